Source: an optimization exercise on an open RTL-to-GDS flow (aim: small area and a short achievable clock period). Production flows keep margins and buffers that such runs may drop. Only simulation tests tie the RTL to the original design; equivalence was not proved. The runs stand in the order in which they began. Some may have run side by side, so a run need not build on the results above it, and the first need not be the original design. The series may have gaps, and a smaller design here may also do less where the tests do not look. The clock port is modelled as an ideal driver; clocking choices that lean on that would not hold on a real chip. Power and IR drop assume default switching activity.

==> config.mk <==
export PLATFORM = sky130hd
export DESIGN_NAME = singlecycle
export DESIGN_NICKNAME = singlecycle
export VERILOG_FILES = /design/flow/design.v
export SDC_FILE = /design/flow/constraint.sdc
export NUM_CORES = 8
export LEC_CHECK = 0
export CAP_MARGIN = 20
export CORE_MARGIN = 2
export CORE_UTILIZATION = 40
export SLEW_MARGIN = 20
==> constraint.sdc <==
create_clock -name core_clock -period 15.0 [get_ports {i_clk}]
set_input_delay 3.0000 -clock core_clock [delete_from_list [all_inputs] [get_ports {i_clk}]]
set_output_delay 3.0000 -clock core_clock [all_outputs]
set_load 0.01 [all_outputs]
==> design.v <==
module Address_Generator (
  input logic          i_rst   ,
  input logic          i_clk   ,
  input logic          br_sel  ,
  input logic  [31:0]   pc_four,
  input logic  [31:0]   pc_bru ,
  output logic [31:0]   pc
);
  logic [31:0] nxt_pc;
  always_comb begin   
    nxt_pc = br_sel ? pc_bru : pc_four;
  end
  always_ff @(posedge i_clk or posedge i_rst) begin  
    if (i_rst) begin
      pc <= 32'd0;
    end else begin
	   pc <= nxt_pc;
	 end
  end 
endmodule
module PCPlus4(
	input  logic [31:0]   pc,
	output logic [31:0]   pc_four
);
  always_comb begin
	 pc_four = pc + 4;
  end
endmodule
module decoder (
  input  logic [31:0]   instr   ,
  output logic [4:0]    rs1_addr,
  output logic [4:0]    rs2_addr,
  output logic [4:0]    rd_addr ,
  output logic [6:0]    OP      ,
  output logic [2:0]    funct3  ,
  output logic          funct7  ,
  output logic          OPb5    ,
  output logic [24:0]   imm     ,
  output logic [6:0]    funct77
);
  always_comb begin
    rs1_addr = instr[19:15];
	 rs2_addr = instr[24:20];
	 rd_addr  = instr[11:7];
	 OP       = instr[6:0];
	 OPb5	 	 = instr[5];
	 funct3   = instr[14:12];
	 funct7   = instr[30];
	 imm      = instr[31:7];
	 funct77  = instr[31:25];
  end
endmodule
module regfile (
  input  logic [4:0]   i_rs1_addr,
  input  logic [4:0]   i_rs2_addr,
  input  logic [4:0]   i_rd_addr ,
  input  logic [31:0]  i_rd_data ,
  input  logic         i_clk     ,
  input  logic         i_rd_wren ,
  input  logic         i_rst     ,
  output logic [31:0]  o_rs1_data,
  output logic [31:0]  o_rs2_data,
  output logic [31:0]  checkx1   ,   
  output logic [31:0]  checkx2   ,
  output logic [31:0]  checkx3   ,
  output logic [31:0]  checkx4   ,
  output logic [31:0]  checkx5   ,
  output logic [31:0]  checkx6   ,
  output logic [31:0]  checkx7
);
  logic [31:0] Registers[31:0];
  integer j;
  always_comb begin
    o_rs1_data = Registers[i_rs1_addr];
    o_rs2_data = Registers[i_rs2_addr];
    checkx1 = Registers[1];
    checkx2 = Registers[2];
    checkx3 = Registers[3];
    checkx4 = Registers[4];
    checkx5 = Registers[5];
    checkx6 = Registers[6];
	 checkx7 = Registers[7];
  end
  always_ff @(posedge i_clk or posedge i_rst) begin
    if (i_rst) begin
      for(j = 0; j < 32;j = j + 1) begin
        Registers[j] <= 32'd0;
      end
    end else if (i_rd_wren && (|i_rd_addr)) begin     
      Registers[i_rd_addr] <= i_rd_data;
    end
  end
endmodule
module ImmGen (
	input  logic [24:0]   imm    ,
	input  logic [2:0]    ImmSel ,
	output logic [31:0]   ImmExtD
);
  always_comb begin
    casex(ImmSel)
      3'b000:  ImmExtD = {{20{imm[24]}}, imm[24:13]};                             
		3'b001:  ImmExtD = {{20{imm[24]}}, imm[24:18], imm[4:0]};                   
		3'b010:  ImmExtD = {{20{imm[24]}}, imm[0],  imm[23:18], imm[4:1], 1'b0};    
		3'b011:  ImmExtD = {{12{imm[24]}}, imm[12:5],  imm[13], imm[23:14], 1'b0};  
		3'b100:  ImmExtD = {imm[24:5], 12'b000000000000 };                          
		default: ImmExtD = 32'd0;                                                   
    endcase
  end
endmodule
module brc(
  input  logic [31:0]   i_rs1_data,       
  input  logic [31:0]   i_rs2_data,       
  input  logic          i_br_un   ,       
  input  logic [31:0]   ImmExtD   ,
  input  logic				i_slti_sel,
  output logic          o_br_less ,       
  output logic          o_br_equal        
);
  logic [31:0] eq_bits;              
  logic [32:0] sub_result;           
  logic [31:0] i_rs2_data_tmp;
  assign i_rs2_data_tmp = (i_slti_sel)? ImmExtD : i_rs2_data;
  assign eq_bits = ~(i_rs1_data ^ i_rs2_data_tmp);
  assign o_br_equal = &eq_bits;
  always_comb begin
    sub_result = {1'b0, i_rs1_data} + {1'b0, (~i_rs2_data_tmp + 1)};
    if (i_br_un) begin
      o_br_less = !sub_result[32];  
    end else begin
      o_br_less = (i_rs1_data[31] ^ i_rs2_data_tmp[31]) ? i_rs1_data[31] : sub_result[31];
    end
  end
endmodule
module Controller (
  input  logic [31:0]  instr      ,
  input  logic [6:0]   OP         ,
  input  logic [6:0]   funct77    ,
  input  logic [2:0]   funct3     ,
  input  logic         funct7     ,
  input	logic			  OPb5       ,
  input  logic			  br_less    ,
  input  logic			  br_equal   ,
  output logic         mem_wren   ,
  output logic         rd_wren    ,
  output logic 		  op_a_sel   ,
  output logic 		  op_b_sel   ,
  output logic 		  br_sel     ,
  output logic	 		  br_unsigned,
  output logic 		  slti_sel   ,
  output logic 		  insn_vld   ,
  output logic [3:0]   alu_op     ,
  output logic [1:0]   wb_sel     ,
  output logic [2:0]   ImmSel
);
  logic [1:0] alu_control;
  logic 		  br_sel_tmp;
  always_comb begin
    if (instr == 32'b0) begin
      insn_vld = 0;   
    end else begin
      case (OP)
        7'b0000011: insn_vld = 1;  
		  7'b0100011: insn_vld = 1;  
		  7'b0110011: insn_vld = 1;  
	     7'b1100011: insn_vld = 1;  
		  7'b0010011: insn_vld = 1;  
		  7'b1101111: insn_vld = 1;  
		  7'b1100111: insn_vld = 1;  
		  7'b0110111: insn_vld = 1;  
        7'b0010111: insn_vld = 1;  
        default: insn_vld = 0;   
      endcase
    end
  end
  always_comb begin
    br_unsigned = 0;
    slti_sel = 0;
    if (OP == 7'b1100011) begin
      case(funct3)
	     3'b000:   br_unsigned =  0;  
		  3'b001:   br_unsigned =  0;  
		  3'b100:   br_unsigned =  0;   
		  3'b101:   br_unsigned =  0;   
		  3'b110:   br_unsigned =  1;   
		  3'b111:   br_unsigned =  1;  
		  default : br_unsigned =  0;
	   endcase
    end else if (OP == 7'b0110011) begin
		case(funct3)
		  3'b010:   br_unsigned =  0;  
		  3'b011:   br_unsigned =  1;  
		  default: br_unsigned = 0;
		endcase
    end else if (OP == 7'b0010011) begin
		case(funct3)
		  3'b010: begin
		    slti_sel = 1;
			 br_unsigned = 0;	 
		  end
		  3'b011: begin
		    slti_sel = 1;
		    br_unsigned = 1;	 
		  end
		  default: begin
		    slti_sel = 0;
		    br_unsigned = 0;
		  end
      endcase
    end else begin
      br_unsigned = 0;
    end
  end	
  always_comb begin
    case(funct3)
	   3'b000:   br_sel_tmp = (br_equal)? 1'b1 : 1'b0;  
		3'b001:   br_sel_tmp = (~br_equal)? 1'b1 : 1'b0;  
		3'b100:   br_sel_tmp = (br_less)? 1'b1 : 1'b0;   
		3'b101:   br_sel_tmp = (!br_less | br_equal)? 1'b1 : 1'b0;   
		3'b110:   br_sel_tmp = (br_less)? 1'b1 : 1'b0;   
		3'b111:   br_sel_tmp = (!br_less | br_equal)? 1'b1 : 1'b0;  
		default : br_sel_tmp =  1'b0;
    endcase
  end
  always_comb begin
    casex (OP)
	   7'b0000011: begin         
		  mem_wren = 1'b0;
		  rd_wren = 1'b1;
		  op_a_sel = 1'b0;
		  op_b_sel = 1'b1;
		  br_sel = 1'b0;
		  wb_sel = 2'b01;
		  alu_control= 2'b00;
		  ImmSel    = 3'b000;
      end 
      7'b0100011: begin   
		  mem_wren = 1'b1;
		  rd_wren = 1'b0;
		  op_a_sel = 1'b0;
		  op_b_sel = 1'b1;
		  br_sel = 1'b0;
		  wb_sel = 2'b00;
		  alu_control= 2'b00;
		  ImmSel    = 3'b001;
      end
		7'b0110011: begin   
		  mem_wren = 1'b0;
		  rd_wren = 1'b1;
		  op_a_sel = 1'b0;
		  op_b_sel = 1'b0;
		  br_sel = 1'b0;
		  wb_sel = 2'b00;
		  alu_control= 2'b10;
		  ImmSel    = 3'b000;
      end
      7'b1100011: begin   
		  mem_wren = 1'b0;
		  rd_wren = 1'b0;
		  op_a_sel = 1'b1;
		  op_b_sel = 1'b1;
		  br_sel = br_sel_tmp;
		  wb_sel = 2'b00;
		  alu_control= 2'b00;  
		  ImmSel    = 3'b010;
      end
      7'b0010011: begin   
		  mem_wren = 1'b0;
		  rd_wren = 1'b1;
		  op_a_sel = 1'b0;
		  op_b_sel = 1'b1;
		  br_sel = 1'b0;
		  wb_sel = 2'b00;
		  alu_control= 2'b10;
		  ImmSel    = 3'b000;
      end
      7'b1101111: begin  
		  mem_wren = 1'b0;
		  rd_wren = 1'b1;
		  op_a_sel = 1'b1;
		  op_b_sel = 1'b1;
		  br_sel = 1'b1;
		  wb_sel = 2'b11;
		  alu_control= 2'b11;
		  ImmSel    = 3'b011;
	   end
      7'b1100111: begin  
		  mem_wren = 1'b0;	
		  rd_wren = 1'b1;
		  op_a_sel = 1'b0;
		  op_b_sel = 1'b1;
		  br_sel = 1'b1;
		  wb_sel = 2'b11;
		  alu_control= 2'b11;
		  ImmSel    = 3'b000;
      end
      7'b0110111: begin  
		  mem_wren = 1'b0;
		  rd_wren = 1'b1;
		  op_a_sel = 1'b0;
		  op_b_sel = 1'b1;
		  br_sel = 1'b0;
		  wb_sel = 2'b00;
		  alu_control= 2'b01;
		  ImmSel = 3'b100;
      end
      7'b0010111: begin  
		  mem_wren = 1'b0;
		  rd_wren = 1'b1;
		  op_a_sel = 1'b1;
		  op_b_sel = 1'b1;
		  br_sel = 1'b0;
		  wb_sel = 2'b00;
		  alu_control= 2'b00;
		  ImmSel = 3'b100;
      end 
      default: begin
		  mem_wren = 1'b0;
		  rd_wren = 1'b0;
		  op_a_sel = 1'b0;
		  op_b_sel = 1'b0;
		  br_sel = 1'b0;
		  wb_sel = 2'b00;
		  alu_control= 2'b00;
		  ImmSel    = 3'b000;
		end 
    endcase
  end
  logic RtypeSub;
  assign RtypeSub = funct7 & OPb5;  
  always @ (*) begin
    case(alu_control)
      2'b00: alu_op = 4'b0000;  
		2'b01: alu_op = 4'b1100;  
		2'b11: alu_op = 4'b0000;  
	   default: begin
		  case(funct3)  
		    3'b000: 
			   if (RtypeSub)
				  alu_op = 4'b0001;  
				else
				  alu_op = 4'b0000;  
	       3'b001: alu_op = 4'b0100;  
			 3'b010: alu_op = 4'b0101;  
			 3'b011: alu_op = 4'b1000;  
			 3'b100: alu_op = 4'b1010;  
			 3'b101: 
			   if (~funct7)
				  alu_op = 4'b1011;	 
				else
				  alu_op = 4'b0111;   
			 3'b110: alu_op = 4'b0011;  
			 3'b111: alu_op = 4'b0010;  
			 default: alu_op = 4'b0000;  
			endcase
      end		
    endcase
	end
endmodule
module alu(
  input  logic [31:0]   i_operand_a, i_operand_b,   
  input  logic				op_a_sel, op_b_sel      ,	
  input  logic [31:0] 	pc                      ,
  input	logic	[31:0] 	ImmExtD                 ,
  input  logic [3:0]  	i_alu_op                ,   
  input	logic				br_less                 ,
  output logic [31:0] 	o_alu_data  			       
);
  logic [31:0]   o_alu_data_temp;
  logic [31:0]   operand_a, operand_b;
  logic [31:0]   shift_temp;	
  assign operand_a = (op_a_sel)? pc : i_operand_a;
  assign operand_b = (op_b_sel)? ImmExtD : i_operand_b;
  always_comb begin
    shift_temp = operand_a;  
      case(i_alu_op)
        4'b0000: o_alu_data_temp =   operand_a + operand_b;   
        4'b0001: o_alu_data_temp =   operand_a + ~operand_b + 1;   
        4'b0010: o_alu_data_temp =   operand_a & operand_b;	   
        4'b0011: o_alu_data_temp =   operand_a | operand_b;    
		  4'b0100: begin    
		    if (operand_b[0]) shift_temp = {shift_temp[30:0], 1'b0};
          if (operand_b[1]) shift_temp = {shift_temp[29:0], 2'b00};
          if (operand_b[2]) shift_temp = {shift_temp[27:0], 4'b0000};
          if (operand_b[3]) shift_temp = {shift_temp[23:0], 8'b00000000};
          if (operand_b[4]) shift_temp = {shift_temp[15:0], 16'b0000000000000000};
          o_alu_data_temp = shift_temp;
        end 
        4'b0101: o_alu_data_temp =	(br_less) ? 32'd1 : 32'd0 ;  
		  4'b0111: begin
		    if (operand_b[0]) shift_temp = {shift_temp[31], shift_temp[31:1]};
          if (operand_b[1]) shift_temp = {{2{shift_temp[31]}}, shift_temp[31:2]};
          if (operand_b[2]) shift_temp = {{4{shift_temp[31]}}, shift_temp[31:4]};
          if (operand_b[3]) shift_temp = {{8{shift_temp[31]}}, shift_temp[31:8]};
          if (operand_b[4]) shift_temp = {{16{shift_temp[31]}}, shift_temp[31:16]};
          o_alu_data_temp = shift_temp;
		  end
        4'b1000: o_alu_data_temp =   (br_less) ? 32'd1 : 32'd0;  
        4'b1010: o_alu_data_temp =   operand_a ^ operand_b;  
        4'b1011: begin
		    if (operand_b[0]) shift_temp = {1'b0, shift_temp[31:1]};
          if (operand_b[1]) shift_temp = {2'b00, shift_temp[31:2]};
          if (operand_b[2]) shift_temp = {4'b0000, shift_temp[31:4]};
          if (operand_b[3]) shift_temp = {8'b00000000, shift_temp[31:8]};
          if (operand_b[4]) shift_temp = {16'b0000000000000000, shift_temp[31:16]};
          o_alu_data_temp = shift_temp;
		  end
		  4'b1100: o_alu_data_temp = operand_b;  
        default:  o_alu_data_temp = 32'b0;
		endcase
	end
	always_comb begin
	  o_alu_data = o_alu_data_temp;
	end
endmodule 
module lsu (
  input  logic           i_clk      ,                   
  input  logic           i_rst      ,                   
  input  logic [31:0]    i_st_data  ,      
  input  logic [31:0]    i_lsu_addr ,     
  input  logic           i_lsu_wren ,          
  input  logic [2:0]     funct3     ,
  input	logic	[31:0] 	 i_io_sw    ,      
  input	logic	[31:0] 	 i_io_btn   ,     
  output logic [31:0]    o_ld_data  ,      
  output logic [1:0]     byte_offset,
  output logic [6:0] 	 o_io_hex0  ,    
  output logic [6:0] 	 o_io_hex1  ,
  output logic [6:0] 	 o_io_hex2  ,
  output logic [6:0] 	 o_io_hex3  ,
  output logic [6:0] 	 o_io_hex4  ,
  output logic [6:0] 	 o_io_hex5  ,
  output logic [6:0] 	 o_io_hex6  ,
  output logic [6:0] 	 o_io_hex7  ,
  output logic [31:0] 	 o_io_ledg  ,    
  output logic [31:0] 	 o_io_ledr ,    
  output logic [31:0] 	 o_io_lcd	    
);
  logic [7:0] 	reg_7_segment [7:0];
  logic [31:0] sram_ld_data;
  logic [31:0] sram_st_data;
  localparam [31:0] RED_LED_START    = 32'h7000, RED_LED_END   = 32'h700F;
  localparam [31:0] GREEN_LED_START  = 32'h7010, GREEN_LED_END = 32'h701F;
  localparam [31:0] SEVEN_SEG_START  = 32'h7020   , SEVEN_SEG_END = 32'h7027;
  localparam [31:0] LCD_CTRL_START   = 32'h7030, LCD_CTRL_END  = 32'h703F;
  localparam [31:0] SWITCH_START     = 32'h7800, SWITCH_END    = 32'h780F;
  localparam [31:0] BUTTON_START     = 32'h7810, BUTTON_END    = 32'h781F;
  localparam [31:0] SDRAM_START      = 32'h2000, SDRAM_END     = 32'h3FFF;
  localparam F3_B   = 3'b000;   
  localparam F3_H   = 3'b001;   
  localparam F3_W   = 3'b010;   
  localparam F3_BU  = 3'b100;   
  localparam F3_HU  = 3'b101;   
  assign byte_offset = i_lsu_addr[1:0];
  logic [31:0] mem [63:0];
  logic [5:0]  i_addr;
  assign i_addr  = i_lsu_addr[7:2];
  assign sram_ld_data = mem[i_addr];
  always_ff @(posedge i_clk) begin
    if (i_lsu_wren)
      mem[i_addr] <= sram_st_data;
  end
  logic [31:0] ld_data;
  always_comb begin 
    case(i_lsu_addr[1:0]) 
      2'b00: ld_data = sram_ld_data;
      2'b01: ld_data = {8'b0, sram_ld_data[31:8]};
      2'b10: ld_data = {16'b0, sram_ld_data[31:16]};
      2'b11: ld_data = {24'b0, sram_ld_data[31:24]};
    endcase
  end
  always_comb begin
    o_ld_data = 32'b0;
      if (!i_lsu_wren) begin
		  if (i_lsu_addr >= SDRAM_START && i_lsu_addr <= SDRAM_END) begin
		    o_ld_data = ld_data;
			 case (funct3)
			   F3_W: begin  
				o_ld_data = ld_data;
			 end
			 F3_H: begin  
				if (byte_offset != 2'b11)
				  o_ld_data = {{16{ld_data[15]}},ld_data[15:0]};
				else
				  o_ld_data = 32'b0;  
			 end
			 F3_B: begin  
			   o_ld_data = {{24{ld_data[7]}},ld_data[7:0]};
			 end
			 F3_BU: begin  
			   o_ld_data = {24'b0,ld_data[7:0]};
			 end
			 F3_HU: begin  
			   if (byte_offset != 2'b11)
				  o_ld_data = {16'b0,ld_data[15:0]};
				else
				  o_ld_data = 32'b0;  
			 end
			 default : o_ld_data = 32'b0;  
		  endcase	
		  end else if (i_lsu_addr >= RED_LED_START && i_lsu_addr <= RED_LED_END) begin
				o_ld_data = {15'b0, o_io_ledr[16:0]};
			end else if (i_lsu_addr >= GREEN_LED_START && i_lsu_addr <= GREEN_LED_END) begin
				o_ld_data = {24'b0, o_io_ledg[7:0]};
			end else if (i_lsu_addr >= 32'h7020 && i_lsu_addr <= 32'h7023) begin
				case (funct3)
					F3_W: begin  
						case (byte_offset)
							2'b00:
								o_ld_data = {reg_7_segment[3], reg_7_segment[2], reg_7_segment[1], reg_7_segment[0]};
							2'b01: 
								o_ld_data = {8'b0,reg_7_segment[3], reg_7_segment[2], reg_7_segment[1]};
							2'b10:
								o_ld_data = {16'b0,reg_7_segment[3], reg_7_segment[2]};
							2'b11:
								o_ld_data = {24'b0,reg_7_segment[3]};
						endcase		
					end
					F3_H: begin  
						case (byte_offset)
							2'b00:
								o_ld_data = {{16{reg_7_segment[1][7]}}, reg_7_segment[1], reg_7_segment[0]};
							2'b01: 
								o_ld_data = {{16{reg_7_segment[2][7]}}, reg_7_segment[2], reg_7_segment[1]};
							2'b10:
								o_ld_data = {{16{reg_7_segment[3][7]}},reg_7_segment[3], reg_7_segment[2]};
							2'b11:
								o_ld_data = 32'b0;  
						endcase	
					end
					F3_B: begin  
						case (byte_offset)
							2'b00:
								o_ld_data = {{24{reg_7_segment[0][7]}}, reg_7_segment[0]};
							2'b01: 
								o_ld_data = {{24{reg_7_segment[1][7]}}, reg_7_segment[1]};
							2'b10:
								o_ld_data = {{24{reg_7_segment[2][7]}}, reg_7_segment[2]};
							2'b11:
								o_ld_data = {{24{reg_7_segment[3][7]}},reg_7_segment[3]};
						endcase
					end
					F3_BU: begin  
							case (byte_offset)
							2'b00:
								o_ld_data = {24'b0, reg_7_segment[0]};
							2'b01: 
								o_ld_data = {24'b0, reg_7_segment[1]};
							2'b10:
								o_ld_data = {24'b0, reg_7_segment[2]};
							2'b11:
								o_ld_data = {24'b0,reg_7_segment[3]};
						endcase
					end
					F3_HU: begin  
						case (byte_offset)
							2'b00:
								o_ld_data = {16'b0, reg_7_segment[1], reg_7_segment[0]};
							2'b01: 
								o_ld_data = {16'b0, reg_7_segment[2], reg_7_segment[1]};
							2'b10:
								o_ld_data = {16'b0,reg_7_segment[3], reg_7_segment[2]};
							2'b11:
								o_ld_data = 32'b0;  
						endcase	
					end
					default : o_ld_data = 32'b0;  
				endcase
			end else if (i_lsu_addr >= 32'h7024 && i_lsu_addr <= 32'h7027) begin
				case (funct3)
					F3_W: begin  
						case (byte_offset)
							2'b00:
								o_ld_data = {reg_7_segment[7], reg_7_segment[6], reg_7_segment[5], reg_7_segment[4]};
							2'b01: 
								o_ld_data = {8'b0,reg_7_segment[7], reg_7_segment[6], reg_7_segment[5]};
							2'b10:
								o_ld_data = {16'b0,reg_7_segment[7], reg_7_segment[6]};
							2'b11:
								o_ld_data = {24'b0,reg_7_segment[7]};
						endcase		
					end
					F3_H: begin  
						case (byte_offset)
							2'b00:
								o_ld_data = {{16{reg_7_segment[5][7]}}, reg_7_segment[5], reg_7_segment[4]};
							2'b01: 
								o_ld_data = {{16{reg_7_segment[6][7]}}, reg_7_segment[6], reg_7_segment[5]};
							2'b10:
								o_ld_data = {{16{reg_7_segment[7][7]}},reg_7_segment[7], reg_7_segment[6]};
							2'b11:
								o_ld_data = 32'b0;  
						endcase	
					end
					F3_B: begin  
						case (byte_offset)
							2'b00:
								o_ld_data = {{24{reg_7_segment[4][7]}}, reg_7_segment[4]};
							2'b01: 
								o_ld_data = {{24{reg_7_segment[5][7]}}, reg_7_segment[5]};
							2'b10:
								o_ld_data = {{24{reg_7_segment[6][7]}}, reg_7_segment[6]};
							2'b11:
								o_ld_data = {{24{reg_7_segment[7][7]}},reg_7_segment[7]};
						endcase
					end
					F3_BU: begin  
							case (byte_offset)
							2'b00:
								o_ld_data = {24'b0, reg_7_segment[4]};
							2'b01: 
								o_ld_data = {24'b0, reg_7_segment[5]};
							2'b10:
								o_ld_data = {24'b0, reg_7_segment[6]};
							2'b11:
								o_ld_data = {24'b0,reg_7_segment[7]};
						endcase
					end
					F3_HU: begin  
						case (byte_offset)
							2'b00:
								o_ld_data = {16'b0, reg_7_segment[5], reg_7_segment[4]};
							2'b01: 
								o_ld_data = {16'b0, reg_7_segment[6], reg_7_segment[5]};
							2'b10:
								o_ld_data = {16'b0,reg_7_segment[7], reg_7_segment[6]};
							2'b11:
								o_ld_data = 32'b0;  
						endcase	
					end
					default : o_ld_data = 32'b0;  
				endcase
			end else if (i_lsu_addr >= LCD_CTRL_START && i_lsu_addr <= LCD_CTRL_END) begin
				o_ld_data = o_io_lcd;
			end else if (i_lsu_addr >= SWITCH_START && i_lsu_addr <= SWITCH_END) begin
				o_ld_data = {14'b0, i_io_sw[17:0]};
			end else if (i_lsu_addr >= BUTTON_START && i_lsu_addr <= BUTTON_END) begin
				o_ld_data = {22'b0, i_io_btn[9:0]};
			end else begin
				o_ld_data = 32'b0;
			end
		end
	 end
	 always_comb begin
		sram_st_data = sram_ld_data;
		if (i_lsu_addr >= SDRAM_START && i_lsu_addr <= SDRAM_END) begin
			case (byte_offset)
				2'b00: begin
					case (funct3)
						F3_W: begin  
							sram_st_data = i_st_data;
						end
						F3_H: begin  
							sram_st_data [15:0] = i_st_data [15:0];
						end
						F3_B: begin  
							sram_st_data [7:0] = i_st_data [7:0];
						end
						default: ; 
					endcase
				end
				2'b01: begin
					case (funct3)
						F3_W: begin  
							sram_st_data [31:8] = i_st_data [23:0];
						end
						F3_H: begin  
							sram_st_data [23:8] = i_st_data [15:0];
						end
						F3_B: begin  
							sram_st_data [15:8] = i_st_data [7:0];
						end
						default: ; 
					endcase
				end
				2'b10: begin
					case (funct3)
						F3_W: begin  
							sram_st_data [31:16] = i_st_data [15:0];
						end
						F3_H: begin  
							sram_st_data [31:16] = i_st_data [15:0];
						end
						F3_B: begin  
							sram_st_data [23:16] = i_st_data [7:0];
						end
						default: ; 
					endcase
				end
				2'b11: begin
					case (funct3)
						F3_W: begin  
							sram_st_data [31:24] = i_st_data [7:0];
						end
						F3_H: begin  
							sram_st_data [31:24] = i_st_data [7:0];
						end
						F3_B: begin  
							sram_st_data [31:24] = i_st_data [7:0];
						end
						default: ; 
					endcase
				end
			endcase
		end
	 end
	 always_ff @(posedge i_clk or posedge i_rst) begin
        if (i_rst) begin
            reg_7_segment[0] <= 8'h0;
				reg_7_segment[1] <= 8'h0;
				reg_7_segment[2] <= 8'h0;
				reg_7_segment[3] <= 8'h0;
				reg_7_segment[4] <= 8'h0;
				reg_7_segment[5] <= 8'h0;
				reg_7_segment[6] <= 8'h0;
				reg_7_segment[7] <= 8'h0;
            o_io_ledg <= 32'b0;
            o_io_ledr <= 32'b0;
            o_io_lcd  <= 32'b0;
		 end else if(i_lsu_wren) begin
			if (i_lsu_addr >= RED_LED_START && i_lsu_addr <= RED_LED_END) begin
				o_io_ledr <= i_st_data[16:0];
			end else if (i_lsu_addr >= GREEN_LED_START && i_lsu_addr <= GREEN_LED_END) begin
				o_io_ledg <= i_st_data[7:0];
			end else if (i_lsu_addr >= 32'h7020 && i_lsu_addr <= 32'h7023) begin
				case (byte_offset)
				2'b00: begin
					case (funct3)
						F3_W: begin  
							reg_7_segment[0] <= i_st_data [7:0];
							reg_7_segment[1] <= i_st_data [15:8];
							reg_7_segment[2] <= i_st_data [23:16];
							reg_7_segment[3] <= i_st_data [31:24];
						end
						F3_H: begin  
							reg_7_segment[0] <= i_st_data [7:0];
							reg_7_segment[1] <= i_st_data [15:8];
						end
						F3_B: begin  
							reg_7_segment[0] <= i_st_data [7:0];
						end
						default: ; 
					endcase
				end
				2'b01: begin
					case (funct3)
						F3_W: begin  
							reg_7_segment[1] <= i_st_data [7:0];
							reg_7_segment[2] <= i_st_data [15:8];
							reg_7_segment[3] <= i_st_data [23:16];
						end
						F3_H: begin  
							reg_7_segment[1] <= i_st_data [7:0];
							reg_7_segment[2] <= i_st_data [15:8];
						end
						F3_B: begin  
							reg_7_segment[1] <= i_st_data [7:0];
						end
						default: ; 
					endcase
				end
				2'b10: begin
					case (funct3)
						F3_W: begin  
							reg_7_segment[2] <= i_st_data [7:0];
							reg_7_segment[3] <= i_st_data [15:8];
						end
						F3_H: begin  
							reg_7_segment[2] <= i_st_data [7:0];
							reg_7_segment[3] <= i_st_data [15:8];
						end
						F3_B: begin  
							reg_7_segment[2] <= i_st_data [7:0];
						end
						default: ; 
					endcase
				end
				2'b11: begin
					case (funct3)
						F3_W: begin  
							reg_7_segment[3] <= i_st_data [7:0];
						end
						F3_H: begin  
						end
						F3_B: begin  
							reg_7_segment[3] <= i_st_data [7:0];
						end
						default: ; 
					endcase
				end
			endcase	
			end else if (i_lsu_addr >= 32'h7023 && i_lsu_addr <= 32'h7027) begin
				case (byte_offset)
				2'b00: begin
					case (funct3)
						F3_W: begin  
							reg_7_segment[4] <= i_st_data [7:0];
							reg_7_segment[5] <= i_st_data [15:8];
							reg_7_segment[6] <= i_st_data [23:16];
							reg_7_segment[7] <= i_st_data [31:24];
						end
						F3_H: begin  
							reg_7_segment[4] <= i_st_data [7:0];
							reg_7_segment[5] <= i_st_data [15:8];
						end
						F3_B: begin  
							reg_7_segment[4] <= i_st_data [7:0];
						end
						default: ; 
					endcase
				end
				2'b01: begin
					case (funct3)
						F3_W: begin  
							reg_7_segment[5] <= i_st_data [7:0];
							reg_7_segment[6] <= i_st_data [15:8];
							reg_7_segment[7] <= i_st_data [23:16];
						end
						F3_H: begin  
							reg_7_segment[5] <= i_st_data [7:0];
							reg_7_segment[6] <= i_st_data [15:8];
						end
						F3_B: begin  
							reg_7_segment[5] <= i_st_data [7:0];
						end
						default: ; 
					endcase
				end
				2'b10: begin
					case (funct3)
						F3_W: begin  
							reg_7_segment[6] <= i_st_data [7:0];
							reg_7_segment[7] <= i_st_data [15:8];
						end
						F3_H: begin  
							reg_7_segment[6] <= i_st_data [7:0];
							reg_7_segment[7] <= i_st_data [15:8];
						end
						F3_B: begin  
							reg_7_segment[6] <= i_st_data [7:0];
						end
						default: ; 
					endcase
				end
				2'b11: begin
					case (funct3)
						F3_W: begin  
							reg_7_segment[7] <= i_st_data [7:0];
						end
						F3_H: begin  
						end
						F3_B: begin  
							reg_7_segment[7] <= i_st_data [7:0];
						end
						default: ; 
					endcase
				end
			endcase
			end else if (i_lsu_addr >= LCD_CTRL_START && i_lsu_addr <= LCD_CTRL_END) begin
				o_io_lcd <= i_st_data;
			end
		 end
	end
    always_comb begin
        o_io_hex0 = reg_7_segment[0][6:0];
        o_io_hex1 = reg_7_segment[1][6:0];
        o_io_hex2 = reg_7_segment[2][6:0];
        o_io_hex3 = reg_7_segment[3][6:0];
        o_io_hex4 = reg_7_segment[4][6:0];
        o_io_hex5 = reg_7_segment[5][6:0];
        o_io_hex6 = reg_7_segment[6][6:0];
        o_io_hex7 = reg_7_segment[7][6:0];
    end
endmodule
module mux_1(
  input  logic [31:0] 	pc_four  ,
  input 	logic	[31:0] 	alu_data ,
  input 	logic	[31:0] 	ld_data_2,
  input 	logic	[1:0] 	wb_sel   ,
  output logic [31:0] 	wb_data
);
  always_comb begin
    case (wb_sel)
      2'b00: 	wb_data 	= alu_data;
	   2'b01: 	wb_data 	= ld_data_2;
		default: wb_data 	= pc_four;
	 endcase
  end
endmodule	
module pc_inst_debug(
	input  logic          i_clk     ,
	input  logic          i_rst     ,
	input  logic          insn_vld  ,
	input  logic [31:0]   pc        ,
	output logic          o_insn_vld,
	output logic [31:0]   o_pc_debug
);
  always_ff @(posedge i_clk or posedge i_rst) begin
    if (i_rst) begin
	   o_insn_vld <= 1'b0;
		o_pc_debug <= 32'b0;
	 end else begin
		o_insn_vld <= insn_vld;
		o_pc_debug <= pc;
	 end
  end
endmodule
module singlecycle(
	input i_clk,
	input i_rst,
	input [31:0] i_io_sw,
	input [31:0] i_io_btn,
	output wire [31:0]	o_imem_addr,
	input  wire [31:0]	i_imem_data,
	output wire [31:0]	o_pc_debug,
	output wire 			o_insn_vld,
	output wire [31:0] 	o_io_ledg,
	output wire [31:0]	o_io_ledr,
	output wire [31:0]	o_io_lcd,
	output wire [6:0]	o_io_hex0,
	output wire [6:0]	o_io_hex1,
	output wire [6:0]	o_io_hex2,
	output wire [6:0]	o_io_hex3,
	output wire [6:0]	o_io_hex4,
	output wire [6:0]	o_io_hex5,
	output wire [6:0]	o_io_hex6,
	output wire [6:0]	o_io_hex7
);
	wire [31:0] checkx4;
	wire [31:0] checkx5;
	wire 			br_sel;
	wire [31:0] pc, pc_four, pc_bru;
	wire [31:0]	instr;
	wire [4:0] 	rs1_addr, rs2_addr, rd_addr;
	wire [31:0] i_operand_a, i_operand_b;
	wire [31:0] o_alu_data;
	wire [6:0] 	OP;
	wire [2:0] 	funct3;
	wire 			funct7, OPb5;
	wire [24:0] imm;
	wire [6:0] 	funct77;
	wire 			rd_wren;
	wire [31:0] rs1_data, rs2_data, st_data;
	wire [2:0] 	ImmSel;
	wire [31:0] ImmExtD;
	wire 			br_unsigned, br_less, br_equal;
	wire 			mem_wren;
	wire 			op_a_sel, op_b_sel;
	wire [3:0] 	alu_op;
	wire [1:0]	wb_sel;
	wire [31:0] alu_data, addr, wb_data;
	wire [31:0] io_sw;
	wire [31:0] io_hex0, io_hex1, io_hex2, io_hex3, io_hex4, io_hex5, io_hex6, io_hex7;
	wire [31:0] ld_data, io_lcd, io_ledg, io_ledr;
	wire 			slti_sel;
	wire 			insn_vld;
	wire [31:0] ld_data_2;
	wire [6:0] io_hex0_o, io_hex1_o,io_hex2_o,io_hex3_o,io_hex4_o,io_hex5_o,io_hex6_o, io_hex7_o;
	Address_Generator u0(
		.i_rst	(i_rst		),
		.i_clk	(i_clk		),
		.br_sel	(br_sel		),
		.pc_four	(pc_four		),
		.pc_bru	(alu_data	),	
		.pc		(pc			)
	);
	PCPlus4 u1(
		.pc 		(pc		),
		.pc_four (pc_four	)
	);
	assign o_imem_addr = pc;
	assign instr = i_imem_data;
	decoder u3(
		.instr 	(instr	),
		.rs1_addr(rs1_addr),
		.rs2_addr(rs2_addr),
		.rd_addr	(rd_addr	),
		.OP		(OP		),
		.funct3 	(funct3	),
		.funct7 	(funct7	),
		.OPb5 	(OPb5		),
		.imm 		(imm		),
		.funct77 (funct77	)
	);
	regfile u4(
		.i_rs1_addr(rs1_addr),
		.i_rs2_addr(rs2_addr),
		.i_rd_addr	(rd_addr	),
		.i_rd_data	(wb_data	),
		.i_clk 	(i_clk	),
		.i_rd_wren (rd_wren	),
		.i_rst 	(i_rst	),
		.o_rs1_data(rs1_data),
		.o_rs2_data(rs2_data),
		.checkx1 (	),
		.checkx2 (	),
		.checkx3 (	),
		.checkx4 (	),
		.checkx5 (	),
		.checkx6 (	),
		.checkx7 (	)
	);
	ImmGen u5(
		.imm		(imm		),
		.ImmSel 	(ImmSel	),
		.ImmExtD (ImmExtD	)
	);
	brc u6(
		.i_rs1_data 	(rs1_data	),
		.i_rs2_data 	(rs2_data	),
		.ImmExtD		(ImmExtD		),
		.i_slti_sel 	(slti_sel	),
		.i_br_un(br_unsigned),
		.o_br_less 	(br_less		),
		.o_br_equal 	(br_equal	)
	);
	Controller u7(
		.OP				(OP			),
		.instr 			(instr		),
		.funct3 			(funct3		),
		.funct77		(funct77	),
		.funct7 			(funct7		),
		.OPb5 			(OPb5			),
		.br_less 		(br_less		),
		.br_equal 		(br_equal	),
		.mem_wren 		(mem_wren	),
		.rd_wren 		(rd_wren		),
		.op_a_sel 		(op_a_sel	),
		.op_b_sel 		(op_b_sel	),
		.br_sel 			(br_sel		),
		.br_unsigned	(br_unsigned),
		.slti_sel		(slti_sel	),
		.insn_vld 		(insn_vld	),
		.alu_op 			(alu_op		),
		.wb_sel 			(wb_sel		),
		.ImmSel 			(ImmSel		)
	);
	alu u8(
		.i_operand_a 	(rs1_data),
		.i_operand_b 	(rs2_data),
		.op_a_sel 	(op_a_sel),
		.op_b_sel 	(op_b_sel),
		.pc 			(pc		),
		.ImmExtD		(ImmExtD	),
		.i_alu_op 		(alu_op	),
		.br_less 	(br_less	),
		.o_alu_data 	(alu_data)
	);
	lsu u9(
		.i_st_data (rs2_data	),
		.i_lsu_addr 	(alu_data	),
		.i_clk 	(i_clk		),
		.i_lsu_wren 	(mem_wren	),
		.i_rst 	(i_rst		),
		.funct3	(funct3		),
		.i_io_sw 	(i_io_sw		),
		.i_io_btn (i_io_btn),
		.o_io_hex0 (o_io_hex0	),
		.o_io_hex1 (o_io_hex1	),
		.o_io_hex2 (o_io_hex2	),
		.o_io_hex3 (o_io_hex3	),
		.o_io_hex4 (o_io_hex4	),
		.o_io_hex5 (o_io_hex5	),
		.o_io_hex6 (o_io_hex6	),
		.o_io_hex7 (o_io_hex7	),
		.o_io_ledg (o_io_ledg	),
		.o_io_ledr (o_io_ledr	),
		.o_io_lcd 	(o_io_lcd	),
		.byte_offset (	),
		.o_ld_data (ld_data)
	);
	mux_1 u10(
		.pc_four (pc_four	),
		.alu_data(alu_data),
		.ld_data_2 (ld_data),
		.wb_sel 	(wb_sel	),
		.wb_data (wb_data	)
	);
	pc_inst_debug u11(
		.i_clk (i_clk),
		.i_rst (i_rst),
		.insn_vld (insn_vld),
		.pc (pc),
		.o_insn_vld (o_insn_vld),
		.o_pc_debug (o_pc_debug)
	);
endmodule
==> run.sh <==
#!/bin/bash
# synth_recipe.tcl (not shown) runs the flow's synth.tcl, then flattens the netlist and writes it again
# the make line also repeats each setting of config.mk as NAME=value (left out here)
make -C /OpenROAD-flow-scripts/flow DESIGN_CONFIG=/design/flow/config.mk WORK_HOME=/design/flow/orfs CLKGATE_MAP_FILE= SYNTH_SCRIPT=/design/flow/synth_recipe.tcl finish
==> summary.txt, run 1 <==
I/O pin cnt 315; Power Density 142 nW/µm²; Die Y 642 µm; Max Cap Violations 0; vias in the first global route around 130k; CTS buffer count 348; Static Leakage slightly above 70 nW; Slew HR 0.118; post-synth cell types roughly 140; die width roughly 640 µm; Synth top area share 0.378; Root Driver clkbuf_16; Inst Count DP 20,700; crit-path max FO 43; Slowest-stage cell, CP nor2_2; cell repeated most along the worst path buf_4; Final min period about 15 ns; Met3 Wirelength roughly 110 mm; Residual DRC 0; 1st-iter DRT viols about 26,000; cell area after synthesis between 150,000 and 200,000 µm²; fmax about 69 MHz; vias per cell 6.87; CP Capture Type flip-flop; HPWL after DPL about 550 mm; Area Overhead vs Synth 14.9%; H-tree depth 5; DR vias around 150k; die area around 410,000 µm²; Reg2Reg Depth 42; Post-synth EDFFs between 2,000 and 2,500; Cell Area, Placed 176,000 µm²; synthesized instance count between 15,000 and 20,000; largest net degree at the start of global routing 156; Global Route Usage Sum 0.392; post-synth top area cell edfxtp_1; Initial DRT Pass Iterations 10; ys flop type edfxtp_1; top-count cell post-synth nand2_1; worst skew pair latency approximately 1.0 ns; global placement routability congestion about 1.1; Initial Utilization 0.401; status no timing/DRC/antenna violations; CTS tree done; worst reg2reg setup slack 3.49 ns; r2r startpoint u4.Registers[24][0]; Worst EP arrival between 15 and 20 ns; RSZ-0062 raised after global routing false; share of cells above drive strength 1 0.137; Routed Antenna Nets 0; Fin. Hold Viols 0; clock skew 0.0597 ns; post-synthesis sequential area ratio 0.564; Tcrit/Tclk final 0.968; final instance area 187,000 µm²; M1 wire length between 200 and 300 mm; first-pass GRT wire length 1130 mm; clock-pin slew on the worst setup and hold paths approximately 0.060 ns; clock sink count ~3,300; IO Port Bufs ~240; final worst slack 0.483 ns; hold_buf cts 0; CP required about 16 ns; worst setup path end u4.Registers[21][15]; worst-margin pin slew ~1.3 ns; Routed WL per cell a little under 40 µm; Setup CP Type in2reg; startpoint types input pin; register bit count reported by yosys 3,258; Finished Layout Cells approximately 21,000; ys async rst share 0.371; Place WS 0.528 ns; Warnings, synthesis 13; postcts setup bufs 0; grt total ovfl 0; initial antenna violation count 96; Crit. Startpoint i_imem_data[16]; Worst VDD drop roughly 0.13 mV; most area-consuming cells after synthesis edfxtp_1 38%, dfrtp_1 19%, nand2_1 5.4%; # resized after CTS 0; Final Max Slew Viols 0; Setup Viol. Count Final 0; CP peak stage delay 1.04 ns; Final nets ~16,000; Post-Route WL 839 mm; total power approximately 27 mW; worst r2r dst u4.Registers[1][17]; synthesized area per cell between 10 and 15 µm²; synth cell count leaders 2,322 x nand2_1, 2,048 x edfxtp_1, 1,288 x nor2_1, 1,210 x dfrtp_1, 897 x nand3_1; Core Rows about 230; metal2 WL about 340 mm; core box area 406,000 µm²; Final Core Density 0.461; Clock Path Buffers 4; Top Metal Used met5; worst min-delay path category reg2reg
-- power by group --
group / internal, mW / leakage, nW / switching [mW] / total, mW
Combinational: 1.95 / 30.9 / 5.07 / 7.03
Clock: 4.71 / 5.31 / 3.74 / 8.45
Sequential: 10.8 / 35.0 / 0.290 / 11.1
-- through the flow --
stage / hold WS (ns) / TNS [ns]
after floorplan: 0.435 / -5705.89
after CTS: 0.404 / 0
after global placement: 0.390 / 0
final: 0.404 / 0
after global routing: 0.410 / 0
after detailed placement: 0.390 / 0
-- cell usage in the layout (no fill, tap or decap), types with 351 or more instances in the layout --
cell type and n:
and3_1 495, clkbuf_16 351, a31oi_1 627, nor2_1 1142, nand2_1 2313, a21oi_1 685
dfrtp_1 1210, buf_4 859, edfxtp_1 2048, nand3_1 890, a22oi_1 487
-- cell families (layout without fill, tap and decap cells) --
logic type                 after synthesis  in the layout  synth area share
adders and majority gates              138            138            0.0107
other                                    1            149         0.0000230
xor gates and xnor gates               103            103           0.00554
AOI/OAI and AO/OA                     3940           3940             0.171
buffers and inverters                 1618           2044            0.0532
and+or+nand+nor                       5956           5956             0.168
DFF                                   3258           3258             0.564
muxes                                  419            419            0.0274
-- layer usage --
metal | track usage | vias up
met1 | 0.484 | 72600
met2 | 0.547 | 12700
met5 | 0.00347 | -
met3 | 0.145 | 3592
met4 | 0.315 | 40
li1 | - | 58500
-- layout make-up --
type | instances | area, µm²
Timing Repair Buffer | 1272 | 12300
Multi-Input combinational cell | 10600 | 64600
Sequential cell | 3258 | 91800
Fill cell | 37800 | 219000
Inverter | 144 | 547
Antenna cell | 110 | 275
Tap cell | 5428 | 6790
Clock buffer | 478 | 9720
Clock inverter | 150 | 1100
-- worst min path at each step --
stage                                   start                  end  slack, ns  depth (start not counted)
after floorplan                      u0.pc[1]    u11.o_pc_debug[1]       0.43                          0
after global placement    u4.Registers[0][15]  u4.Registers[0][15]       0.39                          0
after detailed placement   u4.Registers[0][6]   u4.Registers[0][6]       0.39                          0
after CTS                  u4.Registers[0][6]   u4.Registers[0][6]       0.40                          0
after global routing       u4.Registers[0][6]   u4.Registers[0][6]       0.41                          0
final                      u4.Registers[0][6]   u4.Registers[0][6]       0.40                          0
-- sequential cells by signal (all words and copies together) (netlist names) --
| signal | count |
|---|---|
| u11.o_insn_vld | 1 |
| u4.Registers | 1024 |
| u9.o_io_ledr | 17 |
| u9.mem | 2048 |
| u9.o_io_lcd | 32 |
| u11.o_pc_debug | 32 |
| u0.pc | 32 |
| u9.o_io_ledg | 8 |
| u9.reg_7_segment | 64 |
-- critical path, delay by kind of cell --
| family | cells | cell delay (ns) |
|---|---|---|
| simple gates | 7 | 3.10 |
| fa+ha+maj | 1 | 0.32 |
| compound gates | 16 | 6.17 |
| buf+inv | 6 | 2.25 |
| mux | 1 | 0.31 |
==> run 2: changes to the inputs <==
==> design.v (replaced) <==
module regfile (
  input  logic        i_clk,
  input  logic        i_rst,
  input  logic [4:0]  i_rs1,
  input  logic [4:0]  i_rs2,
  input  logic [4:0]  i_rd,
  input  logic        i_we,
  input  logic [31:0] i_wd,
  output logic [31:0] o_rs1,
  output logic [31:0] o_rs2
);
  logic [31:0] valid;
  logic [31:0] regs [32];
  assign valid[0] = 1'b0;
  assign regs[0]  = '0;
  genvar i;
  generate
    for (i = 1; i < 32; i++) begin : g_reg
      logic [31:0] r;
      logic        v;
      wire wen = i_we && (i_rd == i);
      always_ff @(posedge i_clk)
        if (wen) r <= i_wd;
      always_ff @(posedge i_clk or posedge i_rst)
        if (i_rst) v <= 1'b0;
        else if (wen) v <= 1'b1;
      assign regs[i]  = r;
      assign valid[i] = v;
    end
  endgenerate
  always_comb begin
    o_rs1 = '0;
    o_rs2 = '0;
    for (int k = 1; k < 32; k++) begin
      o_rs1 = o_rs1 | ({32{valid[k] && (i_rs1 == k)}} & regs[k]);
      o_rs2 = o_rs2 | ({32{valid[k] && (i_rs2 == k)}} & regs[k]);
    end
  end
endmodule
module brc (
  input  logic [31:0] i_a,
  input  logic [31:0] i_b,
  input  logic        i_un,
  output logic        o_less,
  output logic        o_eq
);
  logic [32:0] d;
  assign d = {1'b0, i_a} - {1'b0, i_b};
  assign o_eq = (i_a == i_b);
  assign o_less = i_un ? (d[32] | (i_b == 32'b0))
                       : ((i_a[31] ^ i_b[31]) ? i_a[31] : d[31]);
endmodule
module alu (
  input  logic [31:0] i_a,
  input  logic [31:0] i_b,
  input  logic        i_sub,
  input  logic [2:0]  i_f3,
  input  logic        i_arith,      
  input  logic        i_less,       
  input  logic        i_op,         
  output logic [31:0] o_sum,
  output logic [31:0] o_res
);
  assign o_sum = i_a + (i_sub ? ~i_b : i_b) + {31'b0, i_sub};
  logic [31:0] shr, shl;
  logic [63:0] shr_w;
  assign shr_w = {{32{i_arith & i_a[31]}}, i_a} >> i_b[4:0];
  assign shr   = shr_w[31:0];
  assign shl = i_a << i_b[4:0];
  always_comb begin
    if (!i_op) o_res = o_sum;
    else case (i_f3)
      3'b000: o_res = o_sum;
      3'b001: o_res = shl;
      3'b010: o_res = {31'b0, i_less};
      3'b011: o_res = {31'b0, i_less};
      3'b100: o_res = i_a ^ i_b;
      3'b101: o_res = shr;
      3'b110: o_res = i_a | i_b;
      default: o_res = i_a & i_b;
    endcase
  end
endmodule
module lsu (
  input  logic        i_clk,
  input  logic        i_rst,
  input  logic [31:0] i_addr,
  input  logic [31:0] i_st_data,
  input  logic        i_st,         
  input  logic [2:0]  i_f3,
  input  logic [31:0] i_io_sw,
  input  logic [31:0] i_io_btn,
  output logic [31:0] o_ld_data,
  output logic [16:0] o_ledr,
  output logic [7:0]  o_ledg,
  output logic [31:0] o_lcd,
  output logic [63:0] o_seg
);
  wire [1:0] off = i_addr[1:0];
  wire in_mem  = (i_addr[31:13] == 19'd1);
  wire in_ledr = (i_addr[31:4] == 28'h700);
  wire in_ledg = (i_addr[31:4] == 28'h701);
  wire in_seg0 = (i_addr[31:2] == 30'h1C08);
  wire in_seg1 = (i_addr[31:2] == 30'h1C09);
  wire in_lcd  = (i_addr[31:4] == 28'h703);
  wire in_sw   = (i_addr[31:4] == 28'h780);
  wire in_btn  = (i_addr[31:4] == 28'h781);
  logic [63:0] wsel;
  always_comb
    for (int w = 0; w < 64; w++) wsel[w] = (i_addr[7:2] == w);
  logic [31:0] words [64];
  logic [31:0] mem_rd;
  always_comb begin
    mem_rd = '0;
    for (int w = 0; w < 64; w++) mem_rd = mem_rd | ({32{wsel[w]}} & words[w]);
  end
  logic [3:0]  m0, mask;
  logic [31:0] sdata;
  always_comb begin
    case (i_f3)
      3'b010:  m0 = 4'b1111;
      3'b001:  m0 = 4'b0011;
      3'b000:  m0 = 4'b0001;
      default: m0 = 4'b0000;
    endcase
    mask  = m0 << off;
    sdata = i_st_data << {off, 3'b000};
  end
  logic [31:0] mem_wd;
  always_comb
    for (int b = 0; b < 4; b++)
      mem_wd[8*b +: 8] = mask[b] ? sdata[8*b +: 8] : mem_rd[8*b +: 8];
  wire mem_we = i_st && in_mem;
  genvar g;
  generate
    for (g = 0; g < 64; g++) begin : g_mem
      logic [31:0] q;
      always_ff @(posedge i_clk)
        if (mem_we && wsel[g]) q <= mem_wd;
      assign words[g] = q;
    end
  endgenerate
  logic [63:0] seg;
  wire seg_h3 = (i_f3 == 3'b001) && (off == 2'b11);    
  always_ff @(posedge i_clk or posedge i_rst) begin
    if (i_rst) begin
      o_ledr <= '0;
      o_ledg <= '0;
      o_lcd  <= '0;
      seg    <= '0;
    end else if (i_st) begin
      if (in_ledr) o_ledr <= i_st_data[16:0];
      if (in_ledg) o_ledg <= i_st_data[7:0];
      if (in_lcd)  o_lcd  <= i_st_data;
      for (int b = 0; b < 4; b++) begin
        if (in_seg0 && mask[b] && !seg_h3) seg[8*b +: 8]      <= sdata[8*b +: 8];
        if (in_seg1 && mask[b] && !seg_h3) seg[32 + 8*b +: 8] <= sdata[8*b +: 8];
      end
    end
  end
  assign o_seg = seg;
  logic [31:0] wsrc, al;
  always_comb begin
    wsrc = ({32{in_mem}} & mem_rd) | ({32{in_seg0}} & seg[31:0]) | ({32{in_seg1}} & seg[63:32]);
    al   = wsrc >> {off, 3'b000};
    case (i_f3)
      3'b010:  o_ld_data = al;
      3'b001:  o_ld_data = (off == 2'b11) ? 32'b0 : {{16{al[15]}}, al[15:0]};
      3'b000:  o_ld_data = {{24{al[7]}}, al[7:0]};
      3'b100:  o_ld_data = {24'b0, al[7:0]};
      3'b101:  o_ld_data = (off == 2'b11) ? 32'b0 : {16'b0, al[15:0]};
      default: o_ld_data = 32'b0;
    endcase
    o_ld_data = o_ld_data
              | ({32{in_ledr}} & {15'b0, o_ledr})
              | ({32{in_ledg}} & {24'b0, o_ledg})
              | ({32{in_lcd}}  & o_lcd)
              | ({32{in_sw}}   & {14'b0, i_io_sw[17:0]})
              | ({32{in_btn}}  & {22'b0, i_io_btn[9:0]});
  end
endmodule
module singlecycle(
  input  wire        i_clk,
  input  wire        i_rst,
  input  wire [31:0] i_io_sw,
  input  wire [31:0] i_io_btn,
  output wire [31:0] o_imem_addr,
  input  wire [31:0] i_imem_data,
  output wire [31:0] o_pc_debug,
  output wire        o_insn_vld,
  output wire [31:0] o_io_ledg,
  output wire [31:0] o_io_ledr,
  output wire [31:0] o_io_lcd,
  output wire [6:0]  o_io_hex0,
  output wire [6:0]  o_io_hex1,
  output wire [6:0]  o_io_hex2,
  output wire [6:0]  o_io_hex3,
  output wire [6:0]  o_io_hex4,
  output wire [6:0]  o_io_hex5,
  output wire [6:0]  o_io_hex6,
  output wire [6:0]  o_io_hex7
);
  logic [31:0] pc, pc_dbg;
  logic        vld;
  wire  [31:0] ins = i_imem_data;
  assign o_imem_addr = pc;
  wire [6:0] op = ins[6:0];
  wire [2:0] f3 = ins[14:12];
  wire is_load  = (op == 7'b0000011);
  wire is_store = (op == 7'b0100011);
  wire is_r     = (op == 7'b0110011);
  wire is_br    = (op == 7'b1100011);
  wire is_i     = (op == 7'b0010011);
  wire is_jal   = (op == 7'b1101111);
  wire is_jalr  = (op == 7'b1100111);
  wire is_lui   = (op == 7'b0110111);
  wire is_auipc = (op == 7'b0010111);
  wire insn_vld = is_load | is_store | is_r | is_br | is_i | is_jal | is_jalr | is_lui | is_auipc;
  wire rd_we    = is_load | is_r | is_i | is_jal | is_jalr | is_lui | is_auipc;
  logic [31:0] imm;
  always_comb begin
    if (is_store)             imm = {{20{ins[31]}}, ins[31:25], ins[11:7]};
    else if (is_br)           imm = {{20{ins[31]}}, ins[7], ins[30:25], ins[11:8], 1'b0};
    else if (is_jal)          imm = {{12{ins[31]}}, ins[19:12], ins[20], ins[30:21], 1'b0};
    else if (is_lui | is_auipc) imm = {ins[31:12], 12'b0};
    else                      imm = {{20{ins[31]}}, ins[31:20]};
  end
  logic [31:0] rs1, rs2, wb;
  regfile u_rf (
    .i_clk(i_clk), .i_rst(i_rst),
    .i_rs1(ins[19:15]), .i_rs2(ins[24:20]), .i_rd(ins[11:7]),
    .i_we(rd_we), .i_wd(wb),
    .o_rs1(rs1), .o_rs2(rs2)
  );
  wire slti = is_i && (f3[2:1] == 2'b01);
  wire un   = (is_br && f3[2:1] == 2'b11) || ((is_r || is_i) && f3 == 3'b011);
  logic less, eq;
  brc u_brc (.i_a(rs1), .i_b(slti ? imm : rs2), .i_un(un), .o_less(less), .o_eq(eq));
  logic taken;
  always_comb
    case (f3)
      3'b000:  taken = eq;
      3'b001:  taken = !eq;
      3'b100:  taken = less;
      3'b101:  taken = !less | eq;
      3'b110:  taken = less;
      3'b111:  taken = !less | eq;
      default: taken = 1'b0;
    endcase
  wire a_pc = is_br | is_jal | is_auipc;
  logic [31:0] sum, res;
  alu u_alu (
    .i_a(a_pc ? pc : rs1), .i_b(is_r ? rs2 : imm),
    .i_sub(is_r && ins[30] && f3 == 3'b000),
    .i_f3(f3), .i_arith(ins[30]), .i_less(less), .i_op(is_r | is_i),
    .o_sum(sum), .o_res(res)
  );
  logic [31:0] ld;
  logic [16:0] ledr;
  logic [7:0]  ledg;
  logic [63:0] seg;
  lsu u_lsu (
    .i_clk(i_clk), .i_rst(i_rst), .i_addr(sum), .i_st_data(rs2), .i_st(is_store),
    .i_f3(f3), .i_io_sw(i_io_sw), .i_io_btn(i_io_btn), .o_ld_data(ld),
    .o_ledr(ledr), .o_ledg(ledg), .o_lcd(o_io_lcd), .o_seg(seg)
  );
  assign o_io_ledr = {15'b0, ledr};
  assign o_io_ledg = {24'b0, ledg};
  assign o_io_hex0 = seg[6:0];
  assign o_io_hex1 = seg[14:8];
  assign o_io_hex2 = seg[22:16];
  assign o_io_hex3 = seg[30:24];
  assign o_io_hex4 = seg[38:32];
  assign o_io_hex5 = seg[46:40];
  assign o_io_hex6 = seg[54:48];
  assign o_io_hex7 = seg[62:56];
  wire [31:0] pc4 = pc + 32'd4;
  always_comb begin
    if (is_load)              wb = ld;
    else if (is_jal | is_jalr) wb = pc4;
    else if (is_lui)          wb = imm;
    else                      wb = res;
  end
  wire jump = is_jal | is_jalr | (is_br & taken);
  always_ff @(posedge i_clk or posedge i_rst) begin
    if (i_rst) begin
      pc     <= '0;
      pc_dbg <= '0;
      vld    <= 1'b0;
    end else begin
      pc     <= jump ? sum : pc4;
      pc_dbg <= pc;
      vld    <= insn_vld;
    end
  end
  assign o_pc_debug = pc_dbg;
  assign o_insn_vld = vld;
endmodule
==> run 2 against run 1 <==
Hold slack better by 0.080 ns. Core utilization up 4.2 points. Worst setup slack better by 0.43 ns. Die area down 12%. Cell area down 4.3%. Synthesized cell count down 31%. Largest cell class unchanged.
==> summary.txt, run 2 <==
status no timing/DRC/antenna violations; global placement routability congestion between 1 and 1.5; worst skew pair latency between 1 and 1.5 ns; Final min period ~14 ns; cell area after synthesis about 140,000 µm²; final instance area 179,000 µm²; Initial Utilization 0.403; Final nets between 10,000 and 15,000; most common cell after layout, fill and taps aside edfxtp_1; biggest regs u_lsu.g_mem.q: 2048 flops, u_rf.g.r: 992 flops, u_lsu.seg: 64 flops; Tcrit/Tclk final 0.939; register bit count reported by yosys approximately 3,300; Power Density approximately 140 nW/µm²; ys async rst share 0.0666; Warnings, synthesis 6; Residual DRC 0; Setup CP Type in2reg; worst-margin pin slew ~1.3 ns; met2 Use GR 0.620; Routed WL per cell between 40 and 50 µm; clock-pin slew on the worst setup and hold paths 0.05 ns; CP peak stage delay 1.31 ns; Core Rows roughly 220; Max Cap Violations 0; largest net degree at the start of global routing slightly above 100; crit-path max FO 31; vias per cell around 7.4; core box area between 300,000 and 400,000 µm²; ys flop type edfxtp_1; Synth top area share 0.637; H-tree depth 5; Worst EP arrival about 15 ns; die area around 360,000 µm²; post-synth top area cell edfxtp_1; Final Max Slew Viols 0; top-count cell post-synth edfxtp_1; Slew HR 0.116; startpoint types input pin; Routed Antenna Nets 0; grt total ovfl 0; initial antenna violation count just under 90; worst min-delay path category reg2reg; setup TNS 0 ns; die width 603 µm; clock sink count about 3,300; Root Driver clkbuf_16; first-pass GRT wire length about 1100 mm; fmax 71.0 MHz; Cell Area, Placed around 170,000 µm²; clock skew about 0.10 ns; grt peak-use layer met2; post-synth cell types 114; IO Port Bufs around 240; Post-Route WL roughly 840 mm; post-synthesis sequential area ratio 0.675; CTS tree done; met1 GRT Util 0.536; synthesized area per cell about 13 µm²; hold_buf cts 0; DR vias around 130k; share of cells above drive strength 1 0.225; Setup Viol. Count Final 0; most frequent cells in the layout 3,040 x edfxtp_1, 1,298 x buf_4, 989 x a22oi_1; Slowest-stage cell, CP clkdlybuf4s50_1; Initial DRT Pass Iterations 14; Clock Path Buffers 4; Largest Register u_lsu.g_mem.q; RSZ-0062 raised after global routing false; I/O pin cnt roughly 320; synthesized instance count ~11,000; Area Overhead vs Synth 24.9%; CTS buffer count roughly 350; Worst VDD drop approximately 0.11 mV; most area-consuming cells after synthesis edfxtp_1 64%, a22oi_1 5.2%, dfrtp_1 3.8%; Global Route Usage Sum 0.448; number of flip-flops under the largest register name 2,048; cell repeated most along the worst path buf_4; Fin. Hold Viols 0; 1st-iter DRT viols 28,900; CP required roughly 16 ns; vias in the first global route 117,000; final worst slack 0.918 ns; Die Y 603 µm; # resized after CTS 0; Post-synth EDFFs between 3,000 and 4,000; synth cell count leaders 3,040 x edfxtp_1, 993 x a22oi_1, 791 x nand2_1, 555 x nand3_1, 539 x clkbuf_1; GR Util met3 0.191; HPWL after DPL 566 mm; postcts setup bufs 0; Static Leakage between 60 and 70 nW; CP Capture Type flip-flop; Place WS ~0.61 ns
==> run 2: area by class of cell <==
type / count / area (µm²)
antenna: 61 / 153
clock buffer: 438 / 9310
clock inverter: 201 / 1830
fill: 30400 / 177000
inverter: 97 / 377
multi-input combinational: 6516 / 45000
sequential: 3257 / 96700
tap: 4751 / 5940
timing repair buffer: 1923 / 19700
==> run 2: critical path: cells and delay by family <==
| family | cells | cell delay, ns |
|---|---|---|
| compound gates | 10 | 3.21 |
| xor+xnor | 1 | 0.45 |
| fa+ha+maj | 1 | 0.59 |
| buf+inv | 11 | 3.82 |
| simple gates | 9 | 3.63 |
==> run 2: path summary, 6_finish.rpt <==
kind | start | to | slack [ns] | cells past startpoint
min in group asynchronous | i_rst | pc[15] | 2.58 | 2
max | i_imem_data[20] | u_rf.g_reg[27].r[6] | 0.92 | 32
min | u_lsu.seg[15] | u_lsu.seg[15] | 0.48 | 2
max reg2reg | u_rf.g_reg[10].v | u_rf.g_reg[27].r[6] | 3.84 | 30
min reg2reg | u_lsu.seg[15] | u_lsu.seg[15] | 0.48 | 2
max in group asynchronous | i_rst | u_rf.g_reg[18].v | 10.85 | 3
==> run 2: power breakdown <==
group,leakage [nW],switching [mW],internal (mW)
Clock,5.43,3.85,4.81
Sequential,30.3,0.105,11.0
Combinational,26.4,4.14,1.50
==> run 2: cells by family (layout without fill, tap and decap cells) <==
group	Yosys count	after routing	share of synthesized area
AO/OA/AOI/OAI	2841	2841	0.144
adder cells (fa/ha/maj)	130	130	0.0114
XOR/XNOR	68	68	0.00415
multiplexers	343	343	0.0259
AND/OR/NAND/NOR	3095	3095	0.110
other	1	100	0.0000262
flip-flops	3257	3257	0.675
buffers and inverters	965	2659	0.0297
==> run 2: per-layer routing <==
| metal | up-vias | share of wire |
|---|---|---|
| met5 | - | 0.00057 |
| met4 | 36 | 0.11 |
| met1 | 62400 | 0.32 |
| met3 | 4076 | 0.17 |
| li1 | 46100 | - |
| met2 | 14700 | 0.40 |
==> run 2: stage by stage <==
step	hold slack, ns	cells	utilization	total power, mW
finish	0.484	17200	0.503	25.4
CTS	0.481	17200	0.502	24.9
global placement	0.462	16500	0.470	16.4
detailed placement	0.469	16500	0.471	16.5
floorplan	0.445	10700	-	13.2
global route	0.513	17200	0.502	25.6
==> run 3: changes to the inputs <==
==> design.v (replaced) <==
module rf_rd_bit (
  input  logic [31:1] s,
  input  logic [31:1] d,
  output logic        y
);
  logic [3:0] p;
  ao8  u0 (.s(s[8:1]),   .d(d[8:1]),   .y(p[0]));
  ao8  u1 (.s(s[16:9]),  .d(d[16:9]),  .y(p[1]));
  ao8  u2 (.s(s[24:17]), .d(d[24:17]), .y(p[2]));
  ao7  u3 (.s(s[31:25]), .d(d[31:25]), .y(p[3]));
  or4x uo (.a(p), .y(y));
endmodule
module mem_rd_bit (
  input  logic [63:0] s,
  input  logic [63:0] d,
  output logic        y
);
  logic [7:0] p;
  genvar i;
  generate
    for (i = 0; i < 8; i++) begin : g_p
      ao8 u (.s(s[8*i +: 8]), .d(d[8*i +: 8]), .y(p[i]));
    end
  endgenerate
  or8x uo (.a(p), .y(y));
endmodule
module ao8 (
  input  logic [7:0] s,
  input  logic [7:0] d,
  output logic       y
);
  assign y = |(s & d);
endmodule
module ao7 (
  input  logic [6:0] s,
  input  logic [6:0] d,
  output logic       y
);
  assign y = |(s & d);
endmodule
module or4x (
  input  logic [3:0] a,
  output logic       y
);
  assign y = |a;
endmodule
module or8x (
  input  logic [7:0] a,
  output logic       y
);
  assign y = |a;
endmodule
module singlecycle(
  input  wire        i_clk,
  input  wire        i_rst,
  input  wire [31:0] i_io_sw,
  input  wire [31:0] i_io_btn,
  output wire [31:0] o_imem_addr,
  input  wire [31:0] i_imem_data,
  output wire [31:0] o_pc_debug,
  output wire        o_insn_vld,
  output wire [31:0] o_io_ledg,
  output wire [31:0] o_io_ledr,
  output wire [31:0] o_io_lcd,
  output wire [6:0]  o_io_hex0,
  output wire [6:0]  o_io_hex1,
  output wire [6:0]  o_io_hex2,
  output wire [6:0]  o_io_hex3,
  output wire [6:0]  o_io_hex4,
  output wire [6:0]  o_io_hex5,
  output wire [6:0]  o_io_hex6,
  output wire [6:0]  o_io_hex7
);
  logic [31:0] pc, pc_dbg;
  logic        vld;
  wire  [31:0] ins = i_imem_data;
  assign o_imem_addr = pc;
  wire [6:0] op  = ins[6:0];
  wire [2:0] f3  = ins[14:12];
  wire [4:0] rs1a = ins[19:15];
  wire [4:0] rs2a = ins[24:20];
  wire [4:0] rda  = ins[11:7];
  wire is_load  = (op == 7'b0000011);
  wire is_store = (op == 7'b0100011);
  wire is_r     = (op == 7'b0110011);
  wire is_br    = (op == 7'b1100011);
  wire is_i     = (op == 7'b0010011);
  wire is_jal   = (op == 7'b1101111);
  wire is_jalr  = (op == 7'b1100111);
  wire is_lui   = (op == 7'b0110111);
  wire is_auipc = (op == 7'b0010111);
  wire insn_vld = is_load | is_store | is_r | is_br | is_i | is_jal | is_jalr | is_lui | is_auipc;
  wire rd_we    = is_load | is_r | is_i | is_jal | is_jalr | is_lui | is_auipc;
  wire [31:0] imm_i = {{20{ins[31]}}, ins[31:20]};
  wire [31:0] imm_s = {{20{ins[31]}}, ins[31:25], ins[11:7]};
  wire [31:0] imm_b = {{20{ins[31]}}, ins[7], ins[30:25], ins[11:8], 1'b0};
  wire [31:0] imm_j = {{12{ins[31]}}, ins[19:12], ins[20], ins[30:21], 1'b0};
  wire [31:0] imm_u = {ins[31:12], 12'b0};
  logic [31:0] wb;
  logic [31:0] rfq [32];
  logic [31:1] rf_v;
  logic [31:1] rf_we;
  genvar g, b;
  generate
    for (g = 1; g < 32; g++) begin : g_rf
      logic [31:0] q;
      logic        v;
      assign rf_we[g] = rd_we && (rda == g);
      always_ff @(posedge i_clk)
        if (rf_we[g]) q <= wb;
      always_ff @(posedge i_clk or posedge i_rst)
        if (i_rst) v <= 1'b0;
        else if (rf_we[g]) v <= 1'b1;
      assign rfq[g]  = q;
      assign rf_v[g] = v;
    end
  endgenerate
  logic [31:1] s1, s2;
  always_comb
    for (int k = 1; k < 32; k++) begin
      s1[k] = rf_v[k] && (rs1a == k);
      s2[k] = rf_v[k] && (rs2a == k);
    end
  logic [31:0] rs1, rs2;
  generate
    for (b = 0; b < 32; b++) begin : g_rfrd
      logic [31:1] col;
      for (g = 1; g < 32; g++) begin : g_c
        assign col[g] = rfq[g][b];
      end
      rf_rd_bit u1 (.s(s1), .d(col), .y(rs1[b]));
      rf_rd_bit u2 (.s(s2), .d(col), .y(rs2[b]));
    end
  endgenerate
  wire slti = is_i && (f3[2:1] == 2'b01);
  wire un   = (is_br && f3[2:1] == 2'b11) || ((is_r || is_i) && f3 == 3'b011);
  wire [31:0] cmp_b = slti ? imm_i : rs2;
  wire [32:0] cmp_d = {1'b0, rs1} - {1'b0, cmp_b};
  wire eq   = (rs1 == cmp_b);
  wire less = un ? (cmp_d[32] | (cmp_b == 32'b0))
                 : ((rs1[31] ^ cmp_b[31]) ? rs1[31] : cmp_d[31]);
  logic taken;
  always_comb
    case (f3)
      3'b000:  taken = eq;
      3'b001:  taken = !eq;
      3'b100:  taken = less;
      3'b101:  taken = !less | eq;
      3'b110:  taken = less;
      3'b111:  taken = !less | eq;
      default: taken = 1'b0;
    endcase
  wire [31:0] alu_a = (is_br | is_jal | is_auipc) ? pc : rs1;
  logic [31:0] alu_b;
  always_comb begin
    if (is_r)       alu_b = rs2;
    else if (is_br) alu_b = imm_b;
    else if (is_jal) alu_b = imm_j;
    else if (is_auipc) alu_b = imm_u;
    else            alu_b = imm_i;
  end
  wire        sub = is_r && ins[30];
  wire [31:0] sum = alu_a + (sub ? ~alu_b : alu_b) + {31'b0, sub};
  wire [4:0]  sh = alu_b[4:0];
  wire        shl_op = ~f3[2];
  logic [31:0] sh_in, shl;
  always_comb
    for (int k = 0; k < 32; k++) sh_in[k] = shl_op ? rs1[31-k] : rs1[k];
  wire [63:0] shr_w = {{32{ins[30] & rs1[31] & ~shl_op}}, sh_in} >> sh;
  always_comb
    for (int k = 0; k < 32; k++) shl[k] = shr_w[31-k];
  logic [31:0] res;
  always_comb
    case (f3)
      3'b000:  res = sum;
      3'b001:  res = shl;
      3'b010:  res = {31'b0, less};
      3'b011:  res = {31'b0, less};
      3'b100:  res = rs1 ^ alu_b;
      3'b101:  res = shr_w[31:0];
      3'b110:  res = rs1 | alu_b;
      default: res = rs1 & alu_b;
    endcase
  wire [31:0] imm_ls = is_store ? imm_s : imm_i;
  wire [31:0] addr = rs1 + imm_ls;
  wire [1:0]  off  = addr[1:0];
  wire in_mem  = (addr[31:13] == 19'd1);
  wire in_ledr = (addr[31:4] == 28'h700);
  wire in_ledg = (addr[31:4] == 28'h701);
  wire in_seg0 = (addr[31:2] == 30'h1C08);
  wire in_seg1 = (addr[31:2] == 30'h1C09);
  wire in_lcd  = (addr[31:4] == 28'h703);
  wire in_sw   = (addr[31:4] == 28'h780);
  wire in_btn  = (addr[31:4] == 28'h781);
  wire [7:0] sa = rs1[7:0];
  wire [7:0] sb = imm_ls[7:0];
  wire       c2 = (sa[1] & sb[1]) | ((sa[1] | sb[1]) & sa[0] & sb[0]);
  logic [63:0] wsel;
  always_comb
    for (int w = 0; w < 64; w++) begin
      logic [7:0] k;
      logic       ok, ci;
      k  = {w[5:0], 2'b00};
      ok = ~(sa[2] ^ sb[2] ^ c2 ^ k[2]);
      for (int i = 3; i < 8; i++) begin
        ci = (sa[i-1] == sb[i-1]) ? sa[i-1] : ~k[i-1];
        ok = ok & ~(sa[i] ^ sb[i] ^ ci ^ k[i]);
      end
      wsel[w] = ok;
    end
  logic [31:0] memq [64];
  logic [31:0] mem_rd, mem_wd;
  wire mem_we = is_store && in_mem;
  generate
    for (g = 0; g < 64; g++) begin : g_mem
      logic [31:0] q;
      always_ff @(posedge i_clk)
        if (mem_we && wsel[g]) q <= mem_wd;
      assign memq[g] = q;
    end
    for (b = 0; b < 32; b++) begin : g_mrd
      logic [63:0] col;
      for (g = 0; g < 64; g++) begin : g_c
        assign col[g] = memq[g][b];
      end
      mem_rd_bit u (.s(wsel), .d(col), .y(mem_rd[b]));
    end
  endgenerate
  logic [3:0]  m0, mask;
  logic [31:0] sdata;
  always_comb begin
    case (f3)
      3'b010:  m0 = 4'b1111;
      3'b001:  m0 = 4'b0011;
      3'b000:  m0 = 4'b0001;
      default: m0 = 4'b0000;
    endcase
    mask  = m0 << off;
    sdata = rs2 << {off, 3'b000};
    for (int k = 0; k < 4; k++)
      mem_wd[8*k +: 8] = mask[k] ? sdata[8*k +: 8] : mem_rd[8*k +: 8];
  end
  logic [16:0] ledr;
  logic [7:0]  ledg;
  logic [31:0] lcd;
  logic [63:0] seg;
  wire seg_h3 = (f3 == 3'b001) && (off == 2'b11);    
  always_ff @(posedge i_clk or posedge i_rst) begin
    if (i_rst) begin
      ledr <= '0;
      ledg <= '0;
      lcd  <= '0;
      seg  <= '0;
    end else if (is_store) begin
      if (in_ledr) ledr <= rs2[16:0];
      if (in_ledg) ledg <= rs2[7:0];
      if (in_lcd)  lcd  <= rs2;
      for (int k = 0; k < 4; k++) begin
        if (in_seg0 && mask[k] && !seg_h3) seg[8*k +: 8]      <= sdata[8*k +: 8];
        if (in_seg1 && mask[k] && !seg_h3) seg[32 + 8*k +: 8] <= sdata[8*k +: 8];
      end
    end
  end
  assign o_io_ledr = {15'b0, ledr};
  assign o_io_ledg = {24'b0, ledg};
  assign o_io_lcd  = lcd;
  assign o_io_hex0 = seg[6:0];
  assign o_io_hex1 = seg[14:8];
  assign o_io_hex2 = seg[22:16];
  assign o_io_hex3 = seg[30:24];
  assign o_io_hex4 = seg[38:32];
  assign o_io_hex5 = seg[46:40];
  assign o_io_hex6 = seg[54:48];
  assign o_io_hex7 = seg[62:56];
  logic [31:0] wsrc, al, ld;
  always_comb begin
    wsrc = ({32{in_mem}} & mem_rd) | ({32{in_seg0}} & seg[31:0]) | ({32{in_seg1}} & seg[63:32]);
    al   = wsrc >> {off, 3'b000};
    case (f3)
      3'b010:  ld = al;
      3'b001:  ld = (off == 2'b11) ? 32'b0 : {{16{al[15]}}, al[15:0]};
      3'b000:  ld = {{24{al[7]}}, al[7:0]};
      3'b100:  ld = {24'b0, al[7:0]};
      3'b101:  ld = (off == 2'b11) ? 32'b0 : {16'b0, al[15:0]};
      default: ld = 32'b0;
    endcase
    ld = ld | ({32{in_ledr}} & {15'b0, ledr})
            | ({32{in_ledg}} & {24'b0, ledg})
            | ({32{in_lcd}}  & lcd)
            | ({32{in_sw}}   & {14'b0, i_io_sw[17:0]})
            | ({32{in_btn}}  & {22'b0, i_io_btn[9:0]});
  end
  wire [31:0] pc4 = pc + 32'd4;
  always_comb begin
    if (is_load)                wb = ld;
    else if (is_jal | is_jalr)  wb = pc4;
    else if (is_lui)            wb = imm_u;
    else if (is_r | is_i)       wb = res;
    else                        wb = sum;       
  end
  logic [31:0] pc_nx;
  always_comb begin
    if (is_jalr)                      pc_nx = addr;
    else if (is_jal | (is_br & taken)) pc_nx = sum;
    else                              pc_nx = pc4;
  end
  always_ff @(posedge i_clk or posedge i_rst) begin
    if (i_rst) begin
      pc     <= '0;
      pc_dbg <= '0;
      vld    <= 1'b0;
    end else begin
      pc     <= pc_nx;
      pc_dbg <= pc;
      vld    <= insn_vld;
    end
  end
  assign o_pc_debug = pc_dbg;
  assign o_insn_vld = vld;
endmodule
--- a/config.mk
+++ b/config.mk
@@ -9,3 +9,6 @@
 export CORE_MARGIN = 2
-export CORE_UTILIZATION = 40
+export CORE_UTILIZATION = 60
+export SETUP_SLACK_MARGIN = 5
 export SLEW_MARGIN = 20
+export SYNTH_HIERARCHICAL = 1
+export SYNTH_MINIMUM_KEEP_SIZE = 0
==> run 3 against run 2 <==
Sequential share of layout area grew 5.9 points. Wire length shrank 34%. Core utilization grew 21 points. Hold slack lost 0.0021 ns. Synthesized cell count shrank 16%. Maximum frequency grew 37%. Clock power shrank 5.4%. Clock skew grew 0.0059 ns. Die area shrank 37%. Cell area shrank 9.8%. Count of clock-buffer cells in the layout shrank 26. Sequential power shrank 4%. Critical path type unchanged.
==> summary.txt, run 3 <==
Slowest-stage cell, CP and3_2; share of cells above drive strength 1 0.175; clock sink count ~3,300; Residual DRC 0; Initial DRT Pass Iterations 10; RSZ-0062 raised after global routing true; Flop pwr share 0.493; worst-margin pin slew around 1.3 ns; grt total ovfl 0; synthesized area per cell between 15 and 20 µm²; Warnings, synthesis 9; initial antenna violation count between 40 and 50; CTS buffer count 337; I/O pin cnt roughly 320; cell area after synthesis ~140,000 µm²; area of the multi-input gates 41,400 µm²; startpoint types input pin; H-tree depth 5; IO Port Bufs roughly 240; worst path cell trace clkdlybuf4s15_2 > inv_1 > nor3_2 > and3_2 > buf_4 > a22oi_1 > nand4_1 > or4_1 > buf_6 > and4_2 > a31oi_2 > inv_1 > buf_4 > mux2i_1 > nor2_1 > or4_1 > a211oi_1 > a311oi_1 > a221oi_1 > o221ai_1 > and3_1 > a31oi_4 > buf_12 > buf_4; synth cell count leaders 3,040 x edfxtp_1, 1,957 x a22oi_1, 484 x nand4_1, 382 x nand2_1, 378 x nor2_1; vias per cell 7.69; ys flop type edfxtp_1; post-synthesis sequential area ratio 0.711; Tcrit/Tclk final 0.686; crit-path max FO 20; biggest regs g_mem.q: 2048 flops, g_rf.q: 992 flops, seg: 64 flops; combinational share of power 0.130; CTS tree done; ys async rst share 0.0666; most common cell after layout, fill and taps aside edfxtp_1; fmax 97.1 MHz; Final Max Slew Viols 0; Worst EP arrival 11.09 ns; cell repeated most along the worst path buf_4; 1st-iter DRT viols between 15,000 and 20,000; clock-pin slew on the worst setup and hold paths ~0.070 ns; Synth top area share 0.671; Crit path max-delay family simple AND/OR/NAND/NOR gates; largest net degree at the start of global routing a little under 90; Hold Path Depth 1; status no timing/DRC/antenna violations; worst path bufs/invs 8; Max Cap Violations 0; Power Density about 130 nW/µm²; final worst slack 4.71 ns; clock skew 0.106 ns; DR vias slightly above 100k; most frequent cells in the layout 3,040 x edfxtp_1, 1,953 x a22oi_1, 565 x buf_4; vias in the first global route ~94,000; Initial Utilization 0.604; global placement routability congestion between 1 and 1.5; switching portion of total power 0.263; Root Driver clkbuf_16; Routed WL per cell 41.4 µm; synthesized instance count 9,015; total power 21.7 mW; Slew HR 0.110; Global Route Usage Sum 0.465; Routed Antenna Nets 0; Worst VDD drop 0.128 mV; number of flip-flops under the largest register name a little over 2,000; setup TNS 0 ns; Post-synth EDFFs a little over 3,000; Pint about 16 mW; Setup CP Type in2reg; Filler Cells Inserted 14,600; die width between 400 and 500 µm; Place WS around 1.5 ns; CP peak stage delay about 0.66 ns; Clock Path Buffers 4; most area-consuming cells after synthesis edfxtp_1 67%, a22oi_1 11%, dfrtp_1 4.0%; Largest Register g_mem.q; worst min-delay path category reg2reg; Reg2Reg Depth 24; core box area 225,000 µm²; first-pass GRT wire length between 700 and 800 mm; Final nets ~10,000; Static Leakage ~54 nW; Final min period slightly above 10 ns; top-count cell post-synth edfxtp_1; Fin. Hold Viols 0; worst skew pair latency 1.00 ns; hold_buf cts 0; Clock power frac 0.377; HPWL after DPL 346 mm; CP required 15.79 ns; post-synth top area cell edfxtp_1; CP Depth 24; Die Y 480 µm; Post-Route WL 551 mm; register area about 97,000 µm²; register bit count reported by yosys ~3,300; WHS ~0.48 ns; post-synth cell types 107; Area Overhead vs Synth 18.7%; net switching power about 5.7 mW; Core Rows around 170; die area around 230,000 µm²; CP Capture Type flip-flop; Setup Viol. Count Final 0
==> run 3: cell count changes after synthesis, moves of 81 or more <==
cell,previous run,this run
a222oi_1,148,67
nor3_1,270,55
nand3_1,555,144
clkbuf_1,539,152
buf_1,108,23
nand2_1,791,382
a22oi_1,993,1957
o21ai_0,374,198
a21oi_1,383,230
a22o_1,155,6
and3_1,177,89
==> run 3: kinds of logic (layout without fill, tap and decap cells) <==
group,Yosys count,in the layout,synth area share
AND/OR/NAND/NOR,1866,1913,0.0720
other,1,76,0.0000276
XOR/XNOR,119,119,0.00766
buffers and inverters,414,1600,0.0150
AO/OA/AOI/OAI,2886,2895,0.154
multiplexers,300,300,0.0244
adder cells (fa/ha/maj),172,172,0.0160
flip-flops,3257,3257,0.711
==> run 3: metal layers <==
layer / global-route usage / vias up / part of all wire
met5: 0 / - / 0.00070
met3: 0.196 / 1904 / 0.17
met4: 0.269 / 32 / 0.075
met2: 0.641 / 9705 / 0.41
met1: 0.621 / 50800 / 0.34
li1: - / 40000 / -
==> run 3: final cells by class <==
type | count | area share
sequential | 3257 | 0.599
multi-input combinational | 5438 | 0.257
clock buffer | 412 | 0.0547
timing repair buffer | 910 | 0.0530
tap | 2992 | 0.0232
clock inverter | 172 | 0.0106
inverter | 106 | 0.00256
antenna | 37 | 0.000573
==> run 3: through the flow <==
step / util / std cells / cell area (µm²)
after floorplan: - / 9053 / 137000
after global placement: 0.648 / 12400 / 146000
after detailed placement: 0.649 / 12400 / 146000
after CTS: 0.711 / 13200 / 160000
after global routing: 0.717 / 13300 / 161000
final: 0.717 / 13300 / 162000
==> run 3: repair_timing <==
item / CTS / global route
gates resized for setup: 354 / 152
gates cloned: 54 / 3
setup buffers: 121 / 79
pin swaps: 106 / 43
setup endpoints to repair: 5240 / 3200
==> run 3: path summary, 6_finish.rpt <==
path / from / endpoint / slack (ns)
worst max-delay path: i_imem_data[22] / g_rf[4].q[11] / 4.71
worst min-delay path: g_rf[11].v / g_rf[11].v / 0.48
worst max register to register: g_rf[28].v / g_rf[21].q[6] / 7.14
worst min register to register: g_rf[11].v / g_rf[11].v / 0.48
max in group asynchronous: i_rst / g_rf[27].v / 10.92
min in group asynchronous: i_rst / seg[20] / 2.57
==> run 3: power groups by stage <==
| stage | combinational [mW] | clock, mW | sequential [mW] |
|---|---|---|---|
| after floorplan | 1.02 | 0 | 10.9 |
| after detailed placement | 2.41 | 0 | 10.9 |
| after global placement | 2.36 | 0 | 10.9 |
| final | 2.82 | 8.19 | 10.7 |
| after global routing | 2.82 | 8.53 | 10.7 |
| after CTS | 2.57 | 8.16 | 10.7 |
==> run 3: worst register-to-register path, stage by stage (launching register included) <==
cell	delay, ns
dfrtp_1	0.40
and3_2	0.29
buf_4	0.27
a222oi_1	0.50
nand3_2	0.33
or4_4	0.61
inv_2	0.21
ha_2	0.41
xnor2_4	0.31
nor2_4	0.08
buf_12	0.15
nand2_8	0.24
nor2_2	0.10
buf_8	0.21
a22oi_1	0.24
nand4_1	0.67
nor4_4	0.48
buf_4	0.23
nand2_1	0.16
a221oi_1	0.33
a21oi_1	0.08
mux2_2	0.33
a311oi_4	0.49
a22oi_2	0.16
buf_6	0.25
==> run 3: modules after synthesis (local to each module, per instance), excerpt <==
module       times used  area, µm²
ao8                 448       36.3
or4x                 64       7.51
ao7                  64       30.0
or8x                 32       16.3
singlecycle           1     117000
==> run 4: changes to the inputs <==
--- a/design.v
+++ b/design.v
@@ -40,2 +40,20 @@
 endmodule
+module g_nor2 (
+  input  logic a, b,
+  output logic y
+);
+  assign y = ~(a | b);
+endmodule
+module g_nand2 (
+  input  logic a, b,
+  output logic y
+);
+  assign y = ~(a & b);
+endmodule
+module g_nand4 (
+  input  logic a, b, c, d,
+  output logic y
+);
+  assign y = ~(a & b & c & d);
+endmodule
 module or4x (
@@ -44,3 +62,6 @@
 );
-  assign y = |a;
+  logic [1:0] n;
+  g_nor2  u0 (.a(a[0]), .b(a[1]), .y(n[0]));
+  g_nor2  u1 (.a(a[2]), .b(a[3]), .y(n[1]));
+  g_nand2 u2 (.a(n[0]), .b(n[1]), .y(y));
 endmodule
@@ -50,3 +71,8 @@
 );
-  assign y = |a;
+  logic [3:0] n;
+  g_nor2  u0 (.a(a[0]), .b(a[1]), .y(n[0]));
+  g_nor2  u1 (.a(a[2]), .b(a[3]), .y(n[1]));
+  g_nor2  u2 (.a(a[4]), .b(a[5]), .y(n[2]));
+  g_nor2  u3 (.a(a[6]), .b(a[7]), .y(n[3]));
+  g_nand4 u4 (.a(n[0]), .b(n[1]), .c(n[2]), .d(n[3]), .y(y));
 endmodule
@@ -134,9 +160,11 @@
   endgenerate
-  wire slti = is_i && (f3[2:1] == 2'b01);
+  wire [31:0] imm_ls = is_store ? imm_s : imm_i;
+  wire [31:0] opb    = (is_r | is_br) ? rs2 : imm_ls;
+  wire slt_op = (is_r | is_i) && (f3[2:1] == 2'b01);
+  wire msub   = is_br | slt_op | (is_r && f3 == 3'b000 && ins[30]);
+  wire [32:0] madd = {1'b0, rs1} + {1'b0, opb ^ {32{msub}}} + {32'b0, msub};
   wire un   = (is_br && f3[2:1] == 2'b11) || ((is_r || is_i) && f3 == 3'b011);
-  wire [31:0] cmp_b = slti ? imm_i : rs2;
-  wire [32:0] cmp_d = {1'b0, rs1} - {1'b0, cmp_b};
-  wire eq   = (rs1 == cmp_b);
-  wire less = un ? (cmp_d[32] | (cmp_b == 32'b0))
-                 : ((rs1[31] ^ cmp_b[31]) ? rs1[31] : cmp_d[31]);
+  wire eq   = (rs1 == opb);
+  wire less = un ? (~madd[32] | (opb == 32'b0))
+                 : ((rs1[31] ^ opb[31]) ? rs1[31] : madd[31]);
   logic taken;
@@ -152,14 +180,10 @@
     endcase
-  wire [31:0] alu_a = (is_br | is_jal | is_auipc) ? pc : rs1;
-  logic [31:0] alu_b;
+  logic [31:0] imm_pc;
   always_comb begin
-    if (is_r)       alu_b = rs2;
-    else if (is_br) alu_b = imm_b;
-    else if (is_jal) alu_b = imm_j;
-    else if (is_auipc) alu_b = imm_u;
-    else            alu_b = imm_i;
+    if (is_br)       imm_pc = imm_b;
+    else if (is_jal) imm_pc = imm_j;
+    else             imm_pc = imm_u;
   end
-  wire        sub = is_r && ins[30];
-  wire [31:0] sum = alu_a + (sub ? ~alu_b : alu_b) + {31'b0, sub};
-  wire [4:0]  sh = alu_b[4:0];
+  wire [31:0] pct = pc + imm_pc;
+  wire [4:0]  sh = opb[4:0];
   wire        shl_op = ~f3[2];
@@ -174,3 +198,3 @@
     case (f3)
-      3'b000:  res = sum;
+      3'b000:  res = madd[31:0];
       3'b001:  res = shl;
@@ -178,18 +202,33 @@
       3'b011:  res = {31'b0, less};
-      3'b100:  res = rs1 ^ alu_b;
+      3'b100:  res = rs1 ^ opb;
       3'b101:  res = shr_w[31:0];
-      3'b110:  res = rs1 | alu_b;
-      default: res = rs1 & alu_b;
+      3'b110:  res = rs1 | opb;
+      default: res = rs1 & opb;
     endcase
-  wire [31:0] imm_ls = is_store ? imm_s : imm_i;
-  wire [31:0] addr = rs1 + imm_ls;
-  wire [1:0]  off  = addr[1:0];
-  wire in_mem  = (addr[31:13] == 19'd1);
-  wire in_ledr = (addr[31:4] == 28'h700);
-  wire in_ledg = (addr[31:4] == 28'h701);
-  wire in_seg0 = (addr[31:2] == 30'h1C08);
-  wire in_seg1 = (addr[31:2] == 30'h1C09);
-  wire in_lcd  = (addr[31:4] == 28'h703);
-  wire in_sw   = (addr[31:4] == 28'h780);
-  wire in_btn  = (addr[31:4] == 28'h781);
+  wire [13:0] alo = {1'b0, rs1[12:0]} + {1'b0, imm_ls[12:0]};    
+  wire [1:0]  off = alo[1:0];
+  wire [31:0] ax = rs1 ^ imm_ls;
+  wire [31:0] ag = rs1 & imm_ls;
+  localparam [31:0] K_MEM = 32'h0000_2000;    
+  localparam [31:0] K_IO  = 32'h0000_7000;    
+  logic [31:0] e_mem, e_io;
+  always_comb begin
+    e_mem = '1;
+    e_io  = '1;
+    e_mem[13] = ~(ax[13] ^ alo[13] ^ K_MEM[13]);
+    for (int i = 14; i < 32; i++)
+      e_mem[i] = ~(ax[i] ^ (ax[i-1] ? ~K_MEM[i-1] : ag[i-1]) ^ K_MEM[i]);
+    e_io[12] = ~(alo[12] ^ K_IO[12]);
+    for (int i = 13; i < 32; i++)
+      e_io[i] = ~(ax[i] ^ (ax[i-1] ? ~K_IO[i-1] : ag[i-1]) ^ K_IO[i]);
+  end
+  wire in_mem  = &e_mem;
+  wire in_io   = &e_io;
+  wire in_ledr = in_io && (alo[11:4] == 8'h00);
+  wire in_ledg = in_io && (alo[11:4] == 8'h01);
+  wire in_seg0 = in_io && (alo[11:2] == 10'h008);
+  wire in_seg1 = in_io && (alo[11:2] == 10'h009);
+  wire in_lcd  = in_io && (alo[11:4] == 8'h03);
+  wire in_sw   = in_io && (alo[11:4] == 8'h80);
+  wire in_btn  = in_io && (alo[11:4] == 8'h81);
   wire [7:0] sa = rs1[7:0];
@@ -212,3 +251,2 @@
   logic [31:0] mem_rd, mem_wd;
-  wire mem_we = is_store && in_mem;
   generate
@@ -217,3 +255,3 @@
       always_ff @(posedge i_clk)
-        if (mem_we && wsel[g]) q <= mem_wd;
+        if (is_store && wsel[g]) q <= mem_wd;
       assign memq[g] = q;
@@ -240,3 +278,3 @@
     for (int k = 0; k < 4; k++)
-      mem_wd[8*k +: 8] = mask[k] ? sdata[8*k +: 8] : mem_rd[8*k +: 8];
+      mem_wd[8*k +: 8] = (mask[k] && in_mem) ? sdata[8*k +: 8] : mem_rd[8*k +: 8];
   end
@@ -274,27 +312,49 @@
   assign o_io_hex7 = seg[62:56];
-  logic [31:0] wsrc, al, ld;
+  wire ld_w  = is_load && (f3 == 3'b010);
+  wire ld_h  = is_load && (f3 == 3'b001) && (off != 2'b11);
+  wire ld_hu = is_load && (f3 == 3'b101) && (off != 2'b11);
+  wire ld_b  = is_load && (f3 == 3'b000);
+  wire ld_bu = is_load && (f3 == 3'b100);
+  logic [3:0] lane_ok;    
   always_comb begin
+    lane_ok[0] = ld_w | ld_h | ld_hu | ld_b | ld_bu;
+    lane_ok[1] = ld_w | ld_h | ld_hu;
+    lane_ok[2] = ld_w;
+    lane_ok[3] = ld_w;
+  end
+  logic [31:0] wsrc;
+  always_comb
     wsrc = ({32{in_mem}} & mem_rd) | ({32{in_seg0}} & seg[31:0]) | ({32{in_seg1}} & seg[63:32]);
-    al   = wsrc >> {off, 3'b000};
-    case (f3)
-      3'b010:  ld = al;
-      3'b001:  ld = (off == 2'b11) ? 32'b0 : {{16{al[15]}}, al[15:0]};
-      3'b000:  ld = {{24{al[7]}}, al[7:0]};
-      3'b100:  ld = {24'b0, al[7:0]};
-      3'b101:  ld = (off == 2'b11) ? 32'b0 : {16'b0, al[15:0]};
-      default: ld = 32'b0;
-    endcase
-    ld = ld | ({32{in_ledr}} & {15'b0, ledr})
-            | ({32{in_ledg}} & {24'b0, ledg})
-            | ({32{in_lcd}}  & lcd)
-            | ({32{in_sw}}   & {14'b0, i_io_sw[17:0]})
-            | ({32{in_btn}}  & {22'b0, i_io_btn[9:0]});
+  logic [31:0] ld;
+  logic        sign8, sign16;
+  always_comb begin
+    sign8  = 1'b0;
+    sign16 = 1'b0;
+    for (int s2 = 0; s2 < 4; s2++) begin
+      sign8  = sign8  | ((off == s2)     & wsrc[8*s2 + 7]);
+      sign16 = sign16 | ((off + 1 == s2) & wsrc[8*s2 + 7]);
+    end
+    for (int r = 0; r < 4; r++) begin
+      logic [7:0] byt;
+      byt = '0;
+      for (int s2 = r; s2 < 4; s2++)
+        byt = byt | ({8{lane_ok[r] && (s2 - r == off)}} & wsrc[8*s2 +: 8]);
+      if (r >= 1) byt = byt | {8{ld_b & sign8}};
+      if (r >= 2) byt = byt | {8{ld_h & sign16}};
+      ld[8*r +: 8] = byt;
+    end
+    ld = ld | ({32{is_load & in_ledr}} & {15'b0, ledr})
+            | ({32{is_load & in_ledg}} & {24'b0, ledg})
+            | ({32{is_load & in_lcd}}  & lcd)
+            | ({32{is_load & in_sw}}   & {14'b0, i_io_sw[17:0]})
+            | ({32{is_load & in_btn}}  & {22'b0, i_io_btn[9:0]});
   end
   wire [31:0] pc4 = pc + 32'd4;
+  logic [31:0] wb_nl;
   always_comb begin
-    if (is_load)                wb = ld;
-    else if (is_jal | is_jalr)  wb = pc4;
-    else if (is_lui)            wb = imm_u;
-    else if (is_r | is_i)       wb = res;
-    else                        wb = sum;       
+    if (is_jal | is_jalr)       wb_nl = pc4;
+    else if (is_lui)            wb_nl = imm_u;
+    else if (is_r | is_i)       wb_nl = res;
+    else                        wb_nl = pct;       
+    wb = ld | ({32{~is_load}} & wb_nl);
   end
@@ -302,4 +362,4 @@
   always_comb begin
-    if (is_jalr)                      pc_nx = addr;
-    else if (is_jal | (is_br & taken)) pc_nx = sum;
+    if (is_jalr)                      pc_nx = madd[31:0];
+    else if (is_jal | (is_br & taken)) pc_nx = pct;
     else                              pc_nx = pc4;
--- a/config.mk
+++ b/config.mk
@@ -10,2 +10,4 @@
 export CORE_UTILIZATION = 60
+export CTS_CLUSTER_DIAMETER = 80
+export CTS_CLUSTER_SIZE = 24
 export SETUP_SLACK_MARGIN = 5
==> run 4 against run 3 <==
First-iteration DRC count shrank 14%. Worst setup slack gained 0.096 ns. Sequential share of layout area grew 3.3 points. Critical endpoint is now g_rf[9].q[7]. Die area grew 0.32%. Global-route usage shrank 2.5 points. Total power shrank 5.1%. Critical path depth is the same. Sequential cell count is the same. Count of clock-buffer cells in the layout shrank 216. Synthesized cell count grew 2.8%. Clock skew shrank 0.042 ns. Synthesized area grew 0.32%.
==> summary.txt, run 4 <==
Initial Utilization 0.602; startpoint types input pin; worst skew pair latency between 0.9 and 1 ns; Reg2Reg Depth 26; Root Driver clkbuf_16; top-count cell post-synth edfxtp_1; area of the multi-input gates 39,800 µm²; register area approximately 97,000 µm²; initial antenna violation count 33; r2r startpoint g_rf[10].v; most common cell after layout, fill and taps aside edfxtp_1; Place WS 1.70 ns; Die Y roughly 480 µm; crit-path max FO 41; Static Leakage ~50 nW; die area 231,000 µm²; share of cells above drive strength 1 0.128; setup TNS 0 ns; Crit. Startpoint i_imem_data[20]; Setup CP Type in2reg; Initial DRT Pass Iterations 10; worst min-delay path category reg2reg; core box area 227,000 µm²; cell area after synthesis ~140,000 µm²; Final min period between 10 and 15 ns; worst-margin pin slew 1.35 ns; most area-consuming cells after synthesis edfxtp_1 67%, a22oi_1 11%, dfrtp_1 4.0%; global placement routability congestion 1.08; Power Density between 100 and 150 nW/µm²; clock skew about 0.064 ns; CTS tree done; Max Cap Violations 0; number of flip-flops under the largest register name a little over 2,000; Warnings, synthesis 9; Synth top area share 0.669; final worst slack 4.80 ns; Routed WL per cell between 30 and 40 µm; Residual DRC 0; DR vias a little under 100k; worst setup path end g_rf[9].q[7]; Worst VDD drop between 0.1 and 0.15 mV; biggest regs g_mem.q: 2048 flops, g_rf.q: 992 flops, seg: 64 flops; post-synth cell types 104; total power approximately 21 mW; Largest Register g_mem.q; IO Port Bufs about 240; Global Route Usage Sum 0.440; H-tree depth 4; CP Capture Type flip-flop; 1st-iter DRT viols between 15,000 and 20,000; HPWL after DPL ~340 mm; Clock Path Buffers 3; Fin. Hold Viols 0; Core Rows ~180; first-pass GRT wire length a little over 700 mm; post-synthesis sequential area ratio 0.709; ys flop type edfxtp_1; CTS buffer count about 170; Final Max Slew Viols 0; vias in the first global route 92,200; Setup Viol. Count Final 0; CP required ~16 ns; Final nets slightly above 10,000; die width around 480 µm; Worst EP arrival roughly 11 ns; synthesized area per cell ~15 µm²; vias per cell around 7.5; Slew HR 0.0996; status no timing/DRC/antenna violations; worst reg2reg setup slack roughly 7.4 ns; Post-synth EDFFs 3,040; Area Overhead vs Synth 12.2%; most frequent cells in the layout 3,040 x edfxtp_1, 1,945 x a22oi_1, 523 x nand4_1; largest net degree at the start of global routing just over 90; I/O pin cnt roughly 320; Tcrit/Tclk final 0.680; clock sink count 3,257; post-synth top area cell edfxtp_1; synth cell count leaders 3,040 x edfxtp_1, 1,945 x a22oi_1, 627 x nor2_1, 523 x nand4_1, 417 x nand2_1; grt total ovfl 0; fmax ~100 MHz; worst r2r dst g_rf[2].q[0]; Routed Antenna Nets 0; clock-pin slew on the worst setup and hold paths 0.09 ns; register bit count reported by yosys 3,257; Post-Route WL just over 500 mm; Filler Cells Inserted between 15,000 and 20,000; RSZ-0062 raised after global routing true; synthesized instance count between 9,000 and 10,000; ys async rst share 0.0666
run 4: metal layers:
layer / routed length [µm] / global-route usage / vias to the layer above
met3: 64200 / 0.106 / 1753
met2: 234000 / 0.672 / 7962
met4: 45200 / 0.305 / 16
li1: - / - / 39600
met1: 173000 / 0.560 / 48700
met5: 91 / 0 / -
run 4: worst min-delay path by stage:
stage | start | to | slack (ns) | cells past startpoint
2_1_floorplan | g_rf[10].v | g_rf[10].v | 0.45 | 1
3_3_place_gp | g_rf[21].v | g_rf[21].v | 0.46 | 1
3_5_place_dp | g_rf[21].v | g_rf[21].v | 0.46 | 1
4_1_cts | g_rf[21].v | g_rf[21].v | 0.48 | 1
5_1_grt | pc[1] | pc_dbg[1] | 0.48 | 0
6_report | pc[29] | pc_dbg[29] | 0.48 | 0
run 4: critical path, stage by stage:
cell,delay (ns)
clkdlybuf4s50_1,0.64
inv_1,0.31
and2_1,0.30
and3_1,0.22
buf_6,0.24
a22oi_1,0.26
nand4_1,0.18
nor2_2,0.33
nand2_1,0.16
buf_4,0.24
o22ai_1,0.33
a21oi_1,0.12
buf_4,0.27
inv_2,0.31
buf_4,0.51
a211oi_1,0.15
a311oi_1,0.58
a211oi_1,0.17
a221oi_1,0.97
o21ai_0,0.56
a21oi_1,0.24
or3_1,0.19
o211ai_1,0.12
buf_4,0.26
run 4: stage by stage:
| step | cells | utilization | hold WS [ns] | cell area, µm² |
|---|---|---|---|---|
| after floorplan | 9308 | - | 0.446 | 137000 |
| after global placement | 12700 | 0.643 | 0.458 | 146000 |
| after detailed placement | 12700 | 0.645 | 0.462 | 146000 |
| after CTS | 13000 | 0.671 | 0.484 | 152000 |
| after global routing | 13000 | 0.675 | 0.476 | 153000 |
| final | 13100 | 0.675 | 0.480 | 153000 |
run 4: area by class of cell:
| class | instances | area share |
|---|---|---|
| antenna | 33 | 0.000539 |
| tap | 3009 | 0.0246 |
| clock buffer | 196 | 0.0286 |
| multi-input combinational | 5630 | 0.260 |
| clock inverter | 38 | 0.00379 |
| inverter | 119 | 0.00299 |
| sequential | 3257 | 0.632 |
| timing repair buffer | 795 | 0.0477 |
run 4: cell families (layout without fill, tap and decap cells):
| kind of cell | after synthesis | in the layout | synth area share |
|---|---|---|---|
| AO/OA/AOI/OAI | 2976 | 2976 | 0.158 |
| XOR/XNOR | 162 | 162 | 0.0105 |
| adder cells (fa/ha/maj) | 173 | 173 | 0.0160 |
| buffers and inverters | 422 | 1148 | 0.0149 |
| flip-flops | 3257 | 3257 | 0.709 |
| multiplexers | 223 | 223 | 0.0178 |
| other | 1 | 72 | 0.0000275 |
| AND/OR/NAND/NOR | 2056 | 2057 | 0.0742 |
run 4: per-module statistics from Yosys, one instance, submodules excluded, excerpt:
module | flip-flops and latches | area, µm² | times used | cells inside
g_nand2 | 0 | 3.75 | 64 | 1
ao8 | 0 | 36.3 | 448 | 5
g_nor2 | 0 | 3.75 | 256 | 1
g_nand4 | 0 | 6.26 | 32 | 1
ao7 | 0 | 30.0 | 64 | 4
singlecycle | 3257 | 117000 | 1 | 6422
run 4: report_power, final:
group	switching (mW)	internal, mW	total, mW
combinational	3.18	0.868	4.05
clock	2.85	2.20	5.05
sequential	0.115	11.4	11.5
run 4: repair_timing:
action	in CTS	in global routing
buffers inserted	56	16
pin swaps	21	9
resized for setup	147	73
hold buffers	0	0
setup endpoints to repair	3136	1386
cloned	1	0
==> run 5: changes to the inputs <==
--- a/design.v
+++ b/design.v
@@ -78,2 +78,11 @@
 endmodule
+module ld_bit (
+  input  logic [3:0] s,
+  input  logic [3:0] d,
+  input  logic       a,
+  input  logic       e,
+  output logic       y
+);
+  assign y = (|(s & d)) | a | e;
+endmodule
 module singlecycle(
@@ -324,29 +333,39 @@
   end
-  logic [31:0] wsrc;
+  logic [3:0] tk [4];     
+  logic [3:0] sg [4];     
   always_comb
-    wsrc = ({32{in_mem}} & mem_rd) | ({32{in_seg0}} & seg[31:0]) | ({32{in_seg1}} & seg[63:32]);
-  logic [31:0] ld;
-  logic        sign8, sign16;
+    for (int r = 0; r < 4; r++)
+      for (int s2 = 0; s2 < 4; s2++) begin
+        tk[r][s2] = (s2 >= r) && lane_ok[r] && (s2 - r == off);
+        sg[r][s2] = ((r >= 1) && ld_b && (off == s2)) || ((r >= 2) && ld_h && (off + 1 == s2));
+      end
+  wire [31:0] segw = ({32{in_seg0}} & seg[31:0]) | ({32{in_seg1}} & seg[63:32]);
+  logic [31:0] ld_io;
   always_comb begin
-    sign8  = 1'b0;
-    sign16 = 1'b0;
-    for (int s2 = 0; s2 < 4; s2++) begin
-      sign8  = sign8  | ((off == s2)     & wsrc[8*s2 + 7]);
-      sign16 = sign16 | ((off + 1 == s2) & wsrc[8*s2 + 7]);
-    end
     for (int r = 0; r < 4; r++) begin
       logic [7:0] byt;
+      logic       sb7;
       byt = '0;
-      for (int s2 = r; s2 < 4; s2++)
-        byt = byt | ({8{lane_ok[r] && (s2 - r == off)}} & wsrc[8*s2 +: 8]);
-      if (r >= 1) byt = byt | {8{ld_b & sign8}};
-      if (r >= 2) byt = byt | {8{ld_h & sign16}};
-      ld[8*r +: 8] = byt;
+      sb7 = 1'b0;
+      for (int s2 = 0; s2 < 4; s2++) begin
+        byt = byt | ({8{tk[r][s2]}} & segw[8*s2 +: 8]);
+        sb7 = sb7 | (sg[r][s2] & segw[8*s2 + 7]);
+      end
+      ld_io[8*r +: 8] = byt | {8{sb7}};
     end
-    ld = ld | ({32{is_load & in_ledr}} & {15'b0, ledr})
-            | ({32{is_load & in_ledg}} & {24'b0, ledg})
-            | ({32{is_load & in_lcd}}  & lcd)
-            | ({32{is_load & in_sw}}   & {14'b0, i_io_sw[17:0]})
-            | ({32{is_load & in_btn}}  & {22'b0, i_io_btn[9:0]});
+    ld_io = ld_io | ({32{is_load & in_ledr}} & {15'b0, ledr})
+                  | ({32{is_load & in_ledg}} & {24'b0, ledg})
+                  | ({32{is_load & in_lcd}}  & lcd)
+                  | ({32{is_load & in_sw}}   & {14'b0, i_io_sw[17:0]})
+                  | ({32{is_load & in_btn}}  & {22'b0, i_io_btn[9:0]});
   end
+  logic [3:0] tkm [4];
+  logic [3:0] sgm;        
+  always_comb
+    for (int r = 0; r < 4; r++) begin
+      tkm[r] = tk[r] & {4{in_mem}};
+      sgm[r] = 1'b0;
+      for (int s2 = 0; s2 < 4; s2++)
+        sgm[r] = sgm[r] | (sg[r][s2] & in_mem & mem_rd[8*s2 + 7]);
+    end
   wire [31:0] pc4 = pc + 32'd4;
@@ -358,4 +377,13 @@
     else                        wb_nl = pct;       
-    wb = ld | ({32{~is_load}} & wb_nl);
   end
+  wire [31:0] wb_e = ld_io | ({32{~is_load}} & wb_nl);
+  generate
+    for (b = 0; b < 32; b++) begin : g_wb
+      logic [3:0] dsrc;
+      for (g = 0; g < 4; g++) begin : g_s
+        assign dsrc[g] = mem_rd[8*g + (b % 8)];
+      end
+      ld_bit u (.s(tkm[b / 8]), .d(dsrc), .a(sgm[b / 8]), .e(wb_e[b]), .y(wb[b]));
+    end
+  endgenerate
   logic [31:0] pc_nx;
==> flow/run.sh (new file) <==
#!/bin/bash
set -euo pipefail
LATE_MARGIN=6.5

bash standard.sh synth floorplan place > flow_1_synth_floorplan_place.log 2>&1

# the make command of standard.sh, with the late setup margin
MK=$(grep '^make ' standard.sh | sed -e 's/ "\${@:-finish}"$//' -e 's/ SETUP_SLACK_MARGIN=[^ ]*//')
MK="$MK SETUP_SLACK_MARGIN=$LATE_MARGIN"
eval "$MK cts"    > flow_2_cts.log 2>&1
eval "$MK route"  > flow_3_route.log 2>&1
eval "$MK finish" > flow_4_finish.log 2>&1

# nothing left to make; standard.sh writes out/final.def
bash standard.sh finish > flow_5_write_def.log 2>&1
==> standard.sh (new file) <==
#!/bin/bash
# synth_recipe.tcl (not shown) runs the flow's synth.tcl, then flattens the netlist and writes it again
# the make line also repeats each setting of config.mk as NAME=value (left out here)
make -C /OpenROAD-flow-scripts/flow DESIGN_CONFIG=/design/flow/config.mk WORK_HOME=/design/flow/orfs CLKGATE_MAP_FILE= SYNTH_SCRIPT=/design/flow/synth_recipe.tcl "${@:-finish}"
removed: run.sh
==> run 5 against run 4 <==
Sequential cell count did not move. Worst setup slack improved by 1.4 ns. Clock power rose by 1%. Maximum frequency rose by 15%. Die area rose by 0.34%. Wire length rose by 6.6%. Non-clock buffer count rose by 468. Global-route usage rose by 1.7 points. Register-to-register slack improved by 0.87 ns. Cell count rose by 4.5%.
==> summary.txt, run 5 <==
worst min-delay path category reg2reg; crit-path max FO 9; final worst slack a little over 6 ns; clock sink count between 3,000 and 4,000; Setup CP Type in2reg; CP required around 16 ns; Static Leakage 54.0 nW; Area Overhead vs Synth 20.0%; RSZ-0062 raised after global routing true; Post-Route WL roughly 550 mm; worst-margin pin slew 1.14 ns; Routed WL per cell ~40 µm; worst skew pair latency approximately 0.93 ns; most frequent cells in the layout 3,040 x edfxtp_1, 1,907 x a22oi_1, 696 x buf_4; Synth top area share 0.667; CP Capture Type flip-flop; Final nets 10,800; synthesized area per cell between 10 and 15 µm²; IO Port Bufs roughly 240; vias per cell around 7.6; Slew HR 0.232; top-count cell post-synth edfxtp_1; startpoint types input pin; 1st-iter DRT viols 18,900; status no timing/DRC/antenna violations; Post-synth EDFFs approximately 3,000; met2 Use GR 0.663; fmax between 100 and 150 MHz; vias in the first global route around 95,000; H-tree depth 4; Final Max Slew Viols 0; Warnings, synthesis 17; synth cell count leaders 3,040 x edfxtp_1, 1,954 x a22oi_1, 616 x nor2_1, 520 x nand4_1, 440 x nand2_1; Power Density about 130 nW/µm²; Worst EP arrival ~9.5 ns; Core Rows ~180; Die Y between 400 and 500 µm; Largest Register g_mem.q; post-synth top area cell edfxtp_1; Synth Area in Compound Gates 0.160; grt peak-use layer met2; post-synth cell types 100; met1 GRT Util 0.589; Reg2Reg Depth 22; die area between 200,000 and 250,000 µm²; worst reg2reg setup slack between 8 and 9 ns; grt total ovfl 0; Place WS between 1.5 and 2 ns; area of the multi-input gates roughly 45,000 µm²; ys flop type edfxtp_1; post-synthesis mux area share 0.0161; most area-consuming cells after synthesis edfxtp_1 67%, a22oi_1 11%, dfrtp_1 4.0%; global placement routability congestion 1.02; Routed Antenna Nets 0; cell area after synthesis 137,000 µm²; main combinational cell family by area after synthesis compound AO/OA/AOI/OAI gates; Synth Area in XOR/XNOR 0.0109; adder-cell share of the synthesized area 0.0161; Post-Synth Simple-Gate Area 0.0755; hold_sp pc[29]; register area 96,700 µm²; Global Route Usage Sum 0.457; initial antenna violation count 38; Initial Utilization 0.603; biggest regs g_mem.q: 2048 flops, g_rf.q: 992 flops, seg: 64 flops; Max Cap Violations 0; number of flip-flops under the largest register name 2,048; r2r startpoint g_rf[16].v; Fin. Hold Viols 0; Root Driver clkbuf_16; WHS Endpoint pc_dbg[29]; Clock Path Buffers 3; Final Core Density 0.723; share of cells above drive strength 1 0.215; Final min period ~8.8 ns; DR vias about 100k; Filler Cells Inserted ~14,000; Setup Viol. Count Final 0; core box area around 230,000 µm²; worst r2r dst g_rf[19].q[0]; clock skew just over 0.1 ns; most common cell after layout, fill and taps aside edfxtp_1; Worst VDD drop around 0.14 mV; CTS tree done; die width between 400 and 500 µm; Hold Path Depth 0; synthesized instance count 9,312; I/O pin cnt around 320; register bit count reported by yosys 3,257; setup TNS 0 ns; Initial DRT Pass Iterations 10; post-synthesis sequential area ratio 0.706; Tcrit/Tclk final 0.589; CTS buffer count ~170; ys async rst share 0.0666; HPWL after DPL ~340 mm; Residual DRC 0; clock-pin slew on the worst setup and hold paths ~0.090 ns; GR Util met3 0.143; largest net degree at the start of global routing 89; first-pass GRT wire length around 740 mm
[run 5: through the flow]
| stage | hold slack, ns | std cells | instance area, µm² | power [mW] |
|---|---|---|---|---|
| global route | 0.509 | 13600 | 164000 | 21.4 |
| global placement | 0.457 | 12800 | 146000 | 14.7 |
| detailed placement | 0.463 | 12800 | 147000 | 14.8 |
| CTS | 0.486 | 13400 | 159000 | 20.4 |
| finish | 0.499 | 13700 | 164000 | 21.2 |
| floorplan | 0.446 | 9406 | 137000 | 12.8 |
[run 5: worst max-delay path: stages]
cell	delay, ns
buf_4	0.16
buf_12	0.16
nor3b_4	0.17
and3_4	0.22
buf_4	0.15
buf_4	0.17
a22oi_1	0.21
nand4_1	0.45
nor2_2	0.36
nand2_2	0.30
a21oi_4	0.37
xnor2_1	0.12
ha_1	0.41
nand2_1	0.11
nor2_1	0.05
a211oi_2	0.36
o21bai_1	0.23
nor3_4	0.27
mux2i_1	0.21
o31a_1	0.24
o21ai_2	0.09
and3_4	0.24
or4_4	0.49
a211oi_4	0.32
nand2_4	0.25
clkbuf_16	0.30
[run 5: repair_timing]
item                                    in CTS  in global routing
pin swaps                                  233                256
setup buffers                              297                227
hold buffers                                 0                  0
cloned                                      39                 27
resized for setup                         1071                487
endpoints found under the setup margin    5223               2822
[run 5: cell type report]
class                   count  share of cell area
diodes                     29            0.000441
clock buffers             205              0.0265
clock inverters            35             0.00418
inverters                 125             0.00324
multi-input cells        5749               0.272
flip-flops and latches   3257               0.588
well taps                3009              0.0229
repair buffers           1263              0.0828
[run 5: kinds of logic after synthesis]
logic type / Yosys count
buf+inv: 420
mux: 197
compound gates: 3001
xor+xnor: 171
simple gates: 2091
fa+ha+maj: 174
other cells: 1
flops: 3257
[run 5: worst max path at each step]
stage,startpoint,slack (ns),end,cells after the start
5_1_grt,i_imem_data[23],6.15,g_rf[22].q[0],26
4_1_cts,i_imem_data[0],6.45,g_rf[31].q[0],26
6_report,i_imem_data[23],6.16,g_rf[19].q[0],26
3_5_place_dp,i_imem_data[17],1.73,g_rf[16].q[29],26
2_1_floorplan,i_imem_data[18],4.62,g_mem[0].q[29],20
3_3_place_gp,i_imem_data[17],1.84,g_rf[13].q[21],26
[run 5: per-module statistics from Yosys (local to each module, per instance), excerpt]
module	times used	cells inside
ao7	64	4
ao8	448	5
g_nand2	64	1
g_nand4	32	1
g_nor2	256	1
ld_bit	32	3
singlecycle	1	6368
[run 5: per-layer routing]
layer	vias up	wire, µm
met5	-	312
met2	9152	237000
met1	51300	179000
met3	2078	83900
met4	22	51800
li1	41100	-
[run 5: where the power goes]
part           leakage (nW)  total [mW]  internal [mW]  switching, mW
sequential             30.2        11.1           11.0          0.110
clock                  2.42        5.11           2.21           2.89
combinational          21.3        4.97           1.52           3.45
total                  54.0        21.2           14.7           6.45
==> run 6: changes to the inputs <==
--- a/design.v
+++ b/design.v
@@ -12,2 +12,31 @@
 endmodule
+module add33 (
+  input  logic [31:0] a,
+  input  logic [31:0] b,
+  input  logic        ci,
+  output logic [32:0] s
+);
+  logic [31:0] g0, p0;
+  logic [31:0] g [6];
+  logic [31:0] p [6];
+  assign g0 = a & b;
+  assign p0 = a ^ b;
+  always_comb begin
+    g[0] = g0;
+    p[0] = p0;
+    g[0][0] = g0[0] | (p0[0] & ci);
+    for (int l = 0; l < 5; l++)
+      for (int i = 0; i < 32; i++)
+        if ((i >> l) & 1) begin
+          g[l+1][i] = g[l][i] | (p[l][i] & g[l][((i >> l) << l) - 1]);
+          p[l+1][i] = p[l][i] & p[l][((i >> l) << l) - 1];
+        end else begin
+          g[l+1][i] = g[l][i];
+          p[l+1][i] = p[l][i];
+        end
+    s[0] = p0[0] ^ ci;
+    for (int i = 1; i < 32; i++) s[i] = p0[i] ^ g[5][i-1];
+    s[32] = g[5][31];
+  end
+endmodule
 module mem_rd_bit (
@@ -87,2 +116,10 @@
 endmodule
+module wb_ao (
+  input  logic [8:0] s,
+  input  logic [8:0] d,
+  input  logic       e,
+  output logic       y
+);
+  assign y = (|(s & d)) | e;
+endmodule
 module singlecycle(
@@ -173,3 +210,4 @@
   wire msub   = is_br | slt_op | (is_r && f3 == 3'b000 && ins[30]);
-  wire [32:0] madd = {1'b0, rs1} + {1'b0, opb ^ {32{msub}}} + {32'b0, msub};
+  logic [32:0] madd;
+  add33 u_add (.a(rs1), .b(opb ^ {32{msub}}), .ci(msub), .s(madd));
   wire un   = (is_br && f3[2:1] == 2'b11) || ((is_r || is_i) && f3 == 3'b011);
@@ -204,14 +242,2 @@
     for (int k = 0; k < 32; k++) shl[k] = shr_w[31-k];
-  logic [31:0] res;
-  always_comb
-    case (f3)
-      3'b000:  res = madd[31:0];
-      3'b001:  res = shl;
-      3'b010:  res = {31'b0, less};
-      3'b011:  res = {31'b0, less};
-      3'b100:  res = rs1 ^ opb;
-      3'b101:  res = shr_w[31:0];
-      3'b110:  res = rs1 | opb;
-      default: res = rs1 & opb;
-    endcase
   wire [13:0] alo = {1'b0, rs1[12:0]} + {1'b0, imm_ls[12:0]};    
@@ -259,3 +285,4 @@
   logic [31:0] memq [64];
-  logic [31:0] mem_rd, mem_wd;
+  logic [31:0] mem_rd;
+  logic [3:0]  lane_we;
   generate
@@ -263,4 +290,6 @@
       logic [31:0] q;
-      always_ff @(posedge i_clk)
-        if (is_store && wsel[g]) q <= mem_wd;
+      for (b = 0; b < 4; b++) begin : g_lane
+        always_ff @(posedge i_clk)
+          if (lane_we[b] && wsel[g]) q[8*b +: 8] <= sdata[8*b +: 8];
+      end
       assign memq[g] = q;
@@ -286,4 +315,3 @@
     sdata = rs2 << {off, 3'b000};
-    for (int k = 0; k < 4; k++)
-      mem_wd[8*k +: 8] = (mask[k] && in_mem) ? sdata[8*k +: 8] : mem_rd[8*k +: 8];
+    lane_we = mask & {4{is_store & in_mem}};
   end
@@ -371,10 +399,27 @@
   wire [31:0] pc4 = pc + 32'd4;
-  logic [31:0] wb_nl;
+  wire alu_op = is_r | is_i;
+  logic [8:0] wsl;
   always_comb begin
-    if (is_jal | is_jalr)       wb_nl = pc4;
-    else if (is_lui)            wb_nl = imm_u;
-    else if (is_r | is_i)       wb_nl = res;
-    else                        wb_nl = pct;       
+    wsl[0] = alu_op && f3 == 3'b000;       
+    wsl[1] = alu_op && f3 == 3'b001;       
+    wsl[2] = alu_op && f3 == 3'b100;       
+    wsl[3] = alu_op && f3 == 3'b101;       
+    wsl[4] = alu_op && f3 == 3'b110;       
+    wsl[5] = alu_op && f3 == 3'b111;       
+    wsl[6] = is_jal | is_jalr;             
+    wsl[7] = is_lui;
+    wsl[8] = is_auipc;
   end
-  wire [31:0] wb_e = ld_io | ({32{~is_load}} & wb_nl);
+  wire slt_wb = alu_op && f3[2:1] == 2'b01 && less;
+  logic [31:0] wb_e;
+  generate
+    for (b = 0; b < 32; b++) begin : g_wbe
+      wb_ao u (
+        .s(wsl),
+        .d({pct[b], imm_u[b], pc4[b], rs1[b] & opb[b], rs1[b] | opb[b], shr_w[b],
+            rs1[b] ^ opb[b], shl[b], madd[b]}),
+        .e(ld_io[b] | (b == 0 ? slt_wb : 1'b0)),
+        .y(wb_e[b]));
+    end
+  endgenerate
   generate
==> run 6 against run 5 <==
Core utilization shrank 2.2 points. Die area shrank 0.33%. Non-clock buffer count shrank 197. Clock skew shrank 0.038 ns. Sequential power shrank 7%. Highest routed layer unchanged. Sequential share of layout area grew 2.0 points. Synthesized cell count shrank 1.9%. Count of clock-buffer cells in the layout grew 4. Still clean. Synthesized area shrank 0.33%. Hold slack lost 0.0021 ns. Cell area shrank 3.2%.
==> summary.txt, run 6 <==
status no timing/DRC/antenna violations; register bit count reported by yosys roughly 3,300; top-count cell post-synth edfxtp_1; worst-margin pin slew between 1 and 1.5 ns; most common cell after layout, fill and taps aside edfxtp_1; die width 481 µm; largest net degree at the start of global routing 98; Tcrit/Tclk final 0.633; IO Port Bufs 239; core box area 227,000 µm²; RSZ-0062 raised after global routing true; HPWL after DPL 317 mm; CTS buffer count 162; Final min period approximately 9.5 ns; cell area after synthesis approximately 140,000 µm²; Worst EP arrival between 10 and 15 ns; WHS Endpoint pc_dbg[30]; Slew HR 0.207; Root Driver clkbuf_16; CP Capture Type flip-flop; clock-pin slew on the worst setup and hold paths ~0.090 ns; Final Max Slew Viols 0; Static Leakage 54.5 nW; clock skew roughly 0.065 ns; clock sink count roughly 3,300; Routed WL per cell around 37 µm; worst min-delay path category reg2reg; ys async rst share 0.0666; Hold Path Depth 0; I/O pin cnt between 300 and 400; worst r2r dst g_rf[24].q[0]; worst reg2reg setup slack 7.70 ns; DR vias about 100,000; post-synthesis sequential area ratio 0.708; Area Overhead vs Synth 16.5%; WHS about 0.50 ns; Filler Cells Inserted between 15,000 and 20,000; Final Core Density 0.701; synth cell count leaders 3,040 x edfxtp_1, 1,988 x a22oi_1, 649 x nor2_1, 545 x nand4_1, 340 x nand2_1; Worst VDD drop 0.147 mV; vias per cell 7.35; r2r startpoint g_rf[12].v; startpoint types input pin; fmax between 100 and 150 MHz; ys flop type edfxtp_1; Core Rows about 180; Initial Utilization 0.602; final instance area ~160,000 µm²; H-tree depth 4; post-synth top area cell edfxtp_1; vias in the first global route 91,200; die area between 200,000 and 250,000 µm²; Synth top area share 0.669; hold_sp pc[30]; most area-consuming cells after synthesis edfxtp_1 67%, a22oi_1 11%, dfrtp_1 4.0%; Setup CP Type in2reg; Slowest-stage cell, CP a21oi_2; setup TNS 0 ns; synthesized instance count 9,132; Fin. Hold Viols 0; final worst slack ~5.5 ns; share of cells above drive strength 1 0.192; Routed Antenna Nets 0; post-synth cell types between 90 and 100; first-pass GRT wire length approximately 680 mm; grt total ovfl 0; CP required 15.66 ns; CTS tree done; Residual DRC 0; Post-synth EDFFs between 3,000 and 4,000; 1st-iter DRT viols around 17,000; Cell Area, Placed 145,000 µm²; Global Route Usage Sum 0.420; CP peak stage delay 0.51 ns; Max Cap Violations 0; Die Y between 400 and 500 µm; Final nets roughly 11,000; Initial DRT Pass Iterations 12; global placement routability congestion just over 1; worst skew pair latency roughly 0.92 ns; Largest Register g_mem.q; most frequent cells in the layout 3,040 x edfxtp_1, 1,953 x a22oi_1, 624 x buf_4; Warnings, synthesis 20; cell repeated most along the worst path buf_12; synthesized area per cell approximately 15 µm²; biggest regs g_mem.q: 2048 flops, g_rf.q: 992 flops, seg: 64 flops; initial antenna violation count 16; number of flip-flops under the largest register name approximately 2,000; Clock Path Buffers 3; Place WS approximately 1.5 ns; Setup Viol. Count Final 0; Post-Route WL roughly 500 mm; crit-path max FO 18; Power Density between 100 and 150 nW/µm²; Reg2Reg Depth 27
[run 6: cell count changes in the layout (fill, tap and decap cells not counted), sizes merged, moves of 32 or more]
cell	delta
o221ai	-32
mux2i	+67
nor3	+55
a22oi	+34
a21oi	-34
inv	+72
nand3	-65
o21ai	-131
buf	-190
nand2	-87
clkinvlp	+54
o211ai	-33
[run 6: power by group]
group	internal, mW	switching (mW)	leakage [nW]
combinational	0.771	1.53	19.9
clock	2.11	2.89	2.33
sequential	10.1	0.116	32.3
total	13.0	4.54	54.5
[run 6: area by class of cell]
type	count	area [µm²]	share of cell area
well taps	3009	3760	0.0237
clock buffers	209	4290	0.0270
repair inverters	7	45.0	0.000283
multi-input cells	5504	42000	0.264
flip-flops and latches	3257	96700	0.608
repair buffers	1066	10500	0.0660
inverters	247	1160	0.00728
diodes	11	27.5	0.000173
clock inverters	34	571	0.00359
[run 6: per-layer routing]
layer,part of all wire,vias to the layer above,track usage
met5,0.00037,-,0
met4,0.090,10,0.292
met3,0.13,1788,0.115
met2,0.44,7578,0.617
met1,0.34,48900,0.547
li1,-,39800,-
[run 6: worst max-delay path: cells and delay by family]
| kind | cells | cell delay (ns) |
|---|---|---|
| muxes | 1 | 0.24 |
| adders and majority gates | 1 | 0.39 |
| xor gates and xnor gates | 1 | 0.14 |
| and+or+nand+nor | 12 | 2.26 |
| buffers and inverters | 9 | 1.47 |
| AOI/OAI and AO/OA | 9 | 2.61 |
[run 6: how the worst max path moves through the flow]
stage,start,endpoint,slack [ns],depth (start not counted)
6_report,i_imem_data[22],g_rf[24].q[0],5.51,33
5_1_grt,i_imem_data[22],g_rf[20].q[0],5.64,33
4_1_cts,i_imem_data[22],g_rf[20].q[0],6.03,38
3_3_place_gp,i_imem_data[17],g_rf[1].q[9],1.75,24
2_1_floorplan,i_imem_data[21],g_rf[10].q[0],5.09,34
3_5_place_dp,i_imem_data[17],g_rf[3].q[19],1.55,26
[run 6: logic make-up after synthesis]
group,share of synthesized area
XOR/XNOR,0.00950
buffers and inverters,0.0165
adder cells (fa/ha/maj),0.0167
AND/OR/NAND/NOR,0.0745
AO/OA/AOI/OAI,0.150
flip-flops,0.708
multiplexers,0.0243
other,0.0000275
[run 6: through the flow]
stage	power [mW]	instances
final	17.6	13300
after CTS	17.2	13200
after global routing	17.9	13300
after global placement	12.2	12600
after floorplan	11.3	9238
after detailed placement	12.3	12600
[run 6: per-module statistics from Yosys (local to each module, per instance), excerpt]
| module | times used | flip-flops and latches | cells |
|---|---|---|---|
| singlecycle | 1 | 3257 | 5821 |
| add33 | 1 | 0 | 175 |
| wb_ao | 32 | 0 | 6 |
| ao8 | 448 | 0 | 5 |
| ao7 | 64 | 0 | 4 |
| ld_bit | 32 | 0 | 3 |
| g_nand4 | 32 | 0 | 1 |
| g_nand2 | 64 | 0 | 1 |
| g_nor2 | 256 | 0 | 1 |
[run 6: repair_timing]
item                                   in CTS  in global routing
endpoints found under the hold margin       0                  0
buffers inserted                          251                160
setup endpoints to repair                5224               2185
pin swaps                                 122                158
resized for setup                         796                442
hold buffers                                0                  0
gates cloned                               23                 20
==> run 7: changes to the inputs <==
--- a/design.v
+++ b/design.v
@@ -12,2 +12,14 @@
 endmodule
+module rf_rd_bit2 (
+  input  logic [32:1] s,
+  input  logic [32:1] d,
+  output logic        y
+);
+  logic [3:0] p;
+  ao8  u0 (.s(s[8:1]),   .d(d[8:1]),   .y(p[0]));
+  ao8  u1 (.s(s[16:9]),  .d(d[16:9]),  .y(p[1]));
+  ao8  u2 (.s(s[24:17]), .d(d[24:17]), .y(p[2]));
+  ao8  u3 (.s(s[32:25]), .d(d[32:25]), .y(p[3]));
+  or4x uo (.a(p), .y(y));
+endmodule
 module add33 (
@@ -41,2 +53,24 @@
 endmodule
+module cla13 (
+  input  logic [12:0] a,
+  input  logic [12:0] b,
+  output logic [13:1] c
+);
+  logic [12:0] g [5];
+  logic [12:0] t [5];
+  always_comb begin
+    g[0] = a & b;
+    t[0] = a | b;
+    for (int l = 0; l < 4; l++)
+      for (int i = 0; i < 13; i++)
+        if ((i >> l) & 1) begin
+          g[l+1][i] = g[l][i] | (t[l][i] & g[l][((i >> l) << l) - 1]);
+          t[l+1][i] = t[l][i] & t[l][((i >> l) << l) - 1];
+        end else begin
+          g[l+1][i] = g[l][i];
+          t[l+1][i] = t[l][i];
+        end
+    for (int i = 1; i < 14; i++) c[i] = g[4][i-1];
+  end
+endmodule
 module mem_rd_bit (
@@ -112,5 +146,6 @@
   input  logic       e,
+  input  logic       f,
   output logic       y
 );
-  assign y = (|(s & d)) | a | e;
+  assign y = (|(s & d)) | a | e | f;
 endmodule
@@ -119,6 +154,12 @@
   input  logic [8:0] d,
-  input  logic       e,
   output logic       y
 );
-  assign y = (|(s & d)) | e;
+  assign y = |(s & d);
+endmodule
+module and4x (
+  input  logic [3:0] a,
+  input  logic       en,
+  output logic [3:0] y
+);
+  assign y = a & {4{en}};
 endmodule
@@ -189,2 +230,4 @@
   endgenerate
+  wire use_rs2 = ins[5] & ~ins[3] & ~ins[2];
+  wire [31:0] imm_i_w = imm_i;
   logic [31:1] s1, s2;
@@ -193,5 +236,5 @@
       s1[k] = rf_v[k] && (rs1a == k);
-      s2[k] = rf_v[k] && (rs2a == k);
+      s2[k] = rf_v[k] && (rs2a == k) && use_rs2;
     end
-  logic [31:0] rs1, rs2;
+  logic [31:0] rs1, opb;
   generate
@@ -202,13 +245,13 @@
       end
-      rf_rd_bit u1 (.s(s1), .d(col), .y(rs1[b]));
-      rf_rd_bit u2 (.s(s2), .d(col), .y(rs2[b]));
+      rf_rd_bit  u1 (.s(s1), .d(col), .y(rs1[b]));
+      rf_rd_bit2 u2 (.s({~use_rs2, s2}), .d({imm_i_w[b], col}), .y(opb[b]));
     end
   endgenerate
-  wire [31:0] imm_ls = is_store ? imm_s : imm_i;
-  wire [31:0] opb    = (is_r | is_br) ? rs2 : imm_ls;
-  wire slt_op = (is_r | is_i) && (f3[2:1] == 2'b01);
-  wire msub   = is_br | slt_op | (is_r && f3 == 3'b000 && ins[30]);
+  wire [31:0] imm_ls = {imm_i[31:5], ins[5] ? ins[11:7] : ins[24:20]};
+  wire op_br  = ins[6] & ~ins[2];
+  wire op_ri  = ins[4] & ~ins[2];
+  wire msub   = op_br | (op_ri && f3[2:1] == 2'b01) | (op_ri && ins[5] && f3 == 3'b000 && ins[30]);
   logic [32:0] madd;
   add33 u_add (.a(rs1), .b(opb ^ {32{msub}}), .ci(msub), .s(madd));
-  wire un   = (is_br && f3[2:1] == 2'b11) || ((is_r || is_i) && f3 == 3'b011);
+  wire un   = (op_br && f3[2:1] == 2'b11) || (op_ri && f3 == 3'b011);
   wire eq   = (rs1 == opb);
@@ -242,28 +285,35 @@
     for (int k = 0; k < 32; k++) shl[k] = shr_w[31-k];
-  wire [13:0] alo = {1'b0, rs1[12:0]} + {1'b0, imm_ls[12:0]};    
-  wire [1:0]  off = alo[1:0];
+  logic [13:1] cy;                     
+  cla13 u_cla (.a(rs1[12:0]), .b(imm_ls[12:0]), .c(cy));
+  wire [1:0]  off = rs1[1:0] + imm_ls[1:0];
   wire [31:0] ax = rs1 ^ imm_ls;
   wire [31:0] ag = rs1 & imm_ls;
-  localparam [31:0] K_MEM = 32'h0000_2000;    
-  localparam [31:0] K_IO  = 32'h0000_7000;    
-  logic [31:0] e_mem, e_io;
-  always_comb begin
-    e_mem = '1;
-    e_io  = '1;
-    e_mem[13] = ~(ax[13] ^ alo[13] ^ K_MEM[13]);
-    for (int i = 14; i < 32; i++)
-      e_mem[i] = ~(ax[i] ^ (ax[i-1] ? ~K_MEM[i-1] : ag[i-1]) ^ K_MEM[i]);
-    e_io[12] = ~(alo[12] ^ K_IO[12]);
-    for (int i = 13; i < 32; i++)
-      e_io[i] = ~(ax[i] ^ (ax[i-1] ? ~K_IO[i-1] : ag[i-1]) ^ K_IO[i]);
-  end
-  wire in_mem  = &e_mem;
-  wire in_io   = &e_io;
-  wire in_ledr = in_io && (alo[11:4] == 8'h00);
-  wire in_ledg = in_io && (alo[11:4] == 8'h01);
-  wire in_seg0 = in_io && (alo[11:2] == 10'h008);
-  wire in_seg1 = in_io && (alo[11:2] == 10'h009);
-  wire in_lcd  = in_io && (alo[11:4] == 8'h03);
-  wire in_sw   = in_io && (alo[11:4] == 8'h80);
-  wire in_btn  = in_io && (alo[11:4] == 8'h81);
+  localparam int NR = 8;
+  localparam logic [32*NR-1:0] RK  = {32'h7810, 32'h7800, 32'h7030, 32'h7024,
+                                      32'h7020, 32'h7010, 32'h7000, 32'h2000};
+  localparam logic [5*NR-1:0]  RLO = {5'd4, 5'd4, 5'd4, 5'd2, 5'd2, 5'd4, 5'd4, 5'd13};
+  logic [NR-1:0] hit;
+  always_comb
+    for (int r = 0; r < NR; r++) begin
+      logic ok, ci;
+      ok = 1'b1;
+      for (int i = 2; i < 32; i++) begin
+        if (i == RLO[5*r +: 5]) begin
+          ci = (i == 13) ? cy[13] : (i == 4) ? cy[4] : cy[2];
+          ok = ok & ~(ax[i] ^ ci ^ RK[32*r + i]);
+        end else if (i > RLO[5*r +: 5]) begin
+          ci = ax[i-1] ? ~RK[32*r + i - 1] : ag[i-1];
+          ok = ok & ~(ax[i] ^ ci ^ RK[32*r + i]);
+        end
+      end
+      hit[r] = ok;
+    end
+  wire in_mem  = hit[0];
+  wire in_ledr = hit[1];
+  wire in_ledg = hit[2];
+  wire in_seg0 = hit[3];
+  wire in_seg1 = hit[4];
+  wire in_lcd  = hit[5];
+  wire in_sw   = hit[6];
+  wire in_btn  = hit[7];
   wire [7:0] sa = rs1[7:0];
@@ -286,3 +336,3 @@
   logic [31:0] mem_rd;
-  logic [3:0]  lane_we;
+  logic [3:0]  lane_we [4];    
   generate
@@ -292,3 +342,3 @@
         always_ff @(posedge i_clk)
-          if (lane_we[b] && wsel[g]) q[8*b +: 8] <= sdata[8*b +: 8];
+          if (lane_we[g / 16][b] && wsel[g]) q[8*b +: 8] <= sdata[8*b +: 8];
       end
@@ -314,5 +364,10 @@
     mask  = m0 << off;
-    sdata = rs2 << {off, 3'b000};
-    lane_we = mask & {4{is_store & in_mem}};
+    sdata = opb << {off, 3'b000};
   end
+  wire st_mem = is_store & in_mem;
+  generate
+    for (g = 0; g < 4; g++) begin : g_lwe
+      and4x u (.a(mask), .en(st_mem), .y(lane_we[g]));
+    end
+  endgenerate
   logic [16:0] ledr;
@@ -329,5 +384,5 @@
     end else if (is_store) begin
-      if (in_ledr) ledr <= rs2[16:0];
-      if (in_ledg) ledg <= rs2[7:0];
-      if (in_lcd)  lcd  <= rs2;
+      if (in_ledr) ledr <= opb[16:0];
+      if (in_ledg) ledg <= opb[7:0];
+      if (in_lcd)  lcd  <= opb;
       for (int k = 0; k < 4; k++) begin
@@ -420,3 +475,2 @@
             rs1[b] ^ opb[b], shl[b], madd[b]}),
-        .e(ld_io[b] | (b == 0 ? slt_wb : 1'b0)),
         .y(wb_e[b]));
@@ -430,3 +484,3 @@
       end
-      ld_bit u (.s(tkm[b / 8]), .d(dsrc), .a(sgm[b / 8]), .e(wb_e[b]), .y(wb[b]));
+      ld_bit u (.s(tkm[b / 8]), .d(dsrc), .a(b == 0 ? slt_wb : sgm[b / 8]), .e(wb_e[b]), .f(ld_io[b]), .y(wb[b]));
     end
==> flow/run.sh (replaced) <==
#!/bin/bash
set -euo pipefail
LATE_MARGIN=6.5

bash standard.sh synth floorplan > flow_1_synth_floorplan.log 2>&1

# the make command of standard.sh, without its setup margin
MK=$(grep '^make ' standard.sh | sed -e 's/ "\${@:-finish}"$//' -e 's/ SETUP_SLACK_MARGIN=[^ ]*//')
eval "$MK SETUP_SLACK_MARGIN=5 'BUFFER_PORTS_ARGS=-buffer_cell sky130_fd_sc_hd__buf_2' place" > flow_2_place.log 2>&1
eval "$MK SETUP_SLACK_MARGIN=$LATE_MARGIN cts"    > flow_3_cts.log 2>&1
eval "$MK SETUP_SLACK_MARGIN=$LATE_MARGIN route"  > flow_4_route.log 2>&1
eval "$MK SETUP_SLACK_MARGIN=$LATE_MARGIN finish" > flow_5_finish.log 2>&1

# nothing left to make; standard.sh writes out/final.def
bash standard.sh finish > flow_6_write_def.log 2>&1
==> run 7 against run 6 <==
Cell area fell by 3.7%. Cell count fell by 1.9%. First-iteration DRC count rose by 10%. Global-route usage fell by 0.60 points. Die area barely moved. Critical path type unchanged. Critical endpoint is now g_rf[10].q[1]. Largest cell class unchanged.
==> summary.txt, run 7 <==
status no timing/DRC/antenna violations; worst path bufs/invs 7; Initial Utilization 0.602; worst min-delay path category reg2reg; clock sink count 3,257; cell repeated most along the worst path buf_4; Routed Antenna Nets 0; largest net degree at the start of global routing about 100; RSZ-0062 raised after global routing true; biggest regs g_mem.q: 2048 flops, g_rf.q: 992 flops, seg: 64 flops; Post-Route WL around 500 mm; CP peak stage delay 1.03 ns; Clock power frac 0.270; Setup Viol. Count Final 0; net switching power ~5.0 mW; Largest Register g_mem.q; switching portion of total power 0.277; Final Core Density 0.675; worst-margin pin slew between 1 and 1.5 ns; CTS buffer count between 150 and 200; startpoint types input pin; die area about 230,000 µm²; Inst Count DP about 13,000; Fin. Hold Viols 0; final instance area 153,000 µm²; Initial DRT Pass Iterations 11; CP required ~16 ns; IO Port Bufs 239; Power Density ~120 nW/µm²; total power ~18 mW; Max Cap Violations 0; vias in the first global route about 89,000; Warnings, synthesis 24; synthesized area per cell approximately 15 µm²; worst skew pair latency just over 0.9 ns; Final nets roughly 10,000; Slowest-stage cell, CP a222oi_1; core box area ~230,000 µm²; I/O pin cnt 315; clock skew around 0.076 ns; Tcrit/Tclk final 0.586; most frequent cells in the layout 3,040 x edfxtp_1, 2,111 x a22oi_1, 546 x nand4_1; WHS 0.496 ns; Place WS about 2.6 ns; 1st-iter DRT viols approximately 18,000; Worst EP arrival 9.38 ns; Finished Layout Cells 13,100; Pint 13.1 mW; Crit path max-delay family simple AND/OR/NAND/NOR gates; Die Y slightly below 500 µm; fmax roughly 110 MHz; CTS tree done; Routed WL per cell between 30 and 40 µm; most common cell after layout, fill and taps aside edfxtp_1; Global Route Usage Sum 0.414; synthesized instance count about 9,200; Core Rows about 180; first-pass GRT wire length between 600 and 700 mm; Final Max Slew Viols 0; die width approximately 480 µm; number of flip-flops under the largest register name around 2,000; vias per cell 7.46; Static Leakage 50.6 nW; Root Driver clkbuf_16; initial antenna violation count 26; cell area after synthesis 137,000 µm²; share of cells above drive strength 1 0.157; final worst slack ~6.2 ns; combinational share of power 0.149; setup TNS 0 ns; HPWL after DPL about 320 mm; clock-pin slew on the worst setup and hold paths 0.08 ns; Final min period around 9 ns; Clock Path Buffers 3; Slew HR 0.149; Residual DRC 0; hold_buf cts 0; worst path cell trace buf_8 > nor2b_4 > nor2b_4 > and3_1 > buf_4 > buf_6 > a22oi_1 > nand4_1 > nor2_1 > nand2_1 > inv_1 > ha_1 > xor2_1 > nand3_1 > nor4_4 > buf_4 > nand3_4 > nor4_4 > buf_4 > a222oi_1 > nand4_1 > nor3_4 > nand3_1 > buf_4; Worst VDD drop approximately 0.14 mV; Flop pwr share 0.582; DR vias ~98,000; grt total ovfl 0; crit-path max FO 32; CP Capture Type flip-flop; Cell Area, Placed ~140,000 µm²; H-tree depth 4; Area Overhead vs Synth 12.2%; Setup CP Type in2reg; global placement routability congestion 1.05
[run 7: cell count changes in the layout (fill, tap and decap cells not counted), moves of 104 or more]
cell	delta
o21ai_0	+152
nand2_1	+156
buf_4	-261
and2_1	+276
nor2_1	-145
a22oi_1	+158
buf_2	+227
mux2_2	-104
clkdlybuf4s50_1	-224
[run 7: cell type report]
cell class,instances,area (µm²)
repair buffers,736,6310
well taps,3009,3760
clock inverters,33,607
multi-input cells,5659,40900
clock buffers,182,4090
diodes,26,65.1
inverters,185,797
fillers,15700,73600
flip-flops and latches,3257,96700
[run 7: repair_timing]
| action | CTS | global route |
|---|---|---|
| resized for setup | 493 | 263 |
| endpoints found under the setup margin | 3079 | 3071 |
| hold endpoints to repair | 0 | 0 |
| buffers inserted | 84 | 38 |
| pin swaps | 73 | 100 |
| cloned | 7 | 15 |
[run 7: routing by layer]
layer,GRT usage,vias up,part of all wire
li1,-,39500,-
met2,0.590,7891,0.43
met5,0.00911,-,0.00083
met3,0.140,1430,0.16
met4,0.178,22,0.053
met1,0.582,48800,0.36
[run 7: power by group through the flow]
stage	Clock [mW]	Combinational [mW]	Sequential, mW
CTS	4.89	2.52	10.5
global placement	0	2.35	10.7
detailed placement	0	2.40	10.7
finish	4.89	2.70	10.5
global route	5.19	2.77	10.5
floorplan	0	1.14	10.8
[run 7: worst paths after layout]
check,startpoint,end,slack (ns),cells after the start
min in group asynchronous,i_rst,pc_dbg[11],2.21,2
min reg2reg,seg[7],seg[7],0.50,2
max,i_imem_data[16],g_rf[10].q[1],6.20,24
max reg2reg,g_rf[9].v,g_rf[10].q[1],8.45,20
max in group asynchronous,i_rst,lcd[21],11.31,3
min,seg[7],seg[7],0.50,2
[run 7: worst min-delay path, stage by stage (launching register included)]
cell	delay (ns)
dfrtp_1	0.36
nand2_1	0.05
o21ai_0	0.06
==> run 8: changes to the inputs <==
--- a/design.v
+++ b/design.v
@@ -30,24 +30,537 @@
 );
-  logic [31:0] g0, p0;
-  logic [31:0] g [6];
-  logic [31:0] p [6];
-  assign g0 = a & b;
-  assign p0 = a ^ b;
-  always_comb begin
-    g[0] = g0;
-    p[0] = p0;
-    g[0][0] = g0[0] | (p0[0] & ci);
-    for (int l = 0; l < 5; l++)
-      for (int i = 0; i < 32; i++)
-        if ((i >> l) & 1) begin
-          g[l+1][i] = g[l][i] | (p[l][i] & g[l][((i >> l) << l) - 1]);
-          p[l+1][i] = p[l][i] & p[l][((i >> l) << l) - 1];
-        end else begin
-          g[l+1][i] = g[l][i];
-          p[l+1][i] = p[l][i];
-        end
-    s[0] = p0[0] ^ ci;
-    for (int i = 1; i < 32; i++) s[i] = p0[i] ^ g[5][i-1];
-    s[32] = g[5][31];
-  end
+  logic gmaj;
+  logic g0n_1;
+  logic t0n_1;
+  logic g0n_2;
+  logic t0n_2;
+  logic g0n_3;
+  logic t0n_3;
+  logic g0n_4;
+  logic t0n_4;
+  logic g0n_5;
+  logic t0n_5;
+  logic g0n_6;
+  logic t0n_6;
+  logic g0n_7;
+  logic t0n_7;
+  logic g0n_8;
+  logic t0n_8;
+  logic g0n_9;
+  logic t0n_9;
+  logic g0n_10;
+  logic t0n_10;
+  logic g0n_11;
+  logic t0n_11;
+  logic g0n_12;
+  logic t0n_12;
+  logic g0n_13;
+  logic t0n_13;
+  logic g0n_14;
+  logic t0n_14;
+  logic g0n_15;
+  logic t0n_15;
+  logic g0n_16;
+  logic t0n_16;
+  logic g0n_17;
+  logic t0n_17;
+  logic g0n_18;
+  logic t0n_18;
+  logic g0n_19;
+  logic t0n_19;
+  logic g0n_20;
+  logic t0n_20;
+  logic g0n_21;
+  logic t0n_21;
+  logic g0n_22;
+  logic t0n_22;
+  logic g0n_23;
+  logic t0n_23;
+  logic g0n_24;
+  logic t0n_24;
+  logic g0n_25;
+  logic t0n_25;
+  logic g0n_26;
+  logic t0n_26;
+  logic g0n_27;
+  logic t0n_27;
+  logic g0n_28;
+  logic t0n_28;
+  logic g0n_29;
+  logic t0n_29;
+  logic g0n_30;
+  logic t0n_30;
+  logic g0n_31;
+  logic t0n_31;
+  logic gmaj_i;
+  logic g1_1;
+  logic g1_3;
+  logic t1_3;
+  logic g1_5;
+  logic t1_5;
+  logic g1_7;
+  logic t1_7;
+  logic g1_9;
+  logic t1_9;
+  logic g1_11;
+  logic t1_11;
+  logic g1_13;
+  logic t1_13;
+  logic g1_15;
+  logic t1_15;
+  logic g1_17;
+  logic t1_17;
+  logic g1_19;
+  logic t1_19;
+  logic g1_21;
+  logic t1_21;
+  logic g1_23;
+  logic t1_23;
+  logic g1_25;
+  logic t1_25;
+  logic g1_27;
+  logic t1_27;
+  logic g1_29;
+  logic t1_29;
+  logic g1_31;
+  logic t1_31;
+  logic g1_1_i;
+  logic g2_2;
+  logic g2n_3;
+  logic g1_5_i;
+  logic t1_5_i;
+  logic g2_6;
+  logic t2_6;
+  logic g2n_7;
+  logic t2n_7;
+  logic g1_9_i;
+  logic t1_9_i;
+  logic g2_10;
+  logic t2_10;
+  logic g2n_11;
+  logic t2n_11;
+  logic g1_13_i;
+  logic t1_13_i;
+  logic g2_14;
+  logic t2_14;
+  logic g2n_15;
+  logic t2n_15;
+  logic g1_17_i;
+  logic t1_17_i;
+  logic g2_18;
+  logic t2_18;
+  logic g2n_19;
+  logic t2n_19;
+  logic g1_21_i;
+  logic t1_21_i;
+  logic g2_22;
+  logic t2_22;
+  logic g2n_23;
+  logic t2n_23;
+  logic g1_25_i;
+  logic t1_25_i;
+  logic g2_26;
+  logic t2_26;
+  logic g2n_27;
+  logic t2n_27;
+  logic g1_29_i;
+  logic t1_29_i;
+  logic g2_30;
+  logic t2_30;
+  logic g2n_31;
+  logic t2n_31;
+  logic g3_4;
+  logic g2n_3_i;
+  logic g3n_5;
+  logic g3n_6;
+  logic g3_7;
+  logic g3_12;
+  logic t3_12;
+  logic g2n_11_i;
+  logic t2n_11_i;
+  logic g3n_13;
+  logic t3n_13;
+  logic g3n_14;
+  logic t3n_14;
+  logic g3_15;
+  logic t3_15;
+  logic g3_20;
+  logic t3_20;
+  logic g2n_19_i;
+  logic t2n_19_i;
+  logic g3n_21;
+  logic t3n_21;
+  logic g3n_22;
+  logic t3n_22;
+  logic g3_23;
+  logic t3_23;
+  logic g3_28;
+  logic t3_28;
+  logic g2n_27_i;
+  logic t2n_27_i;
+  logic g3n_29;
+  logic t3n_29;
+  logic g3n_30;
+  logic t3n_30;
+  logic g3_31;
+  logic t3_31;
+  logic g3_7_i;
+  logic g4_8;
+  logic g4n_9;
+  logic g4n_10;
+  logic g4_11;
+  logic g4n_12;
+  logic g4_13;
+  logic g4_14;
+  logic g4n_15;
+  logic g3_23_i;
+  logic t3_23_i;
+  logic g4_24;
+  logic t4_24;
+  logic g4n_25;
+  logic t4n_25;
+  logic g4n_26;
+  logic t4n_26;
+  logic g4_27;
+  logic t4_27;
+  logic g4n_28;
+  logic t4n_28;
+  logic g4_29;
+  logic t4_29;
+  logic g4_30;
+  logic t4_30;
+  logic g4n_31;
+  logic t4n_31;
+  logic g5_16;
+  logic g4n_15_i;
+  logic g5n_17;
+  logic g5n_18;
+  logic g5_19;
+  logic g5n_20;
+  logic g5_21;
+  logic g5_22;
+  logic g5n_23;
+  logic g5n_24;
+  logic g5_25;
+  logic g5_26;
+  logic g5n_27;
+  logic g5_28;
+  logic g5n_29;
+  logic g5n_30;
+  logic g5_31;
+  logic p0;
+  logic p_1;
+  logic p_2;
+  logic p_3;
+  logic p_4;
+  logic p_5;
+  logic p_6;
+  logic p_7;
+  logic p_8;
+  logic p_9;
+  logic p_10;
+  logic p_11;
+  logic p_12;
+  logic p_13;
+  logic p_14;
+  logic p_15;
+  logic p_16;
+  logic p_17;
+  logic p_18;
+  logic p_19;
+  logic p_20;
+  logic p_21;
+  logic p_22;
+  logic p_23;
+  logic p_24;
+  logic p_25;
+  logic p_26;
+  logic p_27;
+  logic p_28;
+  logic p_29;
+  logic p_30;
+  logic p_31;
+  g_maj u1 (.a(a[0]), .b(b[0]), .c(ci), .y(gmaj));
+  g_nand2 u2 (.a(a[1]), .b(b[1]), .y(g0n_1));
+  g_nor2 u3 (.a(a[1]), .b(b[1]), .y(t0n_1));
+  g_nand2 u4 (.a(a[2]), .b(b[2]), .y(g0n_2));
+  g_nor2 u5 (.a(a[2]), .b(b[2]), .y(t0n_2));
+  g_nand2 u6 (.a(a[3]), .b(b[3]), .y(g0n_3));
+  g_nor2 u7 (.a(a[3]), .b(b[3]), .y(t0n_3));
+  g_nand2 u8 (.a(a[4]), .b(b[4]), .y(g0n_4));
+  g_nor2 u9 (.a(a[4]), .b(b[4]), .y(t0n_4));
+  g_nand2 u10 (.a(a[5]), .b(b[5]), .y(g0n_5));
+  g_nor2 u11 (.a(a[5]), .b(b[5]), .y(t0n_5));
+  g_nand2 u12 (.a(a[6]), .b(b[6]), .y(g0n_6));
+  g_nor2 u13 (.a(a[6]), .b(b[6]), .y(t0n_6));
+  g_nand2 u14 (.a(a[7]), .b(b[7]), .y(g0n_7));
+  g_nor2 u15 (.a(a[7]), .b(b[7]), .y(t0n_7));
+  g_nand2 u16 (.a(a[8]), .b(b[8]), .y(g0n_8));
+  g_nor2 u17 (.a(a[8]), .b(b[8]), .y(t0n_8));
+  g_nand2 u18 (.a(a[9]), .b(b[9]), .y(g0n_9));
+  g_nor2 u19 (.a(a[9]), .b(b[9]), .y(t0n_9));
+  g_nand2 u20 (.a(a[10]), .b(b[10]), .y(g0n_10));
+  g_nor2 u21 (.a(a[10]), .b(b[10]), .y(t0n_10));
+  g_nand2 u22 (.a(a[11]), .b(b[11]), .y(g0n_11));
+  g_nor2 u23 (.a(a[11]), .b(b[11]), .y(t0n_11));
+  g_nand2 u24 (.a(a[12]), .b(b[12]), .y(g0n_12));
+  g_nor2 u25 (.a(a[12]), .b(b[12]), .y(t0n_12));
+  g_nand2 u26 (.a(a[13]), .b(b[13]), .y(g0n_13));
+  g_nor2 u27 (.a(a[13]), .b(b[13]), .y(t0n_13));
+  g_nand2 u28 (.a(a[14]), .b(b[14]), .y(g0n_14));
+  g_nor2 u29 (.a(a[14]), .b(b[14]), .y(t0n_14));
+  g_nand2 u30 (.a(a[15]), .b(b[15]), .y(g0n_15));
+  g_nor2 u31 (.a(a[15]), .b(b[15]), .y(t0n_15));
+  g_nand2 u32 (.a(a[16]), .b(b[16]), .y(g0n_16));
+  g_nor2 u33 (.a(a[16]), .b(b[16]), .y(t0n_16));
+  g_nand2 u34 (.a(a[17]), .b(b[17]), .y(g0n_17));
+  g_nor2 u35 (.a(a[17]), .b(b[17]), .y(t0n_17));
+  g_nand2 u36 (.a(a[18]), .b(b[18]), .y(g0n_18));
+  g_nor2 u37 (.a(a[18]), .b(b[18]), .y(t0n_18));
+  g_nand2 u38 (.a(a[19]), .b(b[19]), .y(g0n_19));
+  g_nor2 u39 (.a(a[19]), .b(b[19]), .y(t0n_19));
+  g_nand2 u40 (.a(a[20]), .b(b[20]), .y(g0n_20));
+  g_nor2 u41 (.a(a[20]), .b(b[20]), .y(t0n_20));
+  g_nand2 u42 (.a(a[21]), .b(b[21]), .y(g0n_21));
+  g_nor2 u43 (.a(a[21]), .b(b[21]), .y(t0n_21));
+  g_nand2 u44 (.a(a[22]), .b(b[22]), .y(g0n_22));
+  g_nor2 u45 (.a(a[22]), .b(b[22]), .y(t0n_22));
+  g_nand2 u46 (.a(a[23]), .b(b[23]), .y(g0n_23));
+  g_nor2 u47 (.a(a[23]), .b(b[23]), .y(t0n_23));
+  g_nand2 u48 (.a(a[24]), .b(b[24]), .y(g0n_24));
+  g_nor2 u49 (.a(a[24]), .b(b[24]), .y(t0n_24));
+  g_nand2 u50 (.a(a[25]), .b(b[25]), .y(g0n_25));
+  g_nor2 u51 (.a(a[25]), .b(b[25]), .y(t0n_25));
+  g_nand2 u52 (.a(a[26]), .b(b[26]), .y(g0n_26));
+  g_nor2 u53 (.a(a[26]), .b(b[26]), .y(t0n_26));
+  g_nand2 u54 (.a(a[27]), .b(b[27]), .y(g0n_27));
+  g_nor2 u55 (.a(a[27]), .b(b[27]), .y(t0n_27));
+  g_nand2 u56 (.a(a[28]), .b(b[28]), .y(g0n_28));
+  g_nor2 u57 (.a(a[28]), .b(b[28]), .y(t0n_28));
+  g_nand2 u58 (.a(a[29]), .b(b[29]), .y(g0n_29));
+  g_nor2 u59 (.a(a[29]), .b(b[29]), .y(t0n_29));
+  g_nand2 u60 (.a(a[30]), .b(b[30]), .y(g0n_30));
+  g_nor2 u61 (.a(a[30]), .b(b[30]), .y(t0n_30));
+  g_nand2 u62 (.a(a[31]), .b(b[31]), .y(g0n_31));
+  g_nor2 u63 (.a(a[31]), .b(b[31]), .y(t0n_31));
+  g_inv u64 (.a(gmaj), .y(gmaj_i));
+  g_oai21 u65 (.a1(t0n_1), .a2(gmaj_i), .b(g0n_1), .y(g1_1));
+  g_oai21 u66 (.a1(t0n_3), .a2(g0n_2), .b(g0n_3), .y(g1_3));
+  g_nor2 u67 (.a(t0n_3), .b(t0n_2), .y(t1_3));
+  g_oai21 u68 (.a1(t0n_5), .a2(g0n_4), .b(g0n_5), .y(g1_5));
+  g_nor2 u69 (.a(t0n_5), .b(t0n_4), .y(t1_5));
+  g_oai21 u70 (.a1(t0n_7), .a2(g0n_6), .b(g0n_7), .y(g1_7));
+  g_nor2 u71 (.a(t0n_7), .b(t0n_6), .y(t1_7));
+  g_oai21 u72 (.a1(t0n_9), .a2(g0n_8), .b(g0n_9), .y(g1_9));
+  g_nor2 u73 (.a(t0n_9), .b(t0n_8), .y(t1_9));
+  g_oai21 u74 (.a1(t0n_11), .a2(g0n_10), .b(g0n_11), .y(g1_11));
+  g_nor2 u75 (.a(t0n_11), .b(t0n_10), .y(t1_11));
+  g_oai21 u76 (.a1(t0n_13), .a2(g0n_12), .b(g0n_13), .y(g1_13));
+  g_nor2 u77 (.a(t0n_13), .b(t0n_12), .y(t1_13));
+  g_oai21 u78 (.a1(t0n_15), .a2(g0n_14), .b(g0n_15), .y(g1_15));
+  g_nor2 u79 (.a(t0n_15), .b(t0n_14), .y(t1_15));
+  g_oai21 u80 (.a1(t0n_17), .a2(g0n_16), .b(g0n_17), .y(g1_17));
+  g_nor2 u81 (.a(t0n_17), .b(t0n_16), .y(t1_17));
+  g_oai21 u82 (.a1(t0n_19), .a2(g0n_18), .b(g0n_19), .y(g1_19));
+  g_nor2 u83 (.a(t0n_19), .b(t0n_18), .y(t1_19));
+  g_oai21 u84 (.a1(t0n_21), .a2(g0n_20), .b(g0n_21), .y(g1_21));
+  g_nor2 u85 (.a(t0n_21), .b(t0n_20), .y(t1_21));
+  g_oai21 u86 (.a1(t0n_23), .a2(g0n_22), .b(g0n_23), .y(g1_23));
+  g_nor2 u87 (.a(t0n_23), .b(t0n_22), .y(t1_23));
+  g_oai21 u88 (.a1(t0n_25), .a2(g0n_24), .b(g0n_25), .y(g1_25));
+  g_nor2 u89 (.a(t0n_25), .b(t0n_24), .y(t1_25));
+  g_oai21 u90 (.a1(t0n_27), .a2(g0n_26), .b(g0n_27), .y(g1_27));
+  g_nor2 u91 (.a(t0n_27), .b(t0n_26), .y(t1_27));
+  g_oai21 u92 (.a1(t0n_29), .a2(g0n_28), .b(g0n_29), .y(g1_29));
+  g_nor2 u93 (.a(t0n_29), .b(t0n_28), .y(t1_29));
+  g_oai21 u94 (.a1(t0n_31), .a2(g0n_30), .b(g0n_31), .y(g1_31));
+  g_nor2 u95 (.a(t0n_31), .b(t0n_30), .y(t1_31));
+  g_inv u96 (.a(g1_1), .y(g1_1_i));
+  g_oai21 u97 (.a1(t0n_2), .a2(g1_1_i), .b(g0n_2), .y(g2_2));
+  g_aoi21 u98 (.a1(t1_3), .a2(g1_1), .b(g1_3), .y(g2n_3));
+  g_inv u99 (.a(g1_5), .y(g1_5_i));
+  g_inv u100 (.a(t1_5), .y(t1_5_i));
+  g_oai21 u101 (.a1(t0n_6), .a2(g1_5_i), .b(g0n_6), .y(g2_6));
+  g_nor2 u102 (.a(t0n_6), .b(t1_5_i), .y(t2_6));
+  g_aoi21 u103 (.a1(t1_7), .a2(g1_5), .b(g1_7), .y(g2n_7));
+  g_nand2 u104 (.a(t1_7), .b(t1_5), .y(t2n_7));
+  g_inv u105 (.a(g1_9), .y(g1_9_i));
+  g_inv u106 (.a(t1_9), .y(t1_9_i));
+  g_oai21 u107 (.a1(t0n_10), .a2(g1_9_i), .b(g0n_10), .y(g2_10));
+  g_nor2 u108 (.a(t0n_10), .b(t1_9_i), .y(t2_10));
+  g_aoi21 u109 (.a1(t1_11), .a2(g1_9), .b(g1_11), .y(g2n_11));
+  g_nand2 u110 (.a(t1_11), .b(t1_9), .y(t2n_11));
+  g_inv u111 (.a(g1_13), .y(g1_13_i));
+  g_inv u112 (.a(t1_13), .y(t1_13_i));
+  g_oai21 u113 (.a1(t0n_14), .a2(g1_13_i), .b(g0n_14), .y(g2_14));
+  g_nor2 u114 (.a(t0n_14), .b(t1_13_i), .y(t2_14));
+  g_aoi21 u115 (.a1(t1_15), .a2(g1_13), .b(g1_15), .y(g2n_15));
+  g_nand2 u116 (.a(t1_15), .b(t1_13), .y(t2n_15));
+  g_inv u117 (.a(g1_17), .y(g1_17_i));
+  g_inv u118 (.a(t1_17), .y(t1_17_i));
+  g_oai21 u119 (.a1(t0n_18), .a2(g1_17_i), .b(g0n_18), .y(g2_18));
+  g_nor2 u120 (.a(t0n_18), .b(t1_17_i), .y(t2_18));
+  g_aoi21 u121 (.a1(t1_19), .a2(g1_17), .b(g1_19), .y(g2n_19));
+  g_nand2 u122 (.a(t1_19), .b(t1_17), .y(t2n_19));
+  g_inv u123 (.a(g1_21), .y(g1_21_i));
+  g_inv u124 (.a(t1_21), .y(t1_21_i));
+  g_oai21 u125 (.a1(t0n_22), .a2(g1_21_i), .b(g0n_22), .y(g2_22));
+  g_nor2 u126 (.a(t0n_22), .b(t1_21_i), .y(t2_22));
+  g_aoi21 u127 (.a1(t1_23), .a2(g1_21), .b(g1_23), .y(g2n_23));
+  g_nand2 u128 (.a(t1_23), .b(t1_21), .y(t2n_23));
+  g_inv u129 (.a(g1_25), .y(g1_25_i));
+  g_inv u130 (.a(t1_25), .y(t1_25_i));
+  g_oai21 u131 (.a1(t0n_26), .a2(g1_25_i), .b(g0n_26), .y(g2_26));
+  g_nor2 u132 (.a(t0n_26), .b(t1_25_i), .y(t2_26));
+  g_aoi21 u133 (.a1(t1_27), .a2(g1_25), .b(g1_27), .y(g2n_27));
+  g_nand2 u134 (.a(t1_27), .b(t1_25), .y(t2n_27));
+  g_inv u135 (.a(g1_29), .y(g1_29_i));
+  g_inv u136 (.a(t1_29), .y(t1_29_i));
+  g_oai21 u137 (.a1(t0n_30), .a2(g1_29_i), .b(g0n_30), .y(g2_30));
+  g_nor2 u138 (.a(t0n_30), .b(t1_29_i), .y(t2_30));
+  g_aoi21 u139 (.a1(t1_31), .a2(g1_29), .b(g1_31), .y(g2n_31));
+  g_nand2 u140 (.a(t1_31), .b(t1_29), .y(t2n_31));
+  g_oai21 u141 (.a1(t0n_4), .a2(g2n_3), .b(g0n_4), .y(g3_4));
+  g_inv u142 (.a(g2n_3), .y(g2n_3_i));
+  g_aoi21 u143 (.a1(t1_5), .a2(g2n_3_i), .b(g1_5), .y(g3n_5));
+  g_aoi21 u144 (.a1(t2_6), .a2(g2n_3_i), .b(g2_6), .y(g3n_6));
+  g_oai21 u145 (.a1(t2n_7), .a2(g2n_3), .b(g2n_7), .y(g3_7));
+  g_oai21 u146 (.a1(t0n_12), .a2(g2n_11), .b(g0n_12), .y(g3_12));
+  g_nor2 u147 (.a(t0n_12), .b(t2n_11), .y(t3_12));
+  g_inv u148 (.a(g2n_11), .y(g2n_11_i));
+  g_inv u149 (.a(t2n_11), .y(t2n_11_i));
+  g_aoi21 u150 (.a1(t1_13), .a2(g2n_11_i), .b(g1_13), .y(g3n_13));
+  g_nand2 u151 (.a(t1_13), .b(t2n_11_i), .y(t3n_13));
+  g_aoi21 u152 (.a1(t2_14), .a2(g2n_11_i), .b(g2_14), .y(g3n_14));
+  g_nand2 u153 (.a(t2_14), .b(t2n_11_i), .y(t3n_14));
+  g_oai21 u154 (.a1(t2n_15), .a2(g2n_11), .b(g2n_15), .y(g3_15));
+  g_nor2 u155 (.a(t2n_15), .b(t2n_11), .y(t3_15));
+  g_oai21 u156 (.a1(t0n_20), .a2(g2n_19), .b(g0n_20), .y(g3_20));
+  g_nor2 u157 (.a(t0n_20), .b(t2n_19), .y(t3_20));
+  g_inv u158 (.a(g2n_19), .y(g2n_19_i));
+  g_inv u159 (.a(t2n_19), .y(t2n_19_i));
+  g_aoi21 u160 (.a1(t1_21), .a2(g2n_19_i), .b(g1_21), .y(g3n_21));
+  g_nand2 u161 (.a(t1_21), .b(t2n_19_i), .y(t3n_21));
+  g_aoi21 u162 (.a1(t2_22), .a2(g2n_19_i), .b(g2_22), .y(g3n_22));
+  g_nand2 u163 (.a(t2_22), .b(t2n_19_i), .y(t3n_22));
+  g_oai21 u164 (.a1(t2n_23), .a2(g2n_19), .b(g2n_23), .y(g3_23));
+  g_nor2 u165 (.a(t2n_23), .b(t2n_19), .y(t3_23));
+  g_oai21 u166 (.a1(t0n_28), .a2(g2n_27), .b(g0n_28), .y(g3_28));
+  g_nor2 u167 (.a(t0n_28), .b(t2n_27), .y(t3_28));
+  g_inv u168 (.a(g2n_27), .y(g2n_27_i));
+  g_inv u169 (.a(t2n_27), .y(t2n_27_i));
+  g_aoi21 u170 (.a1(t1_29), .a2(g2n_27_i), .b(g1_29), .y(g3n_29));
+  g_nand2 u171 (.a(t1_29), .b(t2n_27_i), .y(t3n_29));
+  g_aoi21 u172 (.a1(t2_30), .a2(g2n_27_i), .b(g2_30), .y(g3n_30));
+  g_nand2 u173 (.a(t2_30), .b(t2n_27_i), .y(t3n_30));
+  g_oai21 u174 (.a1(t2n_31), .a2(g2n_27), .b(g2n_31), .y(g3_31));
+  g_nor2 u175 (.a(t2n_31), .b(t2n_27), .y(t3_31));
+  g_inv u176 (.a(g3_7), .y(g3_7_i));
+  g_oai21 u177 (.a1(t0n_8), .a2(g3_7_i), .b(g0n_8), .y(g4_8));
+  g_aoi21 u178 (.a1(t1_9), .a2(g3_7), .b(g1_9), .y(g4n_9));
+  g_aoi21 u179 (.a1(t2_10), .a2(g3_7), .b(g2_10), .y(g4n_10));
+  g_oai21 u180 (.a1(t2n_11), .a2(g3_7_i), .b(g2n_11), .y(g4_11));
+  g_aoi21 u181 (.a1(t3_12), .a2(g3_7), .b(g3_12), .y(g4n_12));
+  g_oai21 u182 (.a1(t3n_13), .a2(g3_7_i), .b(g3n_13), .y(g4_13));
+  g_oai21 u183 (.a1(t3n_14), .a2(g3_7_i), .b(g3n_14), .y(g4_14));
+  g_aoi21 u184 (.a1(t3_15), .a2(g3_7), .b(g3_15), .y(g4n_15));
+  g_inv u185 (.a(g3_23), .y(g3_23_i));
+  g_inv u186 (.a(t3_23), .y(t3_23_i));
+  g_oai21 u187 (.a1(t0n_24), .a2(g3_23_i), .b(g0n_24), .y(g4_24));
+  g_nor2 u188 (.a(t0n_24), .b(t3_23_i), .y(t4_24));
+  g_aoi21 u189 (.a1(t1_25), .a2(g3_23), .b(g1_25), .y(g4n_25));
+  g_nand2 u190 (.a(t1_25), .b(t3_23), .y(t4n_25));
+  g_aoi21 u191 (.a1(t2_26), .a2(g3_23), .b(g2_26), .y(g4n_26));
+  g_nand2 u192 (.a(t2_26), .b(t3_23), .y(t4n_26));
+  g_oai21 u193 (.a1(t2n_27), .a2(g3_23_i), .b(g2n_27), .y(g4_27));
+  g_nor2 u194 (.a(t2n_27), .b(t3_23_i), .y(t4_27));
+  g_aoi21 u195 (.a1(t3_28), .a2(g3_23), .b(g3_28), .y(g4n_28));
+  g_nand2 u196 (.a(t3_28), .b(t3_23), .y(t4n_28));
+  g_oai21 u197 (.a1(t3n_29), .a2(g3_23_i), .b(g3n_29), .y(g4_29));
+  g_nor2 u198 (.a(t3n_29), .b(t3_23_i), .y(t4_29));
+  g_oai21 u199 (.a1(t3n_30), .a2(g3_23_i), .b(g3n_30), .y(g4_30));
+  g_nor2 u200 (.a(t3n_30), .b(t3_23_i), .y(t4_30));
+  g_aoi21 u201 (.a1(t3_31), .a2(g3_23), .b(g3_31), .y(g4n_31));
+  g_nand2 u202 (.a(t3_31), .b(t3_23), .y(t4n_31));
+  g_oai21 u203 (.a1(t0n_16), .a2(g4n_15), .b(g0n_16), .y(g5_16));
+  g_inv u204 (.a(g4n_15), .y(g4n_15_i));
+  g_aoi21 u205 (.a1(t1_17), .a2(g4n_15_i), .b(g1_17), .y(g5n_17));
+  g_aoi21 u206 (.a1(t2_18), .a2(g4n_15_i), .b(g2_18), .y(g5n_18));
+  g_oai21 u207 (.a1(t2n_19), .a2(g4n_15), .b(g2n_19), .y(g5_19));
+  g_aoi21 u208 (.a1(t3_20), .a2(g4n_15_i), .b(g3_20), .y(g5n_20));
+  g_oai21 u209 (.a1(t3n_21), .a2(g4n_15), .b(g3n_21), .y(g5_21));
+  g_oai21 u210 (.a1(t3n_22), .a2(g4n_15), .b(g3n_22), .y(g5_22));
+  g_aoi21 u211 (.a1(t3_23), .a2(g4n_15_i), .b(g3_23), .y(g5n_23));
+  g_aoi21 u212 (.a1(t4_24), .a2(g4n_15_i), .b(g4_24), .y(g5n_24));
+  g_oai21 u213 (.a1(t4n_25), .a2(g4n_15), .b(g4n_25), .y(g5_25));
+  g_oai21 u214 (.a1(t4n_26), .a2(g4n_15), .b(g4n_26), .y(g5_26));
+  g_aoi21 u215 (.a1(t4_27), .a2(g4n_15_i), .b(g4_27), .y(g5n_27));
+  g_oai21 u216 (.a1(t4n_28), .a2(g4n_15), .b(g4n_28), .y(g5_28));
+  g_aoi21 u217 (.a1(t4_29), .a2(g4n_15_i), .b(g4_29), .y(g5n_29));
+  g_aoi21 u218 (.a1(t4_30), .a2(g4n_15_i), .b(g4_30), .y(g5n_30));
+  g_oai21 u219 (.a1(t4n_31), .a2(g4n_15), .b(g4n_31), .y(g5_31));
+  g_xor2 u220 (.a(a[0]), .b(b[0]), .y(p0));
+  g_xor2 u221 (.a(p0), .b(ci), .y(s[0]));
+  g_xor2 u222 (.a(a[1]), .b(b[1]), .y(p_1));
+  g_xor2 u223 (.a(p_1), .b(gmaj), .y(s[1]));
+  g_xor2 u224 (.a(a[2]), .b(b[2]), .y(p_2));
+  g_xor2 u225 (.a(p_2), .b(g1_1), .y(s[2]));
+  g_xor2 u226 (.a(a[3]), .b(b[3]), .y(p_3));
+  g_xor2 u227 (.a(p_3), .b(g2_2), .y(s[3]));
+  g_xor2 u228 (.a(a[4]), .b(b[4]), .y(p_4));
+  g_xnor2 u229 (.a(p_4), .b(g2n_3), .y(s[4]));
+  g_xor2 u230 (.a(a[5]), .b(b[5]), .y(p_5));
+  g_xor2 u231 (.a(p_5), .b(g3_4), .y(s[5]));
+  g_xor2 u232 (.a(a[6]), .b(b[6]), .y(p_6));
+  g_xnor2 u233 (.a(p_6), .b(g3n_5), .y(s[6]));
+  g_xor2 u234 (.a(a[7]), .b(b[7]), .y(p_7));
+  g_xnor2 u235 (.a(p_7), .b(g3n_6), .y(s[7]));
+  g_xor2 u236 (.a(a[8]), .b(b[8]), .y(p_8));
+  g_xor2 u237 (.a(p_8), .b(g3_7), .y(s[8]));
+  g_xor2 u238 (.a(a[9]), .b(b[9]), .y(p_9));
+  g_xor2 u239 (.a(p_9), .b(g4_8), .y(s[9]));
+  g_xor2 u240 (.a(a[10]), .b(b[10]), .y(p_10));
+  g_xnor2 u241 (.a(p_10), .b(g4n_9), .y(s[10]));
+  g_xor2 u242 (.a(a[11]), .b(b[11]), .y(p_11));
+  g_xnor2 u243 (.a(p_11), .b(g4n_10), .y(s[11]));
+  g_xor2 u244 (.a(a[12]), .b(b[12]), .y(p_12));
+  g_xor2 u245 (.a(p_12), .b(g4_11), .y(s[12]));
+  g_xor2 u246 (.a(a[13]), .b(b[13]), .y(p_13));
+  g_xnor2 u247 (.a(p_13), .b(g4n_12), .y(s[13]));
+  g_xor2 u248 (.a(a[14]), .b(b[14]), .y(p_14));
+  g_xor2 u249 (.a(p_14), .b(g4_13), .y(s[14]));
+  g_xor2 u250 (.a(a[15]), .b(b[15]), .y(p_15));
+  g_xor2 u251 (.a(p_15), .b(g4_14), .y(s[15]));
+  g_xor2 u252 (.a(a[16]), .b(b[16]), .y(p_16));
+  g_xnor2 u253 (.a(p_16), .b(g4n_15), .y(s[16]));
+  g_xor2 u254 (.a(a[17]), .b(b[17]), .y(p_17));
+  g_xor2 u255 (.a(p_17), .b(g5_16), .y(s[17]));
+  g_xor2 u256 (.a(a[18]), .b(b[18]), .y(p_18));
+  g_xnor2 u257 (.a(p_18), .b(g5n_17), .y(s[18]));
+  g_xor2 u258 (.a(a[19]), .b(b[19]), .y(p_19));
+  g_xnor2 u259 (.a(p_19), .b(g5n_18), .y(s[19]));
+  g_xor2 u260 (.a(a[20]), .b(b[20]), .y(p_20));
+  g_xor2 u261 (.a(p_20), .b(g5_19), .y(s[20]));
+  g_xor2 u262 (.a(a[21]), .b(b[21]), .y(p_21));
+  g_xnor2 u263 (.a(p_21), .b(g5n_20), .y(s[21]));
+  g_xor2 u264 (.a(a[22]), .b(b[22]), .y(p_22));
+  g_xor2 u265 (.a(p_22), .b(g5_21), .y(s[22]));
+  g_xor2 u266 (.a(a[23]), .b(b[23]), .y(p_23));
+  g_xor2 u267 (.a(p_23), .b(g5_22), .y(s[23]));
+  g_xor2 u268 (.a(a[24]), .b(b[24]), .y(p_24));
+  g_xnor2 u269 (.a(p_24), .b(g5n_23), .y(s[24]));
+  g_xor2 u270 (.a(a[25]), .b(b[25]), .y(p_25));
+  g_xnor2 u271 (.a(p_25), .b(g5n_24), .y(s[25]));
+  g_xor2 u272 (.a(a[26]), .b(b[26]), .y(p_26));
+  g_xor2 u273 (.a(p_26), .b(g5_25), .y(s[26]));
+  g_xor2 u274 (.a(a[27]), .b(b[27]), .y(p_27));
+  g_xor2 u275 (.a(p_27), .b(g5_26), .y(s[27]));
+  g_xor2 u276 (.a(a[28]), .b(b[28]), .y(p_28));
+  g_xnor2 u277 (.a(p_28), .b(g5n_27), .y(s[28]));
+  g_xor2 u278 (.a(a[29]), .b(b[29]), .y(p_29));
+  g_xor2 u279 (.a(p_29), .b(g5_28), .y(s[29]));
+  g_xor2 u280 (.a(a[30]), .b(b[30]), .y(p_30));
+  g_xnor2 u281 (.a(p_30), .b(g5n_29), .y(s[30]));
+  g_xor2 u282 (.a(a[31]), .b(b[31]), .y(p_31));
+  g_xnor2 u283 (.a(p_31), .b(g5n_30), .y(s[31]));
+  g_buf u284 (.a(g5_31), .y(s[32]));
 endmodule
@@ -165,2 +678,23 @@
 endmodule
+module g_inv (input logic a, output logic y);
+  assign y = ~a;
+endmodule
+module g_buf (input logic a, output logic y);
+  assign y = a;
+endmodule
+module g_maj (input logic a, b, c, output logic y);
+  assign y = (a & b) | (c & (a | b));
+endmodule
+module g_aoi21 (input logic a1, a2, b, output logic y);
+  assign y = ~((a1 & a2) | b);
+endmodule
+module g_oai21 (input logic a1, a2, b, output logic y);
+  assign y = ~((a1 | a2) & b);
+endmodule
+module g_xor2 (input logic a, b, output logic y);
+  assign y = a ^ b;
+endmodule
+module g_xnor2 (input logic a, b, output logic y);
+  assign y = ~(a ^ b);
+endmodule
 module singlecycle(
==> run 8 against run 7 <==
Still clean. Core utilization about the same. Synthesized area is essentially flat. Wire length grew 0.69%. Global-route usage rose by 0.68 points. Count of clock-buffer cells in the layout is 22 higher. Cell area about the same. Die area barely moved. Via count fell by 0.91%. Hold slack gained 0.0065 ns. Highest routed layer unchanged.
==> summary.txt, run 8 <==
status no timing/DRC/antenna violations; crit-path max FO 31; CP Capture Type flip-flop; global placement routability congestion 1.06; Crit. Startpoint i_imem_data[17]; 1st-iter DRT viols approximately 18,000; Max Cap Violations 0; clock sink count 3,257; CP required between 15 and 20 ns; vias per cell ~7.4; Final Max Slew Viols 0; H-tree depth 4; Pint about 13 mW; worst reg2reg setup slack around 8.4 ns; Warnings, synthesis 21; setup TNS 0 ns; Fin. Hold Viols 0; Initial DRT Pass Iterations 10; die width slightly below 500 µm; Worst VDD drop around 0.14 mV; biggest regs g_mem.q: 2048 flops, g_rf.q: 992 flops, seg: 64 flops; die area between 200,000 and 250,000 µm²; final instance area ~150,000 µm²; I/O pin cnt 315; Post-Route WL around 500 mm; Tcrit/Tclk final 0.588; area of the multi-input gates 41,400 µm²; Setup Viol. Count Final 0; worst r2r dst g_rf[28].q[8]; HPWL after DPL about 330 mm; fmax between 100 and 150 MHz; worst skew pair latency 0.92 ns; grt total ovfl 0; worst setup path end g_rf[28].q[8]; first-pass GRT wire length around 680 mm; RSZ-0062 raised after global routing true; Die Y 481 µm; DR vias 96,700; most frequent cells in the layout 3,040 x edfxtp_1, 2,099 x a22oi_1, 538 x nand4_1; IO Port Bufs ~240; CTS buffer count 160; Final min period around 8.8 ns; Setup CP Type in2reg; worst-margin pin slew 1.35 ns; vias in the first global route 88,500; Cell Area, Placed 144,000 µm²; Static Leakage ~50 nW; switching portion of total power 0.283; Final nets between 10,000 and 15,000; Flop pwr share 0.574; Power Density 120 nW/µm²; Largest Register g_mem.q; synthesized instance count ~9,200; Worst EP arrival approximately 9.4 ns; clock skew between 0.07 and 0.08 ns; most common cell after layout, fill and taps aside edfxtp_1; cell area after synthesis 137,000 µm²; Initial Utilization 0.603; CTS tree done; Residual DRC 0; number of flip-flops under the largest register name a little over 2,000; Clock power frac 0.267; register area 96,700 µm²; combinational share of power 0.160; r2r startpoint g_rf[20].v; Area Overhead vs Synth 12.2%; net switching power 5.23 mW; Reg2Reg Depth 22; core box area approximately 230,000 µm²; largest net degree at the start of global routing 98; Root Driver clkbuf_16; worst min-delay path category reg2reg; initial antenna violation count 39; Slew HR 0.0975; Core Rows about 180; startpoint types input pin; clock-pin slew on the worst setup and hold paths around 0.1 ns; Filler Cells Inserted 15,800; Clock Path Buffers 3; synthesized area per cell 14.9 µm²; Global Route Usage Sum 0.421; Routed WL per cell roughly 38 µm; share of cells above drive strength 1 0.170; Routed Antenna Nets 0
==> run 8: stage by stage <==
step	hold WS, ns	setup WS [ns]	power [mW]	utilization	instances
after CTS	0.490	6.50	18.2	0.668	12900
after floorplan	0.410	5.21	11.9	-	9267
final	0.503	6.18	18.5	0.676	13000
after detailed placement	0.465	2.13	13.4	0.634	12600
after global placement	0.459	2.29	13.3	0.634	12600
after global routing	0.525	6.42	18.8	0.676	13000
==> run 8: layout make-up <==
type | instances | area share
diodes | 27 | 0.000441
clock buffers | 204 | 0.0274
clock inverters | 32 | 0.00347
inverters | 151 | 0.00430
multi-input cells | 5630 | 0.270
flip-flops and latches | 3257 | 0.631
well taps | 3009 | 0.0246
repair buffers | 714 | 0.0391
==> run 8: critical path: stages <==
cell and delay (ns):
buf_6 0.19, nor2b_4 0.26, nor2b_4 0.28, and3_4 0.32, buf_4 0.24, buf_4 0.22, a22oi_1 0.11, nand4_1 0.36
nor2_1 0.14, nand2_4 0.22, inv_1 0.21, ha_1 0.42, xor2_1 0.21, nor3_1 0.11, and2_1 0.17, nand4_1 0.25
nor2_4 0.09, buf_12 0.16, a222oi_1 1.14, nand2_1 0.26, a21oi_1 0.21, o2111ai_1 0.19, nor3_4 0.22, nand3_2 0.15
buf_12 0.21
==> run 8: what timing repair did <==
item | in CTS | in global routing
hold buffers | 0 | 0
gates resized for setup | 491 | 273
pin swaps | 88 | 65
setup endpoints to repair | 4207 | 3071
buffers inserted | 106 | 44
gates cloned | 11 | 9
==> run 8: how the worst min path moves through the flow <==
stage	endpoint	start	slack, ns	cells past startpoint
3_5_place_dp	g_rf[1].v	g_rf[1].v	0.47	1
4_1_cts	g_rf[1].v	g_rf[1].v	0.49	1
6_report	g_rf[12].v	g_rf[12].v	0.50	1
5_1_grt	g_rf[21].v	g_rf[21].v	0.53	1
3_3_place_gp	g_rf[4].v	g_rf[4].v	0.46	1
2_1_floorplan	pc_dbg[0]	pc[0]	0.41	0
==> run 8: power by group through the flow <==
stage               registers [mW]  clock network, mW  logic, mW
finish                        10.6               4.92       2.94
global route                  10.6               5.22       2.98
CTS                           10.6               4.91       2.72
detailed placement            10.8                  0       2.57
global placement              10.8                  0       2.52
floorplan                     10.8                  0       1.15
==> run 8: routing by layer <==
layer	up-vias	part of all wire	wire length, µm	track usage
met5	-	0.00044	219	0.00435
met4	15	0.058	29000	0.187
met3	1199	0.16	80900	0.158
met2	7478	0.42	209000	0.587
met1	48800	0.36	181000	0.590
li1	39200	-	-	-
==> run 9: changes to the inputs <==
==> design.v: back to that of run 7 <==
--- a/flow/run.sh
+++ b/flow/run.sh
@@ -2,3 +2,3 @@
 set -euo pipefail
-LATE_MARGIN=6.5
+LATE_MARGIN=7.0
 
==> run 9 against run 8 <==
Clock skew increased by 0.0071 ns. Synthesized cell count is 0.73% higher. Hold slack got worse by 0.0027 ns. Largest power group unchanged. Global-route usage is 0.37 points higher. Clock power about the same. Die area is essentially flat. Critical path type unchanged. Non-clock buffer count increased by 396. Sequential power hardly changed. Via count up 4.5%. Combinational power increased by 8.2%. Highest routed layer unchanged.
==> summary.txt, run 9 <==
die area 231,000 µm²; Static Leakage between 50 and 60 nW; Final min period slightly below 9 ns; CTS buffer count 160; crit-path max FO 15; status no timing/DRC/antenna violations; Worst VDD drop 0.138 mV; cell repeated most along the worst path buf_6; core box area about 230,000 µm²; CP required ~16 ns; final instance area 161,000 µm²; Core Rows approximately 180; synthesized instance count between 9,000 and 10,000; global placement routability congestion between 1 and 1.5; Setup Viol. Count Final 0; H-tree depth 4; Power Density about 120 nW/µm²; Fin. Hold Viols 0; HPWL after DPL between 300 and 400 mm; biggest regs g_mem.q: 2048 flops, g_rf.q: 992 flops, seg: 64 flops; Die Y a little under 500 µm; first-pass GRT wire length around 680 mm; clock skew 0.0788 ns; Final Max Slew Viols 0; Global Route Usage Sum 0.424; number of flip-flops under the largest register name roughly 2,000; largest net degree at the start of global routing 101; worst path bufs/invs 9; Final Core Density 0.708; fmax about 110 MHz; Tcrit/Tclk final 0.582; Largest Register g_mem.q; IO Port Bufs 239; Inst Count DP roughly 13,000; most common cell after layout, fill and taps aside edfxtp_1; Crit path max-delay family simple AND/OR/NAND/NOR gates; worst min-delay path category reg2reg; final worst slack about 6.3 ns; Setup CP Type in2reg; I/O pin cnt between 300 and 400; synthesized area per cell ~15 µm²; Finished Layout Cells 13,500; die width 481 µm; Place WS 2.59 ns; 1st-iter DRT viols 19,100; clock-pin slew on the worst setup and hold paths approximately 0.090 ns; Worst EP arrival about 9.4 ns; CP peak stage delay approximately 0.6 ns; Filler Cells Inserted approximately 15,000; setup TNS 0 ns; Warnings, synthesis 24; CTS tree done; Clock Path Buffers 3; WHS approximately 0.5 ns; startpoint types input pin; vias per cell about 7.5; most frequent cells in the layout 3,040 x edfxtp_1, 2,043 x a22oi_1, 553 x buf_4; vias in the first global route 90,500; Routed WL per cell between 30 and 40 µm; Cell Area, Placed ~140,000 µm²; total power about 19 mW; worst-margin pin slew 1.39 ns; RSZ-0062 raised after global routing true; Slew HR 0.0620; Max Cap Violations 0; share of cells above drive strength 1 0.236; Residual DRC 0; initial antenna violation count 29; Final nets 10,600; Post-Route WL 521 mm; Routed Antenna Nets 0; grt total ovfl 0; cell area after synthesis roughly 140,000 µm²; CP Capture Type flip-flop; worst skew pair latency about 0.93 ns; Root Driver clkbuf_16; clock sink count roughly 3,300; Initial Utilization 0.602; Area Overhead vs Synth 17.6%; Slowest-stage cell, CP a222oi_1; DR vias roughly 100k; Initial DRT Pass Iterations 12
-- run 9: layout make-up --
class,count,area [µm²],area share
multi-input combinational,5663,43100,0.268
inverter,185,865,0.00538
timing repair buffer,1110,11400,0.0712
sequential,3257,96700,0.602
tap,3009,3760,0.0234
timing repair inverter,1,8.76,0.0000545
clock inverter,33,607,0.00378
antenna,19,47.5,0.000296
clock buffer,182,4090,0.0254
-- run 9: what timing repair did --
action / CTS / global route
endpoints found under the hold margin: 0 / 0
setup buffers: 147 / 301
endpoints found under the setup margin: 3154 / 3070
pin swaps: 164 / 263
gates resized for setup: 873 / 800
hold buffers: 0 / 0
cloned: 26 / 50
-- run 9: report_power, final --
part	internal [mW]	switching (mW)
combinational	0.919	2.26
clock	2.03	2.88
sequential	10.4	0.0999
total	13.4	5.23
-- run 9: worst min-delay path, delay by kind of cell (launching register included) --
kind | cells | cell delay (ns)
flip-flops | 1 | 0.35
AO/OA/AOI/OAI | 1 | 0.07
AND/OR/NAND/NOR | 1 | 0.05
-- run 9: final timing paths --
kind | from | cells after the start | slack (ns) | to
max | i_imem_data[21] | 28 | 6.27 | g_rf[23].q[27]
min | seg[31] | 2 | 0.50 | seg[31]
max reg2reg | g_rf[16].v | 26 | 8.62 | g_rf[23].q[27]
min reg2reg | seg[31] | 2 | 0.50 | seg[31]
max in group asynchronous | i_rst | 3 | 11.30 | seg[61]
min in group asynchronous | i_rst | 2 | 2.20 | pc_dbg[11]
-- run 9: routing by layer --
metal,share of wire,GRT usage,up-vias
li1,-,-,40300
met1,0.35,0.587,50100
met2,0.42,0.602,8848
met3,0.17,0.156,1818
met4,0.065,0.195,20
met5,0.00057,0.00269,-
==> run 10: changes to the inputs <==
==> design.v: back to that of run 8 <==
==> run 10 against run 9 <==
Total power up 1.8%. Synthesized area about the same. Core utilization down 1.0 points. Global-route usage up 0.39 points. Sequential cell count unchanged. Highest routed layer unchanged.
==> summary.txt, run 10 <==
initial antenna violation count 34; HPWL after DPL between 300 and 400 mm; CTS tree done; hold_buf cts 0; Inst Count DP approximately 13,000; Routed Antenna Nets 0; CP Depth 26; worst skew pair latency around 0.92 ns; grt total ovfl 0; clock-pin slew on the worst setup and hold paths around 0.11 ns; CP peak stage delay 1.12 ns; Global Route Usage Sum 0.428; RSZ-0062 raised after global routing true; cell area after synthesis roughly 140,000 µm²; Warnings, synthesis 21; synthesized instance count slightly above 9,000; Slowest-stage cell, CP a222oi_1; CP required around 16 ns; Final Max Slew Viols 0; cell repeated most along the worst path buf_12; Clock Path Buffers 3; CTS buffer count 160; Initial Utilization 0.603; global placement routability congestion 1.06; Static Leakage between 50 and 60 nW; Place WS between 2 and 2.5 ns; status no timing/DRC/antenna violations; worst reg2reg setup slack approximately 8.3 ns; largest net degree at the start of global routing 98; Residual DRC 0; first-pass GRT wire length roughly 690 mm; synthesized area per cell 14.9 µm²; biggest regs g_mem.q: 2048 flops, g_rf.q: 992 flops, seg: 64 flops; Slew HR 0.0842; Core Rows ~180; share of cells above drive strength 1 0.227; I/O pin cnt about 320; most frequent cells in the layout 3,040 x edfxtp_1, 2,072 x a22oi_1, 538 x nand4_1; clock sink count around 3,300; worst r2r dst g_rf[13].q[8]; Final nets 10,400; Fin. Hold Viols 0; H-tree depth 4; Power Density 120 nW/µm²; Setup Viol. Count Final 0; r2r startpoint g_rf[20].v; worst min-delay path category reg2reg; worst setup path end g_rf[13].q[8]; Max Cap Violations 0; core box area between 200,000 and 250,000 µm²; Routed WL per cell 38.9 µm; Finished Layout Cells around 13,000; vias in the first global route ~90,000; Tcrit/Tclk final 0.586; Area Overhead vs Synth 15.8%; Crit. Startpoint i_imem_data[19]; crit-path max FO 32; worst-margin pin slew ~1.4 ns; CP Capture Type flip-flop; Worst EP arrival around 9.4 ns; DR vias around 99,000; Post-Route WL slightly above 500 mm; die width around 480 µm; Final min period roughly 8.8 ns; startpoint types input pin; worst path bufs/invs 8; Reg2Reg Depth 24; 1st-iter DRT viols about 19,000; final worst slack approximately 6.2 ns; Die Y between 400 and 500 µm; vias per cell between 7 and 8; Worst VDD drop ~0.14 mV; clock skew approximately 0.076 ns; Initial DRT Pass Iterations 10; setup TNS 0 ns; Largest Register g_mem.q; fmax approximately 110 MHz; number of flip-flops under the largest register name between 2,000 and 2,500; Crit path max-delay family simple AND/OR/NAND/NOR gates; die area 232,000 µm²; Root Driver clkbuf_16; IO Port Bufs between 200 and 250; Setup CP Type in2reg; most common cell after layout, fill and taps aside edfxtp_1
## run 10: area by class of cell
type / instances / area, µm²
inverters: 151 / 689
repair inverters: 1 / 8.76
repair buffers: 929 / 9240
fillers: 15200 / 68600
well taps: 3009 / 3760
flip-flops and latches: 3257 / 96700
clock buffers: 204 / 4200
clock inverters: 32 / 532
multi-input cells: 5629 / 43000
diodes: 30 / 75.1
## run 10: worst min-delay path by stage
stage | from | end | slack (ns) | cells after the start
after global routing | g_rf[17].v | g_rf[17].v | 0.52 | 1
after global placement | g_rf[4].v | g_rf[4].v | 0.46 | 1
after CTS | g_rf[1].v | g_rf[1].v | 0.49 | 1
after floorplan | pc[0] | pc_dbg[0] | 0.41 | 0
final | g_rf[12].v | g_rf[12].v | 0.50 | 1
after detailed placement | g_rf[1].v | g_rf[1].v | 0.47 | 1
## run 10: repair_timing
action	in CTS	in global routing
endpoints found under the setup margin	5041	3071
pin swaps	166	152
gates cloned	30	31
setup buffers	228	95
hold endpoints to repair	0	0
resized for setup	857	573
## run 10: power by group
part	internal (mW)	leakage [nW]	total, mW	switching, mW
Combinational	1.01	20.0	3.44	2.43
Sequential	10.5	30.5	10.6	0.134
Clock	2.07	2.28	4.93	2.86
Total	13.5	52.8	19.0	5.42
## run 10: layer usage
layer | wire length (µm) | vias to the layer above | GRT usage
li1 | - | 39700 | -
met2 | 215000 | 7958 | 0.596
met1 | 183000 | 49700 | 0.598
met3 | 85000 | 1389 | 0.166
met4 | 31400 | 21 | 0.193
met5 | 275 | - | 0.00435
## run 10: stage by stage
step	total power, mW	util	instance area (µm²)	hold slack [ns]
after floorplan	11.9	-	137000	0.410
after global placement	13.3	0.634	144000	0.459
after detailed placement	13.4	0.634	144000	0.465
after CTS	18.5	0.683	155000	0.490
after global routing	19.3	0.697	158000	0.525
final	19.0	0.698	158000	0.502
## run 10: worst reg2reg max path, cell delays in order, from the launching register on
cell and delay (ns):
dfrtp_1 0.43, and3_4 0.22, buf_12 0.14, buf_8 0.12, a22oi_2 0.16, nand4_1 0.59
nor2_2 0.41, nand2_4 0.19, buf_4 0.19, ha_2 0.26, xnor2_2 0.22, nand2_4 0.10
buf_4 0.17, nor2_1 0.11, nand3_2 0.21, nor2_4 0.07, buf_12 0.15, a222oi_1 1.15
nand2_1 0.25, a21oi_1 0.19, o2111ai_1 0.19, nor3_4 0.31, nand3_4 0.19, buf_12 0.22
buf_16 0.16
==> run 11: changes to the inputs <==
==> design.v: back to that of run 7 <==
--- a/flow/run.sh
+++ b/flow/run.sh
@@ -2,3 +2,3 @@
 set -euo pipefail
-LATE_MARGIN=7.0
+LATE_MARGIN=6.0
 
==> run 11 against run 10 <==
Still clean on timing, DRC and antenna. First-iteration DRC count decreased by 8.8%. Sequential cell count unchanged. Clock power decreased by 1%. Synthesized area about the same. Clock skew increased by 0.0016 ns. Total power decreased by 4.8%. Global-route usage decreased by 1.7 points. Wire length decreased by 5.5%. Core utilization decreased by 3.1 points. Highest routed layer unchanged.
==> summary.txt, run 11 <==
Clock Path Buffers 3; share of cells above drive strength 1 0.142; 1st-iter DRT viols 17,500; Finished Layout Cells between 10,000 and 15,000; synthesized area per cell between 10 and 15 µm²; grt peak-use layer met2; CP Capture Type flip-flop; clock-pin slew on the worst setup and hold paths 0.09 ns; largest net degree at the start of global routing ~100; first-pass GRT wire length about 670 mm; global placement routability congestion 1.05; hold_buf cts 0; fmax approximately 110 MHz; r2r startpoint g_rf[9].v; crit-path max FO 32; GR Util met3 0.137; hold_sp g_rf[28].v; synthesized instance count roughly 9,000; DR vias slightly below 100k; Setup CP Type in2reg; clock skew about 0.078 ns; I/O pin cnt about 320; most frequent cells in the layout 3,040 x edfxtp_1, 2,122 x a22oi_1, 546 x nand4_1; IO Port Bufs ~240; worst min-delay path category reg2reg; Routed WL per cell about 37 µm; initial antenna violation count 32; Die Y between 400 and 500 µm; die area 231,000 µm²; worst-margin pin slew 1.26 ns; startpoint types input pin; final instance area between 150,000 and 200,000 µm²; HPWL after DPL around 320 mm; core box area around 230,000 µm²; met1 GRT Util 0.582; CTS tree done; CP required 15.57 ns; Post-Route WL between 400 and 500 mm; H-tree depth 4; WHS Endpoint g_rf[28].v; Hold Path Depth 1; RSZ-0062 raised after global routing true; Fin. Hold Viols 0; Final nets 10,200; status no timing/DRC/antenna violations; Power Density 119 nW/µm²; Max Cap Violations 0; biggest regs g_mem.q: 2048 flops, g_rf.q: 992 flops, seg: 64 flops; setup TNS 0 ns; Reg2Reg Depth 19; cell area after synthesis about 140,000 µm²; Final Max Slew Viols 0; number of flip-flops under the largest register name just over 2,000; Core Rows about 180; Static Leakage between 40 and 50 nW; most common cell after layout, fill and taps aside edfxtp_1; met2 Use GR 0.585; Initial DRT Pass Iterations 10; Final min period roughly 9 ns; clock sink count approximately 3,300; worst skew pair latency 0.92 ns; Root Driver clkbuf_16; vias per cell between 7 and 8; worst r2r dst g_rf[9].q[12]; Warnings, synthesis 24; Inst Count DP approximately 13,000; Filler Cells Inserted about 16,000; Final Core Density 0.666; Area Overhead vs Synth 10.7%; Tcrit/Tclk final 0.612; worst reg2reg setup slack ~8 ns; Worst EP arrival 9.75 ns; Initial Utilization 0.602; CTS buffer count between 150 and 200; Cell Area, Placed 144,000 µm²; Largest Register g_mem.q; vias in the first global route 89,000; WHS roughly 0.49 ns; die width between 400 and 500 µm; Residual DRC 0; Routed Antenna Nets 0; grt total ovfl 0; Global Route Usage Sum 0.411; Worst VDD drop about 0.14 mV; Setup Viol. Count Final 0; Slew HR 0.151
run 11: report_power, final:
part	internal (mW)	switching (mW)
combinational	0.605	2.02
sequential	10.4	0.0968
clock	2.03	2.85
total	13.1	4.97
run 11: timing repair:
item,4_1_cts,5_1_grt
setup buffers,32,42
gates resized for setup,267,187
gates cloned,4,3
pin swaps,24,32
setup endpoints to repair,3071,3071
run 11: cell type report:
cell class | count | area (µm²) | share of cell area
repair buffers | 675 | 5130 | 0.0339
inverters | 185 | 772 | 0.00511
well taps | 3009 | 3760 | 0.0249
clock buffers | 182 | 4090 | 0.0270
flip-flops and latches | 3257 | 96700 | 0.640
diodes | 15 | 37.5 | 0.000248
clock inverters | 33 | 607 | 0.00401
multi-input cells | 5656 | 40000 | 0.265
run 11: worst max-delay path, cell delays in order:
cell,delay [ns]
buf_4,0.20
nor2b_2,0.21
and2_1,0.21
and3_2,0.37
buf_4,0.27
buf_4,0.23
a22oi_1,0.20
nand4_1,0.18
nor2_2,0.43
nand2_2,0.31
inv_1,0.27
ha_1,0.28
xor2_1,0.16
nand4_1,0.15
nor4_4,0.09
nand3_2,0.29
nor4_4,0.09
buf_4,0.27
a222oi_1,1.13
nand4b_1,0.47
nor3_4,0.45
nand3_1,0.12
buf_4,0.26
run 11: how the worst max path moves through the flow:
stage,start,to,cells after the start,slack (ns)
6_report,i_imem_data[18],g_rf[9].q[12],23,5.82
5_1_grt,i_imem_data[19],g_rf[2].q[8],29,5.93
4_1_cts,i_imem_data[19],g_rf[12].q[12],28,6.00
3_5_place_dp,i_imem_data[16],g_rf[1].q[21],26,2.59
3_3_place_gp,i_imem_data[17],g_rf[2].q[28],27,2.73
2_1_floorplan,i_imem_data[2],pc[25],35,5.11
run 11: metrics by stage:
| stage | power, mW | setup slack [ns] |
|---|---|---|
| after CTS | 17.9 | 6.00 |
| after detailed placement | 13.1 | 2.59 |
| after global routing | 18.4 | 5.93 |
| after floorplan | 11.9 | 5.11 |
| final | 18.0 | 5.82 |
| after global placement | 13.1 | 2.73 |
run 11: per-layer routing:
metal,routed length [µm],share of wire,up-vias
met5,455,0.00093,-
met4,24900,0.051,30
met3,75800,0.16,1322
met2,207000,0.43,7635
met1,179000,0.37,48300
li1,-,-,39300
==> run 12: changes to the inputs <==
--- a/design.v
+++ b/design.v
@@ -9,3 +9,3 @@
   ao8  u2 (.s(s[24:17]), .d(d[24:17]), .y(p[2]));
-  ao7  u3 (.s(s[31:25]), .d(d[31:25]), .y(p[3]));
+  ao8  u3 (.s({1'b0, s[31:25]}), .d({1'b0, d[31:25]}), .y(p[3]));
   or4x uo (.a(p), .y(y));
@@ -96,9 +96,2 @@
 endmodule
-module ao7 (
-  input  logic [6:0] s,
-  input  logic [6:0] d,
-  output logic       y
-);
-  assign y = |(s & d);
-endmodule
 module g_nor2 (
@@ -151,9 +144,2 @@
 endmodule
-module wb_ao (
-  input  logic [8:0] s,
-  input  logic [8:0] d,
-  output logic       y
-);
-  assign y = |(s & d);
-endmodule
 module and4x (
@@ -424,5 +410,4 @@
       end
-  wire [31:0] segw = ({32{in_seg0}} & seg[31:0]) | ({32{in_seg1}} & seg[63:32]);
-  logic [31:0] ld_io;
-  always_comb begin
+  function automatic logic [31:0] seg_align(input logic [31:0] w, input logic [15:0] tkv,
+                                            input logic [15:0] sgv);
     for (int r = 0; r < 4; r++) begin
@@ -433,13 +418,25 @@
       for (int s2 = 0; s2 < 4; s2++) begin
-        byt = byt | ({8{tk[r][s2]}} & segw[8*s2 +: 8]);
-        sb7 = sb7 | (sg[r][s2] & segw[8*s2 + 7]);
+        byt = byt | ({8{tkv[4*r + s2]}} & w[8*s2 +: 8]);
+        sb7 = sb7 | (sgv[4*r + s2] & w[8*s2 + 7]);
       end
-      ld_io[8*r +: 8] = byt | {8{sb7}};
+      seg_align[8*r +: 8] = byt | {8{sb7}};
     end
-    ld_io = ld_io | ({32{is_load & in_ledr}} & {15'b0, ledr})
-                  | ({32{is_load & in_ledg}} & {24'b0, ledg})
-                  | ({32{is_load & in_lcd}}  & lcd)
-                  | ({32{is_load & in_sw}}   & {14'b0, i_io_sw[17:0]})
-                  | ({32{is_load & in_btn}}  & {22'b0, i_io_btn[9:0]});
-  end
+  endfunction
+  wire [15:0] tkp = {tk[3], tk[2], tk[1], tk[0]};
+  wire [15:0] sgp = {sg[3], sg[2], sg[1], sg[0]};
+  wire [31:0] seg0_v = seg_align(seg[31:0], tkp, sgp);
+  wire [31:0] seg1_v = seg_align(seg[63:32], tkp, sgp);
+  wire [7:0] io_sel = {is_auipc, {in_btn, in_sw, in_lcd, in_seg1, in_seg0, in_ledg, in_ledr} & {7{is_load}}};
+  logic [31:0] ld_io;
+  generate
+    for (b = 0; b < 32; b++) begin : g_ldio
+      wire [31:0] ledr_w = {15'b0, ledr};
+      wire [31:0] ledg_w = {24'b0, ledg};
+      wire [31:0] sw_w   = {14'b0, i_io_sw[17:0]};
+      wire [31:0] btn_w  = {22'b0, i_io_btn[9:0]};
+      ao8 u (.s(io_sel),
+             .d({pct[b], btn_w[b], sw_w[b], lcd[b], seg1_v[b], seg0_v[b], ledg_w[b], ledr_w[b]}),
+             .y(ld_io[b]));
+    end
+  endgenerate
   logic [3:0] tkm [4];
@@ -455,3 +452,3 @@
   wire alu_op = is_r | is_i;
-  logic [8:0] wsl;
+  logic [7:0] wsl;
   always_comb begin
@@ -465,3 +462,2 @@
     wsl[7] = is_lui;
-    wsl[8] = is_auipc;
   end
@@ -471,5 +467,5 @@
     for (b = 0; b < 32; b++) begin : g_wbe
-      wb_ao u (
+      ao8 u (
         .s(wsl),
-        .d({pct[b], imm_u[b], pc4[b], rs1[b] & opb[b], rs1[b] | opb[b], shr_w[b],
+        .d({imm_u[b], pc4[b], rs1[b] & opb[b], rs1[b] | opb[b], shr_w[b],
             rs1[b] ^ opb[b], shl[b], madd[b]}),
--- a/flow/run.sh
+++ b/flow/run.sh
@@ -2,3 +2,3 @@
 set -euo pipefail
-LATE_MARGIN=6.0
+LATE_MARGIN=6.5
 
==> run 12 against run 11 <==
The layout now fails its checks (max-slew violations). Total power grew 7.1%. Sequential power hardly changed. Global-route usage is 1.0 points higher. Count of clock-buffer cells in the layout rose by 21. Hold slack improved by 0.011 ns. Clock power up 4.3%. Non-clock buffer count up 268. Largest cell class unchanged.
==> summary.txt, run 12 <==
grt total ovfl 0; Fin. Hold Viols 0; Final nets 10,700; Setup CP Type in2reg; r2r startpoint g_rf[1].v; vias in the first global route 91,700; worst path bufs/invs 7; most common cell after layout, fill and taps aside edfxtp_1; synthesized instance count 9,323; Setup Viol. Count Final 0; Post-Route WL slightly above 500 mm; clock skew just under 0.09 ns; Tcrit/Tclk final 0.588; Initial DRT Pass Iterations 17; worst-margin pin slew around 1.7 ns; cell area after synthesis ~140,000 µm²; WHS Endpoint g_rf[19].v; die area 233,000 µm²; clock-pin slew on the worst setup and hold paths 0.10 ns; die width 483 µm; hold_sp g_rf[19].v; worst reg2reg setup slack between 8 and 9 ns; Final Max Slew Viols 3; number of flip-flops under the largest register name 2,048; RSZ-0062 raised after global routing true; startpoint types input pin; setup TNS 0 ns; Place WS 1.86 ns; Root Driver clkbuf_16; share of cells above drive strength 1 0.182; vias per cell approximately 7.4; CP peak stage delay approximately 0.84 ns; Max Cap Violations 0; hold_buf cts 0; Failing Checks max-slew violations; worst skew pair latency between 0.9 and 1 ns; Global Route Usage Sum 0.421; Final min period 8.82 ns; initial antenna violation count 40; Worst VDD drop around 0.14 mV; Warnings, synthesis 24; global placement routability congestion ~1.0; Routed WL per cell roughly 37 µm; Worst EP arrival around 9.4 ns; Routed Antenna Nets 0; synthesized area per cell around 15 µm²; Initial Utilization 0.604; DR vias roughly 100k; core box area 228,000 µm²; Static Leakage between 50 and 60 nW; final worst slack between 6 and 7 ns; HPWL after DPL around 330 mm; CP required 15.56 ns; H-tree depth 4; IO Port Bufs ~240; Residual DRC 0; Slowest-stage cell, CP nor2_1; crit-path max FO 31; Largest Register g_mem.q; Power Density ~120 nW/µm²; worst r2r dst g_rf[28].q[4]; CTS buffer count 165; worst min-delay path category reg2reg; biggest regs g_mem.q: 2048 flops, g_rf.q: 992 flops, seg: 64 flops; Hold Path Depth 1; first-pass GRT wire length slightly below 700 mm; largest net degree at the start of global routing 95; Clock Path Buffers 3; Slew HR -0.107; Die Y between 400 and 500 µm; CP Capture Type flip-flop; fmax around 110 MHz; I/O pin cnt between 300 and 400; CTS tree done; Crit path max-delay family simple AND/OR/NAND/NOR gates; 1st-iter DRT viols 18,200; most frequent cells in the layout 3,040 x edfxtp_1, 2,340 x a22oi_1, 623 x nand4_1; status finished with violations; Reg2Reg Depth 23; clock sink count approximately 3,300; Area Overhead vs Synth 14.8%; Core Rows 175; WHS 0.497 ns
==> run 12: cell types whose count changed in the layout (fill, tap and decap cells not counted), sizes merged, moves of 23 or more <==
cell / delta
nor2: -28
a221oi: -39
a22oi: +265
a22o: -41
conb: +139
nand3: -35
nand2: -31
nand4: +76
mux2: +55
buf: +249
clkbuf: +23
o21ai: -57
a222oi: -81
==> run 12: power breakdown <==
group / internal [mW] / leakage [nW] / total, mW / switching [mW]
Clock: 2.15 / 2.40 / 5.09 / 2.94
Sequential: 10.5 / 30.5 / 10.7 / 0.133
Combinational: 0.892 / 20.1 / 3.55 / 2.66
==> run 12: metal layers <==
layer | part of all wire | track usage | vias to the layer above
met5 | 0.00055 | 0.00490 | -
met4 | 0.058 | 0.195 | 18
met3 | 0.16 | 0.153 | 1509
met2 | 0.42 | 0.599 | 8135
met1 | 0.35 | 0.583 | 50000
li1 | - | - | 40400
==> run 12: per-stage QoR <==
stage	instance area [µm²]	total power, mW	instances	util
2_1_floorplan	138000	12.2	9535	-
3_3_place_gp	145000	13.7	12900	0.639
3_5_place_dp	145000	13.8	13000	0.639
4_1_cts	155000	18.9	13300	0.680
5_1_grt	158000	19.7	13500	0.693
6_report	158000	19.3	13500	0.693
==> run 12: worst max-delay path by stage <==
stage	startpoint	to	slack [ns]	cells after the start
2_1_floorplan	i_imem_data[17]	g_rf[10].q[16]	5.05	26
3_3_place_gp	i_imem_data[17]	g_rf[9].q[18]	2.06	27
3_5_place_dp	i_imem_data[17]	g_rf[14].q[29]	1.86	27
4_1_cts	i_imem_data[15]	g_rf[27].q[19]	6.47	34
5_1_grt	i_imem_data[2]	pc[24]	6.21	31
6_report	i_imem_data[16]	g_rf[28].q[4]	6.18	25
==> run 12: layout make-up <==
type,instances,area (µm²)
sequential,3257,96700
fill,15500,69900
multi-input combinational,5871,42600
timing repair buffer,943,8920
clock buffer,203,4290
tap,3009,3760
inverter,184,783
clock inverter,42,709
antenna,24,60.1
==> run 12: repair_timing <==
action | 4_1_cts | 5_1_grt
endpoints found under the setup margin | 3160 | 3071
pin swaps | 106 | 145
gates resized for setup | 612 | 331
setup buffers | 118 | 157
gates cloned | 26 | 13
==> run 13: changes to the inputs <==
--- a/flow/run.sh
+++ b/flow/run.sh
@@ -9,5 +9,5 @@
 eval "$MK SETUP_SLACK_MARGIN=5 'BUFFER_PORTS_ARGS=-buffer_cell sky130_fd_sc_hd__buf_2' place" > flow_2_place.log 2>&1
-eval "$MK SETUP_SLACK_MARGIN=$LATE_MARGIN cts"    > flow_3_cts.log 2>&1
-eval "$MK SETUP_SLACK_MARGIN=$LATE_MARGIN route"  > flow_4_route.log 2>&1
-eval "$MK SETUP_SLACK_MARGIN=$LATE_MARGIN finish" > flow_5_finish.log 2>&1
+eval "$MK SETUP_SLACK_MARGIN=$LATE_MARGIN SKIP_GATE_CLONING=1 cts"    > flow_3_cts.log 2>&1
+eval "$MK SETUP_SLACK_MARGIN=$LATE_MARGIN SKIP_GATE_CLONING=1 route"  > flow_4_route.log 2>&1
+eval "$MK SETUP_SLACK_MARGIN=$LATE_MARGIN SKIP_GATE_CLONING=1 finish" > flow_5_finish.log 2>&1
 
==> run 13 against run 12 <==
Now clean on timing, DRC and antenna. Hold slack improved by 0.0083 ns. Non-clock buffer count down 53. Critical path depth is 9 higher. Largest cell class unchanged. Largest power group unchanged.
==> summary.txt, run 13 <==
Final Max Slew Viols 0; biggest regs g_mem.q: 2048 flops, g_rf.q: 992 flops, seg: 64 flops; Routed WL per cell 37.4 µm; Final min period between 8 and 9 ns; synthesized area per cell between 10 and 15 µm²; Residual DRC 0; clock sink count 3,257; status no timing/DRC/antenna violations; CP peak stage delay between 0.3 and 0.4 ns; worst-margin pin slew about 1.1 ns; number of flip-flops under the largest register name about 2,000; Flop pwr share 0.553; vias in the first global route slightly above 90,000; setup TNS 0 ns; most common cell after layout, fill and taps aside edfxtp_1; CTS buffer count 165; Tcrit/Tclk final 0.585; fmax between 100 and 150 MHz; Area Overhead vs Synth 14.0%; Slowest-stage cell, CP nor4_4; Routed Antenna Nets 0; Root Driver clkbuf_16; Largest Register g_mem.q; Initial Utilization 0.604; Slew HR 0.266; IO Port Bufs 239; Initial DRT Pass Iterations 11; Final Core Density 0.688; Clock Path Buffers 3; RSZ-0062 raised after global routing true; HPWL after DPL between 300 and 400 mm; Static Leakage approximately 52 nW; most frequent cells in the layout 3,040 x edfxtp_1, 2,356 x a22oi_1, 623 x nand4_1; Warnings, synthesis 24; share of cells above drive strength 1 0.175; initial antenna violation count 40; Worst VDD drop roughly 0.14 mV; CP Capture Type flip-flop; CP required 15.75 ns; Pint 13.6 mW; Max Cap Violations 0; largest net degree at the start of global routing 95; crit-path max FO 11; final worst slack a little over 6 ns; combinational share of power 0.183; die width just under 500 µm; Clock power frac 0.264; I/O pin cnt between 300 and 400; Post-Route WL roughly 500 mm; clock-pin slew on the worst setup and hold paths approximately 0.090 ns; Setup Viol. Count Final 0; Fin. Hold Viols 0; Place WS between 1.5 and 2 ns; WHS 0.505 ns; net switching power around 5.7 mW; first-pass GRT wire length 683 mm; startpoint types input pin; 1st-iter DRT viols 18,300; DR vias ~99,000; Core Rows roughly 180; CTS tree done; cell repeated most along the worst path buf_4; Worst EP arrival ~9.5 ns; worst min-delay path category reg2reg; Die Y around 480 µm; cell area after synthesis roughly 140,000 µm²; Power Density around 120 nW/µm²; H-tree depth 4; switching portion of total power 0.295; Setup CP Type in2reg; clock skew approximately 0.080 ns; worst skew pair latency 0.91 ns; vias per cell 7.37; core box area around 230,000 µm²; global placement routability congestion approximately 1.0; synthesized instance count a little over 9,000; Global Route Usage Sum 0.418; grt total ovfl 0; Filler Cells Inserted 15,600; Final nets 10,600; die area 233,000 µm²
[run 13: what timing repair did]
action	CTS	global route
setup endpoints to repair	3160	2315
hold buffers	0	0
gates resized for setup	556	322
pin swaps	79	129
setup buffers	119	132
[run 13: cell type report]
class | instances | area, µm² | area share
Clock buffer | 203 | 4290 | 0.0274
Multi-Input combinational cell | 5861 | 42300 | 0.270
Inverter | 184 | 768 | 0.00490
Antenna cell | 11 | 27.5 | 0.000176
Timing Repair Buffer | 890 | 8170 | 0.0521
Tap cell | 3009 | 3760 | 0.0240
Clock inverter | 42 | 709 | 0.00453
Sequential cell | 3257 | 96700 | 0.617
[run 13: critical path: cells and delay by family]
family                     cells  cell delay [ns]
buffers and inverters         11             1.84
AOI/OAI and AO/OA              6             1.20
xor gates and xnor gates       1             0.27
muxes                          2             0.30
adders and majority gates      1             0.27
and+or+nand+nor               13             2.56
[run 13: stage by stage]
stage	power, mW	instance area [µm²]	cells
after CTS	18.9	154000	13300
after floorplan	12.2	138000	9535
final	19.3	157000	13500
after global placement	13.7	145000	12900
after detailed placement	13.8	145000	13000
after global routing	19.6	157000	13400
[run 13: path summary, 6_finish.rpt]
kind	slack, ns	endpoint	cells after the start	start
worst min-delay path	0.51	g_rf[29].v	1	g_rf[29].v
worst max-delay path	6.22	g_rf[23].q[0]	34	i_imem_data[3]
worst min register to register	0.51	g_rf[29].v	1	g_rf[29].v
max in group asynchronous	11.32	seg[17]	3	i_rst
worst max register to register	8.45	g_rf[30].q[22]	23	g_rf[1].v
min in group asynchronous	2.19	pc_dbg[1]	2	i_rst
[run 13: routing by layer]
layer	up-vias	track usage	routed length, µm	part of all wire
li1	40200	-	-	-
met1	49600	0.583	179000	0.36
met2	7968	0.599	214000	0.43
met3	1429	0.141	80500	0.16
met4	24	0.191	29300	0.058
met5	-	0	154	0.00031
[run 13: power groups by stage]
stage,Sequential [mW],Clock [mW],Combinational (mW)
final,10.7,5.09,3.53
after global routing,10.7,5.39,3.57
after detailed placement,10.9,0,2.94
after CTS,10.7,5.09,3.19
after global placement,10.9,0,2.86
after floorplan,10.9,0,1.37
==> run 14: changes to the inputs <==
==> design.v: back to that of run 7 <==
--- a/flow/run.sh
+++ b/flow/run.sh
@@ -9,5 +9,5 @@
 eval "$MK SETUP_SLACK_MARGIN=5 'BUFFER_PORTS_ARGS=-buffer_cell sky130_fd_sc_hd__buf_2' place" > flow_2_place.log 2>&1
-eval "$MK SETUP_SLACK_MARGIN=$LATE_MARGIN SKIP_GATE_CLONING=1 cts"    > flow_3_cts.log 2>&1
-eval "$MK SETUP_SLACK_MARGIN=$LATE_MARGIN SKIP_GATE_CLONING=1 route"  > flow_4_route.log 2>&1
-eval "$MK SETUP_SLACK_MARGIN=$LATE_MARGIN SKIP_GATE_CLONING=1 finish" > flow_5_finish.log 2>&1
+eval "$MK SETUP_SLACK_MARGIN=$LATE_MARGIN cts"    > flow_3_cts.log 2>&1
+eval "$MK SETUP_SLACK_MARGIN=$LATE_MARGIN route"  > flow_4_route.log 2>&1
+eval "$MK SETUP_SLACK_MARGIN=$LATE_MARGIN finish" > flow_5_finish.log 2>&1
 
--- a/config.mk
+++ b/config.mk
@@ -16 +16,2 @@
 export SYNTH_MINIMUM_KEEP_SIZE = 0
+export TNS_END_PERCENT = 0
==> run 14 against run 13 <==
Still clean on timing, DRC and antenna. Hold slack worse by 0.0084 ns. Count of clock-buffer cells in the layout down 21. Synthesized cell count down 1.0%. Total power is 6.2% lower. Sequential cell count unchanged. Cell area fell by 2.5%. Cell count down 2.8%. Critical endpoint is now g_rf[21].q[3].
==> summary.txt, run 14 <==
met1 GRT Util 0.584; hold_buf cts 0; Residual DRC 0; final instance area between 150,000 and 200,000 µm²; Setup CP Type in2reg; vias in the first global route approximately 89,000; Final nets 10,300; biggest regs g_mem.q: 2048 flops, g_rf.q: 992 flops, seg: 64 flops; fmax 113 MHz; CP required approximately 16 ns; Area Overhead vs Synth 11.9%; DR vias 97,800; Die Y 481 µm; Initial Utilization 0.602; Post-Route WL between 400 and 500 mm; Crit path max-delay family simple AND/OR/NAND/NOR gates; CP peak stage delay 1.09 ns; Global Route Usage Sum 0.414; Place WS about 2.6 ns; Tcrit/Tclk final 0.593; I/O pin cnt about 320; Worst VDD drop ~0.14 mV; Final Core Density 0.674; cell repeated most along the worst path buf_4; Clock Path Buffers 3; number of flip-flops under the largest register name a little over 2,000; die width 481 µm; Final min period between 8 and 9 ns; initial antenna violation count 26; Fin. Hold Viols 0; worst path cell trace buf_6 > nor2b_4 > and2_1 > and3_4 > buf_4 > buf_4 > a22oi_1 > nand4_1 > nor2_2 > nand2_2 > inv_1 > ha_1 > xor2_1 > nand4_1 > nor4_4 > nand3_4 > nor4_4 > buf_4 > a222oi_1 > nand4_1 > nor3_4 > nand3_1 > buf_4; Finished Layout Cells approximately 13,000; clock sink count around 3,300; Worst EP arrival 9.45 ns; Largest Register g_mem.q; Inst Count DP ~13,000; final worst slack roughly 6 ns; Final Max Slew Viols 0; worst path bufs/invs 6; 1st-iter DRT viols about 18,000; largest net degree at the start of global routing a little over 100; synthesized instance count 9,229; CTS tree done; first-pass GRT wire length about 670 mm; crit-path max FO 32; GR Util met3 0.139; Routed WL per cell around 38 µm; vias per cell ~7.5; Initial DRT Pass Iterations 12; Warnings, synthesis 24; Slowest-stage cell, CP a222oi_1; Routed Antenna Nets 0; Cell Area, Placed 144,000 µm²; synthesized area per cell 14.8 µm²; most frequent cells in the layout 3,040 x edfxtp_1, 2,121 x a22oi_1, 546 x nand4_1; grt total ovfl 0; CP Capture Type flip-flop; startpoint types input pin; Setup Viol. Count Final 0; Power Density about 120 nW/µm²; Static Leakage just over 50 nW; CTS buffer count between 150 and 200; clock-pin slew on the worst setup and hold paths roughly 0.09 ns; Max Cap Violations 0; Slew HR 0.183; grt peak-use layer met2; most common cell after layout, fill and taps aside edfxtp_1; IO Port Bufs between 200 and 250; worst min-delay path category reg2reg; status no timing/DRC/antenna violations; Core Rows between 150 and 200; worst-margin pin slew approximately 1.2 ns; cell area after synthesis about 140,000 µm²; global placement routability congestion about 1.0; setup TNS 0 ns; clock skew approximately 0.078 ns; H-tree depth 4; Root Driver clkbuf_16; die area 231,000 µm²; Filler Cells Inserted roughly 16,000; share of cells above drive strength 1 0.153; RSZ-0062 raised after global routing true; worst skew pair latency just over 0.9 ns; HPWL after DPL ~320 mm; met2 Use GR 0.589; core box area between 200,000 and 250,000 µm²
[run 14: repair_timing]
item	CTS	global route
endpoints found under the hold margin	0	0
pin swaps	62	64
gates resized for setup	468	174
cloned	7	15
endpoints found under the setup margin	3079	3071
setup buffers	77	48
[run 14: cell type report]
| class | count | area [µm²] | area share |
|---|---|---|---|
| inverters | 185 | 798 | 0.00522 |
| clock buffers | 182 | 4090 | 0.0267 |
| multi-input cells | 5657 | 40600 | 0.266 |
| clock inverters | 33 | 607 | 0.00397 |
| repair buffers | 739 | 6200 | 0.0406 |
| flip-flops and latches | 3257 | 96700 | 0.633 |
| well taps | 3009 | 3760 | 0.0246 |
| diodes | 15 | 37.5 | 0.000246 |
[run 14: report_power, final]
group	leakage [nW]	switching [mW]	internal (mW)	total, mW
clock	2.26	2.86	2.03	4.89
combinational	17.7	2.04	0.623	2.67
sequential	30.5	0.0984	10.4	10.5
total	50.5	5.00	13.1	18.1
[run 14: metrics by stage]
stage	hold slack [ns]	power, mW
2_1_floorplan	0.411	11.9
3_3_place_gp	0.460	13.1
3_5_place_dp	0.467	13.1
4_1_cts	0.486	17.9
5_1_grt	0.505	18.5
6_report	0.497	18.1
[run 14: worst reg2reg max path, delay by kind of cell (launching register included)]
family                     cells  cell delay (ns)
AOI/OAI and AO/OA              2             1.37
xor gates and xnor gates       1             0.17
adders and majority gates      1             0.30
buffers and inverters          3             0.89
DFF                            1             0.49
and+or+nand+nor               11             3.16
[run 14: path summary, 6_finish.rpt]
check                                      from            end  cells after the start  slack [ns]
worst max-delay path            i_imem_data[18]  g_rf[21].q[3]                     23        6.11
worst min-delay path                     seg[7]         seg[7]                      2        0.50
worst max register to register       g_rf[16].v  g_rf[21].q[3]                     18        8.27
worst min register to register           seg[7]         seg[7]                      2        0.50
max in group asynchronous                 i_rst        seg[54]                      3       11.31
min in group asynchronous                 i_rst     pc_dbg[11]                      2        2.21
[run 14: metal layers]
metal	routed length (µm)	up-vias
li1	-	39500
met1	179000	49000
met2	211000	7931
met3	78900	1433
met4	27700	20
met5	386	-
==> run 15: changes to the inputs <==
--- a/design.v
+++ b/design.v
@@ -9,3 +9,3 @@
   ao8  u2 (.s(s[24:17]), .d(d[24:17]), .y(p[2]));
-  ao7  u3 (.s(s[31:25]), .d(d[31:25]), .y(p[3]));
+  ao8  u3 (.s({1'b0, s[31:25]}), .d({1'b0, d[31:25]}), .y(p[3]));
   or4x uo (.a(p), .y(y));
@@ -24,2 +24,17 @@
 endmodule
+module dec2 (
+  input  logic [1:0] a,
+  output logic [3:0] y
+);
+  always_comb
+    for (int k = 0; k < 4; k++) y[k] = (a == k);
+endmodule
+module dec3e (
+  input  logic [2:0] a,
+  input  logic       en,
+  output logic [7:0] y
+);
+  always_comb
+    for (int k = 0; k < 8; k++) y[k] = en && (a == k);
+endmodule
 module add33 (
@@ -96,9 +111,2 @@
 endmodule
-module ao7 (
-  input  logic [6:0] s,
-  input  logic [6:0] d,
-  output logic       y
-);
-  assign y = |(s & d);
-endmodule
 module g_nor2 (
@@ -151,9 +159,2 @@
 endmodule
-module wb_ao (
-  input  logic [8:0] s,
-  input  logic [8:0] d,
-  output logic       y
-);
-  assign y = |(s & d);
-endmodule
 module and4x (
@@ -232,2 +233,8 @@
   wire [31:0] imm_i_w = imm_i;
+  logic [3:0] d1lo, d2lo;
+  logic [7:0] d1hi, d2hi;
+  dec2  u_d1lo (.a(rs1a[1:0]), .y(d1lo));
+  dec3e u_d1hi (.a(rs1a[4:2]), .en(1'b1), .y(d1hi));
+  dec2  u_d2lo (.a(rs2a[1:0]), .y(d2lo));
+  dec3e u_d2hi (.a(rs2a[4:2]), .en(use_rs2), .y(d2hi));
   logic [31:1] s1, s2;
@@ -235,4 +242,4 @@
     for (int k = 1; k < 32; k++) begin
-      s1[k] = rf_v[k] && (rs1a == k);
-      s2[k] = rf_v[k] && (rs2a == k) && use_rs2;
+      s1[k] = rf_v[k] & d1lo[k % 4] & d1hi[k / 4];
+      s2[k] = rf_v[k] & d2lo[k % 4] & d2hi[k / 4];
     end
@@ -424,5 +431,4 @@
       end
-  wire [31:0] segw = ({32{in_seg0}} & seg[31:0]) | ({32{in_seg1}} & seg[63:32]);
-  logic [31:0] ld_io;
-  always_comb begin
+  function automatic logic [31:0] seg_align(input logic [31:0] w, input logic [15:0] tkv,
+                                            input logic [15:0] sgv);
     for (int r = 0; r < 4; r++) begin
@@ -433,13 +439,25 @@
       for (int s2 = 0; s2 < 4; s2++) begin
-        byt = byt | ({8{tk[r][s2]}} & segw[8*s2 +: 8]);
-        sb7 = sb7 | (sg[r][s2] & segw[8*s2 + 7]);
+        byt = byt | ({8{tkv[4*r + s2]}} & w[8*s2 +: 8]);
+        sb7 = sb7 | (sgv[4*r + s2] & w[8*s2 + 7]);
       end
-      ld_io[8*r +: 8] = byt | {8{sb7}};
+      seg_align[8*r +: 8] = byt | {8{sb7}};
     end
-    ld_io = ld_io | ({32{is_load & in_ledr}} & {15'b0, ledr})
-                  | ({32{is_load & in_ledg}} & {24'b0, ledg})
-                  | ({32{is_load & in_lcd}}  & lcd)
-                  | ({32{is_load & in_sw}}   & {14'b0, i_io_sw[17:0]})
-                  | ({32{is_load & in_btn}}  & {22'b0, i_io_btn[9:0]});
-  end
+  endfunction
+  wire [15:0] tkp = {tk[3], tk[2], tk[1], tk[0]};
+  wire [15:0] sgp = {sg[3], sg[2], sg[1], sg[0]};
+  wire [31:0] seg0_v = seg_align(seg[31:0], tkp, sgp);
+  wire [31:0] seg1_v = seg_align(seg[63:32], tkp, sgp);
+  wire [7:0] io_sel = {is_auipc, {in_btn, in_sw, in_lcd, in_seg1, in_seg0, in_ledg, in_ledr} & {7{is_load}}};
+  logic [31:0] ld_io;
+  generate
+    for (b = 0; b < 32; b++) begin : g_ldio
+      wire [31:0] ledr_w = {15'b0, ledr};
+      wire [31:0] ledg_w = {24'b0, ledg};
+      wire [31:0] sw_w   = {14'b0, i_io_sw[17:0]};
+      wire [31:0] btn_w  = {22'b0, i_io_btn[9:0]};
+      ao8 u (.s(io_sel),
+             .d({pct[b], btn_w[b], sw_w[b], lcd[b], seg1_v[b], seg0_v[b], ledg_w[b], ledr_w[b]}),
+             .y(ld_io[b]));
+    end
+  endgenerate
   logic [3:0] tkm [4];
@@ -455,3 +473,3 @@
   wire alu_op = is_r | is_i;
-  logic [8:0] wsl;
+  logic [7:0] wsl;
   always_comb begin
@@ -465,3 +483,2 @@
     wsl[7] = is_lui;
-    wsl[8] = is_auipc;
   end
@@ -471,5 +488,5 @@
     for (b = 0; b < 32; b++) begin : g_wbe
-      wb_ao u (
+      ao8 u (
         .s(wsl),
-        .d({pct[b], imm_u[b], pc4[b], rs1[b] & opb[b], rs1[b] | opb[b], shr_w[b],
+        .d({imm_u[b], pc4[b], rs1[b] & opb[b], rs1[b] | opb[b], shr_w[b],
             rs1[b] ^ opb[b], shl[b], madd[b]}),
--- a/flow/run.sh
+++ b/flow/run.sh
@@ -9,5 +9,5 @@
 eval "$MK SETUP_SLACK_MARGIN=5 'BUFFER_PORTS_ARGS=-buffer_cell sky130_fd_sc_hd__buf_2' place" > flow_2_place.log 2>&1
-eval "$MK SETUP_SLACK_MARGIN=$LATE_MARGIN cts"    > flow_3_cts.log 2>&1
-eval "$MK SETUP_SLACK_MARGIN=$LATE_MARGIN route"  > flow_4_route.log 2>&1
-eval "$MK SETUP_SLACK_MARGIN=$LATE_MARGIN finish" > flow_5_finish.log 2>&1
+eval "$MK SETUP_SLACK_MARGIN=$LATE_MARGIN SKIP_GATE_CLONING=1 cts"    > flow_3_cts.log 2>&1
+eval "$MK SETUP_SLACK_MARGIN=$LATE_MARGIN SKIP_GATE_CLONING=1 route"  > flow_4_route.log 2>&1
+eval "$MK SETUP_SLACK_MARGIN=$LATE_MARGIN SKIP_GATE_CLONING=1 finish" > flow_5_finish.log 2>&1
 
--- a/config.mk
+++ b/config.mk
@@ -16,2 +16 @@
 export SYNTH_MINIMUM_KEEP_SIZE = 0
-export TNS_END_PERCENT = 0
==> run 15 against run 14 <==
Still clean. Sequential power is essentially flat. Sequential cell count is the same. Die area grew 0.52%. Synthesized area grew 0.52%. Register-to-register slack gained 0.08 ns. Core utilization grew 1.3 points. Via count grew 1.4%. Critical path type unchanged. Critical endpoint is now g_rf[21].q[18].
==> summary.txt, run 15 <==
Tcrit/Tclk final 0.586; largest net degree at the start of global routing 95; Hold Path Depth 1; H-tree depth 4; Reg2Reg Depth 31; worst min-delay path category reg2reg; CTS buffer count 161; Static Leakage a little over 50 nW; clock-pin slew on the worst setup and hold paths approximately 0.090 ns; Core Rows roughly 180; die area between 200,000 and 250,000 µm²; Slew HR 0.235; CP peak stage delay between 0.4 and 0.5 ns; core box area between 200,000 and 250,000 µm²; Pint roughly 13 mW; clock sink count 3,257; cell area after synthesis ~140,000 µm²; Fin. Hold Viols 0; first-pass GRT wire length between 600 and 700 mm; global placement routability congestion ~1.0; initial antenna violation count 37; status no timing/DRC/antenna violations; Max Cap Violations 0; switching portion of total power 0.292; die width roughly 480 µm; setup TNS 0 ns; Setup Viol. Count Final 0; Initial Utilization 0.604; worst-margin pin slew approximately 1.1 ns; Final min period around 8.8 ns; CP Capture Type flip-flop; startpoint types input pin; fmax roughly 110 MHz; Flop pwr share 0.561; Slowest-stage cell, CP nor3_4; CP required approximately 16 ns; Die Y between 400 and 500 µm; synthesized area per cell between 10 and 15 µm²; share of cells above drive strength 1 0.172; HPWL after DPL about 330 mm; RSZ-0062 raised after global routing true; Global Route Usage Sum 0.422; CTS tree done; Warnings, synthesis 26; net switching power around 5.6 mW; hold_buf cts 0; crit-path max FO 36; most common cell after layout, fill and taps aside edfxtp_1; Final Max Slew Viols 0; Worst EP arrival about 9.4 ns; IO Port Bufs 239; combinational share of power 0.181; Post-Route WL 506 mm; Area Overhead vs Synth 13.8%; Power Density 122 nW/µm²; 1st-iter DRT viols about 18,000; Initial DRT Pass Iterations 9; worst skew pair latency 0.91 ns; register area 96,700 µm²; Final nets approximately 11,000; number of flip-flops under the largest register name roughly 2,000; most frequent cells in the layout 3,040 x edfxtp_1, 2,337 x a22oi_1, 628 x nand4_1; Routed Antenna Nets 0; Filler Cells Inserted around 16,000; clock skew 0.0539 ns; Clock power frac 0.258; DR vias between 90,000 and 100k; Setup CP Type in2reg; area of the multi-input gates approximately 42,000 µm²; synthesized instance count slightly above 9,000; biggest regs g_mem.q: 2048 flops, g_rf.q: 992 flops, seg: 64 flops; vias per cell 7.40; Worst VDD drop around 0.14 mV; Largest Register g_mem.q; vias in the first global route 91,900; Root Driver clkbuf_16; Clock Path Buffers 3; Final Core Density 0.687; Residual DRC 0; I/O pin cnt about 320; grt total ovfl 0; Routed WL per cell ~38 µm
run 15: path summary, 6_finish.rpt:
path | slack (ns) | startpoint | end
worst max-delay path | 6.21 | i_imem_data[17] | g_rf[21].q[18]
worst min-delay path | 0.48 | g_rf[20].v | g_rf[20].v
worst max register to register | 8.35 | g_rf[14].v | g_rf[21].q[18]
worst min register to register | 0.48 | g_rf[20].v | g_rf[20].v
max in group asynchronous | 11.52 | i_rst | seg[63]
min in group asynchronous | 2.22 | i_rst | pc_dbg[14]
run 15: routing by layer:
| layer | vias up | track usage | wire length (µm) |
|---|---|---|---|
| li1 | 40100 | - | - |
| met1 | 49500 | 0.584 | 181000 |
| met2 | 7936 | 0.603 | 214000 |
| met3 | 1580 | 0.143 | 78900 |
| met4 | 24 | 0.206 | 31600 |
| met5 | - | 0 | 270 |
run 15: power by group through the flow:
stage | logic, mW | clock network, mW | registers, mW
2_1_floorplan | 1.32 | 0 | 10.9
3_3_place_gp | 2.76 | 0 | 10.9
3_5_place_dp | 2.84 | 0 | 10.9
4_1_cts | 3.06 | 4.91 | 10.7
5_1_grt | 3.48 | 5.23 | 10.7
6_report | 3.44 | 4.91 | 10.7
run 15: critical path: cells and delay by family:
family / cells / cell delay, ns
XOR/XNOR: 1 / 0.27
AO/OA/AOI/OAI: 4 / 0.81
AND/OR/NAND/NOR: 13 / 2.66
adder cells (fa/ha/maj): 1 / 0.25
buffers and inverters: 14 / 2.30
run 15: metrics by stage:
| step | power (mW) | hold WS (ns) | cells | instance area [µm²] | setup WS [ns] |
|---|---|---|---|---|---|
| final | 19.0 | 0.484 | 13400 | 156000 | 6.21 |
| after floorplan | 12.2 | 0.415 | 9511 | 138000 | 5.04 |
| after global placement | 13.6 | 0.461 | 12900 | 146000 | 2.77 |
| after global routing | 19.4 | 0.502 | 13400 | 156000 | 6.27 |
| after CTS | 18.6 | 0.485 | 13200 | 153000 | 6.50 |
| after detailed placement | 13.7 | 0.463 | 12900 | 146000 | 2.65 |
run 15: repair_timing:
action / 4_1_cts / 5_1_grt
gates resized for setup: 476 / 325
setup endpoints to repair: 3143 / 3071
cloned: 0 / 0
endpoints found under the hold margin: 0 / 0
buffers inserted: 130 / 137
pin swaps: 55 / 100
run 15: final cells by class:
class                           count  share of cell area
Antenna cell                       22            0.000352
Inverter                          151             0.00445
Clock buffer                      176              0.0267
Tap cell                         3009              0.0241
Timing Repair Buffer              885              0.0503
Clock inverter                     33             0.00316
Sequential cell                  3257               0.619
Multi-Input combinational cell   5869               0.272
==> run 16: changes to the inputs <==
--- a/design.v
+++ b/design.v
@@ -9,3 +9,3 @@
   ao8  u2 (.s(s[24:17]), .d(d[24:17]), .y(p[2]));
-  ao8  u3 (.s({1'b0, s[31:25]}), .d({1'b0, d[31:25]}), .y(p[3]));
+  ao7  u3 (.s(s[31:25]), .d(d[31:25]), .y(p[3]));
   or4x uo (.a(p), .y(y));
@@ -111,2 +111,9 @@
 endmodule
+module ao7 (
+  input  logic [6:0] s,
+  input  logic [6:0] d,
+  output logic       y
+);
+  assign y = |(s & d);
+endmodule
 module g_nor2 (
@@ -159,2 +166,9 @@
 endmodule
+module wb_ao (
+  input  logic [8:0] s,
+  input  logic [8:0] d,
+  output logic       y
+);
+  assign y = |(s & d);
+endmodule
 module and4x (
@@ -431,4 +445,5 @@
       end
-  function automatic logic [31:0] seg_align(input logic [31:0] w, input logic [15:0] tkv,
-                                            input logic [15:0] sgv);
+  wire [31:0] segw = ({32{in_seg0}} & seg[31:0]) | ({32{in_seg1}} & seg[63:32]);
+  logic [31:0] ld_io;
+  always_comb begin
     for (int r = 0; r < 4; r++) begin
@@ -439,25 +454,13 @@
       for (int s2 = 0; s2 < 4; s2++) begin
-        byt = byt | ({8{tkv[4*r + s2]}} & w[8*s2 +: 8]);
-        sb7 = sb7 | (sgv[4*r + s2] & w[8*s2 + 7]);
+        byt = byt | ({8{tk[r][s2]}} & segw[8*s2 +: 8]);
+        sb7 = sb7 | (sg[r][s2] & segw[8*s2 + 7]);
       end
-      seg_align[8*r +: 8] = byt | {8{sb7}};
+      ld_io[8*r +: 8] = byt | {8{sb7}};
     end
-  endfunction
-  wire [15:0] tkp = {tk[3], tk[2], tk[1], tk[0]};
-  wire [15:0] sgp = {sg[3], sg[2], sg[1], sg[0]};
-  wire [31:0] seg0_v = seg_align(seg[31:0], tkp, sgp);
-  wire [31:0] seg1_v = seg_align(seg[63:32], tkp, sgp);
-  wire [7:0] io_sel = {is_auipc, {in_btn, in_sw, in_lcd, in_seg1, in_seg0, in_ledg, in_ledr} & {7{is_load}}};
-  logic [31:0] ld_io;
-  generate
-    for (b = 0; b < 32; b++) begin : g_ldio
-      wire [31:0] ledr_w = {15'b0, ledr};
-      wire [31:0] ledg_w = {24'b0, ledg};
-      wire [31:0] sw_w   = {14'b0, i_io_sw[17:0]};
-      wire [31:0] btn_w  = {22'b0, i_io_btn[9:0]};
-      ao8 u (.s(io_sel),
-             .d({pct[b], btn_w[b], sw_w[b], lcd[b], seg1_v[b], seg0_v[b], ledg_w[b], ledr_w[b]}),
-             .y(ld_io[b]));
-    end
-  endgenerate
+    ld_io = ld_io | ({32{is_load & in_ledr}} & {15'b0, ledr})
+                  | ({32{is_load & in_ledg}} & {24'b0, ledg})
+                  | ({32{is_load & in_lcd}}  & lcd)
+                  | ({32{is_load & in_sw}}   & {14'b0, i_io_sw[17:0]})
+                  | ({32{is_load & in_btn}}  & {22'b0, i_io_btn[9:0]});
+  end
   logic [3:0] tkm [4];
@@ -473,3 +476,3 @@
   wire alu_op = is_r | is_i;
-  logic [7:0] wsl;
+  logic [8:0] wsl;
   always_comb begin
@@ -483,2 +486,3 @@
     wsl[7] = is_lui;
+    wsl[8] = is_auipc;
   end
@@ -488,5 +492,5 @@
     for (b = 0; b < 32; b++) begin : g_wbe
-      ao8 u (
+      wb_ao u (
         .s(wsl),
-        .d({imm_u[b], pc4[b], rs1[b] & opb[b], rs1[b] | opb[b], shr_w[b],
+        .d({pct[b], imm_u[b], pc4[b], rs1[b] & opb[b], rs1[b] | opb[b], shr_w[b],
             rs1[b] ^ opb[b], shl[b], madd[b]}),
--- a/flow/run.sh
+++ b/flow/run.sh
@@ -9,5 +9,5 @@
 eval "$MK SETUP_SLACK_MARGIN=5 'BUFFER_PORTS_ARGS=-buffer_cell sky130_fd_sc_hd__buf_2' place" > flow_2_place.log 2>&1
-eval "$MK SETUP_SLACK_MARGIN=$LATE_MARGIN SKIP_GATE_CLONING=1 cts"    > flow_3_cts.log 2>&1
-eval "$MK SETUP_SLACK_MARGIN=$LATE_MARGIN SKIP_GATE_CLONING=1 route"  > flow_4_route.log 2>&1
-eval "$MK SETUP_SLACK_MARGIN=$LATE_MARGIN SKIP_GATE_CLONING=1 finish" > flow_5_finish.log 2>&1
+eval "$MK SETUP_SLACK_MARGIN=$LATE_MARGIN cts"    > flow_3_cts.log 2>&1
+eval "$MK SETUP_SLACK_MARGIN=$LATE_MARGIN route"  > flow_4_route.log 2>&1
+eval "$MK SETUP_SLACK_MARGIN=$LATE_MARGIN finish" > flow_5_finish.log 2>&1
 
==> run 16 against run 15 <==
Still clean on timing, DRC and antenna. Register-to-register slack got worse by 0.10 ns. Worst setup slack improved by 0.017 ns. Die area decreased by 0.39%. Largest power group unchanged.
==> summary.txt, run 16 <==
status no timing/DRC/antenna violations; M1 wire length roughly 180 mm; first-pass GRT wire length 683 mm; Final Core Density 0.692; Fin. Hold Viols 0; die area 232,000 µm²; Core Rows between 150 and 200; synthesized instance count 9,192; worst skew pair latency between 0.9 and 1 ns; IO Port Bufs about 240; register area just under 100,000 µm²; Final min period 8.77 ns; CTS buffer count between 150 and 200; Global Route Usage Sum 0.422; Root Driver clkbuf_16; H-tree depth 4; Largest Register g_mem.q; Met3 Wirelength approximately 81 mm; Routed WL per cell around 38 µm; vias in the first global route between 90,000 and 100k; CP Capture Type flip-flop; Max Cap Violations 0; I/O pin cnt 315; crit-path max FO 9; most frequent cells in the layout 3,040 x edfxtp_1, 2,064 x a22oi_1, 537 x nand4_1; CTS tree done; Routed Antenna Nets 0; startpoint types input pin; setup TNS 0 ns; DR vias 99,600; Tcrit/Tclk final 0.585; initial antenna violation count 31; global placement routability congestion ~1.1; area of the multi-input gates around 42,000 µm²; total power 17.9 mW; largest net degree at the start of global routing 87; Initial DRT Pass Iterations 10; Place WS 2.30 ns; Post-Route WL just over 500 mm; Initial Utilization 0.602; clock sink count 3,257; grt total ovfl 0; core box area 227,000 µm²; Worst VDD drop 0.136 mV; most common cell after layout, fill and taps aside edfxtp_1; cell area after synthesis 137,000 µm²; Warnings, synthesis 26; HPWL after DPL 316 mm; 1st-iter DRT viols 18,200; Final Max Slew Viols 0; Die Y 481 µm; clock skew a little over 0.06 ns; Setup CP Type in2reg; Setup Viol. Count Final 0; synthesized area per cell between 10 and 15 µm²; Clock Path Buffers 3; RSZ-0062 raised after global routing true; share of cells above drive strength 1 0.195; clock-pin slew on the worst setup and hold paths around 0.10 ns; Power Density around 110 nW/µm²; Filler Cells Inserted between 15,000 and 20,000; vias per cell between 7 and 8; Slew HR 0.143; Final nets 10,500; number of flip-flops under the largest register name roughly 2,000; biggest regs g_mem.q: 2048 flops, g_rf.q: 992 flops, seg: 64 flops; metal2 WL around 210 mm; Worst EP arrival 9.40 ns; worst min-delay path category reg2reg; Top Metal Used met5; fmax ~110 MHz; die width roughly 480 µm; worst-margin pin slew roughly 1.3 ns; CP required about 16 ns; final worst slack roughly 6.2 ns; Area Overhead vs Synth 14.9%; Residual DRC 0; Static Leakage 52.6 nW
run 16: cell types whose count changed in the layout (fill, tap and decap cells not counted), sizes merged, moves of 36 or more:
cell	delta
nand4	-92
conb	-139
a222oi	+70
buf	+65
inv	+46
a22o	+36
and3	+36
a22oi	-238
nand3	+88
run 16: power breakdown:
group          switching, mW  internal [mW]  total (mW)
clock                   2.90           2.17        5.07
sequential             0.120           10.3        10.4
combinational           1.77          0.658        2.43
total                   4.79           13.1        17.9
run 16: final cells by class:
cell class / count / share of cell area
multi-input cells: 5659 / 0.269
well taps: 3009 / 0.0240
repair buffers: 964 / 0.0546
clock buffers: 191 / 0.0269
repair inverters: 1 / 0.0000478
clock inverters: 41 / 0.00455
diodes: 20 / 0.000319
flip-flops and latches: 3257 / 0.616
inverters: 182 / 0.00497
run 16: critical path, stage by stage:
cell,delay [ns]
buf_12,0.13
buf_12,0.16
and4bb_2,0.28
and3_4,0.23
buf_4,0.21
a22oi_2,0.20
nand4_1,0.34
nor2_4,0.49
nand2_8,0.10
clkinvlp_4,0.11
ha_4,0.25
xnor2_4,0.25
nor2_1,0.14
nand2_4,0.17
buf_4,0.17
nor2_4,0.08
buf_8,0.15
a22oi_1,0.18
nand4_1,0.23
nor2_4,0.31
nand4_1,0.28
mux4_2,0.54
nor3b_1,0.16
buf_4,0.19
nor3_4,0.32
nand3_4,0.32
clkbuf_16,0.32
run 16: through the flow:
| step | cells | hold slack (ns) | instance area (µm²) |
|---|---|---|---|
| 6_report | 13300 | 0.473 | 157000 |
| 5_1_grt | 13300 | 0.486 | 157000 |
| 4_1_cts | 13100 | 0.473 | 153000 |
| 3_5_place_dp | 12600 | 0.441 | 144000 |
| 3_3_place_gp | 12600 | 0.433 | 144000 |
| 2_1_floorplan | 9304 | 0.411 | 137000 |
run 16: what timing repair did:
item | in CTS | in global routing
resized for setup | 554 | 456
gates cloned | 33 | 24
endpoints found under the setup margin | 3183 | 2239
setup buffers | 193 | 206
pin swaps | 136 | 163
hold buffers | 0 | 0
run 16: worst paths after layout:
check | to | slack, ns | cells after the start | startpoint
worst max register to register | g_rf[2].q[12] | 8.25 | 21 | g_rf[14].v
worst min-delay path | pc_dbg[29] | 0.47 | 0 | pc[29]
worst min register to register | pc_dbg[29] | 0.47 | 0 | pc[29]
max in group asynchronous | seg[40] | 10.59 | 4 | i_rst
min in group asynchronous | pc_dbg[24] | 2.22 | 2 | i_rst
worst max-delay path | g_rf[26].q[13] | 6.23 | 27 | i_imem_data[17]
run 16: layer usage:
layer / up-vias / global-route usage
met5: - / 0.000829
met4: 20 / 0.215
met3: 1616 / 0.154
met2: 8440 / 0.595
met1: 49500 / 0.578
li1: 40000 / -
==> run 17: changes to the inputs <==
--- a/design.v
+++ b/design.v
@@ -24,17 +24,2 @@
 endmodule
-module dec2 (
-  input  logic [1:0] a,
-  output logic [3:0] y
-);
-  always_comb
-    for (int k = 0; k < 4; k++) y[k] = (a == k);
-endmodule
-module dec3e (
-  input  logic [2:0] a,
-  input  logic       en,
-  output logic [7:0] y
-);
-  always_comb
-    for (int k = 0; k < 8; k++) y[k] = en && (a == k);
-endmodule
 module add33 (
@@ -247,8 +232,2 @@
   wire [31:0] imm_i_w = imm_i;
-  logic [3:0] d1lo, d2lo;
-  logic [7:0] d1hi, d2hi;
-  dec2  u_d1lo (.a(rs1a[1:0]), .y(d1lo));
-  dec3e u_d1hi (.a(rs1a[4:2]), .en(1'b1), .y(d1hi));
-  dec2  u_d2lo (.a(rs2a[1:0]), .y(d2lo));
-  dec3e u_d2hi (.a(rs2a[4:2]), .en(use_rs2), .y(d2hi));
   logic [31:1] s1, s2;
@@ -256,4 +235,4 @@
     for (int k = 1; k < 32; k++) begin
-      s1[k] = rf_v[k] & d1lo[k % 4] & d1hi[k / 4];
-      s2[k] = rf_v[k] & d2lo[k % 4] & d2hi[k / 4];
+      s1[k] = rf_v[k] && (rs1a == k);
+      s2[k] = rf_v[k] && (rs2a == k) && use_rs2;
     end
==> flow/run.sh (replaced) <==
#!/bin/bash
set -euo pipefail
LATE_MARGIN=6.5

PLAT_DU=$(sed -n '/^export DONT_USE_CELLS += /,/^#/p' "$FLOW_HOME/platforms/sky130hd/config.mk" \
          | grep -o 'sky130_fd_sc_hd__[a-z0-9_]*' | tr '\n' ' ')
DU="${PLAT_DU}sky130_fd_sc_hd__a222oi_1"

# the make command of standard.sh, without its setup margin
MK=$(grep '^make ' standard.sh | sed -e 's/ "\${@:-finish}"$//' -e 's/ SETUP_SLACK_MARGIN=[^ ]*//')
MK="$MK 'DONT_USE_CELLS=$DU'"
eval "$MK SETUP_SLACK_MARGIN=5 synth"     > flow_1_synth.log 2>&1
eval "$MK SETUP_SLACK_MARGIN=5 floorplan" > flow_2_floorplan.log 2>&1
eval "$MK SETUP_SLACK_MARGIN=5 'BUFFER_PORTS_ARGS=-buffer_cell sky130_fd_sc_hd__buf_2' place" > flow_3_place.log 2>&1
eval "$MK SETUP_SLACK_MARGIN=$LATE_MARGIN cts"    > flow_4_cts.log 2>&1
eval "$MK SETUP_SLACK_MARGIN=$LATE_MARGIN route"  > flow_5_route.log 2>&1
eval "$MK SETUP_SLACK_MARGIN=$LATE_MARGIN finish" > flow_6_finish.log 2>&1

# nothing left to make; standard.sh writes out/final.def
bash standard.sh finish > flow_7_write_def.log 2>&1
==> run 17 against run 16 <==
Now fails the layout checks on max-slew violations. Combinational power is 19% higher. Global-route usage shrank 0.31 points. Critical path depth up 2. Total power is 2.8% higher. Worst setup slack got worse by 0.033 ns. Register-to-register slack better by 0.25 ns. First-iteration DRC count decreased by 2.2%. Critical path type unchanged. Die area is essentially flat.
==> summary.txt, run 17 <==
die width 482 µm; Post-Route WL about 500 mm; CP Depth 29; Largest Register g_mem.q; CTS buffer count roughly 160; Routed WL per cell approximately 38 µm; initial antenna violation count 30; clock sink count about 3,300; most common cell after layout, fill and taps aside edfxtp_1; worst skew pair latency 0.91 ns; IO Port Bufs 239; synthesized instance count about 9,300; startpoint types input pin; DR vias between 90,000 and 100k; Final min period between 8 and 9 ns; clock-pin slew on the worst setup and hold paths around 0.09 ns; Final Max Slew Viols 4; Residual DRC 0; vias in the first global route 90,800; vias per cell about 7.4; Warnings, synthesis 24; Die Y 482 µm; Final nets around 11,000; synthesized area per cell between 10 and 15 µm²; largest net degree at the start of global routing 82; Crit. Startpoint i_imem_data[23]; cell area after synthesis around 140,000 µm²; Initial Utilization 0.603; Static Leakage roughly 52 nW; Slowest-stage cell, CP nor2_1; number of flip-flops under the largest register name slightly above 2,000; Worst EP arrival ~9.6 ns; worst min-delay path category reg2reg; Slew HR -0.131; WHS approximately 0.49 ns; global placement routability congestion ~1.0; r2r startpoint g_rf[16].v; worst path bufs/invs 6; Routed Antenna Nets 0; Setup CP Type in2reg; setup TNS 0 ns; CP Capture Type flip-flop; clock skew about 0.067 ns; worst setup path end pc[28]; Setup Viol. Count Final 0; I/O pin cnt 315; Area Overhead vs Synth 13.9%; 1st-iter DRT viols around 18,000; Final Core Density 0.687; worst reg2reg setup slack 8.50 ns; register area ~97,000 µm²; CP required 15.77 ns; status finished with violations; RSZ-0062 raised after global routing true; biggest regs g_mem.q: 2048 flops, g_rf.q: 992 flops, seg: 64 flops; Fin. Hold Viols 0; Clock Path Buffers 3; CTS tree done; hold_buf cts 0; Worst VDD drop ~0.13 mV; core box area approximately 230,000 µm²; Max Cap Violations 0; Initial DRT Pass Iterations 7; worst-margin pin slew 1.70 ns; Tcrit/Tclk final 0.587; HPWL after DPL 325 mm; first-pass GRT wire length 679 mm; most frequent cells in the layout 3,040 x edfxtp_1, 2,132 x a22oi_1, 580 x nand4_1; share of cells above drive strength 1 0.176; Power Density around 120 nW/µm²; area of the multi-input gates roughly 42,000 µm²; worst r2r dst g_rf[29].q[16]; H-tree depth 4; Crit path max-delay family compound AO/OA/AOI/OAI gates; crit-path max FO 16; Core Rows roughly 180; fmax roughly 110 MHz; Global Route Usage Sum 0.419; Failing Checks max-slew violations; Root Driver clkbuf_16; CP peak stage delay roughly 0.65 ns; die area around 230,000 µm²; Reg2Reg Depth 32; Filler Cells Inserted ~16,000; grt total ovfl 0
-- run 17: per-stage QoR --
| stage | power, mW | std cells | area [µm²] | setup WS, ns |
|---|---|---|---|---|
| after floorplan | 11.9 | 9430 | 137000 | 5.14 |
| after global placement | 13.1 | 12800 | 144000 | 2.00 |
| after detailed placement | 13.1 | 12800 | 144000 | 1.84 |
| after CTS | 18.1 | 13200 | 153000 | 6.40 |
| after global routing | 18.7 | 13300 | 156000 | 6.10 |
| final | 18.4 | 13400 | 156000 | 6.20 |
-- run 17: worst min-delay path, stage by stage (launching register included) --
cell and delay, ns:
dfrtp_1 0.35, nand2_1 0.05, o21ai_0 0.06
-- run 17: area by class of cell --
class,count,area share
diodes,15,0.000241
clock inverters,34,0.00352
flip-flops and latches,3257,0.620
multi-input cells,5761,0.268
inverters,185,0.00536
repair buffers,902,0.0518
well taps,3009,0.0241
clock buffers,192,0.0273
-- run 17: layer usage --
metal  share of wire  vias up  track usage
met3            0.16     1491        0.144
li1                -    40000            -
met5         0.00017        -            0
met1            0.36    49500        0.579
met4           0.057       14        0.188
met2            0.43     8016        0.603
-- run 17: report_power, final --
part / internal, mW / total [mW] / switching, mW
logic: 0.734 / 2.88 / 2.15
clock network: 2.10 / 4.96 / 2.86
registers: 10.4 / 10.5 / 0.0965
-- run 17: repair_timing --
item                        CTS  global route
resized for setup           560           359
pin swaps                    95           120
gates cloned                 20            16
buffers inserted            137           145
setup endpoints to repair  3079          3071
-- run 17: how the worst min path moves through the flow --
stage	start	to	cells past startpoint
finish	seg[63]	seg[63]	2
global route	pc[19]	pc_dbg[19]	0
CTS	seg[31]	seg[31]	2
detailed placement	g_rf[12].v	g_rf[12].v	1
global placement	g_rf[12].v	g_rf[12].v	1
floorplan	pc[0]	pc_dbg[0]	0
==> run 18: changes to the inputs <==
--- a/flow/run.sh
+++ b/flow/run.sh
@@ -14,5 +14,5 @@
 eval "$MK SETUP_SLACK_MARGIN=5 'BUFFER_PORTS_ARGS=-buffer_cell sky130_fd_sc_hd__buf_2' place" > flow_3_place.log 2>&1
-eval "$MK SETUP_SLACK_MARGIN=$LATE_MARGIN cts"    > flow_4_cts.log 2>&1
-eval "$MK SETUP_SLACK_MARGIN=$LATE_MARGIN route"  > flow_5_route.log 2>&1
-eval "$MK SETUP_SLACK_MARGIN=$LATE_MARGIN finish" > flow_6_finish.log 2>&1
+eval "$MK SETUP_SLACK_MARGIN=$LATE_MARGIN SKIP_GATE_CLONING=1 cts"    > flow_4_cts.log 2>&1
+eval "$MK SETUP_SLACK_MARGIN=$LATE_MARGIN SKIP_GATE_CLONING=1 route"  > flow_5_route.log 2>&1
+eval "$MK SETUP_SLACK_MARGIN=$LATE_MARGIN SKIP_GATE_CLONING=1 finish" > flow_6_finish.log 2>&1
 
==> run 18 against run 17 <==
The run now finishes clean. Combinational power down 3%. Total power down 0.48%. Count of clock-buffer cells in the layout unchanged. Critical path depth up 7. Synthesized cell count unchanged. Synthesized area unchanged. Sequential power about the same. Sequential share of layout area up 0.31 points.
==> summary.txt, run 18 <==
Inst Count DP 12,800; worst-margin pin slew 1.19 ns; Final min period roughly 8.7 ns; synthesized instance count just over 9,000; Post-Route WL about 500 mm; CP peak stage delay 0.38 ns; WHS around 0.49 ns; Worst VDD drop 0.130 mV; Fin. Hold Viols 0; clock skew 0.0721 ns; Area Overhead vs Synth 13.4%; clock sink count about 3,300; Filler Cells Inserted 15,600; synthesized area per cell ~15 µm²; Warnings, synthesis 24; global placement routability congestion about 1.0; Initial DRT Pass Iterations 8; die width 482 µm; CTS tree done; Worst EP arrival 9.45 ns; Finished Layout Cells about 13,000; CP Capture Type flip-flop; clock-pin slew on the worst setup and hold paths 0.09 ns; CTS buffer count 163; Tcrit/Tclk final 0.581; Crit. Startpoint i_imem_data[3]; Cell Area, Placed around 140,000 µm²; crit-path max FO 17; CP required roughly 16 ns; most frequent cells in the layout 3,040 x edfxtp_1, 2,150 x a22oi_1, 580 x nand4_1; Global Route Usage Sum 0.416; RSZ-0062 raised after global routing true; r2r startpoint g_rf[8].v; worst reg2reg setup slack ~8.6 ns; Routed Antenna Nets 0; initial antenna violation count 31; worst r2r dst g_rf[24].q[22]; Residual DRC 0; die area ~230,000 µm²; fmax 115 MHz; Root Driver clkbuf_16; Clock Path Buffers 3; Static Leakage between 50 and 60 nW; Largest Register g_mem.q; Slew HR 0.198; most common cell after layout, fill and taps aside edfxtp_1; Setup CP Type in2reg; vias per cell around 7.4; area of the multi-input gates 41,300 µm²; final worst slack ~6.3 ns; Final nets between 10,000 and 15,000; Core Rows about 180; final instance area 155,000 µm²; Place WS around 1.8 ns; register area a little under 100,000 µm²; HPWL after DPL 325 mm; vias in the first global route 90,500; Final Max Slew Viols 0; Max Cap Violations 0; Slowest-stage cell, CP o32a_1; Final Core Density 0.684; cell repeated most along the worst path buf_12; worst min-delay path category reg2reg; 1st-iter DRT viols about 17,000; hold_buf cts 0; number of flip-flops under the largest register name 2,048; startpoint types input pin; largest net degree at the start of global routing a little over 80; Die Y 482 µm; first-pass GRT wire length around 670 mm; worst setup path end pc[29]; share of cells above drive strength 1 0.171; Power Density roughly 120 nW/µm²; H-tree depth 4; DR vias 98,800; Routed WL per cell 37.5 µm; total power between 15 and 20 mW; Reg2Reg Depth 30; I/O pin cnt 315; grt total ovfl 0; cell area after synthesis approximately 140,000 µm²; setup TNS 0 ns; core box area between 200,000 and 250,000 µm²; biggest regs g_mem.q: 2048 flops, g_rf.q: 992 flops, seg: 64 flops; Setup Viol. Count Final 0; status no timing/DRC/antenna violations; Initial Utilization 0.603; worst skew pair latency 0.91 ns; IO Port Bufs roughly 240
## run 18: cell count changes in the layout (fill, tap and decap cells not counted), sizes merged
cell / delta
nor2: -3
buf: -7
clkinvlp: -1
and3: -1
diode: +3
nand3: -9
bufbuf: -7
clkbuf: -9
inv: +1
## run 18: how the worst min path moves through the flow
| stage | startpoint | to | cells past startpoint |
|---|---|---|---|
| floorplan | pc[0] | pc_dbg[0] | 0 |
| global placement | g_rf[12].v | g_rf[12].v | 1 |
| detailed placement | g_rf[12].v | g_rf[12].v | 1 |
| CTS | seg[31] | seg[31] | 2 |
| global route | pc[31] | pc_dbg[31] | 0 |
| finish | seg[31] | seg[31] | 2 |
## run 18: timing repair
action / CTS / global route
setup buffers: 149 / 133
resized for setup: 551 / 299
setup endpoints to repair: 3079 / 3071
pin swaps: 85 / 118
## run 18: final cells by class
cell class,instances,area share
tap,3009,0.0243
clock inverter,34,0.00354
clock buffer,192,0.0275
sequential,3257,0.623
timing repair buffer,879,0.0499
inverter,185,0.00539
antenna,18,0.000290
multi-input combinational,5748,0.266
## run 18: metal layers
layer | wire length, µm | vias up | share of wire | track usage
met3 | 77200 | 1569 | 0.15 | 0.137
met2 | 214000 | 8001 | 0.43 | 0.601
li1 | - | 39900 | - | -
met5 | 112 | - | 0.00022 | 0
met1 | 179000 | 49200 | 0.36 | 0.577
met4 | 29300 | 18 | 0.059 | 0.189
## run 18: where the power goes
| group | internal, mW | switching [mW] | total (mW) |
|---|---|---|---|
| Combinational | 0.702 | 2.09 | 2.79 |
| Sequential | 10.4 | 0.0959 | 10.5 |
| Clock | 2.10 | 2.86 | 4.96 |
## run 18: worst max-delay path, delay by kind of cell
family / cells / cell delay, ns
buffers and inverters: 10 / 1.03
AOI/OAI and AO/OA: 12 / 2.53
xor gates and xnor gates: 1 / 0.12
adders and majority gates: 2 / 0.57
and+or+nand+nor: 9 / 1.73
muxes: 2 / 0.41
==> run 19: changes to the inputs <==
==> flow/run.sh (replaced) <==
#!/bin/bash
set -euo pipefail
LATE_MARGIN=6.5

bash standard.sh synth floorplan > flow_1_synth_floorplan.log 2>&1

# the make command of standard.sh, without its setup margin
MK=$(grep '^make ' standard.sh | sed -e 's/ "\${@:-finish}"$//' -e 's/ SETUP_SLACK_MARGIN=[^ ]*//')
eval "$MK SETUP_SLACK_MARGIN=5 'BUFFER_PORTS_ARGS=-buffer_cell sky130_fd_sc_hd__buf_2' place" > flow_2_place.log 2>&1
eval "$MK SETUP_SLACK_MARGIN=$LATE_MARGIN SKIP_GATE_CLONING=1 cts"    > flow_3_cts.log 2>&1
eval "$MK SETUP_SLACK_MARGIN=$LATE_MARGIN SKIP_GATE_CLONING=1 route"  > flow_4_route.log 2>&1
eval "$MK SETUP_SLACK_MARGIN=$LATE_MARGIN SKIP_GATE_CLONING=1 finish" > flow_5_finish.log 2>&1

# nothing left to make; standard.sh writes out/final.def
bash standard.sh finish > flow_6_write_def.log 2>&1
==> run 19 against run 18 <==
First-iteration DRC count increased by 5.1%. Cell count fell by 1.5%. Critical path depth down 14. Total power is 0.87% lower. Maximum frequency is 0.90% lower. Critical path type unchanged.
==> summary.txt, run 19 <==
final worst slack between 6 and 7 ns; Routed Antenna Nets 0; Finished Layout Cells between 10,000 and 15,000; vias in the first global route roughly 90,000; met1 GRT Util 0.587; crit-path max FO 32; first-pass GRT wire length between 600 and 700 mm; Static Leakage ~50 nW; Cell Area, Placed 144,000 µm²; biggest regs g_mem.q: 2048 flops, g_rf.q: 992 flops, seg: 64 flops; initial antenna violation count 26; synthesized instance count a little over 9,000; most frequent cells in the layout 3,040 x edfxtp_1, 2,112 x a22oi_1, 546 x nand4_1; IO Port Bufs 239; met2 Use GR 0.589; global placement routability congestion 1.05; number of flip-flops under the largest register name 2,048; fmax 114 MHz; vias per cell between 7 and 8; I/O pin cnt roughly 320; final instance area approximately 150,000 µm²; worst skew pair latency slightly above 0.9 ns; grt total ovfl 0; CTS buffer count 160; Inst Count DP approximately 13,000; setup TNS 0 ns; core box area 227,000 µm²; register area approximately 97,000 µm²; Fin. Hold Viols 0; Worst VDD drop between 0.1 and 0.15 mV; Worst EP arrival roughly 9.4 ns; Filler Cells Inserted ~16,000; CTS tree done; Initial Utilization 0.602; Final Max Slew Viols 0; HPWL after DPL 319 mm; Final Core Density 0.677; 1st-iter DRT viols 18,200; Initial DRT Pass Iterations 14; worst-margin pin slew 1.30 ns; Slew HR 0.135; Tcrit/Tclk final 0.586; clock skew around 0.073 ns; Final nets approximately 10,000; die area roughly 230,000 µm²; Die Y ~480 µm; RSZ-0062 raised after global routing true; Warnings, synthesis 24; Largest Register g_mem.q; Place WS between 2 and 3 ns; Core Rows roughly 180; GR Util met3 0.135; largest net degree at the start of global routing ~100; WHS a little under 0.5 ns; worst min-delay path category reg2reg; clock-pin slew on the worst setup and hold paths approximately 0.09 ns; CP required 15.57 ns; Clock Path Buffers 3; cell area after synthesis approximately 140,000 µm²; startpoint types input pin; Setup CP Type in2reg; die width 481 µm; area of the multi-input gates around 41,000 µm²; status no timing/DRC/antenna violations; CP Capture Type flip-flop; Global Route Usage Sum 0.414; H-tree depth 4; synthesized area per cell 14.8 µm²; share of cells above drive strength 1 0.161; Area Overhead vs Synth 12.4%; DR vias between 90,000 and 100k; Max Cap Violations 0; Routed WL per cell approximately 38 µm; Root Driver clkbuf_16; clock sink count roughly 3,300; Setup Viol. Count Final 0; most common cell after layout, fill and taps aside edfxtp_1; total power 18.1 mW; grt peak-use layer met2; Power Density about 120 nW/µm²; Post-Route WL about 500 mm; Residual DRC 0; Final min period 8.79 ns
run 19: path summary, 6_finish.rpt:
check | from | end | slack [ns] | cells past startpoint
max | i_imem_data[16] | g_rf[21].q[3] | 6.21 | 22
min | seg[7] | seg[7] | 0.50 | 2
max reg2reg | g_rf[1].v | g_rf[21].q[3] | 8.39 | 20
min reg2reg | seg[7] | seg[7] | 0.50 | 2
max in group asynchronous | i_rst | lcd[20] | 11.31 | 3
min in group asynchronous | i_rst | pc_dbg[11] | 2.21 | 2
run 19: critical path, cell delays in order:
cell and delay, ns:
buf_6 0.16, and2_4 0.21, nor2b_4 0.15, and3_1 0.20
buf_8 0.21, a22oi_1 0.23, nand4_1 0.12, nor2_1 0.56
nand2_2 0.34, inv_1 0.29, ha_1 0.29, xor2_1 0.17
nand4_1 0.17, nor4_4 0.10, nand3_4 0.21, nor4_4 0.08
buf_4 0.27, a222oi_1 1.10, nand4_1 0.51, nor3_4 0.49
nand3_1 0.13, buf_4 0.27
run 19: what timing repair did:
| item | in CTS | in global routing |
|---|---|---|
| gates resized for setup | 470 | 285 |
| setup buffers | 81 | 109 |
| endpoints found under the setup margin | 3079 | 3071 |
| pin swaps | 60 | 90 |
| hold buffers | 0 | 0 |
run 19: area by class of cell:
type / count / area share
multi-input cells: 5653 / 0.266
clock buffers: 182 / 0.0266
repair buffers: 786 / 0.0439
well taps: 3009 / 0.0245
flip-flops and latches: 3257 / 0.630
diodes: 14 / 0.000228
clock inverters: 33 / 0.00395
inverters: 185 / 0.00521
run 19: power breakdown:
| part | switching [mW] | internal (mW) | leakage (nW) |
|---|---|---|---|
| clock network | 2.87 | 2.03 | 2.26 |
| logic | 2.05 | 0.643 | 18.0 |
| registers | 0.0976 | 10.4 | 30.5 |
| total | 5.01 | 13.1 | 50.8 |
run 19: metal layers:
layer | share of wire | vias to the layer above
met1 | 0.36 | 48700
met5 | 0.00021 | -
li1 | - | 39500
met4 | 0.055 | 16
met2 | 0.42 | 8130
met3 | 0.16 | 1453
==> run 20: changes to the inputs <==
==> flow/run.sh (replaced) <==
#!/bin/bash
set -euo pipefail
LATE_MARGIN=7.0

PLAT_DU=$(sed -n '/^export DONT_USE_CELLS += /,/^#/p' "$FLOW_HOME/platforms/sky130hd/config.mk" \
          | grep -o 'sky130_fd_sc_hd__[a-z0-9_]*' | tr '\n' ' ')
DU="${PLAT_DU}sky130_fd_sc_hd__a222oi_1"

# the make command of standard.sh, without its setup margin
MK=$(grep '^make ' standard.sh | sed -e 's/ "\${@:-finish}"$//' -e 's/ SETUP_SLACK_MARGIN=[^ ]*//')
MK="$MK 'DONT_USE_CELLS=$DU'"
eval "$MK SETUP_SLACK_MARGIN=5 synth"     > flow_1_synth.log 2>&1
eval "$MK SETUP_SLACK_MARGIN=5 floorplan" > flow_2_floorplan.log 2>&1
eval "$MK SETUP_SLACK_MARGIN=5 'BUFFER_PORTS_ARGS=-buffer_cell sky130_fd_sc_hd__buf_2' place" > flow_3_place.log 2>&1
eval "$MK SETUP_SLACK_MARGIN=$LATE_MARGIN SKIP_GATE_CLONING=1 cts"    > flow_4_cts.log 2>&1
eval "$MK SETUP_SLACK_MARGIN=$LATE_MARGIN SKIP_GATE_CLONING=1 route"  > flow_5_route.log 2>&1
eval "$MK SETUP_SLACK_MARGIN=$LATE_MARGIN SKIP_GATE_CLONING=1 finish" > flow_6_finish.log 2>&1

# nothing left to make; standard.sh writes out/final.def
bash standard.sh finish > flow_7_write_def.log 2>&1
==> run 20 against run 19 <==
Cell area grew 4.6%. Synthesized cell count rose by 1.0%. Register-to-register slack got worse by 0.08 ns. Total power is 6.1% higher. Sequential power about the same. Synthesized area grew 0.22%. Combinational power up 39%. Clock skew decreased by 0.0046 ns. Global-route usage grew 1.1 points. Worst setup slack got worse by 0.093 ns. Largest power group unchanged. Highest routed layer unchanged.
==> summary.txt, run 20 <==
crit-path max FO 18; M1 wire length 183 mm; worst reg2reg setup slack between 8 and 9 ns; Place WS between 1.5 and 2 ns; I/O pin cnt between 300 and 400; worst min-delay path category reg2reg; Slew HR 0.177; Max Cap Violations 0; Final Max Slew Viols 0; most frequent cells in the layout 3,040 x edfxtp_1, 2,119 x a22oi_1, 580 x nand4_1; synthesized area per cell about 15 µm²; biggest regs g_mem.q: 2048 flops, g_rf.q: 992 flops, seg: 64 flops; worst r2r dst g_rf[1].q[8]; Worst EP arrival between 9 and 10 ns; HPWL after DPL ~320 mm; CP required roughly 16 ns; vias per cell around 7.5; Filler Cells Inserted around 15,000; global placement routability congestion 1.04; Clock Path Buffers 3; Initial Utilization 0.603; grt total ovfl 0; number of flip-flops under the largest register name a little over 2,000; Final min period a little under 9 ns; Setup Viol. Count Final 0; RSZ-0062 raised after global routing true; CP Capture Type flip-flop; hold_buf cts 0; Initial DRT Pass Iterations 9; fmax about 110 MHz; area of the multi-input gates around 43,000 µm²; final worst slack between 6 and 7 ns; worst setup path end g_rf[1].q[20]; largest net degree at the start of global routing around 80; die width between 400 and 500 µm; share of cells above drive strength 1 0.223; status no timing/DRC/antenna violations; Root Driver clkbuf_16; Final Core Density 0.708; Setup CP Type in2reg; Crit. Startpoint i_imem_data[17]; CP peak stage delay around 0.44 ns; Fin. Hold Viols 0; Worst VDD drop 0.131 mV; most common cell after layout, fill and taps aside edfxtp_1; Met3 Wirelength between 80 and 90 mm; initial antenna violation count 34; clock skew 0.0683 ns; setup TNS 0 ns; CTS tree done; Final nets around 11,000; Residual DRC 0; cell area after synthesis about 140,000 µm²; startpoint types input pin; CTS buffer count 163; Static Leakage ~54 nW; Post-Route WL approximately 520 mm; Routed Antenna Nets 0; Cell Area, Placed 144,000 µm²; Tcrit/Tclk final 0.592; Largest Register g_mem.q; r2r startpoint g_rf[4].v; synthesized instance count 9,325; metal2 WL 219 mm; Core Rows between 150 and 200; Top Metal Used met5; cell repeated most along the worst path buf_12; Area Overhead vs Synth 17.4%; 1st-iter DRT viols 18,500; Die Y 482 µm; worst skew pair latency 0.91 ns; vias in the first global route about 92,000; Reg2Reg Depth 34; H-tree depth 4; register area 96,700 µm²; Warnings, synthesis 24; first-pass GRT wire length approximately 700 mm; Power Density roughly 120 nW/µm²; final instance area ~160,000 µm²; DR vias roughly 100k; worst-margin pin slew 1.22 ns; IO Port Bufs 239; Slowest-stage cell, CP ha_4; die area 232,000 µm²; clock sink count 3,257; Global Route Usage Sum 0.425; clock-pin slew on the worst setup and hold paths approximately 0.090 ns; Routed WL per cell approximately 38 µm; core box area ~230,000 µm²
==> run 20: metal layers <==
metal | global-route usage | vias up
met4 | 0.200 | 20
met2 | 0.611 | 8516
met3 | 0.146 | 1814
met1 | 0.584 | 50500
met5 | 0 | -
li1 | - | 40500
==> run 20: final cells by class <==
class | count | share of cell area
Clock buffer | 192 | 0.0265
Inverter | 185 | 0.00523
Timing Repair Buffer | 1142 | 0.0741
Multi-Input combinational cell | 5748 | 0.265
Antenna cell | 27 | 0.000421
Clock inverter | 34 | 0.00342
Tap cell | 3009 | 0.0234
Sequential cell | 3257 | 0.602
==> run 20: power by group <==
part           total (mW)  leakage (nW)  internal (mW)  switching, mW
sequential           10.5          30.5           10.4         0.0959
combinational        3.73          21.3           1.22           2.50
clock                4.98          2.32           2.10           2.88
total                19.2          54.1           13.8           5.48
==> run 20: worst max-delay path, delay by kind of cell <==
| kind | cells | cell delay (ns) |
|---|---|---|
| AND/OR/NAND/NOR | 16 | 2.81 |
| buffers and inverters | 15 | 2.32 |
| AO/OA/AOI/OAI | 4 | 0.60 |
| adder cells (fa/ha/maj) | 1 | 0.44 |
| XOR/XNOR | 1 | 0.30 |
==> run 20: what timing repair did <==
| action | 4_1_cts | 5_1_grt |
|---|---|---|
| setup buffers | 285 | 260 |
| resized for setup | 942 | 546 |
| setup endpoints to repair | 3481 | 3071 |
| pin swaps | 179 | 161 |
==> run 20: worst min-delay path by stage <==
stage	startpoint	to	slack, ns	cells after the start
6_report	seg[63]	seg[63]	0.50	2
5_1_grt	pc[23]	pc_dbg[23]	0.51	0
4_1_cts	seg[31]	seg[31]	0.49	2
3_5_place_dp	g_rf[12].v	g_rf[12].v	0.47	1
3_3_place_gp	g_rf[12].v	g_rf[12].v	0.46	1
2_1_floorplan	pc[0]	pc_dbg[0]	0.41	0
==> run 20: metrics by stage <==
step / power [mW] / hold WS [ns] / cells
5_1_grt: 19.5 / 0.512 / 13600
4_1_cts: 18.3 / 0.494 / 13300
6_report: 19.2 / 0.496 / 13600
3_5_place_dp: 13.1 / 0.466 / 12800
3_3_place_gp: 13.1 / 0.459 / 12800
2_1_floorplan: 11.9 / 0.412 / 9430
==> run 21: changes to the inputs <==
--- a/flow/run.sh
+++ b/flow/run.sh
@@ -2,3 +2,3 @@
 set -euo pipefail
-LATE_MARGIN=7.0
+LATE_MARGIN=6.75
 
==> run 21 against run 20 <==
Clock skew decreased by 0.0048 ns. Clock power about the same. Worst setup slack improved by 0.089 ns. Critical path type unchanged. Critical endpoint unchanged. Largest power group unchanged.
==> summary.txt, run 21 <==
cell repeated most along the worst path buf_12; cell area after synthesis approximately 140,000 µm²; Final nets about 11,000; worst-margin pin slew 1.16 ns; vias per cell 7.41; Worst VDD drop about 0.13 mV; CP Capture Type flip-flop; Worst EP arrival around 9.4 ns; Crit path max-delay family simple AND/OR/NAND/NOR gates; clock skew 0.0635 ns; crit-path max FO 18; Filler Cells Inserted around 15,000; synthesized area per cell 14.7 µm²; global placement routability congestion between 1 and 1.5; CP peak stage delay between 0.3 and 0.4 ns; DR vias roughly 100,000; Final min period between 8 and 9 ns; Slowest-stage cell, CP a31oi_4; Post-Route WL between 500 and 600 mm; first-pass GRT wire length 683 mm; Routed WL per cell 38.1 µm; I/O pin cnt 315; Max Cap Violations 0; worst path bufs/invs 16; Slew HR 0.218; Power Density roughly 120 nW/µm²; clock-pin slew on the worst setup and hold paths around 0.090 ns; number of flip-flops under the largest register name slightly above 2,000; Die Y 482 µm; Global Route Usage Sum 0.421; Setup CP Type in2reg; Root Driver clkbuf_16; share of cells above drive strength 1 0.195; status no timing/DRC/antenna violations; fmax around 110 MHz; most common cell after layout, fill and taps aside edfxtp_1; RSZ-0062 raised after global routing true; core box area 227,000 µm²; Fin. Hold Viols 0; Cell Area, Placed between 100,000 and 150,000 µm²; largest net degree at the start of global routing 82; most frequent cells in the layout 3,040 x edfxtp_1, 2,124 x a22oi_1, 580 x nand4_1; Final Max Slew Viols 0; Warnings, synthesis 24; synthesized instance count ~9,300; H-tree depth 4; Routed Antenna Nets 0; die area 232,000 µm²; worst skew pair latency 0.90 ns; Tcrit/Tclk final 0.586; IO Port Bufs between 200 and 250; setup TNS 0 ns; startpoint types input pin; Initial DRT Pass Iterations 7; Core Rows 175; final instance area between 150,000 and 200,000 µm²; CP required 15.65 ns; vias in the first global route 91,300; grt total ovfl 0; Setup Viol. Count Final 0; worst min-delay path category reg2reg; Initial Utilization 0.603; total power about 19 mW; Largest Register g_mem.q; Residual DRC 0; HPWL after DPL 325 mm; die width approximately 480 µm; biggest regs g_mem.q: 2048 flops, g_rf.q: 992 flops, seg: 64 flops; clock sink count about 3,300; Clock Path Buffers 3; 1st-iter DRT viols around 18,000; Area Overhead vs Synth 15.7%; CTS tree done; hold_buf cts 0; Static Leakage about 53 nW; initial antenna violation count 27; CTS buffer count ~160
## run 21: cell types whose count changed in the layout (fill, tap and decap cells not counted), sizes merged
cell	before	now
inv	169	171
clkinv	22	21
clkbuf	199	201
diode	27	14
clkinvlp	27	26
buf	1135	1042
## run 21: repair_timing
item                       in CTS  in global routing
cloned                          0                  0
resized for setup             765                404
pin swaps                     129                152
setup buffers                 224                230
setup endpoints to repair    3098               3071
## run 21: through the flow
step | util | hold WS, ns | instances | setup slack [ns]
2_1_floorplan | - | 0.412 | 9430 | 5.14
3_3_place_gp | 0.635 | 0.459 | 12800 | 2.00
3_5_place_dp | 0.635 | 0.466 | 12800 | 1.84
4_1_cts | 0.680 | 0.494 | 13200 | 6.47
5_1_grt | 0.698 | 0.515 | 13500 | 6.10
6_report | 0.698 | 0.492 | 13500 | 6.21
## run 21: layout make-up
class | instances | area [µm²] | area share
Antenna cell | 14 | 35.0 | 0.000221
Clock buffer | 192 | 4260 | 0.0269
Clock inverter | 34 | 549 | 0.00347
Inverter | 185 | 833 | 0.00526
Multi-Input combinational cell | 5748 | 42000 | 0.265
Sequential cell | 3257 | 96700 | 0.610
Tap cell | 3009 | 3760 | 0.0238
Timing Repair Buffer | 1051 | 10300 | 0.0649
## run 21: path summary, 6_finish.rpt
check / from / to / slack [ns] / cells after the start
min in group asynchronous: i_rst / pc_dbg[10] / 2.16 / 2
min reg2reg: pc[31] / pc_dbg[31] / 0.49 / 0
max: i_imem_data[17] / g_rf[1].q[20] / 6.21 / 38
min: pc[31] / pc_dbg[31] / 0.49 / 0
max in group asynchronous: i_rst / g_rf[13].v / 11.47 / 3
max reg2reg: g_rf[8].v / g_rf[1].q[20] / 8.33 / 35
## run 21: report_power, final
group          leakage [nW]  internal, mW  switching (mW)
Sequential             30.5          10.4          0.0962
Combinational          20.2         0.944            2.29
Clock                  2.32          2.10            2.88
## run 21: per-layer routing
| metal | up-vias | share of wire | GRT usage |
|---|---|---|---|
| met5 | - | 0.00053 | 0 |
| met4 | 18 | 0.066 | 0.198 |
| met3 | 1759 | 0.16 | 0.145 |
| met2 | 8187 | 0.42 | 0.607 |
| met1 | 49700 | 0.35 | 0.579 |
| li1 | 40300 | - | - |
## run 21: worst register-to-register path: cells and delay by family, from the launching register on
kind / cells / cell delay (ns)
xor+xnor: 1 / 0.17
buf+inv: 15 / 2.17
flops: 1 / 0.41
compound gates: 6 / 1.14
simple gates: 13 / 2.51

port drivers added, routing unchanged:
No port has a modelled driver above. Below, the same layouts with a new extraction and two added sets of constraints. Step 1 (the two cells are an assumption about what drives the block):
set clk [get_ports {i_clk}]
set_driving_cell -lib_cell sky130_fd_sc_hd__clkbuf_16 $clk
set_driving_cell -lib_cell sky130_fd_sc_hd__buf_2 [delete_from_list [all_inputs] $clk]
Step 2 times the ports against the registers' clock, not the clock port: input delays grow and output delays shrink by t, the midpoint of the rising clock arrivals with the driver on. Slacks: ideal / step 1 / step 2; pairs: ideal / step 1.
| run | t (ns) | setup slack, ns | worst setup path after step 2 | slew at the worst register clock pin (ns) |
|---|---|---|---|---|
| run 1 | 1.115 | 0.483 / 0.567 / -0.547 | input to register | 0.07 / 0.07 |
| run 2 | 1.093 | 0.918 / 0.999 / -0.094 | input to register | 0.07 / 0.07 |
| run 3 | 1.038 | 4.705 / 4.775 / 3.738 | input to register | 0.07 / 0.07 |
| run 4 | 0.978 | 4.801 / 4.863 / 3.884 | input to register | 0.10 / 0.10 |
| run 5 | 0.973 | 6.160 / 6.221 / 5.248 | input to register | 0.11 / 0.11 |
| run 6 | 0.988 | 5.510 / 5.571 / 4.583 | input to register | 0.10 / 0.10 |
| run 7 | 0.973 | 6.204 / 6.244 / 5.272 | input to register | 0.10 / 0.10 |
| run 8 | 0.973 | 6.178 / 6.232 / 5.259 | input to register | 0.11 / 0.11 |
| run 9 | 1.002 | 6.265 / 6.322 / 5.320 | input to register | 0.11 / 0.11 |
| run 10 | 0.977 | 6.211 / 6.250 / 5.273 | input to register | 0.11 / 0.11 |
| run 11 | 0.969 | 5.818 / 5.881 / 4.913 | input to register | 0.10 / 0.10 |
| run 12 | 0.971 | 6.185 / 6.209 / 5.239 | input to register | 0.11 / 0.11 |
| run 13 | 0.966 | 6.225 / 6.282 / 5.316 | input to register | 0.10 / 0.10 |
| run 14 | 0.976 | 6.112 / 6.167 / 5.191 | input to register | 0.10 / 0.10 |
| run 15 | 0.977 | 6.213 / 6.203 / 5.226 | input to register | 0.11 / 0.11 |
| run 16 | 0.968 | 6.230 / 6.271 / 5.302 | input to register | 0.10 / 0.10 |
| run 17 | 0.962 | 6.197 / 6.173 / 5.211 | input to register | 0.10 / 0.10 |
| run 18 | 0.962 | 6.290 / 6.332 / 5.370 | input to register | 0.10 / 0.10 |
| run 19 | 0.996 | 6.210 / 6.263 / 5.268 | input to register | 0.10 / 0.10 |
| run 20 | 0.965 | 6.118 / 6.134 / 5.169 | input to register | 0.10 / 0.10 |
| run 21 | 0.963 | 6.207 / 6.222 / 5.259 | input to register | 0.11 / 0.11 |
With both steps, setup timing fails in run 1 and run 2, where it was met with ideal ports. The setup slack of run 1, which loses most, moves by +0.084 ns with the drivers and by -1.030 ns with both steps.
